Context: an optimization exercise on an open-source flow, tuned for small area and a short achievable clock period. The choices shown serve that exercise and are no tape-out recipe.
Where RTL was checked, it was by simulation tests only, not by an equivalence proof against the original.
The runs stand in the order in which they began. Some may have run side by side, so a run need not build on the results above it, and the first need not be the original design.
Some runs may be left out. An edit can pass the tests and still lose a function that they never use.
The RTL of runs 1 to 5, 13, 14 and 25 was laid out without a check of its function.

## design/flow/design.v

```verilog
`timescale 1ns/10ps
module CS(Y, X, reset, clk);
input clk, reset; 
input 	[7:0] X;
output 	[9:0] Y;
wire[8:0] flag;
reg [7:0]inputx[0:8];
integer i;
reg [11:0] accum;
wire  [12:0] sum;
wire[29:0] avg;
wire o_valid_11,o_valid_12,o_valid_13,o_valid_14,o_valid_21,o_valid_22,o_valid_31,
    o_valid_41;
wire [7:0] o_value_11,o_value_12,o_value_13,o_value_14,o_value_21,o_value_22,
            o_value_31,o_value_41;
always @(posedge clk or posedge reset) begin
    if(reset)begin
        for(i=0;i<9;i=i+1)begin
            inputx[i]<=8'b0;
        end
    end
    else begin
        inputx[0] <= X;
        for(i=0;i<8;i=i+1)begin
            inputx[i+1] <= inputx[i];
        end
    end    
end
always @(posedge clk or posedge reset)begin
    if(reset)begin
        accum <= 8'b0;
    end
    else begin
        accum <= accum + {4'b0,X} - {4'b0,inputx[8]};
    end
end
parameter one_nine = 18'b000111000111001000;
wire [29:0]a;
assign a = {4'b0,accum,14'b0}+{5'b0,accum,13'b0}+{6'b0,accum,12'b0}+{10'b0,accum,8'b0}+{11'b0,accum,7'b0}+{12'b0,accum,6'b0}+{15'b0,accum,3'b0};
assign avg = a>>18;
assign flag[0] = inputx[0] > avg[7:0];
assign flag[1] = inputx[1] > avg[7:0];
assign flag[2] = inputx[2] > avg[7:0];
assign flag[3] = inputx[3] > avg[7:0];
assign flag[4] = inputx[4] > avg[7:0];
assign flag[5] = inputx[5] > avg[7:0];
assign flag[6] = inputx[6] > avg[7:0];
assign flag[7] = inputx[7] > avg[7:0];
assign flag[8] = inputx[8] > avg[7:0];
Compare c11(flag[0],flag[1],inputx[0],inputx[1],o_valid_11,o_value_11);
Compare c12(flag[2],flag[3],inputx[2],inputx[3],o_valid_12,o_value_12);
Compare c13(flag[4],flag[5],inputx[4],inputx[5],o_valid_13,o_value_13);
Compare c14(flag[6],flag[7],inputx[6],inputx[7],o_valid_14,o_value_14);
Compare c21(o_valid_11,o_valid_12,o_value_11,o_value_12,o_valid_21,o_value_21);
Compare c22(o_valid_13,o_valid_14,o_value_13,o_value_14,o_valid_22,o_value_22);
Compare c31(o_valid_21,o_valid_22,o_value_21,o_value_22,o_valid_31,o_value_31);
Compare c41(o_valid_31,flag[8],o_value_31,inputx[8],o_valid_41,o_value_41);
wire [11:0]xappr9;
assign xappr9 = {1'b0,o_value_41,3'b0} + {4'b0,o_value_41};
assign sum = accum + xappr9;
assign Y = sum[12:3];
endmodule
module Compare (in_valid1,in_valid2,in_value1,in_value2,out_valid,out_value);
input in_valid1;
input in_valid2;
input [7:0]in_value1;
input [7:0]in_value2;
output reg out_valid;
output reg [7:0]out_value;
wire flag;
assign flag = in_value1 > in_value2;
always @(*) begin
    case({in_valid1,in_valid2})
        2'b00:begin
            out_valid = 1'b0;
            if(flag) out_value = in_value1;
            else out_value = in_value2;
        end
        2'b01:begin
            out_valid = 1'b0;
            out_value = in_value1;
        end
        2'b10:begin
            out_valid = 1'b0;
            out_value = in_value2;
        end
        default:begin
            out_valid = 1'b1;
            out_value = 8'bx;
        end
    endcase
end
endmodule
```

## design/flow/run.sh

```bash
#!/bin/bash
# synth_recipe.tcl (not shown) runs the flow's synth.tcl, then flattens the netlist and writes it again
# the make line also repeats each setting of config.mk as NAME=value (left out here)
make -C /OpenROAD-flow-scripts/flow DESIGN_CONFIG=/design/flow/config.mk WORK_HOME=/design/flow/orfs CLKGATE_MAP_FILE= SYNTH_SCRIPT=/design/flow/synth_recipe.tcl finish
```

## design/flow/config.mk

```make
export PLATFORM = sky130hd
export DESIGN_NAME = CS
export DESIGN_NICKNAME = CS
export VERILOG_FILES = /design/flow/design.v
export SDC_FILE = /design/flow/constraint.sdc
export NUM_CORES = 4
export LEC_CHECK = 0
export CAP_MARGIN = 20
export CORE_MARGIN = 2
export CORE_UTILIZATION = 40
export SLEW_MARGIN = 20
```

## design/flow/constraint.sdc

```tcl
create_clock -name core_clock -period 20.0 [get_ports {clk}]
set_input_delay 4.0000 -clock core_clock [delete_from_list [all_inputs] [get_ports {clk}]]
set_output_delay 4.0000 -clock core_clock [all_outputs]
set_load 0.01 [all_outputs]
```

==> flow_summary.yaml, run 1 <==
status:
  outcome: "complete, no violations"
sta:
  rsz0062_at_grt: "yes"
  finalCriticalPeriod_ps: 19290
  tns_ps: 0
  finalCritPeriodShare: 0.9644
  max_slew.worst_pin.slew_ps: 845.7
  maxSlewHeadroom: 0.4362
  max_freq_ghz: 0.05185
  skew_ps: 5.323
  hold_viol_final: 0
  finalSetupViolations: 0
  drv_slew: 0
placement:
  io_buffers: 19
  gp_congestion: 0.8680
  post_dp_cell_area_um2: 10610
  hpwl_mm: 20.56
  dpl.cell_count: 1399
synthesis:
  synth_area_leaders: "ha_1 (25%), dfrtp_1 (21%), fa_1 (9.3%), inv_1 (6.8%), xnor2_1 (4.8%)"
  synth.top_cell.area_share: 0.2475
  synth_seq_cells: 84
  ys.flop_type: "dfrtp_1"
  syn_area_um2: 9908
  ys_warn_count: 4
  syn_area_per_cell_um2: 9.427
  yosysMostFrequentCell: "ha_1"
  synth_area_leader_cell: "ha_1"
  netlist_top_cells_count: "ha_1 (196), inv_1 (180), dfrtp_1 (84), a21oi_1 (69), xnor2_1 (54)"
  synthDistinctLibCells: 71
  synth_edf_count: 0
  async_reset_ff_frac: 1.000
  netlist_instances: 1051
  synthesis.nets: 1303
  seq_area_frac_synth: 0.2121
cts:
  h-tree-depth: 3
  cts_hold_buffers: 0
  clockRootBuffer: "clkbuf_16"
  clk_pin_slew_ps: 60
  cts_tree: "done"
  clockBufferDepth: 2
  numCtsBuffers: 9
  cts.sink_count: 84
  clk_latency_ps: 350
setup_path:
  path_buf_inv: 8
  critPathCapture: "Y[8]"
  path_common_cell: "ha_1"
  timing.rr.end: "accum[11]"
  crit_arrival_ps: 15290
  crit_path_start: "accum[0]"
  r2r_start: "accum[1]"
  critPathTopFamily: "compound AO/OA/AOI/OAI gates"
  start_kind: "flop"
  critical_path_required_ps: 16000
  path_depth: 63
  crit_fanout: 8
  r2r_cells: 14
  crit_path_end_kind: "output pin"
  reg2reg_slack_ps: 16690
  crit_type: "reg2out"
  slowest_delay_ps: 590
  cp_slowest_cell: "fa_1"
cells_and_area:
  finalNonFillerCells: 1429
  multiInputGateArea_um2: 7295
  seqCellArea_um2: 2106
  fillers: 2260
  design_area_um2: 11220
  areaGrowthSynthToFinish_pct: 13.26
  drive_gt1_frac: 0.08869
  nets: 1352
  diodes: 0
global_routing:
  overflow: 0
  grt_max_degree: 66
  grtUsageTotal: 0.2031
  grt_pass1_wl_mm: 41.39
  grt_pass1_vias: 7786
  antenna_found_initial: 1
drt:
  routed_wl_mm: 25.68
  dr.first_iter.drc_count: 444
  firstDrtPassIters: 5
  drtAntennaViolNets: 0
  route.detailed.drc: 0
  wl_per_cell_um: 17.97
  vias: 7856
  drt-vias-per-instance: 5.498
flow_run:
  drv_cap: 0
floorplan:
  core-area_um2: 24320
  die_x_um: 161.4
  ios: 20
  die_area_um2: 26050
  start_util: 0.4074
  fp.dieH_um: 161.4
  fp-row-count: 57
hold_path:
  hp-class: "reg2reg"
-- timing repair --
action                                  in CTS  in global routing
pin swaps                                    0                  8
gates cloned                                 0                  0
setup buffers                                0                 14
endpoints found under the setup margin       6                  9
resized for setup                           12                 38
-- worst register-to-register path: stages (launching register included) --
cell,delay [ps]
dfrtp_2,420
inv_1,130
fa_1,580
inv_1,60
ha_1,290
a21o_1,180
a21oi_1,230
o21bai_1,110
a21oi_1,240
o21bai_1,90
a21oi_1,240
o21bai_1,100
a21oi_1,220
o21ai_0,160
xnor2_1,140
-- cell usage in the layout, fill, tap and decap left out, types with 16 or more instances in the layout --
cell	instances
ha_1	195
dfrtp_1	81
buf_4	32
xnor2_1	50
clkdlybuf4s50_1	17
mux2i_1	16
nor2_1	40
nand4_1	18
inv_1	179
a21o_1	27
a22o_1	38
fa_1	45
nand2_1	34
o21ai_0	21
nor2b_1	18
maj3_1	19
a21oi_1	63
-- metrics by stage --
stage / hold WS, ps / util / worst slack, ps
global placement: 412.0 / 0.4364 / 258.2
detailed placement: 415.5 / 0.4364 / -0.5667
CTS: 429.6 / 0.4501 / 4.366
floorplan: 374.2 / - / 1103
global route: 442.5 / 0.4614 / -111.2
finish: 431.0 / 0.4614 / 712.9
-- registers in the layout, indices dropped and copies added, names as in the netlist --
signal  flops
accum      12
inputx     72
-- layer usage --
layer  global-route usage  part of all wire  up-vias
met5                    0                 0        -
met4              0.05073             0.016        0
met3              0.02440             0.038       27
met2               0.3285              0.46      146
met1               0.2895              0.49     3857
li1                     -                 -     3826
-- final cells by class --
cell class,instances,share of cell area
inverter,180,0.06032
multi-input combinational,773,0.6500
timing repair buffer,52,0.03980
clock buffer,10,0.02040
clock inverter,6,0.005686
tap,324,0.03612
sequential,84,0.1876
-- logic make-up after synthesis --
family,share of synthesized area
muxes,0.01730
xor gates and xnor gates,0.05670
buffers and inverters,0.07387
DFF,0.2121
and+or+nand+nor,0.08991
AOI/OAI and AO/OA,0.1904
adders and majority gates,0.3596
-- worst min-delay path by stage --
stage	end	start	slack (ps)	cells after the start
2_1_floorplan	inputx[3][0]	inputx[2][0]	370	0
3_3_place_gp	inputx[7][0]	inputx[6][0]	410	0
3_5_place_dp	inputx[7][0]	inputx[6][0]	420	0
4_1_cts	inputx[7][0]	inputx[6][0]	430	0
5_1_grt	inputx[7][0]	inputx[6][0]	440	0
6_report	inputx[7][0]	inputx[6][0]	430	0
Power of run 1 is left out: the tool's default activity adds up to more than one toggle a clock period on the data nets, which glitch-free logic cannot reach.
==> inputs of run 2 (changes only) <==
==> design/flow/design.v (replaced) <==
`timescale 1ns/10ps
module CS(Y, X, reset, clk);
input clk, reset;
input  [7:0] X;
output [9:0] Y;
reg [7:0] w [0:8];
reg [11:0] S;
integer i;
always @(posedge clk or posedge reset) begin
    if (reset) begin
        for (i = 0; i < 9; i = i + 1) w[i] <= 8'd0;
        S <= 12'd0;
    end else begin
        w[0] <= X;
        for (i = 0; i < 8; i = i + 1) w[i+1] <= w[i];
        S <= S + {4'd0, X} - {4'd0, w[8]};
    end
end
function [7:0] div9;
    input [11:0] s;
    reg [3:0] r;
    reg [4:0] t;
    integer b;
    begin
        r = s[11:8];
        for (b = 7; b >= 0; b = b - 1) begin
            t = {r, s[b]};
            div9[b] = (t >= 5'd9);
            r = div9[b] ? (t - 5'd9) : t[3:0];
        end
    end
endfunction
wire [7:0] avg = div9(S);
wire [8:0] f;
genvar g;
generate for (g = 0; g < 9; g = g + 1) begin : cmp
    assign f[g] = (w[g] <= avg);
end endgenerate
function [8:0] pick;  
    input [8:0] a, b;
    begin
        if (a[8] & (~b[8] | (a[7:0] >= b[7:0]))) pick = a;
        else pick = {b[8], b[7:0]};
    end
endfunction
wire [8:0] l1_0 = pick({f[0], w[0]}, {f[1], w[1]});
wire [8:0] l1_1 = pick({f[2], w[2]}, {f[3], w[3]});
wire [8:0] l1_2 = pick({f[4], w[4]}, {f[5], w[5]});
wire [8:0] l1_3 = pick({f[6], w[6]}, {f[7], w[7]});
wire [8:0] l2_0 = pick(l1_0, l1_1);
wire [8:0] l2_1 = pick(l1_2, l1_3);
wire [8:0] l3_0 = pick(l2_0, l2_1);
wire [8:0] l4_0 = pick(l3_0, {f[8], w[8]});
wire [7:0] A = l4_0[7:0];
wire [12:0] T = {1'b0, S} + {2'b0, A, 3'b0} + {5'b0, A};
assign Y = T[12:3];
endmodule
==> run 2 against run 1 <==
Effect of this change: register-to-register slack lost 150 ps; routed wire length is 18% lower; fmax increased by 1.6%; highest routed layer unchanged.
==> flow_summary.yaml, run 2 <==
status:
  outcome: "complete, no violations"
sta:
  max_slew.worst_pin.slew_ps: 926.8
  tns_ps: 0
  max_freq_ghz: 0.05267
  maxSlewHeadroom: 0.3821
  hold_viol_final: 0
  hold_ws_ps: 419.9
  finalSetupViolations: 0
  finalCritPeriodShare: 0.9493
  drv_slew: 0
  finalCriticalPeriod_ps: 18990
  skew_ps: 7.310
cells_and_area:
  mostFrequentLayoutCells: "ha_1 (173), inv_1 (119), dfrtp_1 (83)"
  mostFrequentLayoutCell: "ha_1"
  drive_gt1_frac: 0.1092
  nets: 1116
  regMostFlops: "w"
  areaGrowthSynthToFinish_pct: 13.68
  largest_reg_flops: 72
  top_regs: "w x72, S x12"
  diodes: 0
  finalNonFillerCells: 1195
floorplan:
  die_x_um: 148.2
  ios: 20
  core-area_um2: 20300
  fp-row-count: 52
  fp.dieH_um: 148.2
  die_area_um2: 21960
  start_util: 0.4096
synthesis:
  syn_area_um2: 8315
  synth_seq_cells: 84
  async_reset_ff_frac: 1.000
  syn_area_per_cell_um2: 9.525
  ys.flop_type: "dfrtp_1"
  synth_edf_count: 0
  netlist_top_cells_count: "ha_1 (173), inv_1 (122), dfrtp_1 (84), mux2i_1 (47), a21oi_1 (45)"
  ys_warn_count: 2
  yosysMostFrequentCell: "ha_1"
  synth_area_leaders: "ha_1 (26%), dfrtp_1 (25%), mux2i_1 (5.7%), inv_1 (5.5%), fa_1 (3.1%)"
  synth.top_cell.area_share: 0.2603
  synthDistinctLibCells: 73
  netlist_instances: 873
  seq_area_frac_synth: 0.2528
  synthesis.nets: 1069
  synth_area_leader_cell: "ha_1"
flow_run:
  drv_cap: 0
hold_path:
  hold_depth: 0
  hp-class: "reg2reg"
  min_from: "w[2][0]"
  min_to: "w[3][0]"
cts:
  numCtsBuffers: 9
  cts_hold_buffers: 0
  cts.sink_count: 84
  clockRootBuffer: "clkbuf_16"
  clk_latency_ps: 350
  h-tree-depth: 3
  cts_tree: "done"
  clk_pin_slew_ps: 70
  clockBufferDepth: 2
placement:
  dpl.cell_count: 1169
  io_buffers: 19
  gp_congestion: 0.8752
  hpwl_mm: 16.44
setup_path:
  start_kind: "flop"
  crit_path_end_kind: "output pin"
  cp_slowest_cell: "clkdlybuf4s50_1"
  critical_path_required_ps: 16000
  crit_type: "reg2out"
  r2r_start: "S[3]"
  crit_arrival_ps: 14990
  path_common_cell: "ha_1"
  timing.rr.end: "S[11]"
  r2r_cells: 14
  slowest_delay_ps: 550
  crit_fanout: 17
  reg2reg_slack_ps: 16540
drt:
  vias: 6499
  routed_wl_mm: 20.98
  dr.first_iter.drc_count: 353
  drt-vias-per-instance: 5.438
  route.detailed.drc: 0
  wl_per_cell_um: 17.55
  drtAntennaViolNets: 0
  firstDrtPassIters: 5
global_routing:
  overflow: 0
  grt_pass1_wl_mm: 33.95
  grt_max_degree: 71
  grt_pass1_vias: 6313
  antenna_found_initial: 1
  grtUsageTotal: 0.1966
-- run 2: cell types whose count changed after synthesis, moves of 10 or more --
cell | previous run | this run
inv_1 | 180 | 122
xnor2_1 | 54 | 17
a211o_1 | 13 | 3
o21ai_0 | 24 | 37
a22o_1 | 38 | 1
mux2i_1 | 16 | 47
o21a_1 | 8 | 26
maj3_1 | 19 | 0
ha_1 | 196 | 173
fa_1 | 46 | 13
nor2_1 | 42 | 30
a21oi_1 | 69 | 45
-- run 2: final cells by class --
type                            count  area (µm²)
Inverter                          124       466.7
Multi-Input combinational cell    658        5856
Timing Repair Buffer               43       370.4
Fill cell                        1962       10850
Sequential cell                    84        2103
Clock buffer                        9       225.2
Clock inverter                      7       93.84
Tap cell                          270       337.8
-- run 2: per-layer routing --
layer | global-route usage | part of all wire | up-vias
li1 | - | - | 3255
met2 | 0.3255 | 0.47 | 121
met4 | 0.05524 | 0.021 | 0
met3 | 0.02975 | 0.033 | 31
met5 | 0 | 0 | -
met1 | 0.2682 | 0.48 | 3092
-- run 2: worst max-delay path by stage --
stage,depth (start not counted),endpoint,from
floorplan,68,Y[8],S[9]
global placement,72,Y[8],S[8]
detailed placement,72,Y[8],S[9]
CTS,68,Y[8],S[9]
global route,70,Y[7],S[8]
finish,70,Y[7],S[8]
-- run 2: what timing repair did --
| action | 4_1_cts | 5_1_grt |
|---|---|---|
| resized for setup | 2 | 32 |
| endpoints found under the setup margin | 6 | 10 |
| pin swaps | 0 | 5 |
| buffers inserted | 0 | 10 |
-- run 2: kinds of logic (layout without fill, tap and decap cells) --
| kind of cell | count (synthesis) | in the layout | share of synthesized area |
|---|---|---|---|
| compound gates | 234 | 234 | 0.2021 |
| fa+ha+maj | 186 | 186 | 0.2916 |
| simple gates | 157 | 157 | 0.09690 |
| buf+inv | 131 | 183 | 0.05958 |
| flops | 84 | 84 | 0.2528 |
| mux | 57 | 57 | 0.07087 |
| xor+xnor | 24 | 24 | 0.02618 |
-- run 2: stage by stage --
stage / setup WS (ps) / cell area [µm²] / util
after floorplan: 1342 / 8315 / -
after global placement: 507.8 / 8920 / 0.4394
after detailed placement: 241.5 / 8920 / 0.4394
after CTS: 19.48 / 9246 / 0.4555
after global routing: -59.90 / 9453 / 0.4657
final: 1015 / 9453 / 0.4657
-- run 2: worst max-delay path, delay by kind of cell (launching register included) --
kind	cells	cell delay, ps
compound gates	34	6520
fa+ha+maj	9	2610
simple gates	14	2460
buf+inv	7	1400
mux	4	800
flops	1	450
xor+xnor	2	350
Power of run 2 is left out for the same reason.
==> inputs of run 3 (changes only) <==
--- a/design/flow/design.v
+++ b/design/flow/design.v
@@ -4,17 +4,4 @@
 input  [7:0] X;
 output [9:0] Y;
-reg [7:0] w [0:8];
-reg [11:0] S;
-integer i;
-always @(posedge clk or posedge reset) begin
-    if (reset) begin
-        for (i = 0; i < 9; i = i + 1) w[i] <= 8'd0;
-        S <= 12'd0;
-    end else begin
-        w[0] <= X;
-        for (i = 0; i < 8; i = i + 1) w[i+1] <= w[i];
-        S <= S + {4'd0, X} - {4'd0, w[8]};
-    end
-end
 function [7:0] div9;
     input [11:0] s;
@@ -31,10 +18,24 @@
     end
 endfunction
-wire [7:0] avg = div9(S);
-wire [8:0] f;
-genvar g;
-generate for (g = 0; g < 9; g = g + 1) begin : cmp
-    assign f[g] = (w[g] <= avg);
-end endgenerate
+reg [7:0] w [0:8];
+reg [11:0] S;
+reg [8:0] g;    
+integer i;
+wire [11:0] Sn = S + {4'd0, X} - {4'd0, w[8]};
+wire [7:0] avgn = div9(Sn);
+always @(posedge clk or posedge reset) begin
+    if (reset) begin
+        for (i = 0; i < 9; i = i + 1) w[i] <= 8'd0;
+        S <= 12'd0;
+        g <= 9'd0;
+    end else begin
+        w[0] <= X;
+        for (i = 0; i < 8; i = i + 1) w[i+1] <= w[i];
+        S <= Sn;
+        g[0] <= X > avgn;
+        for (i = 0; i < 8; i = i + 1) g[i+1] <= w[i] > avgn;
+    end
+end
+wire [8:0] f = ~g;
 function [8:0] pick;  
     input [8:0] a, b;
==> run 3 against run 2 <==
Effect of this change: clock skew grew 0.74 ps; synthesized cell count grew 9.3%; fmax grew 18%; die area grew 5.1%; final cell count grew 5.5%; routed wire length grew 6.2%; clock-buffer cell count grew 4; design area grew 1.6%; flip-flop and latch count grew 9; non-clock buffer count shrank 17; critical path type unchanged.
==> flow_summary.yaml, run 3 <==
drt:
  drtAntennaViolNets: 0
  firstDrtPassIters: 5
  vias: 7074
  route.detailed.drc: 0
  dr.first_iter.drc_count: 417
  drt-vias-per-instance: 5.610
  routed_wl_mm: 22.28
  wl_per_cell_um: 17.67
global_routing:
  grtUsageMet1: 0.2755
  overflow: 0
  antenna_found_initial: 0
  globalRouteMet3Util: 0.02966
  grt_pass1_wl_mm: 36.83
  grt_max_degree: 72
  grt_use_met2: 0.3263
  grt_pass1_vias: 6911
  grtUsageTotal: 0.1991
  top_usage_layer: "met2"
placement:
  post_dp_cell_area_um2: 9271
  gp_congestion: 0.8769
  hpwl_mm: 17.34
  post-place-ws_ps: 4383
  io_buffers: 19
sta:
  hold_ws_ps: 403.5
  rsz0062_at_grt: "no"
  skew_ps: 8.054
  finalCriticalPeriod_ps: 16150
  max_freq_ghz: 0.06191
  hold_viol_final: 0
  tns_ps: 0
  finalCritPeriodShare: 0.8077
  max_slew.worst_pin.slew_ps: 1056
  maxSlewHeadroom: 0.2866
  finalSetupViolations: 0
  fin_ws_ps: 3847
  drv_slew: 0
synthesis:
  synthDistinctLibCells: 77
  ys_warn_count: 2
  synth_xor_area_frac: 0.01301
  synth-simple-area-share: 0.1192
  synth_area_leader_cell: "dfrtp_1"
  synth.top_cell.area_share: 0.2659
  netlist_instances: 954
  synthesis.nets: 1142
  async_reset_ff_frac: 1.000
  ys.flop_type: "dfrtp_1"
  synth_fa_ha_area_frac: 0.2669
  yosysMostFrequentCell: "ha_1"
  syn_area_um2: 8752
  synth_area_leaders: "dfrtp_1 (27%), ha_1 (24%), inv_1 (4.4%), a21o_1 (4.3%), o21ai_0 (3.5%)"
  syn_area_per_cell_um2: 9.174
  synth_mux_area_frac: 0.03774
  synth_compound_area_frac: 0.2410
  synth_seq_cells: 93
  netlist_top_cells_count: "ha_1 (165), inv_1 (103), dfrtp_1 (93), o21ai_0 (61)"
  seq_area_frac_synth: 0.2659
  synth_top_family_by_area: "adder cells"
  synth_edf_count: 0
setup_path:
  start_kind: "flop"
  crit_path_end_kind: "output pin"
  crit_type: "reg2out"
  path_buf_inv: 3
  crit_arrival_ps: 12150
  crit_fanout: 17
  cp_slowest_cell: "clkdlybuf4s50_1"
  slowest_delay_ps: 520
  path_common_cell: "a21o_1"
  critical_path_required_ps: 16000
  critPathTopFamily: "compound AO/OA/AOI/OAI gates"
cells_and_area:
  mostFrequentLayoutCells: "ha_1 (165), inv_1 (102), dfrtp_1 (93)"
  nets: 1164
  mostFrequentLayoutCell: "ha_1"
  areaGrowthSynthToFinish_pct: 9.764
  fillers: 2101
  drive_gt1_frac: 0.06218
  largest_reg_flops: 72
  design_area_um2: 9607
  regMostFlops: "w"
  top_regs: "w x72, S x12, g x9"
  diodes: 0
cts:
  clk_latency_ps: 350
  h-tree-depth: 3
  cts_tree: "done"
  cts_hold_buffers: 0
  clockBufferDepth: 2
  cts.sink_count: 93
  clockRootBuffer: "clkbuf_16"
  cts_setup_buffers: 0
  numCtsBuffers: 9
  cts_resized: 0
  clk_pin_slew_ps: 70
floorplan:
  die_x_um: 151.9
  core-area_um2: 21620
  start_util: 0.4048
  fp-row-count: 54
  die_area_um2: 23080
  ios: 20
  fp.dieH_um: 151.9
flow_run:
  drv_cap: 0
status:
  outcome: "complete, no violations"
hold_path:
  hp-class: "reg2reg"
## run 3: cell count changes after synthesis, sizes merged, moves of 11 or more
cell and delta:
mux2i -24, a211oi +15, a21o +15, nor2 +27
a21oi +12, o21ai +25, nand2 +31, inv -19
o21bai -11
## run 3: final cells by class
cell class	instances	area, µm²	area share
Multi-Input combinational cell	738	5951	0.6194
Clock inverter	3	67.56	0.007033
Sequential cell	93	2327	0.2423
Inverter	108	407.9	0.04246
Tap cell	280	350.3	0.03647
Clock buffer	13	260.3	0.02709
Timing Repair Buffer	26	242.7	0.02527
## run 3: path summary, 6_finish.rpt
kind | end | cells after the start | from | slack (ps)
min | w[1][0] | 0 | w[0][0] | 400
min reg2reg | w[1][0] | 0 | w[0][0] | 400
max reg2reg | g[8] | 30 | S[4] | 11610
min in group asynchronous | w[1][3] | 2 | reset | 3960
max in group asynchronous | w[7][5] | 3 | reset | 14830
max | Y[8] | 53 | w[0][0] | 3850
## run 3: cell families (layout without fill, tap and decap cells)
logic type,Yosys count,after routing
compound gates,300,300
simple gates,214,214
fa+ha+maj,179,179
buf+inv,123,150
flops,93,93
mux,32,32
xor+xnor,13,13
## run 3: stage by stage
stage | utilization | instances
after floorplan | - | 954
after global placement | 0.4288 | 1245
after detailed placement | 0.4288 | 1245
after CTS | 0.4440 | 1261
after global routing | 0.4443 | 1261
final | 0.4443 | 1261
## run 3: per-layer routing
metal | vias to the layer above | share of wire
met2 | 144 | 0.46
met1 | 3369 | 0.49
li1 | 3537 | -
met3 | 24 | 0.034
met4 | 0 | 0.019
met5 | - | 0
Power of run 3 is left out for the same reason.
==> inputs of run 4 (changes only) <==
==> design/flow/design.v (replaced) <==
`timescale 1ns/10ps
module CS(Y, X, reset, clk);
input clk, reset;
input  [7:0] X;
output [9:0] Y;
function [7:0] dm9;
    input [7:0] v;
    begin
        dm9[7:4] = v / 9;
        dm9[3:0] = v % 9;
    end
endfunction
reg [7:0]  w [0:8];      
reg [11:0] S;            
reg [8:0]  F;            
reg [80:0] c;         
integer i, j;
wire [11:0] P = S - {4'd0, w[8]};
wire [7:0] d1 = dm9({P[11:8], P[7:4]});
wire [7:0] d2 = dm9({d1[3:0], P[3:0]});
wire [7:0] p  = {d1[7:4], d2[7:4]};
wire [3:0] r  = d2[3:0];
wire [8:0] rx = {5'd0, r} + {1'b0, X};
wire [4:0] q  = rx / 9;
wire [7:0] avgn = p + {3'd0, q};
wire [11:0] Sn = P + {4'd0, X};
always @(posedge clk or posedge reset) begin
    if (reset) begin
        for (i = 0; i < 9; i = i + 1) w[i] <= 8'd0;
        S <= 12'd0;
        F <= 9'h1ff;
        for (i = 0; i < 9; i = i + 1)
            for (j = 0; j < 9; j = j + 1) c[(i)*9+(j)] <= 1'b0;
    end else begin
        w[0] <= X;
        for (i = 0; i < 8; i = i + 1) w[i+1] <= w[i];
        S <= Sn;
        F[0] <= ({1'b0, X} <= P[11:3]);
        for (i = 0; i < 8; i = i + 1) F[i+1] <= (w[i] <= avgn);
        for (j = 1; j < 9; j = j + 1) c[(0)*9+(j)] <= (X > w[j-1]);
        for (i = 1; i < 9; i = i + 1)
            for (j = i + 1; j < 9; j = j + 1) c[(i)*9+(j)] <= c[(i-1)*9+(j-1)];
    end
end
reg [8:0] sel;
reg [7:0] A;
always @(*) begin
    for (i = 0; i < 9; i = i + 1) begin
        sel[i] = F[i];
        for (j = 0; j < 9; j = j + 1)
            if (j < i)      sel[i] = sel[i] & (~F[j] | ~c[(j)*9+(i)]);
            else if (j > i) sel[i] = sel[i] & (~F[j] | c[(i)*9+(j)]);
    end
    A = 8'd0;
    for (i = 0; i < 9; i = i + 1) A = A | ({8{sel[i]}} & w[i]);
end
wire [12:0] T = {1'b0, S} + {2'b0, A, 3'b0} + {5'b0, A};
assign Y = T[12:3];
endmodule
==> run 4 against run 3 <==
Effect of this change: still clean on timing, DRC and antenna; clock skew hardly changed; design area is 46% higher; sequential share of layout area is 1.1 points lower; flip-flop and latch count is 36 higher; synthesized area is 38% higher; clock-buffer cell count is 7 higher; fmax is 14% lower; final cell count is 42% higher; die area is 37% higher.
==> flow_summary.yaml, run 4 <==
cells_and_area:
  drive_gt1_frac: 0.1359
  top_regs: "w x72, c x36, S x12"
  diodes: 0
  areaGrowthSynthToFinish_pct: 15.69
  mostFrequentLayoutCells: "ha_1 (168), inv_1 (123), dfrtp_1 (119)"
  largest_reg_flops: 72
  mostFrequentLayoutCell: "ha_1"
  nets: 1587
  regMostFlops: "w"
  utilization: 0.4705
  design_area_um2: 13980
synthesis:
  async_reset_ff_frac: 1.000
  syn_area_per_cell_um2: 9.136
  ys_warn_count: 2
  netlist_top_cells_count: "ha_1 (183), inv_1 (125), dfrtp_1 (120), a21oi_1 (73), nand2_1 (72)"
  synth_area_leaders: "dfrtp_1 (25%), ha_1 (19%), inv_1 (3.9%), xnor2_1 (3.8%), a21oi_1 (3.0%)"
  yosysMostFrequentCell: "ha_1"
  seq_area_frac_synth: 0.2680
  synth_edf_count: 0
  synth.top_cell.area_share: 0.2484
  ys.flop_type: "dfrtp_1"
  synthDistinctLibCells: 110
  synth_seq_cells: 129
  synth_area_leader_cell: "dfrtp_1"
  syn_area_um2: 12090
  synthesis.nets: 1525
  netlist_instances: 1323
placement:
  io_buffers: 19
  gp_congestion: 0.9040
  post_dp_cell_area_um2: 12930
  hpwl_mm: 27.31
setup_path:
  cp_slowest_cell: "or4b_2"
  start_kind: "flop"
  critPathTopFamily: "compound AO/OA/AOI/OAI gates"
  crit_fanout: 9
  crit_type: "reg2reg"
  path_common_cell: "ha_1"
  slowest_delay_ps: 650
  path_buf_inv: 12
  crit_path_end_kind: "flop"
  crit_arrival_ps: 19100
  r2r_cells: 97
  timing.rr.end: "F[1]"
  reg2reg_slack_ps: 1230
  critical_path_required_ps: 20340
  r2r_start: "S[0]"
floorplan:
  die_x_um: 177.8
  core-area_um2: 29720
  fp.dieH_um: 177.8
  fp-row-count: 63
  ios: 20
  start_util: 0.4067
  die_area_um2: 31620
drt:
  routed_wl_mm: 36.63
  route.detailed.drc: 0
  drt-vias-per-instance: 6.023
  vias: 10770
  dr.first_iter.drc_count: 926
  firstDrtPassIters: 7
  wl_per_cell_um: 20.49
  drtAntennaViolNets: 0
sta:
  finalCriticalPeriod_ps: 18770
  max_freq_ghz: 0.05329
  skew_ps: 7.899
  finalSetupViolations: 0
  max_slew.worst_pin.slew_ps: 1106
  tns_ps: 0
  hold_viol_final: 0
  drv_slew: 0
  finalCritPeriodShare: 0.9383
  maxSlewHeadroom: 0.2600
global_routing:
  overflow: 0
  grt_pass1_wl_mm: 58.13
  grt_max_degree: 82
  antenna_found_initial: 0
  grtUsageTotal: 0.2379
  grt_pass1_vias: 10571
cts:
  cts_tree: "done"
  numCtsBuffers: 17
  cts.sink_count: 129
  clk_latency_ps: 430
  clockBufferDepth: 2
  clk_pin_slew_ps: 60
  cts_hold_buffers: 0
  h-tree-depth: 4
  clockRootBuffer: "clkbuf_16"
hold_path:
  min_from: "c[52]"
  hp-class: "reg2reg"
  hold_depth: 0
  min_to: "c[62]"
flow_run:
  drv_cap: 0
status:
  outcome: "complete, no violations"
[run 4: cell types whose count changed after synthesis, moves of 13 or more]
cell     change
maj3_1      +15
nand4_1     +16
o22ai_1     +15
inv_1       +22
dfrtp_1     +27
ha_1        +18
xnor2_1     +43
a21oi_1     +16
a21o_1      -20
nand3_1     +28
nand2_1     +13
mux2i_1     -13
nor3_1      +15
[run 4: area by class of cell]
type / count / area, µm²
clock buffers: 20 / 466.7
clock inverters: 12 / 180.2
fillers: 2823 / 15730
inverters: 128 / 485.5
multi-input cells: 1039 / 8529
flip-flops and latches: 129 / 3241
well taps: 390 / 488.0
repair buffers: 70 / 593.1
[run 4: worst max path at each step]
stage	cells past startpoint	endpoint	start
after global routing	98	F[6]	S[0]
after detailed placement	93	F[2]	S[6]
final	97	F[1]	S[0]
after global placement	91	F[2]	S[6]
after floorplan	96	F[1]	S[6]
after CTS	93	F[6]	S[6]
[run 4: stage by stage]
step | std cells | hold WS [ps] | setup WS [ps]
2_1_floorplan | 1323 | 353.7 | 305.7
3_3_place_gp | 1743 | 366.6 | 255.3
3_5_place_dp | 1743 | 378.3 | -168.3
4_1_cts | 1775 | 386.9 | 40.58
5_1_grt | 1788 | 397.0 | -79.57
6_report | 1788 | 382.1 | 1235
[run 4: kinds of logic (layout without fill, tap and decap cells)]
family                   Yosys count  in the layout  synth area share
buffers and inverters            155            230           0.05124
AND/OR/NAND/NOR                  345            345            0.1522
flip-flops                       129            129            0.2680
AO/OA/AOI/OAI                    404            404            0.2478
multiplexers                      15             15           0.01346
XOR/XNOR                          68             68           0.05052
adder cells (fa/ha/maj)          207            207            0.2168
[run 4: routing by layer]
| layer | vias up | part of all wire | GRT usage |
|---|---|---|---|
| met5 | - | 0 | 0 |
| met4 | 0 | 0.034 | 0.08607 |
| met3 | 82 | 0.055 | 0.03877 |
| met2 | 357 | 0.47 | 0.3937 |
| met1 | 5272 | 0.44 | 0.3125 |
| li1 | 5059 | - | - |
[run 4: timing repair]
| action | 4_1_cts | 5_1_grt |
|---|---|---|
| hold endpoints to repair | 0 | 0 |
| setup buffers | 0 | 13 |
| pin swaps | 0 | 17 |
| gates resized for setup | 2 | 48 |
| endpoints found under the setup margin | 8 | 8 |
Power of run 4 is left out for the same reason.
==> inputs of run 5 (changes only) <==
==> design/flow/design.v (replaced) <==
`timescale 1ns/10ps
module CS(Y, X, reset, clk);
input clk, reset;
input  [7:0] X;
output [9:0] Y;
reg [7:0] w [0:8];
reg [11:0] S;
integer i;
always @(posedge clk or posedge reset) begin
    if (reset) begin
        for (i = 0; i < 9; i = i + 1) w[i] <= 8'd0;
        S <= 12'd0;
    end else begin
        w[0] <= X;
        for (i = 0; i < 8; i = i + 1) w[i+1] <= w[i];
        S <= S + {4'd0, X} - {4'd0, w[8]};
    end
end
function [7:0] div9;
    input [11:0] s;
    reg [3:0] r;
    reg [4:0] t;
    integer b;
    begin
        r = s[11:8];
        for (b = 7; b >= 0; b = b - 1) begin
            t = {r, s[b]};
            div9[b] = (t >= 5'd9);
            r = div9[b] ? (t - 5'd9) : t[3:0];
        end
    end
endfunction
wire [7:0] avg = div9(S);
wire [8:0] f;
genvar g;
generate for (g = 0; g < 9; g = g + 1) begin : cmp
    assign f[g] = (w[g] <= avg);
end endgenerate
function [8:0] pick;  
    input [8:0] a, b;
    begin
        if (a[8] & (~b[8] | (a[7:0] >= b[7:0]))) pick = a;
        else pick = {b[8], b[7:0]};
    end
endfunction
wire [8:0] l1_0 = pick({f[0], w[0]}, {f[1], w[1]});
wire [8:0] l1_1 = pick({f[2], w[2]}, {f[3], w[3]});
wire [8:0] l1_2 = pick({f[4], w[4]}, {f[5], w[5]});
wire [8:0] l1_3 = pick({f[6], w[6]}, {f[7], w[7]});
wire [8:0] l2_0 = pick(l1_0, l1_1);
wire [8:0] l2_1 = pick(l1_2, l1_3);
wire [8:0] l3_0 = pick(l2_0, l2_1);
wire [8:0] l4_0 = pick(l3_0, {f[8], w[8]});
wire [7:0] A = l4_0[7:0];
wire [12:0] T = {1'b0, S} + {2'b0, A, 3'b0} + {5'b0, A};
assign Y = T[12:3];
endmodule
==> design/flow/flow/run.sh (new file) <==
#!/bin/bash
bash standard.sh > standard.log 2>&1
==> design/flow/standard.sh (new file) <==
#!/bin/bash
# synth_recipe.tcl (not shown) runs the flow's synth.tcl, then flattens the netlist and writes it again
# the make line also repeats each setting of config.mk as NAME=value (left out here)
make -C /OpenROAD-flow-scripts/flow DESIGN_CONFIG=/design/flow/config.mk WORK_HOME=/design/flow/orfs CLKGATE_MAP_FILE= SYNTH_SCRIPT=/design/flow/synth_recipe.tcl "${@:-finish}"
removed: design/flow/run.sh
==> run 5 against run 4 <==
Effect of this change: via count shrank 40%; synthesized area shrank 31%; synthesized cell count shrank 34%; worst hold slack gained 38 ps; sequential share of layout area shrank 0.92 points; clock skew shrank 0.59 ps; core utilization shrank 0.49 points; first-iteration DRC count shrank 62%; global-route usage shrank 4.1 points; largest cell class unchanged; highest routed layer unchanged.
==> flow_summary.yaml, run 5 <==
status:
  outcome: "complete, no violations"
floorplan:
  fp.dieH_um: 148.2
  core-area_um2: 20300
  ios: 20
  die_area_um2: 21960
  fp-row-count: 52
  die_x_um: 148.2
  start_util: 0.4096
setup_path:
  start_kind: "flop"
  critPathTopFamily: "compound AO/OA/AOI/OAI gates"
  slowest_delay_ps: 550
  path_common_cell: "ha_1"
  crit_arrival_ps: 14990
  path_buf_inv: 7
  cp_slowest_cell: "clkdlybuf4s50_1"
  crit_type: "reg2out"
  critical_path_required_ps: 16000
  crit_path_end_kind: "output pin"
  crit_fanout: 17
cells_and_area:
  regMostFlops: "w"
  top_regs: "w x72, S x12"
  mostFrequentLayoutCell: "ha_1"
  mostFrequentLayoutCells: "ha_1 (173), inv_1 (119), dfrtp_1 (83)"
  areaGrowthSynthToFinish_pct: 13.68
  nets: 1116
  largest_reg_flops: 72
  drive_gt1_frac: 0.1092
  diodes: 0
  finalNonFillerCells: 1195
flow_run:
  drv_cap: 0
drt:
  route.detailed.drc: 0
  firstDrtPassIters: 5
  vias: 6499
  wl_per_cell_um: 17.55
  routed_wl_mm: 20.98
  dr.first_iter.drc_count: 353
  drtAntennaViolNets: 0
  drt-vias-per-instance: 5.438
synthesis:
  ys.flop_type: "dfrtp_1"
  netlist_instances: 873
  yosysMostFrequentCell: "ha_1"
  seq_area_frac_synth: 0.2528
  syn_area_um2: 8315
  synth_edf_count: 0
  synth_area_leader_cell: "ha_1"
  synth.top_cell.area_share: 0.2603
  syn_area_per_cell_um2: 9.525
  synth_seq_cells: 84
  netlist_top_cells_count: "ha_1 (173), inv_1 (122), dfrtp_1 (84), mux2i_1 (47), a21oi_1 (45)"
  synth_area_leaders: "ha_1 (26%), dfrtp_1 (25%), mux2i_1 (5.7%), inv_1 (5.5%), fa_1 (3.1%)"
  async_reset_ff_frac: 1.000
  synthesis.nets: 1069
  synthDistinctLibCells: 73
  ys_warn_count: 2
cts:
  cts_hold_buffers: 0
  cts.sink_count: 84
  numCtsBuffers: 9
  cts_tree: "done"
  clockBufferDepth: 2
  clk_pin_slew_ps: 70
  clockRootBuffer: "clkbuf_16"
  clk_latency_ps: 350
  h-tree-depth: 3
global_routing:
  grt_pass1_wl_mm: 33.95
  grt_pass1_vias: 6313
  grt_use_met2: 0.3255
  top_usage_layer: "met2"
  grt_max_degree: 71
  overflow: 0
  antenna_found_initial: 1
  grtUsageTotal: 0.1966
  globalRouteMet3Util: 0.02975
  grtUsageMet1: 0.2682
sta:
  finalSetupViolations: 0
  drv_slew: 0
  hold_viol_final: 0
  tns_ps: 0
  maxSlewHeadroom: 0.3821
  skew_ps: 7.310
  max_slew.worst_pin.slew_ps: 926.8
  max_freq_ghz: 0.05267
  hold_ws_ps: 419.9
  finalCriticalPeriod_ps: 18990
  finalCritPeriodShare: 0.9493
  fin_ws_ps: 1015
hold_path:
  hp-class: "reg2reg"
placement:
  gp_congestion: 0.8752
  hpwl_mm: 16.44
  post-place-ws_ps: 241.5
  io_buffers: 19
  dpl.cell_count: 1169
run 5: layer usage:
| layer | share of wire | vias to the layer above |
|---|---|---|
| met5 | 0 | - |
| met4 | 0.021 | 0 |
| met3 | 0.033 | 31 |
| met2 | 0.47 | 121 |
| met1 | 0.48 | 3092 |
| li1 | - | 3255 |
run 5: timing repair:
| action | in CTS | in global routing |
|---|---|---|
| gates resized for setup | 2 | 32 |
| pin swaps | 0 | 5 |
| endpoints found under the setup margin | 6 | 10 |
| setup buffers | 0 | 10 |
| hold endpoints to repair | 0 | 0 |
run 5: logic make-up (layout without fill, tap and decap cells):
family | Yosys count | after routing | share of synthesized area
buf+inv | 131 | 183 | 0.05958
xor+xnor | 24 | 24 | 0.02618
fa+ha+maj | 186 | 186 | 0.2916
simple gates | 157 | 157 | 0.09690
mux | 57 | 57 | 0.07087
compound gates | 234 | 234 | 0.2021
flops | 84 | 84 | 0.2528
run 5: final cells by class:
cell class / instances / area [µm²]
fillers: 1962 / 10850
multi-input cells: 658 / 5856
flip-flops and latches: 84 / 2103
inverters: 124 / 466.7
repair buffers: 43 / 370.4
well taps: 270 / 337.8
clock buffers: 9 / 225.2
clock inverters: 7 / 93.84
run 5: per-stage QoR:
stage / cell area, µm² / utilization
floorplan: 8315 / -
detailed placement: 8920 / 0.4394
CTS: 9246 / 0.4555
global placement: 8920 / 0.4394
finish: 9453 / 0.4657
global route: 9453 / 0.4657
run 5: path summary, 6_finish.rpt:
path / start / depth (start not counted) / endpoint / slack (ps)
worst min register to register: w[2][0] / 0 / w[3][0] / 420
worst max-delay path: S[8] / 70 / Y[7] / 1010
min in group asynchronous: reset / 2 / w[0][2] / 3870
worst max register to register: S[3] / 14 / S[11] / 16540
worst min-delay path: w[2][0] / 0 / w[3][0] / 420
max in group asynchronous: reset / 3 / S[8] / 14910
run 5: worst register-to-register path: stages, from the launching register on:
cell	delay (ps)
dfrtp_1	630
inv_1	240
fa_1	590
inv_1	50
ha_1	310
inv_1	80
o21bai_1	80
a21oi_1	270
o21bai_1	110
a21oi_1	250
o21bai_1	110
a21oi_1	250
o21bai_1	110
a21oi_1	180
xnor2_1	130
Power of run 5 is left out for the same reason.
==> inputs of run 6 (changes only) <==
==> design/flow/design.v (replaced) <==
`timescale 1ns/10ps
module CS(Y, X, reset, clk);
input clk, reset;
input  [7:0] X;
output [9:0] Y;
reg [11:0] v [0:8];      
reg [11:0] S;            
reg [8:0]  sel;          
reg [80:0] c;            
integer i, j;
wire [7:0]  u8 = v[8][7:0] * 8'd57;
wire [11:0] P  = S - {4'd0, u8};           
wire [11:0] Sn = P + {4'd0, X};
wire [11:0] vx = {X, 3'b000} + {4'd0, X};  
reg [8:0] Fn;    
reg [8:0] cn0;   
reg [8:0] seln;
always @(*) begin
    Fn[0] = ({1'b0, X} <= P[11:3]);        
    for (i = 1; i < 9; i = i + 1) Fn[i] = (v[i-1] <= Sn);
    cn0[0] = 1'b0;
    for (j = 1; j < 9; j = j + 1) cn0[j] = (vx[11:3] > v[j-1][11:3]);
    for (i = 0; i < 9; i = i + 1) begin
        seln[i] = Fn[i];
        for (j = 0; j < 9; j = j + 1)
            if (j < i) begin
                if (j == 0) seln[i] = seln[i] & (~Fn[j] | ~cn0[i]);
                else        seln[i] = seln[i] & (~Fn[j] | ~c[(j-1)*9+i-1]);
            end else if (j > i) begin
                if (i == 0) seln[i] = seln[i] & (~Fn[j] | cn0[j]);
                else        seln[i] = seln[i] & (~Fn[j] | c[(i-1)*9+j-1]);
            end
    end
end
always @(posedge clk or posedge reset) begin
    if (reset) begin
        for (i = 0; i < 9; i = i + 1) v[i] <= 12'd0;
        S   <= 12'd0;
        sel <= 9'h100;
        c   <= 81'd0;
    end else begin
        v[0] <= vx;
        for (i = 0; i < 8; i = i + 1) v[i+1] <= v[i];
        S   <= Sn;
        sel <= seln;
        for (j = 1; j < 9; j = j + 1) c[j] <= cn0[j];
        for (i = 1; i < 9; i = i + 1)
            for (j = i + 1; j < 9; j = j + 1) c[i*9+j] <= c[(i-1)*9+j-1];
    end
end
reg [11:0] A9;
always @(*) begin
    A9 = 12'd0;
    for (i = 0; i < 9; i = i + 1) A9 = A9 | ({12{sel[i]}} & v[i]);
end
wire [12:0] T = {1'b0, S} + {1'b0, A9};
assign Y = T[12:3];
endmodule
==> design/flow/run.sh (new file) <==
#!/bin/bash
# synth_recipe.tcl (not shown) runs the flow's synth.tcl, then flattens the netlist and writes it again
# the make line also repeats each setting of config.mk as NAME=value (left out here)
make -C /OpenROAD-flow-scripts/flow DESIGN_CONFIG=/design/flow/config.mk WORK_HOME=/design/flow/orfs CLKGATE_MAP_FILE= SYNTH_SCRIPT=/design/flow/synth_recipe.tcl finish
removed: design/flow/flow/run.sh
removed: design/flow/standard.sh
==> run 6 against run 5 <==
Effect of this change: still clean; worst setup slack better by 9900 ps; via count up 55%; fmax up 110%; routed wire length up 95%; global-route usage up 7.5 points; core utilization down 1.6 points; clock skew up 6.4 ps; register-to-register slack worse by 4500 ps; final cell count up 36%; synthesized area up 41%; critical endpoint is now sel[6].
==> flow_summary.yaml, run 6 <==
status:
  outcome: "complete, no violations"
synthesis:
  netlist_top_cells_count: "ha_1 (198), dfrtp_1 (156), inv_1 (137), a21oi_1 (61), nand2_1 (57)"
  synth_area_leaders: "dfrtp_1 (33%), ha_1 (21%), inv_1 (4.4%), a21oi_1 (2.6%), xnor2_1 (2.0%)"
  ys.flop_type: "dfrtp_1"
  seq_area_frac_synth: 0.3354
  synthDistinctLibCells: 86
  yosysMostFrequentCell: "ha_1"
  ys_warn_count: 2
  synth_seq_cells: 157
  netlist_instances: 1207
  syn_area_per_cell_um2: 9.707
  synth_edf_count: 0
  async_reset_ff_frac: 1.000
  synth_area_leader_cell: "dfrtp_1"
  synthesis.nets: 1423
  synth.top_cell.area_share: 0.3332
  syn_area_um2: 11720
placement:
  dpl.cell_count: 1591
  io_buffers: 19
  hpwl_mm: 31.26
  gp_congestion: 0.9502
  post_dp_cell_area_um2: 12340
setup_path:
  critPathCapture: "sel[6]"
  path_cells: "clkdlybuf4s50_1, ha_1, inv_1, fa_1, nor2b_1, o2111ai_1, nand3_1, and2_1, xnor2_1, inv_1, ha_1, nand2_1, o31ai_1, o31ai_1, a31oi_1, nand3_1, o21ai_0, or3_1, a21oi_1, a221o_1, nor4_1"
  crit_type: "in2reg"
  start_kind: "primary input"
  path_depth: 21
  r2r_start: "v[8][0]"
  slowest_delay_ps: 560
  crit_path_end_kind: "flop"
  r2r_cells: 29
  cp_slowest_cell: "clkdlybuf4s50_1"
  critPathTopFamily: "compound AO/OA/AOI/OAI gates"
  critical_path_required_ps: 20360
  crit_arrival_ps: 9410
  timing.rr.end: "sel[6]"
  path_buf_inv: 3
  crit_path_start: "X[0]"
  crit_fanout: 11
  reg2reg_slack_ps: 11990
flow_run:
  drv_cap: 0
cells_and_area:
  fillers: 2742
  mostFrequentLayoutCells: "ha_1 (198), dfrtp_1 (156), inv_1 (136)"
  design_area_um2: 12950
  top_regs: "v x108, c x28, S x12"
  regMostFlops: "v"
  finalNonFillerCells: 1622
  areaGrowthSynthToFinish_pct: 10.52
  mostFrequentLayoutCell: "ha_1"
  nets: 1442
  largest_reg_flops: 108
  diodes: 0
  drive_gt1_frac: 0.05008
floorplan:
  fp-row-count: 62
  start_util: 0.4071
  core-area_um2: 28780
  fp.dieH_um: 175.1
  ios: 20
  die_x_um: 175.1
  die_area_um2: 30680
cts:
  cts_setup_buffers: 0
  cts.sink_count: 157
  numCtsBuffers: 17
  clk_pin_slew_ps: 70
  cts_resized: 0
  clockRootBuffer: "clkbuf_16"
  clk_latency_ps: 450
  cts_tree: "done"
  h-tree-depth: 4
  clockBufferDepth: 2
  cts_hold_buffers: 0
drt:
  routed_wl_mm: 40.81
  firstDrtPassIters: 7
  dr.first_iter.drc_count: 1013
  wl_per_cell_um: 25.16
  route.detailed.drc: 0
  vias: 10087
  drt-vias-per-instance: 6.219
  drtAntennaViolNets: 0
sta:
  tns_ps: 0
  finalCriticalPeriod_ps: 9055
  maxSlewHeadroom: 0.4073
  finalSetupViolations: 0
  max_freq_ghz: 0.1104
  drv_slew: 0
  rsz0062_at_grt: "no"
  max_slew.worst_pin.slew_ps: 884.7
  hold_viol_final: 0
  finalCritPeriodShare: 0.4528
  skew_ps: 13.76
global_routing:
  grt_pass1_vias: 9859
  antenna_found_initial: 0
  grt_max_degree: 90
  overflow: 0
  grt_pass1_wl_mm: 62.18
  grtUsageTotal: 0.2713
hold_path:
  hp-class: "reg2reg"
[run 6: cell count changes after synthesis, moves of 15 or more]
cell | previous run | this run
a21o_1 | 34 | 12
a21oi_1 | 45 | 61
a221oi_1 | 3 | 19
a22o_1 | 1 | 16
a22oi_1 | 2 | 17
dfrtp_1 | 84 | 156
ha_1 | 173 | 198
inv_1 | 122 | 137
mux2i_1 | 47 | 1
nand2_1 | 29 | 57
nand3_1 | 22 | 40
nand4_1 | 13 | 28
nor2_1 | 30 | 50
nor3_1 | 7 | 27
[run 6: cell families (layout without fill, tap and decap cells)]
kind of cell / after synthesis / in the layout / synth area share
and+or+nand+nor: 282 / 282 / 0.1259
adders and majority gates: 210 / 210 / 0.2287
DFF: 157 / 157 / 0.3354
muxes: 2 / 2 / 0.001815
xor gates and xnor gates: 43 / 43 / 0.03642
AOI/OAI and AO/OA: 345 / 345 / 0.2166
buffers and inverters: 168 / 199 / 0.05510
[run 6: worst min-delay path by stage]
stage / from / to / slack [ps] / depth (start not counted)
floorplan: v[4][11] / v[5][11] / 350 / 0
global placement: c[42] / c[52] / 360 / 0
detailed placement: c[42] / c[52] / 370 / 0
CTS: c[42] / c[52] / 380 / 0
global route: c[42] / c[52] / 390 / 0
finish: c[42] / c[52] / 380 / 0
[run 6: per-layer routing]
metal / track usage / vias up / routed length [µm]
met1: 0.3706 / 4893 / 17940
met2: 0.4218 / 480 / 18040
li1: - / 4591 / -
met5: 0 / - / 0
met3: 0.03329 / 123 / 2576
met4: 0.1410 / 0 / 2245
[run 6: metrics by stage]
stage | worst slack, ps | hold WS, ps | utilization
after floorplan | 11700 | 351.9 | -
after global placement | 10720 | 360.7 | 0.4289
after detailed placement | 10590 | 367.1 | 0.4289
after CTS | 11010 | 382.2 | 0.4499
after global routing | 10490 | 392.8 | 0.4499
final | 10940 | 379.7 | 0.4499
[run 6: layout make-up]
cell class	count	area, µm²	share of cell area
clock buffers	18	439.2	0.03392
clock inverters	13	166.4	0.01285
inverters	139	526.8	0.04068
multi-input cells	882	7141	0.5515
flip-flops and latches	157	3930	0.3035
well taps	384	480.5	0.03710
repair buffers	29	265.3	0.02048
[run 6: worst reg2reg max path, delay by kind of cell, from the launching register on]
family          cells  cell delay [ps]
xor+xnor            2              400
buf+inv             4              370
simple gates        7             1540
compound gates      8             2350
flops               1              470
fa+ha+maj           8             2830
Power of run 6 is left out for the same reason.
==> inputs of run 7 (changes only) <==
==> design/flow/flow/run.sh (new file) <==
#!/bin/bash
# The standard flow's own layout (standard.sh), with the synthesis of flow/my_synth.tcl:
# no adder-cell extraction before abc, and abc's script from flow/abc.script.
set -euo pipefail
here=$(pwd)
export ABC_SCRIPT_FILE=$here/flow/abc.script
bash standard.sh SYNTH_SCRIPT=$here/flow/my_synth.tcl finish > standard.log 2>&1
==> design/flow/flow/abc.script (new file) <==
strash
ifraig
scorr
dc2
dretime
strash
&get -n
&dch -f
&nf {D}
&put
==> design/flow/flow/my_synth.tcl (new file) <==
# The standard flow's synthesis (synth_recipe.tcl) with two changes: no full/half adder cells are
# extracted before abc, and abc maps with the script in ABC_SCRIPT_FILE (if set).
proc synth {args} { yosys synth -nofsm -noshare {*}$args }
proc extract_fa {args} { puts "extract_fa skipped" }
proc abc {args} {
  set out {}
  set skip 0
  foreach a $args {
    if {$skip} { set skip 0; continue }
    if {$a eq "-script" && [info exists ::env(ABC_SCRIPT_FILE)] && $::env(ABC_SCRIPT_FILE) ne ""} {
      lappend out -script $::env(ABC_SCRIPT_FILE); set skip 1; continue
    }
    if {$a eq "-D" && [info exists ::env(ABC_D_OVERRIDE)]} {
      set skip 1
      if {$::env(ABC_D_OVERRIDE) ne "none"} { lappend out -D $::env(ABC_D_OVERRIDE) }
      continue
    }
    lappend out $a
  }
  puts "abc override: $out"
  yosys abc {*}$out
}
source $::env(SCRIPTS_DIR)/synth.tcl
# left out here: clear keep_hierarchy, flatten, clean up, hide names made inside functions, write 1_2_yosys.v
==> design/flow/standard.sh (new file) <==
#!/bin/bash
# synth_recipe.tcl (not shown) runs the flow's synth.tcl, then flattens the netlist and writes it again
# the make line also repeats each setting of config.mk as NAME=value (left out here)
make -C /OpenROAD-flow-scripts/flow DESIGN_CONFIG=/design/flow/config.mk WORK_HOME=/design/flow/orfs CLKGATE_MAP_FILE= SYNTH_SCRIPT=/design/flow/synth_recipe.tcl "${@:-finish}"
removed: design/flow/run.sh
==> run 7 against run 6 <==
Effect of this change: still clean on timing, DRC and antenna; register-to-register slack gained 1600 ps; core utilization grew 2.0 points; non-clock buffer count grew 1; largest cell class is now sequential cells; highest routed layer is now met5.
==> flow_summary.yaml, run 7 <==
status:
  outcome: "complete, no violations"
cells_and_area:
  drive_gt1_frac: 0.05913
  fillers: 1755
  areaGrowthSynthToFinish_pct: 14.90
  design_area_um2: 9205
  diodes: 0
  regMostFlops: "v"
  mostFrequentLayoutCells: "dfrtp_1 (156), maj3_1 (115), clkinv_1 (44)"
  top_regs: "v x108, c x28, S x12"
  nets: 758
  largest_reg_flops: 108
  mostFrequentLayoutCell: "dfrtp_1"
synthesis:
  seq_area_frac_synth: 0.4906
  syn_area_um2: 8011
  netlist_instances: 699
  yosysMostFrequentCell: "dfrtp_1"
  synth_seq_cells: 157
  ys.flop_type: "dfrtp_1"
  netlist_top_cells_count: "dfrtp_1 (156), maj3_1 (115), clkinv_1 (45), xnor2_1 (39), nand2_1 (37)"
  synth_area_leader_cell: "dfrtp_1"
  synth.top_cell.area_share: 0.4873
  synthDistinctLibCells: 44
  synth_edf_count: 0
  synth_area_leaders: "dfrtp_1 (49%), maj3_1 (14%), a222oi_1 (4.5%), xnor2_1 (4.3%), xnor3_1 (3.1%)"
  async_reset_ff_frac: 1.000
  synthesis.nets: 709
  syn_area_per_cell_um2: 11.46
  ys_warn_count: 2
global_routing:
  overflow: 0
  antenna_found_initial: 0
  grt_pass1_wl_mm: 35.36
  grt_max_degree: 99
  grtUsageTotal: 0.2151
  grt_pass1_vias: 6246
placement:
  hpwl_mm: 15.84
  gp_congestion: 0.9094
  io_buffers: 19
  post_dp_cell_area_um2: 8621
sta:
  skew_ps: 11.49
  maxSlewHeadroom: 0.2553
  finalCritPeriodShare: 0.4842
  finalSetupViolations: 0
  max_slew.worst_pin.slew_ps: 1112
  tns_ps: 0
  finalCriticalPeriod_ps: 9684
  rsz0062_at_grt: "no"
  drv_slew: 0
  max_freq_ghz: 0.1033
  hold_viol_final: 0
cts:
  cts_hold_buffers: 0
  cts_tree: "done"
  cts_setup_buffers: 0
  clk_pin_slew_ps: 70
  clockBufferDepth: 2
  cts.sink_count: 157
  clk_latency_ps: 430
  clockRootBuffer: "clkbuf_16"
  h-tree-depth: 4
  cts_resized: 0
  numCtsBuffers: 17
setup_path:
  r2r_start: "v[8][0]"
  crit_fanout: 14
  start_kind: "primary input"
  cp_slowest_cell: "xor2_1"
  path_cells: "clkdlybuf4s50_1, and2_0, maj3_1, maj3_1, maj3_1, maj3_1, maj3_1, maj3_1, o21ai_0, xor2_1, maj3_1, o221ai_1, a21oi_1, nor2_1, a2111oi_0, and3_1"
  critical_path_required_ps: 20370
  crit_type: "in2reg"
  path_buf_inv: 1
  path_common_cell: "maj3_1"
  crit_arrival_ps: 10050
  crit_path_start: "X[0]"
  crit_path_end_kind: "flop"
  critPathTopFamily: "adder cells"
  slowest_delay_ps: 790
floorplan:
  die_x_um: 145.5
  core-area_um2: 19590
  fp.dieH_um: 145.5
  die_area_um2: 21180
  start_util: 0.4090
  fp-row-count: 51
  ios: 20
drt:
  drt-vias-per-instance: 5.970
  routed_wl_mm: 22.21
  route.detailed.drc: 0
  firstDrtPassIters: 10
  vias: 6125
  drtAntennaViolNets: 0
  wl_per_cell_um: 21.64
  dr.first_iter.drc_count: 801
hold_path:
  min_from: "c[31]"
  hp-class: "reg2reg"
flow_run:
  drv_cap: 0
-- run 7: final timing paths --
kind / end / slack, ps / depth (start not counted)
max in group asynchronous: v[4][9] / 14600 / 3
hold reg to reg: c[41] / 380 / 0
setup / recovery: sel[3] / 10320 / 16
min in group asynchronous: v[0][8] / 4140 / 2
setup reg to reg: sel[3] / 13610 / 16
hold / removal: c[41] / 380 / 0
-- run 7: logic make-up after synthesis --
| group | share of synthesized area |
|---|---|
| AO/OA/AOI/OAI | 0.1629 |
| XOR/XNOR | 0.09699 |
| adder cells (fa/ha/maj) | 0.1437 |
| buffers and inverters | 0.02108 |
| flip-flops | 0.4906 |
| AND/OR/NAND/NOR | 0.08480 |
-- run 7: final cells by class --
cell class                 count  area [µm²]  area share
clock buffer                  19       452.9     0.04920
tap                          265       331.6     0.03602
inverter                      45       173.9     0.01889
multi-input combinational    497        3913      0.4250
timing repair buffer          30       272.8     0.02963
sequential                   157        3930      0.4269
clock inverter                13       131.4     0.01427
-- run 7: through the flow --
stage                     hold WS, ps  utilization  setup WS (ps)  std cells
after global placement          373.6       0.4401          10060        994
after detailed placement        369.8       0.4401           9974        994
after floorplan                 360.9            -          11070        699
after global routing            399.3       0.4699           9943       1026
after CTS                       384.8       0.4699          10410       1026
final                           381.6       0.4699          10320       1026
-- run 7: routing by layer --
layer  part of all wire  track usage  routed length [µm]  vias up
met5             0.0029      0.02273                  65        -
met1               0.47       0.3190               10360     3055
met2               0.44       0.3145                9700      278
met4              0.011      0.05294                 237        2
li1                   -            -                   -     2766
met3              0.083      0.05329                1845       24
Power of run 7 is left out for the same reason.
==> inputs of run 8 (changes only) <==
--- a/design/flow/config.mk
+++ b/design/flow/config.mk
@@ -9,3 +9,6 @@
 export CORE_MARGIN = 2
 export CORE_UTILIZATION = 40
+export CTS_BUF_LIST = sky130_fd_sc_hd__clkbuf_8
+export CTS_CLUSTER_DIAMETER = 100
+export CTS_CLUSTER_SIZE = 20
 export SLEW_MARGIN = 20
==> run 8 against run 7 <==
Effect of this change: flip-flop and latch count unchanged; core utilization shrank 0.98 points; sequential share of layout area grew 0.91 points; clock-buffer cell count unchanged; worst hold slack better by 4.5 ps; die area did not move; synthesized cell count stayed put; final cell count unchanged; clock skew is 3.1 ps higher; synthesized area is the same.
==> flow_summary.yaml, run 8 <==
status:
  outcome: "complete, no violations"
drt:
  route.detailed.drc: 0
  drtAntennaViolNets: 0
  firstDrtPassIters: 8
  routed_wl_mm: 22.21
  wl_per_cell_um: 21.64
  drt-vias-per-instance: 6.012
  dr.first_iter.drc_count: 747
  vias: 6168
placement:
  post_dp_cell_area_um2: 8621
  io_buffers: 19
  hpwl_mm: 15.84
  gp_congestion: 0.9094
cells_and_area:
  mostFrequentLayoutCells: "dfrtp_1 (156), maj3_1 (115), clkinv_1 (44)"
  nets: 758
  design_area_um2: 9014
  largest_reg_flops: 108
  diodes: 0
  areaGrowthSynthToFinish_pct: 12.51
  top_regs: "v x108, c x28, S x12"
  regMostFlops: "v"
  drive_gt1_frac: 0.05913
  mostFrequentLayoutCell: "dfrtp_1"
global_routing:
  overflow: 0
  grt_pass1_vias: 6241
  grt_max_degree: 99
  grt_pass1_wl_mm: 35.33
  grtUsageTotal: 0.2153
  antenna_found_initial: 0
floorplan:
  start_util: 0.4090
  fp.dieH_um: 145.5
  die_x_um: 145.5
  fp-row-count: 51
  ios: 20
  die_area_um2: 21180
  core-area_um2: 19590
sta:
  max_slew.worst_pin.slew_ps: 1169
  drv_slew: 0
  maxSlewHeadroom: 0.2175
  hold_viol_final: 0
  rsz0062_at_grt: "no"
  max_freq_ghz: 0.1037
  finalSetupViolations: 0
  skew_ps: 14.56
  tns_ps: 0
  finalCriticalPeriod_ps: 9646
  finalCritPeriodShare: 0.4823
cts:
  clockRootBuffer: "clkbuf_8"
  clockBufferDepth: 2
  numCtsBuffers: 17
  h-tree-depth: 4
  clk_pin_slew_ps: 90
  clk_latency_ps: 460
  cts_setup_buffers: 0
  cts.sink_count: 157
  cts_tree: "done"
  cts_hold_buffers: 0
  cts_resized: 0
synthesis:
  synth_area_leader_cell: "dfrtp_1"
  ys_warn_count: 2
  seq_area_frac_synth: 0.4906
  ys.flop_type: "dfrtp_1"
  synth_edf_count: 0
  async_reset_ff_frac: 1.000
  syn_area_um2: 8011
  synthesis.nets: 709
  synth_area_leaders: "dfrtp_1 (49%), maj3_1 (14%), a222oi_1 (4.5%), xnor2_1 (4.3%), xnor3_1 (3.1%)"
  synthDistinctLibCells: 44
  netlist_instances: 699
  netlist_top_cells_count: "dfrtp_1 (156), maj3_1 (115), clkinv_1 (45), xnor2_1 (39), nand2_1 (37)"
  synth_seq_cells: 157
  syn_area_per_cell_um2: 11.46
  synth.top_cell.area_share: 0.4873
  yosysMostFrequentCell: "dfrtp_1"
setup_path:
  crit_path_end_kind: "flop"
  critPathCapture: "sel[3]"
  reg2reg_slack_ps: 13590
  crit_type: "in2reg"
  path_cells: "clkdlybuf4s50_1, and2_0, maj3_1, maj3_1, maj3_1, maj3_1, maj3_1, maj3_1, o21ai_0, xor2_1, maj3_1, o221ai_1, a21oi_1, nor2_1, a2111oi_0, and3_1"
  path_buf_inv: 1
  crit_fanout: 14
  timing.rr.end: "sel[3]"
  r2r_start: "v[8][0]"
  cp_slowest_cell: "a21oi_1"
  critPathTopFamily: "adder cells"
  r2r_cells: 16
  path_depth: 16
  crit_path_start: "X[0]"
  crit_arrival_ps: 10050
  critical_path_required_ps: 20410
  start_kind: "primary input"
  path_common_cell: "maj3_1"
  slowest_delay_ps: 780
hold_path:
  hp-class: "reg2reg"
flow_run:
  drv_cap: 0
-- run 8: cell counts after synthesis --
Identical to the previous run, type by type.
-- run 8: cells by family after synthesis --
family / after synthesis / share of synthesized area
compound gates: 175 / 0.1629
simple gates: 139 / 0.08480
buf+inv: 45 / 0.02108
xor+xnor: 68 / 0.09699
flops: 157 / 0.4906
fa+ha+maj: 115 / 0.1437
-- run 8: worst min path at each step --
stage,slack [ps],to,startpoint,cells after the start
2_1_floorplan,360,c[41],c[31],0
3_3_place_gp,370,c[41],c[31],0
3_5_place_dp,370,c[41],c[31],0
4_1_cts,390,c[41],c[31],0
5_1_grt,400,c[41],c[31],0
6_report,390,c[41],c[31],0
-- run 8: cell type report --
class | count | area (µm²)
inverter | 45 | 173.9
clock buffer | 19 | 261.5
tap | 265 | 331.6
timing repair buffer | 30 | 272.8
multi-input combinational | 497 | 3913
clock inverter | 13 | 131.4
fill | 1778 | 10580
sequential | 157 | 3930
-- run 8: worst reg2reg max path, stage by stage (launching register included) --
cell	delay, ps
dfrtp_1	630
nor2b_1	280
xnor2_1	160
maj3_1	410
maj3_1	390
maj3_1	400
maj3_1	420
maj3_1	400
maj3_1	410
o21ai_0	210
xor2_1	770
maj3_1	290
o221ai_1	100
a21oi_1	780
nor2_1	80
a2111oi_0	420
and3_1	200
-- run 8: metal layers --
| layer | track usage | routed length [µm] |
|---|---|---|
| met1 | 0.3176 | 10410 |
| met2 | 0.3135 | 9553 |
| met3 | 0.05611 | 1933 |
| met4 | 0.06078 | 310 |
| met5 | 0 | 0 |
-- run 8: stage by stage --
| step | cells | worst slack (ps) | util | hold WS, ps |
|---|---|---|---|---|
| floorplan | 699 | 11070 | - | 360.9 |
| global placement | 994 | 10060 | 0.4401 | 373.6 |
| detailed placement | 994 | 9974 | 0.4401 | 369.8 |
| CTS | 1026 | 10460 | 0.4601 | 389.9 |
| global route | 1026 | 9993 | 0.4601 | 405.0 |
| finish | 1026 | 10350 | 0.4601 | 386.1 |
Power of run 8 is left out for the same reason.
==> inputs of run 9 (changes only) <==
==> design/flow/design.v (replaced) <==
`timescale 1ns/10ps
module CS(Y, X, reset, clk);
input clk, reset;
input  [7:0] X;
output [9:0] Y;
reg [11:0] v [0:8];      
reg [11:0] S;            
reg [8:0]  sel;          
reg [80:0] c;            
integer i, j;
wire [7:0]  u8 = v[8][7:0] * 8'd57;
wire [11:0] P  = S - {4'd0, u8};           
wire [11:0] Sn, vx;
wire [8:0]  seln;
wire [8:1]  cn0;
CS_next u_next (
    .X(X), .P(P),
    .v0(v[0]), .v1(v[1]), .v2(v[2]), .v3(v[3]), .v4(v[4]), .v5(v[5]), .v6(v[6]), .v7(v[7]),
    .c(c), .Sn(Sn), .vx(vx), .cn0(cn0), .seln(seln));
always @(posedge clk or posedge reset) begin
    if (reset) begin
        for (i = 0; i < 9; i = i + 1) v[i] <= 12'd0;
        S <= 12'd0;
    end else begin
        v[0] <= vx;
        for (i = 0; i < 8; i = i + 1) v[i+1] <= v[i];
        S <= Sn;
    end
end
always @(posedge clk) begin
    sel <= seln;
    c[8:0] <= {cn0, 1'b0};
    for (i = 1; i < 9; i = i + 1)
        for (j = 0; j < 9; j = j + 1)
            if (j > i) c[i*9+j] <= c[(i-1)*9+j-1];
            else       c[i*9+j] <= 1'b0;
end
reg [11:0] A9;
always @(*) begin
    A9 = 12'd0;
    for (i = 0; i < 9; i = i + 1) A9 = A9 | ({12{sel[i]}} & v[i]);
end
wire [12:0] T = {1'b0, S} + {1'b0, A9};
assign Y = T[12:3];
endmodule
module CS_next(X, P, v0, v1, v2, v3, v4, v5, v6, v7, c, Sn, vx, cn0, seln);
input  [7:0]  X;
input  [11:0] P;
input  [11:0] v0, v1, v2, v3, v4, v5, v6, v7;
input  [80:0] c;
output [11:0] Sn, vx;
output [8:1]  cn0;
output reg [8:0] seln;
wire [11:0] v [0:7];
assign v[0] = v0; assign v[1] = v1; assign v[2] = v2; assign v[3] = v3;
assign v[4] = v4; assign v[5] = v5; assign v[6] = v6; assign v[7] = v7;
assign Sn = P + {4'd0, X};
assign vx = {1'b0, X, 3'b000} + {4'd0, X};    
reg [8:0] Fn;    
reg [8:0] cx;    
integer i, j;
assign cn0 = cx[8:1];
always @(*) begin
    Fn[0] = ({1'b0, X} <= P[11:3]);        
    for (i = 1; i < 9; i = i + 1) Fn[i] = (v[i-1] <= Sn);
    cx[0] = 1'b0;
    for (j = 1; j < 9; j = j + 1) cx[j] = (vx[11:3] > v[j-1][11:3]);
    for (i = 0; i < 9; i = i + 1) begin
        seln[i] = Fn[i];
        for (j = 0; j < 9; j = j + 1)
            if (j < i) begin
                if (j == 0) seln[i] = seln[i] & (~Fn[j] | ~cx[i]);
                else        seln[i] = seln[i] & (~Fn[j] | ~c[(j-1)*9+i-1]);
            end else if (j > i) begin
                if (i == 0) seln[i] = seln[i] & (~Fn[j] | cx[j]);
                else        seln[i] = seln[i] & (~Fn[j] | c[(i-1)*9+j-1]);
            end
    end
end
endmodule
==> design/flow/flow/run.sh (replaced) <==
#!/bin/bash
# The standard flow's own layout (standard.sh), with the synthesis of flow/my_synth.tcl: no
# adder-cell extraction before abc; abc maps the logic that completes the next
# window from X (module CS_next) with flow/abc_fast.script and the rest with
# flow/abc.script; then the design is flattened as in the standard flow's synthesis.
set -euo pipefail
here=$(pwd)
export ABC_SCRIPT_FILE=$here/flow/abc.script
export ABC_FAST_SCRIPT_FILE=$here/flow/abc_fast.script
export FAST_MODULES=CS_next
bash standard.sh SYNTH_SCRIPT=$here/flow/my_synth.tcl SYNTH_KEEP_MODULES=CS_next finish > standard.log 2>&1
==> design/flow/flow/abc_fast.script (new file) <==
strash
dc2
&get -n
&dch
&nf
&put
==> design/flow/flow/my_synth.tcl (replaced) <==
# The standard flow's synthesis (synth_recipe.tcl) with these changes: no full/half adder cells
# are extracted before abc; abc maps with flow/abc.script; and the modules named
# in FAST_MODULES (kept apart until then by SYNTH_KEEP_MODULES) are mapped by abc
# with flow/abc_fast.script. The design is flattened afterwards as the standard flow's is.
proc synth {args} { yosys synth -nofsm -noshare {*}$args }
proc extract_fa {args} { puts "extract_fa skipped" }
proc abc_with_script {args script} {
  set out {}
  set skip 0
  foreach a $args {
    if {$skip} { set skip 0; continue }
    if {$a eq "-script"} { lappend out -script $script; set skip 1; continue }
    lappend out $a
  }
  return $out
}
proc abc {args} {
  set fast {}
  if {[info exists ::env(FAST_MODULES)]} { set fast $::env(FAST_MODULES) }
  if {$fast ne ""} {
    set fa [abc_with_script $args $::env(ABC_FAST_SCRIPT_FILE)]
    puts "abc (fast): $fa $fast"
    yosys abc {*}$fa {*}$fast
    set na [abc_with_script $args $::env(ABC_SCRIPT_FILE)]
    puts "abc (rest): $na $::env(DESIGN_NAME)"
    yosys abc {*}$na $::env(DESIGN_NAME)
  } else {
    set na [abc_with_script $args $::env(ABC_SCRIPT_FILE)]
    yosys abc {*}$na
  }
}
source $::env(SCRIPTS_DIR)/synth.tcl
# left out here: clear keep_hierarchy, flatten, clean up, hide names made inside functions, write 1_2_yosys.v
--- a/design/flow/config.mk
+++ b/design/flow/config.mk
@@ -9,6 +9,3 @@
 export CORE_MARGIN = 2
 export CORE_UTILIZATION = 40
-export CTS_BUF_LIST = sky130_fd_sc_hd__clkbuf_8
-export CTS_CLUSTER_DIAMETER = 100
-export CTS_CLUSTER_SIZE = 20
 export SLEW_MARGIN = 20
==> run 9 against run 8 <==
Effect of this change: still clean on timing, DRC and antenna; register-to-register slack gained 400 ps; flip-flop and latch count is the same; critical path depth shrank 1; die area is essentially flat; routed wire length grew 7.0%; sequential share of layout area shrank 3.0 points; clock-buffer cell count shrank 2; global-route usage grew 1.3 points; core utilization grew 1.2 points; synthesized cell count grew 11%; final cell count grew 7.4%; non-clock buffer count grew 4.
==> flow_summary.yaml, run 9 <==
status:
  outcome: "complete, no violations"
cells_and_area:
  largest_reg_flops: 108
  top_regs: "v x108, c x28, S x12"
  multiInputGateArea_um2: 4076
  mostFrequentLayoutCells: "dfrtp_1 (120), nand2_1 (68), maj3_1 (62)"
  areaGrowthSynthToFinish_pct: 15.23
  drive_gt1_frac: 0.05854
  fillers: 1843
  finalNonFillerCells: 1102
  regMostFlops: "v"
  diodes: 0
  seqCellArea_um2: 3744
  nets: 834
  mostFrequentLayoutCell: "dfrtp_1"
sta:
  finalCriticalPeriod_ps: 8663
  hold_viol_final: 0
  hold_ws_ps: 365.5
  max_slew.worst_pin.slew_ps: 1015
  tns_ps: 0
  finalSetupViolations: 0
  fin_ws_ps: 11340
  maxSlewHeadroom: 0.3164
  skew_ps: 9.439
  rsz0062_at_grt: "no"
  finalCritPeriodShare: 0.4332
  drv_slew: 0
  max_freq_ghz: 0.1154
setup_path:
  crit_fanout: 17
  crit_arrival_ps: 9020
  critical_path_required_ps: 20360
  start_kind: "primary input"
  crit_path_end_kind: "flop"
  crit_type: "in2reg"
synthesis:
  syn_area_um2: 8004
  ys_warn_count: 4
  synthesis.nets: 784
  netlist_instances: 774
  syn_area_per_cell_um2: 10.34
cts:
  cts_tree: "done"
  cts.sink_count: 157
  cts_resized: 0
  clk_pin_slew_ps: 70
  cts_setup_buffers: 0
  clockBufferDepth: 2
  numCtsBuffers: 17
  cts_hold_buffers: 0
  clockRootBuffer: "clkbuf_16"
  h-tree-depth: 4
  clk_latency_ps: 440
placement:
  gp_congestion: 0.8709
  post-place-ws_ps: 11000
  hpwl_mm: 16.63
  dpl.cell_count: 1070
  io_buffers: 19
drt:
  route.met2.wl_mm: 10.40
  dr.first_iter.drc_count: 891
  wl_per_cell_um: 21.57
  drtAntennaViolNets: 0
  routed-wl-met3_mm: 2.045
  vias: 6785
  wl_met1_mm: 10.60
  top_layer_used: "met4"
  route.detailed.drc: 0
  drt-vias-per-instance: 6.157
  routed_wl_mm: 23.77
  firstDrtPassIters: 8
floorplan:
  start_util: 0.4099
  fp-row-count: 51
  fp.dieH_um: 145.5
  die_area_um2: 21160
  core-area_um2: 19530
  die_x_um: 145.5
  ios: 20
global_routing:
  overflow: 0
  grt_max_degree: 70
  grtUsageTotal: 0.2283
  grt_pass1_vias: 6392
  grt_pass1_wl_mm: 37.42
  antenna_found_initial: 0
hold_path:
  hp-class: "reg2reg"
flow_run:
  drv_cap: 0
-- run 9: changes by cell type in the layout (fill, tap and decap cells not counted), sizes merged, moves of 6 or more --
cell / before / now
a21oi: 23 / 37
a22o: 5 / 22
a22oi: 19 / 11
dfrtp: 156 / 120
dfxtp: 0 / 37
maj3: 115 / 62
nand2: 37 / 68
nand2b: 3 / 10
o21a: 1 / 8
o21ai: 24 / 30
o22ai: 25 / 38
or3: 1 / 8
xnor3: 11 / 3
-- run 9: final cells by class --
type | count | area share
Timing Repair Buffer | 34 | 0.03283
Tap cell | 265 | 0.03595
Inverter | 45 | 0.01859
Clock inverter | 15 | 0.01859
Clock buffer | 17 | 0.04613
Multi-Input combinational cell | 569 | 0.4420
Sequential cell | 157 | 0.4059
-- run 9: worst max-delay path: stages --
cell and delay [ps]:
clkdlybuf4s50_1 640, xnor2_1 550, o21ai_0 250, maj3_1 440, maj3_1 400, maj3_1 420
nand3_1 140, nand2_1 410, o22ai_1 310, nor2_1 60, a221oi_1 250, a2bb2oi_1 350
clkinv_1 150, a2111oi_0 430, nor3b_1 210
-- run 9: path summary, 6_finish.rpt --
check | to | slack, ps | from | cells after the start
setup reg to reg | sel[1] | 13990 | v[8][2] | 18
hold / removal | c[32] | 370 | c[22] | 0
setup / recovery | sel[0] | 11340 | X[4] | 15
min in group asynchronous | v[4][3] | 4000 | reset | 2
hold reg to reg | c[32] | 370 | c[22] | 0
max in group asynchronous | v[5][10] | 14680 | reset | 3
-- run 9: stage by stage --
step	utilization	cell area (µm²)
floorplan	-	8004
global placement	0.4414	8618
detailed placement	0.4414	8618
CTS	0.4719	9215
global route	0.4723	9223
finish	0.4723	9223
-- run 9: metal layers --
| layer | global-route usage | vias up |
|---|---|---|
| li1 | - | 3085 |
| met3 | 0.05141 | 60 |
| met1 | 0.3316 | 3297 |
| met4 | 0.08971 | 0 |
| met2 | 0.3308 | 343 |
| met5 | 0 | - |
Power of run 9 is left out for the same reason.
==> inputs of run 10 (changes only) <==
--- a/design/flow/config.mk
+++ b/design/flow/config.mk
@@ -9,3 +9,6 @@
 export CORE_MARGIN = 2
 export CORE_UTILIZATION = 40
+export CTS_BUF_LIST = sky130_fd_sc_hd__clkbuf_8
+export CTS_CLUSTER_DIAMETER = 100
+export CTS_CLUSTER_SIZE = 20
 export SLEW_MARGIN = 20
==> run 10 against run 9 <==
Effect of this change: routed wire length fell by 0.23%; final cell count did not move; die area did not move; synthesized cell count did not move; register-to-register slack got worse by 20 ps; non-clock buffer count did not move; still clean.
==> flow_summary.yaml, run 10 <==
status:
  outcome: "complete, no violations"
global_routing:
  grtUsageTotal: 0.2297
  antenna_found_initial: 0
  overflow: 0
  grt_max_degree: 70
  grt_pass1_wl_mm: 37.49
  grt_pass1_vias: 6355
setup_path:
  critPathTopFamily: "compound AO/OA/AOI/OAI gates"
  critical_path_required_ps: 20400
  path_cells: "clkdlybuf4s50_1, xnor2_1, o21ai_0, maj3_1, maj3_1, maj3_1, nand3_1, nand2_1, o22ai_1, nor2_1, a221oi_1, a2bb2oi_1, clkinv_1, a2111oi_0, nor3b_1"
  critPathCapture: "sel[0]"
  r2r_cells: 18
  path_common_cell: "maj3_1"
  crit_path_end_kind: "flop"
  start_kind: "primary input"
  slowest_delay_ps: 640
  crit_path_start: "X[4]"
  path_buf_inv: 2
  path_depth: 15
  crit_arrival_ps: 9010
  reg2reg_slack_ps: 13970
  crit_type: "in2reg"
  r2r_start: "v[8][2]"
  timing.rr.end: "sel[1]"
  cp_slowest_cell: "clkdlybuf4s50_1"
  crit_fanout: 17
placement:
  gp_congestion: 0.8709
  hpwl_mm: 16.63
  post_dp_cell_area_um2: 8618
  io_buffers: 19
cts:
  clockRootBuffer: "clkbuf_8"
  cts_hold_buffers: 0
  cts_setup_buffers: 0
  h-tree-depth: 4
  cts.sink_count: 157
  clockBufferDepth: 2
  clk_latency_ps: 480
  numCtsBuffers: 17
  cts_resized: 0
  cts_tree: "done"
  clk_pin_slew_ps: 100
synthesis:
  ys_warn_count: 4
  syn_area_per_cell_um2: 10.34
  syn_area_um2: 8004
  netlist_instances: 774
  synthesis.nets: 784
cells_and_area:
  multiInputGateArea_um2: 4076
  drive_gt1_frac: 0.05854
  mostFrequentLayoutCell: "dfrtp_1"
  diodes: 0
  areaGrowthSynthToFinish_pct: 12.83
  top_regs: "v x108, c x28, S x12"
  largest_reg_flops: 108
  fillers: 1862
  utilization: 0.4625
  regMostFlops: "v"
  design_area_um2: 9031
  mostFrequentLayoutCells: "dfrtp_1 (120), nand2_1 (68), maj3_1 (62)"
  nets: 834
  seqCellArea_um2: 3744
sta:
  max_freq_ghz: 0.1161
  rsz0062_at_grt: "no"
  maxSlewHeadroom: 0.3387
  skew_ps: 13.03
  finalSetupViolations: 0
  drv_slew: 0
  hold_viol_final: 0
  finalCriticalPeriod_ps: 8610
  tns_ps: 0
  max_slew.worst_pin.slew_ps: 981.6
  finalCritPeriodShare: 0.4305
drt:
  routed_wl_mm: 23.71
  wl_met1_mm: 10.77
  vias: 6682
  top_layer_used: "met4"
  dr.first_iter.drc_count: 945
  route.detailed.drc: 0
  routed-wl-met3_mm: 1.917
  route.met2.wl_mm: 10.20
  drt-vias-per-instance: 6.064
  firstDrtPassIters: 7
  drtAntennaViolNets: 0
  wl_per_cell_um: 21.52
floorplan:
  fp-row-count: 51
  ios: 20
  core-area_um2: 19530
  fp.dieH_um: 145.5
  die_area_um2: 21160
  start_util: 0.4099
  die_x_um: 145.5
flow_run:
  drv_cap: 0
hold_path:
  hp-class: "reg2reg"
run 10: layout make-up:
type	count	area share
Inverter	45	0.01898
Timing Repair Buffer	34	0.03353
Clock buffer	17	0.02591
Multi-Input combinational cell	569	0.4514
Clock inverter	15	0.01898
Tap cell	265	0.03671
Sequential cell	157	0.4145
run 10: metrics by stage:
step,hold WS [ps],setup WS (ps),instances
2_1_floorplan,338.0,12360,774
3_3_place_gp,352.5,11120,1070
3_5_place_dp,361.2,11000,1070
4_1_cts,370.0,11490,1102
5_1_grt,383.1,11100,1102
6_report,369.1,11390,1102
run 10: worst min-delay path by stage:
stage               startpoint    end  slack [ps]  cells past startpoint
global placement         c[22]  c[32]         350                      0
finish                   c[22]  c[32]         370                      0
detailed placement       c[22]  c[32]         360                      0
floorplan                c[22]  c[32]         340                      0
global route              c[1]  c[11]         380                      0
CTS                       c[1]  c[11]         370                      0
run 10: routing by layer:
metal	GRT usage	vias to the layer above
met3	0.04295	51
met4	0.09902	0
met1	0.3368	3213
met5	0	-
li1	-	3078
met2	0.3315	340
Power of run 10 is left out for the same reason.
==> inputs of run 11 (changes only) <==
--- a/design/flow/config.mk
+++ b/design/flow/config.mk
@@ -8,7 +8,8 @@
 export CAP_MARGIN = 20
 export CORE_MARGIN = 2
-export CORE_UTILIZATION = 40
+export CORE_UTILIZATION = 70
 export CTS_BUF_LIST = sky130_fd_sc_hd__clkbuf_8
 export CTS_CLUSTER_DIAMETER = 100
 export CTS_CLUSTER_SIZE = 20
+export PLACE_DENSITY = 0.8
 export SLEW_MARGIN = 20
==> run 11 against run 10 <==
Effect of this change: worst setup slack worse by 140 ps; clock-buffer cell count is 1 higher; critical path type unchanged; sequential share of layout area is 0.89 points higher; die area is 42% lower; via count is 6.1% higher; global-route usage is 18 points higher; register-to-register slack worse by 350 ps; worst hold slack worse by 0.91 ps; synthesized cell count stayed put.
==> flow_summary.yaml, run 11 <==
cells_and_area:
  nets: 829
  fillers: 747
  seqCellArea_um2: 3744
  drive_gt1_frac: 0.05288
  top_regs: "v x108, c x28, S x12"
  mostFrequentLayoutCells: "dfrtp_1 (120), nand2_1 (68), maj3_1 (62)"
  regMostFlops: "v"
  diodes: 0
  areaGrowthSynthToFinish_pct: 10.47
  multiInputGateArea_um2: 4088
  design_area_um2: 8842
  mostFrequentLayoutCell: "dfrtp_1"
  largest_reg_flops: 108
synthesis:
  syn_area_um2: 8004
  synthesis.nets: 784
  syn_area_per_cell_um2: 10.34
  ys_warn_count: 4
  netlist_instances: 774
sta:
  hold_ws_ps: 368.2
  tns_ps: 0
  finalSetupViolations: 0
  rsz0062_at_grt: "no"
  skew_ps: 18.23
  drv_slew: 0
  finalCritPeriodShare: 0.4375
  maxSlewHeadroom: 0.3394
  finalCriticalPeriod_ps: 8750
  max_slew.worst_pin.slew_ps: 983.9
  max_freq_ghz: 0.1143
  hold_viol_final: 0
drt:
  routed_wl_mm: 24.13
  dr.first_iter.drc_count: 1249
  wl_per_cell_um: 24.74
  firstDrtPassIters: 8
  drt-vias-per-instance: 7.274
  vias: 7092
  drtAntennaViolNets: 0
  route.detailed.drc: 0
floorplan:
  core-area_um2: 11270
  die_area_um2: 12310
  die_x_um: 110.9
  ios: 20
  start_util: 0.7101
  fp.dieH_um: 110.9
  fp-row-count: 39
cts:
  cts_setup_buffers: 0
  h-tree-depth: 4
  clk_latency_ps: 470
  numCtsBuffers: 17
  cts_hold_buffers: 0
  cts.sink_count: 157
  clockRootBuffer: "clkbuf_8"
  clockBufferDepth: 2
  cts_resized: 0
  cts_tree: "done"
  clk_pin_slew_ps: 90
setup_path:
  crit_type: "in2reg"
  crit_path_end_kind: "flop"
  crit_fanout: 16
  crit_arrival_ps: 9140
  critical_path_required_ps: 20390
  start_kind: "primary input"
  reg2reg_slack_ps: 13620
global_routing:
  grt_pass1_vias: 6985
  overflow: 0
  grt_max_degree: 89
  grtUsageTotal: 0.4083
  grt_pass1_wl_mm: 38.38
  antenna_found_initial: 0
placement:
  post_dp_cell_area_um2: 8428
  gp_congestion: 0.9308
  hpwl_mm: 16.35
  io_buffers: 19
flow_run:
  drv_cap: 0
status:
  outcome: "complete, no violations"
hold_path:
  hp-class: "reg2reg"
==> run 11: path summary, 6_finish.rpt <==
check | from | end | depth (start not counted)
min in group asynchronous | reset | v[5][1] | 2
max | X[1] | sel[5] | 15
min reg2reg | c[31] | c[41] | 0
max in group asynchronous | reset | v[4][9] | 3
min | c[31] | c[41] | 0
max reg2reg | v[8][1] | sel[8] | 18
==> run 11: critical path, stage by stage <==
cell             delay [ps]
clkdlybuf4s50_1         560
xnor2_1                 290
o21ai_0                 220
a221o_1                 390
a22o_1                  270
a311oi_1                460
o31ai_1                 190
and3_1                  260
or2_0                   550
a22o_1                  320
o221a_1                 210
a21oi_1                 600
a21boi_0                450
o2111ai_1               200
nor3_1                  160
==> run 11: metal layers <==
| layer | share of wire | global-route usage | wire length [µm] | vias to the layer above |
|---|---|---|---|---|
| met2 | 0.45 | 0.6041 | 10780 | 531 |
| met1 | 0.39 | 0.5686 | 9523 | 3408 |
| met3 | 0.12 | 0.1099 | 2957 | 91 |
| met4 | 0.036 | 0.1867 | 867 | 0 |
| li1 | - | - | - | 3062 |
| met5 | 0 | 0 | 0 | - |
==> run 11: per-stage QoR <==
step | setup WS [ps] | util | std cells
after floorplan | 12360 | - | 774
after global placement | 11070 | 0.7477 | 943
after detailed placement | 10950 | 0.7477 | 943
after CTS | 11370 | 0.7824 | 975
after global routing | 11090 | 0.7844 | 975
final | 11250 | 0.7844 | 975
==> run 11: cell type report <==
cell class | instances | share of cell area
sequential | 157 | 0.4234
inverter | 45 | 0.01939
timing repair buffer | 29 | 0.03042
clock inverter | 14 | 0.01627
multi-input combinational | 569 | 0.4623
clock buffer | 18 | 0.02802
tap | 143 | 0.02023
Power of run 11 is left out for the same reason.
==> inputs of run 12 (changes only) <==
--- a/design/flow/flow/run.sh
+++ b/design/flow/flow/run.sh
@@ -4,4 +4,5 @@
 # window from X (module CS_next) with flow/abc_fast.script and the rest with
 # flow/abc.script; then the design is flattened as in the standard flow's synthesis.
+# Ports are buffered with buf_2 cells instead of the delay buffers buffer_ports picks.
 set -euo pipefail
 here=$(pwd)
@@ -9,3 +10,3 @@
 export ABC_FAST_SCRIPT_FILE=$here/flow/abc_fast.script
 export FAST_MODULES=CS_next
-bash standard.sh SYNTH_SCRIPT=$here/flow/my_synth.tcl SYNTH_KEEP_MODULES=CS_next finish > standard.log 2>&1
+bash standard.sh SYNTH_SCRIPT=$here/flow/my_synth.tcl SYNTH_KEEP_MODULES=CS_next "BUFFER_PORTS_ARGS=-buffer_cell sky130_fd_sc_hd__buf_2" finish > standard.log 2>&1
--- a/design/flow/config.mk
+++ b/design/flow/config.mk
@@ -8,8 +8,7 @@
 export CAP_MARGIN = 20
 export CORE_MARGIN = 2
-export CORE_UTILIZATION = 70
+export CORE_UTILIZATION = 40
 export CTS_BUF_LIST = sky130_fd_sc_hd__clkbuf_8
 export CTS_CLUSTER_DIAMETER = 100
 export CTS_CLUSTER_SIZE = 20
-export PLACE_DENSITY = 0.8
 export SLEW_MARGIN = 20
==> run 12 against run 11 <==
Effect of this change: still clean on timing, DRC and antenna; global-route usage shrank 18 points; clock-buffer cell count shrank 1; routed wire length shrank 1.1%; die area grew 72%; flip-flop and latch count is the same; critical endpoint is now sel[0]; highest routed layer unchanged.
==> flow_summary.yaml, run 12 <==
setup_path:
  crit_fanout: 17
  critical_path_required_ps: 20390
  crit_arrival_ps: 8430
  crit_path_start: "X[4]"
  start_kind: "primary input"
  r2r_start: "v[8][2]"
  crit_type: "in2reg"
  crit_path_end_kind: "flop"
cells_and_area:
  mostFrequentLayoutCells: "dfrtp_1 (120), nand2_1 (68), maj3_1 (62)"
  diodes: 0
  drive_gt1_frac: 0.08343
  nets: 836
  top_regs: "v x108, c x28, S x12"
  mostFrequentLayoutCell: "dfrtp_1"
  largest_reg_flops: 108
  areaGrowthSynthToFinish_pct: 12.16
  regMostFlops: "v"
cts:
  h-tree-depth: 4
  clk_latency_ps: 480
  cts_setup_buffers: 0
  cts_hold_buffers: 0
  cts_tree: "done"
  clk_pin_slew_ps: 90
  clockBufferDepth: 2
  cts.sink_count: 157
  clockRootBuffer: "clkbuf_8"
  numCtsBuffers: 17
  cts_resized: 0
drt:
  drtAntennaViolNets: 0
  firstDrtPassIters: 8
  dr.first_iter.drc_count: 895
  drt-vias-per-instance: 6.114
  wl_per_cell_um: 21.61
  routed_wl_mm: 23.86
  vias: 6750
  route.detailed.drc: 0
global_routing:
  grt_pass1_vias: 6387
  grt_use_met2: 0.3355
  overflow: 0
  grtUsageMet1: 0.3253
  grt_pass1_wl_mm: 37.28
  grt_max_degree: 65
  antenna_found_initial: 0
  top_usage_layer: "met2"
  grtUsageTotal: 0.2274
  globalRouteMet3Util: 0.06019
sta:
  skew_ps: 12.24
  tns_ps: 0
  rsz0062_at_grt: "no"
  max_freq_ghz: 0.1244
  hold_viol_final: 0
  finalCriticalPeriod_ps: 8041
  finalSetupViolations: 0
  maxSlewHeadroom: 0.3537
  finalCritPeriodShare: 0.4021
  drv_slew: 0
  max_slew.worst_pin.slew_ps: 969.5
synthesis:
  synthesis.nets: 784
  ys_warn_count: 4
  syn_area_per_cell_um2: 10.34
  netlist_instances: 774
  syn_area_um2: 8004
hold_path:
  hp-class: "reg2reg"
  min_from: "c[22]"
floorplan:
  die_x_um: 145.5
  fp.dieH_um: 145.5
  start_util: 0.4099
  ios: 20
  fp-row-count: 51
  core-area_um2: 19530
  die_area_um2: 21160
placement:
  io_buffers: 19
  hpwl_mm: 16.79
  gp_congestion: 0.8919
flow_run:
  drv_cap: 0
status:
  outcome: "complete, no violations"
run 12: layout make-up:
| cell class | count | area, µm² |
|---|---|---|
| Fill cell | 1877 | 10550 |
| Multi-Input combinational cell | 569 | 4076 |
| Sequential cell | 157 | 3744 |
| Tap cell | 265 | 331.6 |
| Clock buffer | 17 | 234.0 |
| Timing Repair Buffer | 36 | 222.7 |
| Clock inverter | 15 | 197.7 |
| Inverter | 45 | 171.4 |
run 12: layer usage:
metal  part of all wire  routed length (µm)
met4              0.021                 512
met3              0.090                2151
met2               0.44               10550
met1               0.45               10650
met5                  0                   0
run 12: worst paths after layout:
path	cells after the start	endpoint	slack (ps)
worst max-delay path	15	sel[0]	11960
worst min-delay path	0	c[32]	360
worst max register to register	18	sel[8]	13800
worst min register to register	0	c[32]	360
max in group asynchronous	3	v[3][10]	15090
min in group asynchronous	2	v[3][3]	3630
run 12: metrics by stage:
stage	hold slack, ps	util	area [µm²]	cells	setup slack (ps)
5_1_grt	374.2	0.4598	8977	1104	11640
2_1_floorplan	338.0	-	8004	774	12360
4_1_cts	369.6	0.4594	8970	1104	12040
6_report	364.8	0.4598	8977	1104	11960
3_3_place_gp	345.1	0.4373	8538	1072	11590
3_5_place_dp	351.8	0.4373	8538	1072	11540
run 12: worst max-delay path, cell delays in order:
cell and delay, ps:
buf_2 180, xnor2_1 420, o21ai_0 250, maj3_1 430, maj3_1 410, maj3_1 430, nand3_1 150, nand2_1 370
o22ai_1 300, nor2_1 80, a221oi_1 260, a2bb2oi_1 380, clkinv_1 130, a2111oi_0 410, nor3b_1 240
Power of run 12 is left out for the same reason.
==> inputs of run 13 (changes only) <==
==> design/flow/design.v (replaced) <==
`timescale 1ns/10ps
module CS(Y, X, reset, clk);
input clk, reset;
input  [7:0] X;
output [9:0] Y;
reg [11:0] v [0:8];      
reg [11:0] S;            
reg [8:0]  F;            
reg [80:0] c;            
integer i, j;
wire [7:0]  u8 = v[8][7:0] * 8'd57;
wire [11:0] P  = S - {4'd0, u8};           
wire [11:0] Sn, vx;
wire [8:0]  Fn;
wire [8:1]  cn0;
CS_next u_next (
    .X(X), .P(P),
    .v0(v[0]), .v1(v[1]), .v2(v[2]), .v3(v[3]), .v4(v[4]), .v5(v[5]), .v6(v[6]), .v7(v[7]),
    .Sn(Sn), .vx(vx), .cn0(cn0), .Fn(Fn));
always @(posedge clk or posedge reset) begin
    if (reset) begin
        for (i = 0; i < 9; i = i + 1) v[i] <= 12'd0;
        S <= 12'd0;
    end else begin
        v[0] <= vx;
        for (i = 0; i < 8; i = i + 1) v[i+1] <= v[i];
        S <= Sn;
    end
end
always @(posedge clk) begin
    F <= Fn;
    c[8:0] <= {cn0, 1'b0};
    for (i = 1; i < 9; i = i + 1)
        for (j = 0; j < 9; j = j + 1)
            if (j > i) c[i*9+j] <= c[(i-1)*9+j-1];
            else       c[i*9+j] <= 1'b0;
end
CS_out u_out (
    .S(S), .F(F), .c(c),
    .v0(v[0]), .v1(v[1]), .v2(v[2]), .v3(v[3]), .v4(v[4]), .v5(v[5]), .v6(v[6]), .v7(v[7]), .v8(v[8]),
    .Y(Y));
endmodule
module CS_next(X, P, v0, v1, v2, v3, v4, v5, v6, v7, Sn, vx, cn0, Fn);
input  [7:0]  X;
input  [11:0] P;
input  [11:0] v0, v1, v2, v3, v4, v5, v6, v7;
output [11:0] Sn, vx;
output [8:1]  cn0;
output [8:0]  Fn;
assign Sn = P + {4'd0, X};
assign vx = {1'b0, X, 3'b000} + {4'd0, X};    
assign Fn[0] = ({1'b0, X} <= P[11:3]);        
assign Fn[1] = (v0 <= Sn);
assign Fn[2] = (v1 <= Sn);
assign Fn[3] = (v2 <= Sn);
assign Fn[4] = (v3 <= Sn);
assign Fn[5] = (v4 <= Sn);
assign Fn[6] = (v5 <= Sn);
assign Fn[7] = (v6 <= Sn);
assign Fn[8] = (v7 <= Sn);
assign cn0[1] = (vx[11:3] > v0[11:3]);
assign cn0[2] = (vx[11:3] > v1[11:3]);
assign cn0[3] = (vx[11:3] > v2[11:3]);
assign cn0[4] = (vx[11:3] > v3[11:3]);
assign cn0[5] = (vx[11:3] > v4[11:3]);
assign cn0[6] = (vx[11:3] > v5[11:3]);
assign cn0[7] = (vx[11:3] > v6[11:3]);
assign cn0[8] = (vx[11:3] > v7[11:3]);
endmodule
module CS_out(S, F, c, v0, v1, v2, v3, v4, v5, v6, v7, v8, Y);
input  [11:0] S;
input  [8:0]  F;
input  [80:0] c;
input  [11:0] v0, v1, v2, v3, v4, v5, v6, v7, v8;
output [9:0]  Y;
wire [11:0] v [0:8];
assign v[0] = v0; assign v[1] = v1; assign v[2] = v2; assign v[3] = v3; assign v[4] = v4;
assign v[5] = v5; assign v[6] = v6; assign v[7] = v7; assign v[8] = v8;
reg [8:0]  sel;
reg [11:0] A9;
integer i, j;
always @(*) begin
    for (i = 0; i < 9; i = i + 1) begin
        sel[i] = F[i];
        for (j = 0; j < 9; j = j + 1)
            if (j < i)      sel[i] = sel[i] & (~F[j] | ~c[j*9+i]);
            else if (j > i) sel[i] = sel[i] & (~F[j] | c[i*9+j]);
    end
    A9 = 12'd0;
    for (i = 0; i < 9; i = i + 1) A9 = A9 | ({12{sel[i]}} & v[i]);
end
wire [12:0] T = {1'b0, S} + {1'b0, A9};
assign Y = T[12:3];
endmodule
==> design/flow/flow/run.sh (replaced) <==
#!/bin/bash
# The standard flow's own layout (standard.sh), with the synthesis of flow/my_synth.tcl: no
# adder-cell extraction before abc; abc maps the logic between X and the next
# window (module CS_next) and between the registers and Y (module CS_out) with
# flow/abc_fast.script and the rest with flow/abc.script; then the design is
# flattened as in the standard flow's synthesis.
# Ports are buffered with buf_2 cells instead of the delay buffers buffer_ports picks.
set -euo pipefail
here=$(pwd)
export ABC_SCRIPT_FILE=$here/flow/abc.script
export ABC_FAST_SCRIPT_FILE=$here/flow/abc_fast.script
export FAST_MODULES="CS_next CS_out"
bash standard.sh SYNTH_SCRIPT=$here/flow/my_synth.tcl "SYNTH_KEEP_MODULES=CS_next CS_out" \
  "BUFFER_PORTS_ARGS=-buffer_cell sky130_fd_sc_hd__buf_2" finish > standard.log 2>&1
==> run 13 against run 12 <==
Effect of this change: via count fell by 4.9%; fmax fell by 6.1%; global-route usage fell by 2.2 points; sequential share of layout area rose by 1.5 points; synthesized area rose by 1.1%; clock-buffer cell count did not move; critical endpoint is now Y[7].
==> flow_summary.yaml, run 13 <==
synthesis:
  ys_warn_count: 4
  syn_area_per_cell_um2: 10.55
  synthesis.nets: 777
  netlist_instances: 767
  syn_area_um2: 8095
cells_and_area:
  drive_gt1_frac: 0.08293
  multiInputGateArea_um2: 3978
  largest_reg_flops: 108
  fillers: 1953
  seqCellArea_um2: 3904
  areaGrowthSynthToFinish_pct: 11.65
  diodes: 0
  mostFrequentLayoutCell: "dfrtp_1"
  nets: 829
  regMostFlops: "v"
  mostFrequentLayoutCells: "dfrtp_1 (120), maj3_1 (79), nand2_1 (70)"
  top_regs: "v x108, c x36, S x12"
  design_area_um2: 9039
  finalNonFillerCells: 1102
setup_path:
  slowest_delay_ps: 560
  critical_path_required_ps: 16000
  path_cells: "clkinv_1, a2111oi_0, and3_1, a222oi_1, a31oi_1, o221a_1, o21ai_0, a21boi_0, o311ai_0, a211oi_1, o21bai_1, a211o_1, and2_0, buf_2"
  timing.rr.end: "F[2]"
  r2r_cells: 14
  crit_path_end_kind: "output pin"
  crit_type: "reg2out"
  reg2reg_slack_ps: 14600
  crit_fanout: 12
  r2r_start: "v[8][0]"
  crit_arrival_ps: 4560
  cp_slowest_cell: "and3_1"
  start_kind: "flop"
sta:
  finalSetupViolations: 0
  rsz0062_at_grt: "no"
  finalCriticalPeriod_ps: 8561
  tns_ps: 0
  fin_ws_ps: 11440
  drv_slew: 0
  hold_viol_final: 0
  finalCritPeriodShare: 0.4280
  maxSlewHeadroom: 0.3266
  skew_ps: 10.65
  max_slew.worst_pin.slew_ps: 1007
  max_freq_ghz: 0.1168
cts:
  cts.sink_count: 165
  numCtsBuffers: 17
  clk_latency_ps: 460
  cts_tree: "done"
  cts_setup_buffers: 0
  h-tree-depth: 4
  cts_hold_buffers: 0
  clk_pin_slew_ps: 90
  clockBufferDepth: 2
  cts_resized: 0
  clockRootBuffer: "clkbuf_8"
drt:
  vias: 6419
  drtAntennaViolNets: 0
  firstDrtPassIters: 6
  wl_per_cell_um: 19.14
  dr.first_iter.drc_count: 723
  drt-vias-per-instance: 5.825
  routed_wl_mm: 21.09
  route.detailed.drc: 0
global_routing:
  grt_max_degree: 75
  overflow: 0
  grt_pass1_wl_mm: 34.41
  grt_pass1_vias: 6240
  grtUsageTotal: 0.2050
  antenna_found_initial: 1
placement:
  post-place-ws_ps: 12010
  io_buffers: 19
  post_dp_cell_area_um2: 8636
  dpl.cell_count: 1070
  hpwl_mm: 15.53
  gp_congestion: 0.8693
floorplan:
  ios: 20
  core-area_um2: 20040
  fp-row-count: 52
  fp.dieH_um: 146.3
  die_area_um2: 21390
  start_util: 0.4040
  die_x_um: 146.3
hold_path:
  hold_depth: 0
  hp-class: "reg2reg"
  min_from: "c[32]"
  min_to: "c[42]"
status:
  outcome: "complete, no violations"
flow_run:
  drv_cap: 0
==> run 13: area by class of cell <==
cell class,instances,share of cell area
multi-input combinational,548,0.4401
sequential,165,0.4319
tap,270,0.03738
clock buffer,17,0.02589
timing repair buffer,36,0.02464
inverter,51,0.02146
clock inverter,15,0.01869
==> run 13: through the flow <==
step | hold slack (ps) | utilization
after global routing | 373.1 | 0.4510
after floorplan | 325.6 | -
after global placement | 362.8 | 0.4309
after detailed placement | 346.6 | 0.4309
final | 370.3 | 0.4510
after CTS | 362.3 | 0.4510
==> run 13: worst max-delay path by stage <==
stage	start	endpoint	slack (ps)	depth (start not counted)
after floorplan	F[3]	Y[9]	12430	13
after global placement	F[2]	Y[7]	12080	14
after detailed placement	F[2]	Y[7]	12010	14
after CTS	F[2]	Y[7]	11480	14
after global routing	F[2]	Y[9]	11030	14
final	F[2]	Y[7]	11440	14
==> run 13: critical path: cells and delay by family (launching register included) <==
family                 cells  cell delay [ps]
AO/OA/AOI/OAI             10             2580
AND/OR/NAND/NOR            2              710
flip-flops                 1              500
buffers and inverters      2              310
==> run 13: per-layer routing <==
layer  global-route usage  vias to the layer above  routed length [µm]
met2               0.2896                      248                8889
met1               0.3187                     3151               10410
met5                    0                        -                   0
met3              0.04188                       20                1550
met4              0.05291                        0                 238
li1                     -                     3000                   -
Power of run 13 is not shown: the default activity estimate is doubtful for this run.
==> inputs of run 14 (changes only) <==
--- a/design/flow/design.v
+++ b/design/flow/design.v
@@ -5,9 +5,10 @@
 output [9:0] Y;
 reg [11:0] v [0:8];      
+reg [8:0]  vld;          
 reg [11:0] S;            
 reg [8:0]  F;            
 reg [80:0] c;            
 integer i, j;
-wire [7:0]  u8 = v[8][7:0] * 8'd57;
+wire [7:0]  u8 = (v[8][7:0] * 8'd57) & {8{vld[8]}};
 wire [11:0] P  = S - {4'd0, u8};           
 wire [11:0] Sn, vx;
@@ -20,14 +21,15 @@
 always @(posedge clk or posedge reset) begin
     if (reset) begin
-        for (i = 0; i < 9; i = i + 1) v[i] <= 12'd0;
-        S <= 12'd0;
+        vld <= 9'd0;
+        S   <= 12'd0;
     end else begin
-        v[0] <= vx;
-        for (i = 0; i < 8; i = i + 1) v[i+1] <= v[i];
-        S <= Sn;
+        vld <= {vld[7:0], 1'b1};
+        S   <= Sn;
     end
 end
 always @(posedge clk) begin
-    F <= Fn;
+    v[0] <= vx;
+    for (i = 0; i < 8; i = i + 1) v[i+1] <= v[i];
+    F <= Fn & {vld[7:0], 1'b1} & {9{~reset}};
     c[8:0] <= {cn0, 1'b0};
     for (i = 1; i < 9; i = i + 1)
==> design/flow/flow/abc_fast.script (replaced) <==
strash
dc2
&get -n
&dch
&nf
&put
topo
buffer -p
upsize -D 1800
dnsize -D 1800
==> run 14 against run 13 <==
Effect of this change: still clean on timing, DRC and antenna; global-route usage is 0.079 points higher; register-to-register slack better by 570 ps; synthesized area is 1.3% higher; critical path depth stayed put; clock skew is 1.6 ps higher; critical endpoint unchanged; highest routed layer unchanged.
==> flow_summary.yaml, run 14 <==
cells_and_area:
  regMostFlops: "v"
  diodes: 0
  fillers: 1930
  mostFrequentLayoutCell: "dfxtp_1"
  drive_gt1_frac: 0.1583
  mostFrequentLayoutCells: "dfxtp_1 (153), nand2_1 (72), inv_1 (48)"
  areaGrowthSynthToFinish_pct: 9.031
  top_regs: "v x108, c x36, S x12"
  largest_reg_flops: 108
  nets: 850
floorplan:
  start_util: 0.4066
  fp-row-count: 52
  die_area_um2: 21660
  fp.dieH_um: 147.2
  die_x_um: 147.2
  ios: 20
  core-area_um2: 20170
status:
  outcome: "complete, no violations"
setup_path:
  start_kind: "flop"
  r2r_cells: 15
  path_cells: "a21boi_0, o211a_1, and3_1, a222oi_1, a31oi_1, o221a_2, o21ai_2, a21boi_2, o311ai_2, a211oi_2, o21bai_2, a211o_1, and2_1, buf_2"
  crit_path_end_kind: "output pin"
  critPathTopFamily: "compound AO/OA/AOI/OAI gates"
  cp_slowest_cell: "and3_1"
  crit_fanout: 12
  critical_path_required_ps: 16000
  path_buf_inv: 1
  path_depth: 14
  crit_arrival_ps: 4110
  slowest_delay_ps: 560
  crit_type: "reg2out"
flow_run:
  drv_cap: 0
drt:
  drtAntennaViolNets: 0
  dr.first_iter.drc_count: 678
  vias: 6464
  drt-vias-per-instance: 5.756
  routed_wl_mm: 21.80
  firstDrtPassIters: 6
  route.detailed.drc: 0
  wl_per_cell_um: 19.41
cts:
  clockRootBuffer: "clkbuf_8"
  cts_setup_buffers: 0
  numCtsBuffers: 17
  h-tree-depth: 4
  cts_hold_buffers: 0
  clockBufferDepth: 2
  clk_latency_ps: 470
  cts_tree: "done"
  cts_resized: 0
  clk_pin_slew_ps: 90
  cts.sink_count: 174
synthesis:
  synthesis.nets: 833
  syn_area_per_cell_um2: 9.966
  ys_warn_count: 4
  netlist_instances: 823
  syn_area_um2: 8202
sta:
  tns_ps: 0
  rsz0062_at_grt: "no"
  max_slew.worst_pin.slew_ps: 997.9
  finalCritPeriodShare: 0.4053
  maxSlewHeadroom: 0.3299
  hold_viol_final: 0
  skew_ps: 12.21
  drv_slew: 0
  finalCriticalPeriod_ps: 8106
  finalSetupViolations: 0
  max_freq_ghz: 0.1234
hold_path:
  hold_depth: 0
  hp-class: "reg2reg"
placement:
  gp_congestion: 0.8754
  io_buffers: 19
  hpwl_mm: 16.52
global_routing:
  grt_pass1_vias: 6066
  antenna_found_initial: 0
  overflow: 0
  grt_max_degree: 30
  grtUsageTotal: 0.2058
  grt_pass1_wl_mm: 34.44
==> run 14: path summary, 6_finish.rpt <==
path	from	endpoint	slack, ps
worst min-delay path	vld[6]	vld[7]	370
worst max register to register	v[8][0]	F[1]	15170
min in group asynchronous	reset	S[9]	3440
worst max-delay path	F[5]	Y[7]	11890
max in group asynchronous	reset	S[2]	16160
worst min register to register	vld[6]	vld[7]	370
==> run 14: cell type report <==
cell class | instances | area, µm² | area share
Clock inverter | 12 | 110.1 | 0.01231
Inverter | 52 | 195.2 | 0.02183
Sequential cell | 174 | 3588 | 0.4013
Timing Repair Buffer | 31 | 192.7 | 0.02155
Multi-Input combinational cell | 564 | 4243 | 0.4745
Clock buffer | 20 | 275.3 | 0.03078
Tap cell | 270 | 337.8 | 0.03778
==> run 14: layer usage <==
metal / track usage / up-vias / share of wire
met1: 0.3096 / 3096 / 0.50
li1: - / 3090 / -
met3: 0.04441 / 34 / 0.072
met5: 0 / - / 0
met4: 0.06683 / 0 / 0.015
met2: 0.2914 / 244 / 0.42
==> run 14: stage by stage <==
step / hold WS, ps / instance area [µm²] / utilization / setup slack (ps) / cells
after CTS: 375.6 / 8927 / 0.4426 / 11910 / 1122
after detailed placement: 355.3 / 8542 / 0.4235 / 12460 / 1090
after floorplan: 325.6 / 8202 / - / 13060 / 823
after global routing: 377.0 / 8942 / 0.4434 / 11630 / 1123
final: 374.4 / 8942 / 0.4434 / 11890 / 1123
after global placement: 350.3 / 8542 / 0.4235 / 12500 / 1090
Power of run 14 is not shown: the default activity estimate is doubtful for this run.
==> inputs of run 15 (changes only) <==
==> design/flow/design.v (replaced) <==
`timescale 1ns/10ps
module CS(Y, X, reset, clk);
input clk, reset;
input  [7:0] X;
output [9:0] Y;
reg [11:0] v [0:8];      
reg [8:0]  vld;          
reg [11:0] S;            
reg [8:0]  sel;          
reg [80:0] c;            
integer i, j;
wire [7:0]  u8 = (v[8][7:0] * 8'd57) & {8{vld[8]}};
wire [11:0] P  = S - {4'd0, u8};           
wire [11:0] Sn, vx;
wire [8:0]  seln;
wire [8:1]  cn0;
CS_next u_next (
    .X(X), .P(P),
    .v0(v[0]), .v1(v[1]), .v2(v[2]), .v3(v[3]), .v4(v[4]), .v5(v[5]), .v6(v[6]), .v7(v[7]),
    .vld({vld[7:0], ~reset}), .c(c), .Sn(Sn), .vx(vx), .cn0(cn0), .seln(seln));
always @(posedge clk or posedge reset) begin
    if (reset) begin
        vld <= 9'd0;
        S   <= 12'd0;
    end else begin
        vld <= {vld[7:0], 1'b1};
        S   <= Sn;
    end
end
always @(posedge clk) begin
    v[0] <= vx;
    for (i = 0; i < 8; i = i + 1) v[i+1] <= v[i];
    sel <= seln;
    c[8:0] <= {cn0, 1'b0};
    for (i = 1; i < 9; i = i + 1)
        for (j = 0; j < 9; j = j + 1)
            if (j > i) c[i*9+j] <= c[(i-1)*9+j-1];
            else       c[i*9+j] <= 1'b0;
end
CS_out u_out (
    .S(S), .sel(sel),
    .v0(v[0]), .v1(v[1]), .v2(v[2]), .v3(v[3]), .v4(v[4]), .v5(v[5]), .v6(v[6]), .v7(v[7]), .v8(v[8]),
    .Y(Y));
endmodule
module CS_next(X, P, v0, v1, v2, v3, v4, v5, v6, v7, vld, c, Sn, vx, cn0, seln);
input  [7:0]  X;
input  [11:0] P;
input  [11:0] v0, v1, v2, v3, v4, v5, v6, v7;
input  [8:0]  vld;       
input  [80:0] c;
output [11:0] Sn, vx;
output [8:1]  cn0;
output reg [8:0] seln;
wire [11:0] v [0:7];
assign v[0] = v0; assign v[1] = v1; assign v[2] = v2; assign v[3] = v3;
assign v[4] = v4; assign v[5] = v5; assign v[6] = v6; assign v[7] = v7;
assign Sn = P + {4'd0, X};
assign vx = {1'b0, X, 3'b000} + {4'd0, X};    
reg [8:0] Fn;    
reg [8:0] cx;    
integer i, j;
assign cn0 = cx[8:1];
always @(*) begin
    Fn[0] = ({1'b0, X} <= P[11:3]) & vld[0];    
    for (i = 1; i < 9; i = i + 1) Fn[i] = (v[i-1] <= Sn) & vld[i];
    cx[0] = 1'b0;
    for (j = 1; j < 9; j = j + 1) cx[j] = (vx[11:3] > v[j-1][11:3]);
    for (i = 0; i < 9; i = i + 1) begin
        seln[i] = Fn[i];
        for (j = 0; j < 9; j = j + 1)
            if (j < i) begin
                if (j == 0) seln[i] = seln[i] & (~Fn[j] | ~cx[i]);
                else        seln[i] = seln[i] & (~Fn[j] | ~c[(j-1)*9+i-1]);
            end else if (j > i) begin
                if (i == 0) seln[i] = seln[i] & (~Fn[j] | cx[j]);
                else        seln[i] = seln[i] & (~Fn[j] | c[(i-1)*9+j-1]);
            end
    end
end
endmodule
module CS_out(S, sel, v0, v1, v2, v3, v4, v5, v6, v7, v8, Y);
input  [11:0] S;
input  [8:0]  sel;
input  [11:0] v0, v1, v2, v3, v4, v5, v6, v7, v8;
output [9:0]  Y;
wire [11:0] A9 = ({12{sel[0]}} & v0) | ({12{sel[1]}} & v1) | ({12{sel[2]}} & v2)
               | ({12{sel[3]}} & v3) | ({12{sel[4]}} & v4) | ({12{sel[5]}} & v5)
               | ({12{sel[6]}} & v6) | ({12{sel[7]}} & v7) | ({12{sel[8]}} & v8);
wire [12:0] T = {1'b0, S} + {1'b0, A9};
assign Y = T[12:3];
endmodule
==> run 15 against run 14 <==
Effect of this change: sequential share of layout area decreased by 1.0 points; final cell count shrank 0.53%; still clean on timing, DRC and antenna; worst setup slack better by 110 ps; via count is 5.6% higher; global-route usage grew 2.1 points; flip-flop and latch count decreased by 8; first-iteration DRC count is 44% higher; critical path type unchanged; design area is 2.0% lower; routed wire length increased by 9.0%; worst hold slack got worse by 18 ps; synthesized cell count increased by 0.49%; clock skew is 5.6 ps higher.
==> flow_summary.yaml, run 15 <==
global_routing:
  antenna_found_initial: 0
  overflow: 0
  grt_pass1_wl_mm: 37.47
  grt_max_degree: 23
  grtUsageTotal: 0.2265
  grt_pass1_vias: 6617
drt:
  vias: 6823
  routed_wl_mm: 23.77
  firstDrtPassIters: 8
  wl_per_cell_um: 21.28
  drtAntennaViolNets: 0
  dr.first_iter.drc_count: 977
  drt-vias-per-instance: 6.108
  route.detailed.drc: 0
setup_path:
  start_kind: "flop"
  path_depth: 11
  path_buf_inv: 1
  critical_path_required_ps: 16000
  path_cells: "a222oi_1, a31oi_1, o221ai_1, a21oi_1, o21a_1, o21bai_1, a211oi_2, o21ai_1, a2111o_1, a31oi_1, buf_2"
  slowest_delay_ps: 820
  crit_fanout: 12
  r2r_cells: 17
  critPathTopFamily: "compound AO/OA/AOI/OAI gates"
  crit_path_end_kind: "output pin"
  critPathCapture: "Y[9]"
  cp_slowest_cell: "dfxtp_1"
  path_common_cell: "a31oi_1"
  reg2reg_slack_ps: 14090
  crit_type: "reg2out"
  crit_path_start: "sel[3]"
  crit_arrival_ps: 4000
  timing.rr.end: "sel[3]"
  r2r_start: "vld[8]"
cells_and_area:
  largest_reg_flops: 108
  top_regs: "v x108, c x28, S x12"
  mostFrequentLayoutCells: "dfxtp_1 (145), maj3_1 (62), nand2_1 (50)"
  nets: 849
  regMostFlops: "v"
  mostFrequentLayoutCell: "dfxtp_1"
  diodes: 0
  areaGrowthSynthToFinish_pct: 8.703
  utilization: 0.4461
  fillers: 1935
  drive_gt1_frac: 0.1033
status:
  outcome: "complete, no violations"
hold_path:
  hp-class: "reg2reg"
  min_from: "c[14]"
cts:
  cts_tree: "done"
  clk_pin_slew_ps: 90
  cts_setup_buffers: 0
  clockRootBuffer: "clkbuf_8"
  clk_latency_ps: 480
  h-tree-depth: 4
  clockBufferDepth: 2
  cts_hold_buffers: 0
  cts_resized: 0
  cts.sink_count: 166
  numCtsBuffers: 17
flow_run:
  drv_cap: 0
sta:
  maxSlewHeadroom: 0.1909
  finalCriticalPeriod_ps: 8000
  finalSetupViolations: 0
  finalCritPeriodShare: 0.4000
  tns_ps: 0
  hold_viol_final: 0
  rsz0062_at_grt: "no"
  skew_ps: 17.80
  max_slew.worst_pin.slew_ps: 1211
  max_freq_ghz: 0.1250
  drv_slew: 0
placement:
  io_buffers: 19
  hpwl_mm: 17.11
  gp_congestion: 0.9141
floorplan:
  fp.dieH_um: 146.0
  ios: 20
  start_util: 0.4104
  die_x_um: 146.0
  fp-row-count: 51
  core-area_um2: 19650
  die_area_um2: 21310
synthesis:
  syn_area_um2: 8065
  ys_warn_count: 4
  netlist_instances: 827
  synthesis.nets: 837
  syn_area_per_cell_um2: 9.752
==> run 15: worst register-to-register path: stages, from the launching register on <==
cell and delay (ps):
dfrtp_1 550, nand3b_1 240, maj3_1 240, maj3_1 240, a21oi_1 130, maj3_1 420, maj3_1 410, maj3_1 400
a21oi_1 420, nor3_1 120, nand2b_1 250, and3_1 280, xnor2_2 700, a22o_1 260, a21oi_1 40, o211ai_1 660
o221ai_1 220, nor4_1 240
==> run 15: layout make-up <==
cell class	instances	area [µm²]	area share
multi-input cells	577	4263	0.4862
repair buffers	25	140.1	0.01598
clock inverters	15	175.2	0.01998
inverters	52	195.2	0.02226
clock buffers	17	234.0	0.02669
well taps	265	331.6	0.03782
flip-flops and latches	166	3428	0.3910
==> run 15: per-stage QoR <==
stage / instance area, µm² / cells / hold WS [ps] / setup slack, ps
3_3_place_gp: 8351 / 1085 / 337.0 / 11840
6_report: 8767 / 1117 / 356.7 / 12000
2_1_floorplan: 8065 / 827 / 330.8 / 12850
3_5_place_dp: 8351 / 1085 / 340.8 / 11760
4_1_cts: 8760 / 1117 / 358.9 / 12030
5_1_grt: 8767 / 1117 / 363.1 / 11720
==> run 15: worst min-delay path by stage <==
| stage | endpoint | slack (ps) | cells past startpoint |
|---|---|---|---|
| 2_1_floorplan | c[24] | 330 | 0 |
| 3_3_place_gp | c[24] | 340 | 0 |
| 3_5_place_dp | c[24] | 340 | 0 |
| 4_1_cts | c[24] | 360 | 0 |
| 5_1_grt | c[24] | 360 | 0 |
| 6_report | c[24] | 360 | 0 |
==> run 15: per-layer routing <==
metal	track usage	wire (µm)	share of wire	vias to the layer above
met5	0	0	0	-
met4	0.1024	804	0.034	0
met3	0.04796	2212	0.093	63
met2	0.3377	10310	0.43	342
met1	0.3149	10440	0.44	3253
li1	-	-	-	3165
Power of run 15 is not shown: the default activity estimate is doubtful for this run.
==> inputs of run 16 (changes only) <==
--- a/design/flow/flow/run.sh
+++ b/design/flow/flow/run.sh
@@ -6,4 +6,5 @@
 # flattened as in the standard flow's synthesis.
 # Ports are buffered with buf_2 cells instead of the delay buffers buffer_ports picks.
+# The resizer's timing repair aims for 12.3 ns of setup slack (a 7.699999999999999 ns period).
 set -euo pipefail
 here=$(pwd)
@@ -12,3 +13,4 @@
 export FAST_MODULES="CS_next CS_out"
 bash standard.sh SYNTH_SCRIPT=$here/flow/my_synth.tcl "SYNTH_KEEP_MODULES=CS_next CS_out" \
-  "BUFFER_PORTS_ARGS=-buffer_cell sky130_fd_sc_hd__buf_2" finish > standard.log 2>&1
+  "BUFFER_PORTS_ARGS=-buffer_cell sky130_fd_sc_hd__buf_2" \
+  SETUP_SLACK_MARGIN=12.3 finish > standard.log 2>&1
==> run 16 against run 15 <==
Effect of this change: clock skew is 0.60 ps lower; design area is 1.8% higher; core utilization up 0.78 points; highest routed layer unchanged; worst setup slack gained 450 ps; first-iteration DRC count grew 8.7%.
==> flow_summary.yaml, run 16 <==
status:
  outcome: "complete, no violations"
floorplan:
  die_area_um2: 21310
  ios: 20
  start_util: 0.4104
  core-area_um2: 19650
  die_x_um: 146.0
  fp-row-count: 51
  fp.dieH_um: 146.0
sta:
  hold_viol_final: 0
  skew_ps: 17.20
  rsz0062_at_grt: "no"
  finalSetupViolations: 0
  drv_slew: 0
  max_slew.worst_pin.slew_ps: 1177
  finalCritPeriodShare: 0.3773
  maxSlewHeadroom: 0.2139
  max_freq_ghz: 0.1325
  tns_ps: 0
  finalCriticalPeriod_ps: 7547
drt:
  routed_wl_mm: 23.94
  vias: 6901
  wl_per_cell_um: 21.26
  firstDrtPassIters: 8
  drtAntennaViolNets: 0
  dr.first_iter.drc_count: 1062
  drt-vias-per-instance: 6.129
  route.detailed.drc: 0
cts:
  clockBufferDepth: 2
  numCtsBuffers: 17
  clockRootBuffer: "clkbuf_8"
  cts.sink_count: 166
  clk_latency_ps: 480
  h-tree-depth: 4
  clk_pin_slew_ps: 100
  cts_tree: "done"
  cts_hold_buffers: 0
cells_and_area:
  drive_gt1_frac: 0.1359
  regMostFlops: "v"
  top_regs: "v x108, c x28, S x12"
  seqCellArea_um2: 3438
  diodes: 0
  fillers: 1927
  largest_reg_flops: 108
  mostFrequentLayoutCell: "dfxtp_1"
  areaGrowthSynthToFinish_pct: 10.61
  nets: 858
  mostFrequentLayoutCells: "dfxtp_1 (137), maj3_1 (62), nand2_1 (50)"
  multiInputGateArea_um2: 4335
synthesis:
  syn_area_per_cell_um2: 9.752
  netlist_instances: 827
  ys_warn_count: 4
  synthesis.nets: 837
  syn_area_um2: 8065
placement:
  io_buffers: 19
  gp_congestion: 0.9141
  hpwl_mm: 17.11
setup_path:
  crit_path_end_kind: "output pin"
  start_kind: "flop"
  reg2reg_slack_ps: 14400
  crit_fanout: 12
  crit_arrival_ps: 3550
  critical_path_required_ps: 16000
  crit_type: "reg2out"
global_routing:
  grtUsageTotal: 0.2265
  grt_pass1_wl_mm: 37.47
  antenna_found_initial: 0
  grt_max_degree: 23
  overflow: 0
  grt_pass1_vias: 6609
hold_path:
  hp-class: "reg2reg"
flow_run:
  drv_cap: 0
run 16: path summary, 6_finish.rpt:
path                              from  cells after the start      to
worst max register to register  vld[8]                     18  sel[0]
max in group asynchronous        reset                      3    S[4]
worst min-delay path             c[14]                      0   c[24]
min in group asynchronous        reset                      3    S[2]
worst min register to register   c[14]                      0   c[24]
worst max-delay path            sel[0]                     11    Y[9]
run 16: per-stage QoR:
step           setup WS, ps  cells  utilization  hold WS [ps]  area (µm²)
6_report              12450   1126       0.4539         356.6        8921
4_1_cts               12270   1117       0.4468         358.9        8781
5_1_grt               12290   1126       0.4539         363.1        8921
3_5_place_dp          11760   1085       0.4249         340.8        8351
3_3_place_gp          11840   1085       0.4249         337.0        8351
2_1_floorplan         12850    827            -         330.8        8065
run 16: what timing repair did:
item | in CTS | in global routing
pin swaps | 0 | 3
endpoints found under the setup margin | 4 | 11
buffers inserted | 0 | 9
gates resized for setup | 9 | 16
run 16: per-layer routing:
metal  global-route usage  part of all wire
met5                    0                 0
met3              0.04765             0.089
met4               0.1000             0.033
met2               0.3389              0.44
met1               0.3151              0.44
run 16: layout make-up:
class / instances / share of cell area
well taps: 265 / 0.03717
inverters: 52 / 0.02230
clock buffers: 17 / 0.02623
repair buffers: 34 / 0.02328
flip-flops and latches: 166 / 0.3854
multi-input cells: 577 / 0.4860
clock inverters: 15 / 0.01964
run 16: worst max-delay path, stage by stage (launching register included):
cell      delay [ps]
dfxtp_2          450
a222oi_1         480
nand3_1          200
xnor2_1          200
a21oi_2          200
o21a_2           200
o21bai_1         110
a211oi_2         340
o21ai_1          150
a2111o_1         390
a31oi_1          190
buf_2            160
Power of run 16 is not shown: the default activity estimate is doubtful for this run.
==> inputs of run 17 (changes only) <==
--- a/design/flow/flow/run.sh
+++ b/design/flow/flow/run.sh
@@ -6,5 +6,5 @@
 # flattened as in the standard flow's synthesis.
 # Ports are buffered with buf_2 cells instead of the delay buffers buffer_ports picks.
-# The resizer's timing repair aims for 12.3 ns of setup slack (a 7.699999999999999 ns period).
+# The resizer's timing repair aims for 13.3 ns of setup slack (a 6.7 ns period).
 set -euo pipefail
 here=$(pwd)
@@ -14,3 +14,3 @@
 bash standard.sh SYNTH_SCRIPT=$here/flow/my_synth.tcl "SYNTH_KEEP_MODULES=CS_next CS_out" \
   "BUFFER_PORTS_ARGS=-buffer_cell sky130_fd_sc_hd__buf_2" \
-  SETUP_SLACK_MARGIN=12.3 finish > standard.log 2>&1
+  SETUP_SLACK_MARGIN=13.3 finish > standard.log 2>&1
==> run 17 against run 16 <==
Effect of this change: clock-buffer cell count rose by 1; final cell count is 8.0% higher; clock skew decreased by 2.1 ps; still clean on timing, DRC and antenna; worst hold slack about the same; synthesized cell count is the same.
==> flow_summary.yaml, run 17 <==
status:
  outcome: "complete, no violations"
setup_path:
  cp_slowest_cell: "dfxtp_4"
  critical_path_required_ps: 16000
  crit_fanout: 7
  slowest_delay_ps: 400
  r2r_start: "vld[8]"
  crit_path_start: "sel[3]"
  path_cells: "a222oi_1, nand3_1, xnor2_2, a21oi_2, o21a_4, o21bai_4, a211oi_4, o21ai_2, a2111o_1, a31oi_1, buf_2"
  start_kind: "flop"
  crit_arrival_ps: 3180
  crit_path_end_kind: "output pin"
  critPathTopFamily: "compound AO/OA/AOI/OAI gates"
  path_buf_inv: 1
  crit_type: "reg2out"
floorplan:
  ios: 20
  die_area_um2: 21310
  fp-row-count: 51
  core-area_um2: 19650
  die_x_um: 146.0
  start_util: 0.4104
  fp.dieH_um: 146.0
placement:
  io_buffers: 19
  hpwl_mm: 17.69
  gp_congestion: 0.8921
  dpl.cell_count: 1082
  post-place-ws_ps: 12000
sta:
  max_slew.worst_pin.slew_ps: 863.1
  finalCritPeriodShare: 0.3591
  hold_ws_ps: 356.6
  rsz0062_at_grt: "yes"
  finalSetupViolations: 0
  maxSlewHeadroom: 0.4226
  hold_viol_final: 0
  max_freq_ghz: 0.1392
  skew_ps: 15.14
  finalCriticalPeriod_ps: 7182
  fin_ws_ps: 12820
  drv_slew: 0
  tns_ps: 0
global_routing:
  grt_pass1_wl_mm: 42.19
  grt_max_degree: 23
  overflow: 0
  grtUsageTotal: 0.2585
  antenna_found_initial: 0
  grt_pass1_vias: 7162
drt:
  firstDrtPassIters: 7
  drt-vias-per-instance: 6.189
  wl_per_cell_um: 23.35
  dr.first_iter.drc_count: 1152
  route.detailed.drc: 0
  vias: 7526
  drtAntennaViolNets: 0
  routed_wl_mm: 28.40
cells_and_area:
  drive_gt1_frac: 0.3449
  largest_reg_flops: 108
  top_regs: "v x108, c x28, S x12"
  areaGrowthSynthToFinish_pct: 32.83
  regMostFlops: "v"
  mostFrequentLayoutCells: "dfxtp_1 (134), buf_4 (83), nand2_1 (46)"
  mostFrequentLayoutCell: "dfxtp_1"
  diodes: 0
  finalNonFillerCells: 1216
  nets: 948
cts:
  clockBufferDepth: 2
  clk_pin_slew_ps: 100
  h-tree-depth: 4
  clockRootBuffer: "clkbuf_8"
  numCtsBuffers: 17
  cts_hold_buffers: 0
  cts.sink_count: 166
  cts_tree: "done"
  clk_latency_ps: 490
synthesis:
  synthesis.nets: 837
  syn_area_per_cell_um2: 9.752
  netlist_instances: 827
  ys_warn_count: 4
  syn_area_um2: 8065
hold_path:
  hp-class: "reg2reg"
  min_from: "c[14]"
flow_run:
  drv_cap: 0
-- run 17: repair_timing --
action / in CTS / in global routing
cloned: 4 / 1
gates resized for setup: 110 / 69
setup buffers: 65 / 32
pin swaps: 67 / 69
hold endpoints to repair: 0 / 0
endpoints found under the setup margin: 25 / 18
-- run 17: per-layer routing --
| layer | global-route usage | vias to the layer above | share of wire |
|---|---|---|---|
| li1 | - | 3386 | - |
| met1 | 0.3494 | 3572 | 0.41 |
| met2 | 0.3972 | 456 | 0.45 |
| met3 | 0.04702 | 112 | 0.088 |
| met4 | 0.1306 | 0 | 0.049 |
| met5 | 0 | - | 0 |
-- run 17: final timing paths --
kind / endpoint / slack [ps] / cells after the start
min in group asynchronous: S[3] / 3560 / 3
max in group asynchronous: S[10] / 16160 / 3
min: c[24] / 360 / 0
max reg2reg: sel[6] / 14360 / 19
min reg2reg: c[24] / 360 / 0
max: Y[9] / 12820 / 11
-- run 17: layout make-up --
| cell class | instances | area (µm²) |
|---|---|---|
| clock buffer | 18 | 247.7 |
| clock inverter | 14 | 152.6 |
| fill | 1726 | 8941 |
| inverter | 52 | 200.2 |
| multi-input combinational | 582 | 5329 |
| sequential | 166 | 3465 |
| tap | 265 | 331.6 |
| timing repair buffer | 119 | 987.2 |
-- run 17: per-stage QoR --
| step | area (µm²) | utilization |
|---|---|---|
| 6_report | 10710 | 0.5451 |
| 5_1_grt | 10710 | 0.5451 |
| 4_1_cts | 10090 | 0.5132 |
| 3_5_place_dp | 8557 | 0.4354 |
| 3_3_place_gp | 8557 | 0.4354 |
| 2_1_floorplan | 8338 | - |
Power of run 17 is not shown: the default activity estimate is doubtful for this run.
==> inputs of run 18 (changes only) <==
--- a/design/flow/flow/run.sh
+++ b/design/flow/flow/run.sh
@@ -6,5 +6,5 @@
 # flattened as in the standard flow's synthesis.
 # Ports are buffered with buf_2 cells instead of the delay buffers buffer_ports picks.
-# The resizer's timing repair aims for 13.3 ns of setup slack (a 6.7 ns period).
+# The resizer's timing repair aims for 12.8 ns of setup slack (a 7.2 ns period).
 set -euo pipefail
 here=$(pwd)
@@ -14,3 +14,3 @@
 bash standard.sh SYNTH_SCRIPT=$here/flow/my_synth.tcl "SYNTH_KEEP_MODULES=CS_next CS_out" \
   "BUFFER_PORTS_ARGS=-buffer_cell sky130_fd_sc_hd__buf_2" \
-  SETUP_SLACK_MARGIN=13.3 finish > standard.log 2>&1
+  SETUP_SLACK_MARGIN=12.8 finish > standard.log 2>&1
==> run 18 against run 17 <==
Effect of this change: global-route usage down 2.5 points; critical path depth unchanged; core utilization down 6.6 points; synthesized area unchanged; die area unchanged; worst hold slack worse by 1.0 ps; fmax down 1.8%; critical endpoint unchanged; register-to-register slack better by 30 ps; non-clock buffer count down 69; first-iteration DRC count up 15%; via count down 6.4%; routed wire length down 13%.
==> flow_summary.yaml, run 18 <==
sta:
  drv_slew: 0
  max_freq_ghz: 0.1367
  rsz0062_at_grt: "yes"
  finalCriticalPeriod_ps: 7313
  tns_ps: 0
  finalSetupViolations: 0
  maxSlewHeadroom: 0.2190
  max_slew.worst_pin.slew_ps: 1169
  skew_ps: 16.41
  finalCritPeriodShare: 0.3656
  hold_viol_final: 0
placement:
  hpwl_mm: 17.11
  gp_congestion: 0.9141
  io_buffers: 19
cells_and_area:
  mostFrequentLayoutCell: "dfxtp_1"
  regMostFlops: "v"
  areaGrowthSynthToFinish_pct: 16.68
  largest_reg_flops: 108
  top_regs: "v x108, c x28, S x12"
  drive_gt1_frac: 0.1845
  nets: 875
  diodes: 0
  mostFrequentLayoutCells: "dfxtp_1 (136), maj3_1 (62), nand2_1 (48)"
floorplan:
  fp.dieH_um: 146.0
  start_util: 0.4104
  die_area_um2: 21310
  core-area_um2: 19650
  fp-row-count: 51
  die_x_um: 146.0
  ios: 20
synthesis:
  ys_warn_count: 4
  netlist_instances: 827
  syn_area_per_cell_um2: 9.752
  syn_area_um2: 8065
  synthesis.nets: 837
global_routing:
  grtUsageTotal: 0.2330
  antenna_found_initial: 1
  overflow: 0
  grt_pass1_wl_mm: 38.54
  grt_max_degree: 23
  grt_pass1_vias: 6742
setup_path:
  crit_fanout: 12
  timing.rr.end: "sel[0]"
  cp_slowest_cell: "dfxtp_4"
  path_buf_inv: 1
  slowest_delay_ps: 440
  start_kind: "flop"
  critPathTopFamily: "compound AO/OA/AOI/OAI gates"
  path_cells: "a222oi_1, nand3_1, xnor2_2, a21oi_2, o21a_2, o21bai_4, a211oi_4, o21ai_2, a2111o_1, a31oi_1, buf_2"
  critical_path_required_ps: 16000
  crit_arrival_ps: 3310
  r2r_cells: 18
  crit_type: "reg2out"
  reg2reg_slack_ps: 14390
  r2r_start: "vld[8]"
  crit_path_end_kind: "output pin"
cts:
  clockBufferDepth: 2
  cts.sink_count: 166
  h-tree-depth: 4
  clk_pin_slew_ps: 100
  clockRootBuffer: "clkbuf_8"
  cts_hold_buffers: 0
  numCtsBuffers: 17
  cts_tree: "done"
  clk_latency_ps: 480
drt:
  vias: 7044
  routed_wl_mm: 24.82
  firstDrtPassIters: 9
  dr.first_iter.drc_count: 1324
  drt-vias-per-instance: 6.163
  drtAntennaViolNets: 0
  wl_per_cell_um: 21.72
  route.detailed.drc: 0
status:
  outcome: "complete, no violations"
hold_path:
  hold_depth: 0
  hp-class: "reg2reg"
  min_to: "c[24]"
  min_from: "c[14]"
flow_run:
  drv_cap: 0
-- run 18: worst max-delay path by stage --
stage	to	slack [ps]	cells past startpoint	startpoint
3_5_place_dp	sel[3]	11760	14	X[1]
5_1_grt	Y[8]	12560	13	sel[0]
6_report	Y[9]	12690	11	sel[5]
4_1_cts	Y[9]	12680	11	sel[0]
2_1_floorplan	sel[0]	12850	15	X[4]
3_3_place_gp	sel[3]	11840	14	X[1]
-- run 18: repair_timing --
item                                   in CTS  in global routing
buffers inserted                           13                 11
endpoints found under the hold margin       0                  0
setup endpoints to repair                  14                 13
cloned                                      0                  2
pin swaps                                  19                 19
resized for setup                          53                 29
-- run 18: layout make-up --
cell class | count | area [µm²]
repair buffers | 50 | 377.9
flip-flops and latches | 166 | 3455
clock inverters | 15 | 175.2
inverters | 52 | 197.7
clock buffers | 17 | 234.0
multi-input cells | 578 | 4639
fillers | 1882 | 10240
well taps | 265 | 331.6
-- run 18: per-layer routing --
layer,share of wire,vias up,GRT usage
li1,-,3224,-
met1,0.44,3367,0.3233
met2,0.44,387,0.3514
met3,0.089,64,0.05235
met4,0.031,2,0.09417
met5,0.00052,-,0
-- run 18: per-stage QoR --
| stage | utilization | hold slack, ps | std cells | setup slack (ps) | instance area (µm²) |
|---|---|---|---|---|---|
| 6_report | 0.4788 | 355.6 | 1143 | 12690 | 9410 |
| 5_1_grt | 0.4788 | 363.1 | 1143 | 12560 | 9410 |
| 4_1_cts | 0.4641 | 358.9 | 1130 | 12680 | 9121 |
| 3_5_place_dp | 0.4249 | 340.8 | 1085 | 11760 | 8351 |
| 3_3_place_gp | 0.4249 | 337.0 | 1085 | 11840 | 8351 |
| 2_1_floorplan | - | 330.8 | 827 | 12850 | 8065 |
Power of run 18 is not shown: the default activity estimate is doubtful for this run.
==> inputs of run 19 (changes only) <==
==> design/flow/flow/abc_fast.script (replaced) <==
strash
dc2
&get -n
&dch
&nf
&put
==> run 19 against run 18 <==
Effect of this change: die area shrank 3.2%; highest routed layer is now met4; still clean on timing, DRC and antenna; critical path depth shrank 1; design area grew 2.0%.
==> flow_summary.yaml, run 19 <==
placement:
  io_buffers: 19
  gp_congestion: 0.8757
  hpwl_mm: 16.83
cells_and_area:
  mostFrequentLayoutCells: "dfxtp_1 (133), maj3_1 (59), buf_4 (52)"
  drive_gt1_frac: 0.2064
  seqCellArea_um2: 3463
  mostFrequentLayoutCell: "dfxtp_1"
  diodes: 0
  regMostFlops: "v"
  nets: 898
  largest_reg_flops: 108
  areaGrowthSynthToFinish_pct: 23.10
  fillers: 1789
  multiInputGateArea_um2: 4662
  top_regs: "v x108, c x28, S x12"
sta:
  maxSlewHeadroom: 0.3642
  drv_slew: 0
  skew_ps: 17.07
  finalCritPeriodShare: 0.3633
  max_slew.worst_pin.slew_ps: 951.7
  hold_viol_final: 0
  finalSetupViolations: 0
  finalCriticalPeriod_ps: 7266
  rsz0062_at_grt: "yes"
  tns_ps: 0
  max_freq_ghz: 0.1376
setup_path:
  critical_path_required_ps: 16000
  reg2reg_slack_ps: 14550
  start_kind: "flop"
  crit_fanout: 7
  crit_path_end_kind: "output pin"
  crit_type: "reg2out"
  crit_arrival_ps: 3270
synthesis:
  syn_area_um2: 7801
  syn_area_per_cell_um2: 9.776
  synthesis.nets: 808
  ys_warn_count: 4
  netlist_instances: 798
global_routing:
  grtUsageTotal: 0.2416
  grtUsageMet1: 0.3428
  overflow: 0
  globalRouteMet3Util: 0.03965
  grt_pass1_wl_mm: 37.95
  antenna_found_initial: 0
  grt_use_met2: 0.3697
  grt_pass1_vias: 6697
  top_usage_layer: "met2"
  grt_max_degree: 23
floorplan:
  die_x_um: 143.7
  core-area_um2: 19270
  die_area_um2: 20640
  fp.dieH_um: 143.7
  start_util: 0.4048
  fp-row-count: 51
  ios: 20
cts:
  cts_hold_buffers: 0
  clk_latency_ps: 480
  clockBufferDepth: 2
  clockRootBuffer: "clkbuf_8"
  h-tree-depth: 4
  numCtsBuffers: 17
  cts.sink_count: 166
  clk_pin_slew_ps: 100
  cts_tree: "done"
hold_path:
  hp-class: "reg2reg"
drt:
  drtAntennaViolNets: 0
  firstDrtPassIters: 8
  routed_wl_mm: 24.66
  vias: 7103
  route.detailed.drc: 0
  drt-vias-per-instance: 6.092
  wl_per_cell_um: 21.15
  dr.first_iter.drc_count: 1138
status:
  outcome: "complete, no violations"
flow_run:
  drv_cap: 0
[run 19: cell types whose count changed in the layout (fill, tap and decap cells not counted), sizes merged]
cell    change
clkinv     +43
inv        -43
buf        +23
clkbuf      +1
xnor2       -1
[run 19: final cells by class]
type,instances,share of cell area
Multi-Input combinational cell,577,0.4855
Sequential cell,166,0.3607
Timing Repair Buffer,74,0.05681
Tap cell,265,0.03453
Clock buffer,17,0.02436
Inverter,52,0.02059
Clock inverter,15,0.01759
[run 19: timing repair]
item | CTS | global route
endpoints found under the setup margin | 14 | 12
buffers inserted | 32 | 19
cloned | 0 | 0
resized for setup | 74 | 43
pin swaps | 23 | 37
[run 19: through the flow]
step                hold slack, ps  instance area (µm²)  setup WS, ps  utilization  std cells
floorplan                    335.3                 7910         12810            -        798
CTS                          365.6                 9271         12770       0.4811       1147
global route                 377.6                 9603         12620       0.4983       1166
global placement             345.4                 8344         11320       0.4330       1083
finish                       364.7                 9603         12730       0.4983       1166
detailed placement           353.3                 8344         11430       0.4330       1083
[run 19: critical path, cell delays in order, from the launching register on]
cell,delay [ps]
dfxtp_4,400
a222oi_1,370
nand2_1,240
o31ai_4,270
nand2_1,110
o21bai_2,220
a211oi_2,340
o21ai_1,140
a2111o_1,380
a31oi_1,160
buf_2,150
[run 19: worst paths after layout]
| kind | cells past startpoint | start | end |
|---|---|---|---|
| setup / recovery | 10 | sel[0] | Y[9] |
| hold / removal | 0 | vld[1] | vld[2] |
| setup reg to reg | 16 | vld[8] | sel[5] |
| hold reg to reg | 0 | vld[1] | vld[2] |
| max in group asynchronous | 2 | reset | S[3] |
| min in group asynchronous | 2 | reset | vld[3] |
[run 19: per-layer routing]
metal / vias to the layer above / routed length, µm
met3: 53 / 1853
met5: - / 0
met2: 354 / 10840
met4: 0 / 701
met1: 3422 / 11260
li1: 3274 / -
Power of run 19 is not shown: the default activity estimate is doubtful for this run.
==> inputs of run 20 (changes only) <==
--- a/design/flow/flow/run.sh
+++ b/design/flow/flow/run.sh
@@ -6,5 +6,5 @@
 # flattened as in the standard flow's synthesis.
 # Ports are buffered with buf_2 cells instead of the delay buffers buffer_ports picks.
-# The resizer's timing repair aims for 12.8 ns of setup slack (a 7.2 ns period).
+# The resizer's timing repair aims for 12.5 ns of setup slack (a 7.5 ns period).
 set -euo pipefail
 here=$(pwd)
@@ -14,3 +14,3 @@
 bash standard.sh SYNTH_SCRIPT=$here/flow/my_synth.tcl "SYNTH_KEEP_MODULES=CS_next CS_out" \
   "BUFFER_PORTS_ARGS=-buffer_cell sky130_fd_sc_hd__buf_2" \
-  SETUP_SLACK_MARGIN=12.8 finish > standard.log 2>&1
+  SETUP_SLACK_MARGIN=12.5 finish > standard.log 2>&1
==> design/flow/flow/abc_fast.script (replaced) <==
strash
dc2
&get -n
&dch
&nf
&put
topo
buffer -p
upsize -D 1800
dnsize -D 1800
==> run 20 against run 19 <==
Effect of this change: first-iteration DRC count shrank 4.7%; largest cell class unchanged; register-to-register slack lost 150 ps; critical path type unchanged; synthesized cell count grew 3.6%; routed wire length shrank 2.0%; die area grew 3.3%; critical path depth grew 1; core utilization shrank 3.4 points; clock skew is essentially flat; via count shrank 2.4%; critical endpoint unchanged.
==> flow_summary.yaml, run 20 <==
floorplan:
  core-area_um2: 19650
  fp.dieH_um: 146.0
  ios: 20
  start_util: 0.4104
  fp-row-count: 51
  die_area_um2: 21310
  die_x_um: 146.0
cts:
  clk_latency_ps: 480
  clockBufferDepth: 2
  numCtsBuffers: 17
  cts_hold_buffers: 0
  clockRootBuffer: "clkbuf_8"
  h-tree-depth: 4
  cts_tree: "done"
  cts.sink_count: 166
  clk_pin_slew_ps: 100
drt:
  vias: 6933
  wl_per_cell_um: 21.26
  route.detailed.drc: 0
  dr.first_iter.drc_count: 1084
  drt-vias-per-instance: 6.098
  routed_wl_mm: 24.17
  firstDrtPassIters: 8
  drtAntennaViolNets: 0
placement:
  gp_congestion: 0.9141
  io_buffers: 19
  hpwl_mm: 17.11
global_routing:
  antenna_found_initial: 0
  grtUsageTotal: 0.2267
  grt_pass1_wl_mm: 37.48
  grt_pass1_vias: 6595
  grt_max_degree: 23
  overflow: 0
cells_and_area:
  mostFrequentLayoutCell: "dfxtp_1"
  areaGrowthSynthToFinish_pct: 13.22
  top_regs: "v x108, c x28, S x12"
  mostFrequentLayoutCells: "dfxtp_1 (136), maj3_1 (62), nand2_1 (49)"
  drive_gt1_frac: 0.1606
  regMostFlops: "v"
  fillers: 1917
  largest_reg_flops: 108
  nets: 869
  diodes: 0
status:
  outcome: "complete, no violations"
sta:
  max_freq_ghz: 0.1350
  maxSlewHeadroom: 0.2564
  rsz0062_at_grt: "yes"
  finalCriticalPeriod_ps: 7407
  hold_viol_final: 0
  skew_ps: 17.38
  tns_ps: 0
  drv_slew: 0
  finalSetupViolations: 0
  finalCritPeriodShare: 0.3704
  max_slew.worst_pin.slew_ps: 1113
setup_path:
  crit_fanout: 7
  path_cells: "a222oi_1, nand3_1, xnor2_2, a21oi_2, o21a_2, o21bai_4, a211oi_4, o21ai_2, a2111o_1, a31oi_1, buf_2"
  start_kind: "flop"
  crit_path_end_kind: "output pin"
  critical_path_required_ps: 16000
  slowest_delay_ps: 450
  crit_type: "reg2out"
  crit_arrival_ps: 3410
  r2r_cells: 18
  cp_slowest_cell: "a222oi_1"
synthesis:
  syn_area_per_cell_um2: 9.752
  netlist_instances: 827
  syn_area_um2: 8065
  synthesis.nets: 837
  ys_warn_count: 4
hold_path:
  hold_depth: 0
  hp-class: "reg2reg"
flow_run:
  drv_cap: 0
==> run 20: final cells by class <==
class                   instances  area (µm²)  share of cell area
clock buffers                  17       234.0             0.02562
clock inverters                15       175.2             0.01918
inverters                      52       198.9             0.02179
multi-input cells             577        4434              0.4856
flip-flops and latches        166        3457              0.3786
well taps                     265       331.6             0.03631
repair buffers                 45       300.3             0.03289
==> run 20: critical path, delay by kind of cell, from the launching register on <==
family	cells	cell delay [ps]
AO/OA/AOI/OAI	8	1930
XOR/XNOR	1	210
buffers and inverters	1	160
flip-flops	1	400
AND/OR/NAND/NOR	1	240
==> run 20: per-stage QoR <==
step                utilization  instances  worst slack, ps  hold slack (ps)  area [µm²]
finish                   0.4646       1137            12590            356.3        9131
global route             0.4646       1137            12460            363.1        9131
CTS                      0.4491       1121            12440            358.9        8826
detailed placement       0.4249       1085            11760            340.8        8351
global placement         0.4249       1085            11840            337.0        8351
floorplan                     -        827            12850            330.8        8065
==> run 20: worst paths after layout <==
path                            slack (ps)     end  startpoint
worst min-delay path                   360   c[24]       c[14]
min in group asynchronous             3560    S[2]       reset
max in group asynchronous            16180    S[4]       reset
worst min register to register         360   c[24]       c[14]
worst max register to register       14400  sel[0]      vld[8]
worst max-delay path                 12590    Y[9]      sel[0]
==> run 20: what timing repair did <==
item                                    in CTS  in global routing
gates resized for setup                     16                 36
endpoints found under the setup margin      13                 12
setup buffers                                4                 16
pin swaps                                    4                 11
==> run 20: per-layer routing <==
layer  wire length (µm)  part of all wire  GRT usage  vias up
met1              10300              0.43     0.3155     3298
met3               2415              0.10    0.04639       52
li1                   -                 -          -     3201
met4                706             0.029    0.09466        0
met5                  0                 0          0        -
met2              10750              0.44     0.3425      382
Power of run 20 is not shown: the default activity estimate is doubtful for this run.
==> inputs of run 21 (changes only) <==
--- a/design/flow/flow/run.sh
+++ b/design/flow/flow/run.sh
@@ -6,5 +6,5 @@
 # flattened as in the standard flow's synthesis.
 # Ports are buffered with buf_2 cells instead of the delay buffers buffer_ports picks.
-# The resizer's timing repair aims for 12.5 ns of setup slack (a 7.5 ns period).
+# The resizer's timing repair aims for 12.3 ns of setup slack (a 7.7 ns period).
 set -euo pipefail
 here=$(pwd)
@@ -14,3 +14,3 @@
 bash standard.sh SYNTH_SCRIPT=$here/flow/my_synth.tcl "SYNTH_KEEP_MODULES=CS_next CS_out" \
   "BUFFER_PORTS_ARGS=-buffer_cell sky130_fd_sc_hd__buf_2" \
-  SETUP_SLACK_MARGIN=12.5 finish > standard.log 2>&1
+  SETUP_SLACK_MARGIN=12.3 finish > standard.log 2>&1
--- a/design/flow/config.mk
+++ b/design/flow/config.mk
@@ -6,5 +6,5 @@
 export NUM_CORES = 4
 export LEC_CHECK = 0
-export CAP_MARGIN = 20
+export CAP_MARGIN = 0
 export CORE_MARGIN = 2
 export CORE_UTILIZATION = 40
@@ -12,3 +12,3 @@
 export CTS_CLUSTER_DIAMETER = 100
 export CTS_CLUSTER_SIZE = 20
-export SLEW_MARGIN = 20
+export SLEW_MARGIN = 0
==> run 21 against run 20 <==
Effect of this change: still clean on timing, DRC and antenna; critical path depth is the same; synthesized cell count is the same; die area is the same; global-route usage is essentially flat; clock skew grew 1.1 ps.
==> flow_summary.yaml, run 21 <==
status:
  outcome: "complete, no violations"
cells_and_area:
  fillers: 1927
  top_regs: "v x108, c x28, S x12"
  diodes: 0
  seqCellArea_um2: 3438
  largest_reg_flops: 108
  areaGrowthSynthToFinish_pct: 10.61
  design_area_um2: 8921
  regMostFlops: "v"
  nets: 858
  multiInputGateArea_um2: 4335
  drive_gt1_frac: 0.1359
  mostFrequentLayoutCell: "dfxtp_1"
  mostFrequentLayoutCells: "dfxtp_1 (137), maj3_1 (62), nand2_1 (50)"
cts:
  numCtsBuffers: 17
  clockRootBuffer: "clkbuf_8"
  cts_hold_buffers: 0
  h-tree-depth: 4
  clk_pin_slew_ps: 100
  cts_tree: "done"
  clk_latency_ps: 480
  cts.sink_count: 166
  clockBufferDepth: 2
global_routing:
  grt_pass1_wl_mm: 37.47
  grt_max_degree: 23
  grt_pass1_vias: 6609
  grtUsageTotal: 0.2265
  overflow: 0
  antenna_found_initial: 0
setup_path:
  crit_arrival_ps: 3550
  crit_path_end_kind: "output pin"
  start_kind: "flop"
  crit_type: "reg2out"
  crit_fanout: 12
  critical_path_required_ps: 16000
drt:
  drt-vias-per-instance: 6.116
  drtAntennaViolNets: 0
  route.detailed.drc: 0
  firstDrtPassIters: 9
  vias: 6887
  dr.first_iter.drc_count: 1034
  routed_wl_mm: 23.96
  wl_per_cell_um: 21.28
sta:
  drv_slew: 0
  finalCritPeriodShare: 0.3775
  max_slew.worst_pin.slew_ps: 1147
  finalSetupViolations: 0
  tns_ps: 0
  skew_ps: 18.46
  max_freq_ghz: 0.1325
  hold_viol_final: 0
  maxSlewHeadroom: 0.2339
  finalCriticalPeriod_ps: 7550
  rsz0062_at_grt: "no"
placement:
  hpwl_mm: 17.11
  post_dp_cell_area_um2: 8351
  gp_congestion: 0.9141
  io_buffers: 19
floorplan:
  core-area_um2: 19650
  fp-row-count: 51
  ios: 20
  start_util: 0.4104
  fp.dieH_um: 146.0
  die_area_um2: 21310
  die_x_um: 146.0
synthesis:
  netlist_instances: 827
  syn_area_um2: 8065
  ys_warn_count: 4
  syn_area_per_cell_um2: 9.752
  synthesis.nets: 837
hold_path:
  hp-class: "reg2reg"
flow_run:
  drv_cap: 0
## run 21: final timing paths
path,end,start,cells past startpoint,slack [ps]
hold / removal,c[24],c[14],0,360
max in group asynchronous,S[4],reset,3,16190
hold reg to reg,c[24],c[14],0,360
setup reg to reg,sel[0],vld[8],18,14380
setup / recovery,Y[9],sel[0],11,12450
min in group asynchronous,S[2],reset,3,3560
## run 21: what timing repair did
action | 4_1_cts | 5_1_grt
setup endpoints to repair | 4 | 11
gates resized for setup | 9 | 17
endpoints found under the hold margin | 0 | 0
buffers inserted | 0 | 9
pin swaps | 0 | 3
## run 21: cell type report
class	count	area share
repair buffers	34	0.02328
well taps	265	0.03717
flip-flops and latches	166	0.3854
clock inverters	15	0.01964
clock buffers	17	0.02623
multi-input cells	577	0.4860
inverters	52	0.02230
## run 21: through the flow
| step | setup slack [ps] | std cells | utilization | hold WS [ps] |
|---|---|---|---|---|
| 2_1_floorplan | 12850 | 827 | - | 330.8 |
| 3_3_place_gp | 11840 | 1085 | 0.4249 | 337.0 |
| 3_5_place_dp | 11760 | 1085 | 0.4249 | 340.8 |
| 4_1_cts | 12270 | 1117 | 0.4468 | 358.9 |
| 5_1_grt | 12290 | 1126 | 0.4539 | 363.1 |
| 6_report | 12450 | 1126 | 0.4539 | 356.3 |
## run 21: worst max-delay path, cell delays in order (launching register included)
cell      delay, ps
dfxtp_2         450
a222oi_1        470
nand3_1         200
xnor2_1         200
a21oi_2         200
o21a_2          210
o21bai_1        110
a211oi_2        340
o21ai_1         150
a2111o_1        390
a31oi_1         190
buf_2           160
## run 21: layer usage
layer / wire, µm / global-route usage / up-vias / part of all wire
met1: 10610 / 0.3151 / 3291 / 0.44
met3: 2049 / 0.04765 / 62 / 0.086
met5: 0 / 0 / - / 0
met4: 779 / 0.1000 / 0 / 0.033
met2: 10520 / 0.3389 / 350 / 0.44
li1: - / - / 3184 / -
Power of run 21 is not shown: the default activity estimate is doubtful for this run.
==> inputs of run 22 (changes only) <==
--- a/design/flow/config.mk
+++ b/design/flow/config.mk
@@ -6,5 +6,5 @@
 export NUM_CORES = 4
 export LEC_CHECK = 0
-export CAP_MARGIN = 0
+export CAP_MARGIN = 20
 export CORE_MARGIN = 2
 export CORE_UTILIZATION = 40
@@ -12,3 +12,3 @@
 export CTS_CLUSTER_DIAMETER = 100
 export CTS_CLUSTER_SIZE = 20
-export SLEW_MARGIN = 0
+export SLEW_MARGIN = 20
==> run 22 against run 21 <==
Effect of this change: still clean on timing, DRC and antenna; worst hold slack barely moved; die area did not move; via count rose by 0.20%; synthesized cell count did not move; core utilization did not move; non-clock buffer count did not move; worst setup slack improved by 3.1 ps; clock skew fell by 1.3 ps; critical path depth did not move; design area did not move; highest routed layer unchanged.
==> flow_summary.yaml, run 22 <==
drt:
  vias: 6901
  firstDrtPassIters: 8
  route.detailed.drc: 0
  routed_wl_mm: 23.94
  dr.first_iter.drc_count: 1062
  drt-vias-per-instance: 6.129
  wl_per_cell_um: 21.26
  drtAntennaViolNets: 0
cells_and_area:
  top_regs: "v x108, c x28, S x12"
  mostFrequentLayoutCell: "dfxtp_1"
  regMostFlops: "v"
  largest_reg_flops: 108
  areaGrowthSynthToFinish_pct: 10.61
  design_area_um2: 8921
  drive_gt1_frac: 0.1359
  nets: 858
  mostFrequentLayoutCells: "dfxtp_1 (137), maj3_1 (62), nand2_1 (50)"
  diodes: 0
  fillers: 1927
sta:
  fin_ws_ps: 12450
  finalCriticalPeriod_ps: 7547
  rsz0062_at_grt: "no"
  tns_ps: 0
  drv_slew: 0
  maxSlewHeadroom: 0.2139
  skew_ps: 17.20
  finalSetupViolations: 0
  max_slew.worst_pin.slew_ps: 1177
  hold_viol_final: 0
  max_freq_ghz: 0.1325
  finalCritPeriodShare: 0.3773
cts:
  cts_hold_buffers: 0
  clk_pin_slew_ps: 100
  numCtsBuffers: 17
  clockRootBuffer: "clkbuf_8"
  clk_latency_ps: 480
  cts_tree: "done"
  cts.sink_count: 166
  clockBufferDepth: 2
  h-tree-depth: 4
synthesis:
  syn_area_per_cell_um2: 9.752
  ys_warn_count: 4
  netlist_instances: 827
  synthesis.nets: 837
  syn_area_um2: 8065
status:
  outcome: "complete, no violations"
setup_path:
  crit_path_end_kind: "output pin"
  start_kind: "flop"
  crit_arrival_ps: 3550
  crit_type: "reg2out"
  critical_path_required_ps: 16000
  crit_fanout: 12
floorplan:
  core-area_um2: 19650
  start_util: 0.4104
  fp-row-count: 51
  die_area_um2: 21310
  ios: 20
  die_x_um: 146.0
  fp.dieH_um: 146.0
placement:
  post-place-ws_ps: 11760
  post_dp_cell_area_um2: 8351
  hpwl_mm: 17.11
  gp_congestion: 0.9141
  io_buffers: 19
global_routing:
  grt_pass1_vias: 6609
  antenna_found_initial: 0
  grt_max_degree: 23
  grt_pass1_wl_mm: 37.47
  overflow: 0
  grtUsageTotal: 0.2265
hold_path:
  hp-class: "reg2reg"
flow_run:
  drv_cap: 0
==> run 22: metrics by stage <==
step	utilization	std cells	hold WS, ps
2_1_floorplan	-	827	330.8
3_3_place_gp	0.4249	1085	337.0
3_5_place_dp	0.4249	1085	340.8
4_1_cts	0.4468	1117	358.9
5_1_grt	0.4539	1126	363.1
6_report	0.4539	1126	356.6
==> run 22: cell type report <==
class,count,area [µm²],share of cell area
Clock buffer,17,234.0,0.02623
Clock inverter,15,175.2,0.01964
Inverter,52,198.9,0.02230
Multi-Input combinational cell,577,4335,0.4860
Sequential cell,166,3438,0.3854
Tap cell,265,331.6,0.03717
Timing Repair Buffer,34,207.7,0.02328
==> run 22: routing by layer <==
layer,global-route usage,up-vias,share of wire
met2,0.3389,342,0.44
met1,0.3151,3318,0.44
met3,0.04765,57,0.089
met5,0,-,0
li1,-,3184,-
met4,0.1000,0,0.033
==> run 22: timing repair <==
| item | 4_1_cts | 5_1_grt |
|---|---|---|
| pin swaps | 0 | 3 |
| gates resized for setup | 9 | 16 |
| endpoints found under the setup margin | 4 | 11 |
| setup buffers | 0 | 9 |
==> run 22: critical path, cell delays in order, from the launching register on <==
cell and delay, ps:
dfxtp_2 450, a222oi_1 480, nand3_1 200, xnor2_1 200, a21oi_2 200, o21a_2 200, o21bai_1 110, a211oi_2 340
o21ai_1 150, a2111o_1 390, a31oi_1 190, buf_2 160
==> run 22: worst paths after layout <==
check / start / to / slack (ps) / depth (start not counted)
worst min-delay path: c[14] / c[24] / 360 / 0
worst max-delay path: sel[0] / Y[9] / 12450 / 11
max in group asynchronous: reset / S[4] / 16190 / 3
worst min register to register: c[14] / c[24] / 360 / 0
worst max register to register: vld[8] / sel[0] / 14400 / 18
min in group asynchronous: reset / S[2] / 3560 / 3
Power of run 22 is not shown: the default activity estimate is doubtful for this run.
==> inputs of run 23 (changes only) <==
==> design/flow/flow/abc_fast.script (replaced) <==
strash
dc2
&get -n
&dch
&nf
&put
topo
buffer -p
upsize -D 3000
dnsize -D 3000
==> run 23 against run 22 <==
Effect of this change: via count is 0.20% lower; core utilization is 0.42 points higher; register-to-register slack worse by 40 ps; critical path type unchanged; critical endpoint unchanged; largest cell class unchanged; clock-buffer cell count stayed put; clock skew is 1.5 ps higher; worst hold slack better by 7.7 ps; first-iteration DRC count is 21% lower.
==> flow_summary.yaml, run 23 <==
status:
  outcome: "complete, no violations"
cells_and_area:
  drive_gt1_frac: 0.1321
  nets: 860
  top_regs: "v x108, c x28, S x12"
  mostFrequentLayoutCell: "dfxtp_1"
  regMostFlops: "v"
  areaGrowthSynthToFinish_pct: 11.81
  largest_reg_flops: 108
  diodes: 0
  mostFrequentLayoutCells: "dfxtp_1 (139), maj3_1 (62), nand2_1 (51)"
drt:
  drt-vias-per-instance: 6.105
  route.detailed.drc: 0
  drtAntennaViolNets: 0
  wl_per_cell_um: 21.75
  firstDrtPassIters: 6
  vias: 6887
  routed_wl_mm: 24.54
  dr.first_iter.drc_count: 844
setup_path:
  crit_fanout: 12
  crit_path_start: "sel[6]"
  cp_slowest_cell: "a211oi_2"
  crit_type: "reg2out"
  critical_path_required_ps: 16000
  start_kind: "flop"
  r2r_cells: 18
  slowest_delay_ps: 400
  reg2reg_slack_ps: 14360
  crit_arrival_ps: 3540
  crit_path_end_kind: "output pin"
  path_cells: "buf_4, a222oi_1, buf_4, a31oi_1, o221ai_1, a21oi_2, o21a_2, o21bai_2, a211oi_2, o21ai_2, a2111o_1, a31oi_1, buf_2"
  r2r_start: "vld[8]"
  timing.rr.end: "sel[0]"
hold_path:
  hp-class: "reg2reg"
  hold_depth: 0
  min_from: "c[14]"
  min_to: "c[24]"
cts:
  clockBufferDepth: 2
  numCtsBuffers: 17
  cts.sink_count: 166
  cts_hold_buffers: 0
  h-tree-depth: 4
  cts_tree: "done"
  clk_pin_slew_ps: 110
  clockRootBuffer: "clkbuf_8"
  clk_latency_ps: 470
sta:
  tns_ps: 0
  hold_viol_final: 0
  finalCriticalPeriod_ps: 7539
  rsz0062_at_grt: "no"
  max_slew.worst_pin.slew_ps: 985.4
  finalCritPeriodShare: 0.3769
  finalSetupViolations: 0
  maxSlewHeadroom: 0.3383
  max_freq_ghz: 0.1326
  skew_ps: 18.70
  drv_slew: 0
floorplan:
  core-area_um2: 19530
  ios: 20
  die_x_um: 145.4
  start_util: 0.4098
  fp-row-count: 51
  die_area_um2: 21150
  fp.dieH_um: 145.4
synthesis:
  syn_area_um2: 8001
  ys_warn_count: 4
  syn_area_per_cell_um2: 9.675
  netlist_instances: 827
  synthesis.nets: 837
global_routing:
  grt_max_degree: 23
  grtUsageTotal: 0.2325
  grt_pass1_vias: 6498
  overflow: 0
  grt_pass1_wl_mm: 38.32
  antenna_found_initial: 0
placement:
  gp_congestion: 0.9021
  io_buffers: 19
  hpwl_mm: 17.64
flow_run:
  drv_cap: 0
==> run 23: metrics by stage <==
step | hold slack [ps] | cell area (µm²) | instances | worst slack [ps] | utilization
2_1_floorplan | 330.8 | 8001 | 827 | 12850 | -
3_3_place_gp | 334.7 | 8351 | 1088 | 11820 | 0.4277
3_5_place_dp | 344.1 | 8351 | 1088 | 11720 | 0.4277
4_1_cts | 363.4 | 8808 | 1121 | 12300 | 0.4511
5_1_grt | 373.7 | 8946 | 1128 | 12310 | 0.4582
6_report | 364.3 | 8946 | 1128 | 12460 | 0.4582
==> run 23: worst max-delay path by stage <==
stage             end  cells past startpoint
2_1_floorplan  sel[0]                     15
3_3_place_gp   sel[3]                     14
3_5_place_dp   sel[3]                     14
4_1_cts        sel[6]                     14
5_1_grt          Y[9]                     12
6_report         Y[9]                     13
==> run 23: what timing repair did <==
| action | CTS | global route |
|---|---|---|
| resized for setup | 8 | 20 |
| buffers inserted | 1 | 7 |
| cloned | 0 | 0 |
| pin swaps | 2 | 10 |
| setup endpoints to repair | 7 | 12 |
==> run 23: layer usage <==
metal | routed length, µm | track usage | up-vias
li1 | - | - | 3190
met1 | 11330 | 0.3290 | 3350
met4 | 494 | 0.07353 | 0
met2 | 10880 | 0.3614 | 305
met3 | 1827 | 0.04138 | 42
met5 | 0 | 0 | -
==> run 23: cell type report <==
type                       count  area, µm²
tap                          265      331.6
multi-input combinational    577       4312
fill                        1892      10580
sequential                   166       3443
clock inverter                15      200.2
timing repair buffer          36      226.5
clock buffer                  17      234.0
inverter                      52      198.9
==> run 23: critical path: cells and delay by family (launching register included) <==
| family | cells | cell delay (ps) |
|---|---|---|
| flops | 1 | 320 |
| compound gates | 10 | 2130 |
| buf+inv | 3 | 590 |
Power of run 23 is not shown: the default activity estimate is doubtful for this run.
==> inputs of run 24 (changes only) <==
==> design/flow/flow/abc_fast.script (replaced) <==
strash
dc2
&get -n
&dch
&nf
&put
topo
buffer -p
upsize -D 1800
dnsize -D 1800
--- a/design/flow/config.mk
+++ b/design/flow/config.mk
@@ -12,3 +12,4 @@
 export CTS_CLUSTER_DIAMETER = 100
 export CTS_CLUSTER_SIZE = 20
+export PLACE_DENSITY = 0.7
 export SLEW_MARGIN = 20
==> run 24 against run 23 <==
Effect of this change: still clean on timing, DRC and antenna; first-iteration DRC count grew 13%; final cell count shrank 0.44%; design area shrank 0.64%; flip-flop and latch count is the same; non-clock buffer count shrank 5; register-to-register slack gained 40 ps; die area grew 0.77%; critical path type is now in2reg; critical endpoint is now sel[4].
==> flow_summary.yaml, run 24 <==
cts:
  numCtsBuffers: 17
  h-tree-depth: 4
  cts.sink_count: 166
  clockBufferDepth: 2
  clk_latency_ps: 480
  clockRootBuffer: "clkbuf_8"
  cts_tree: "done"
  clk_pin_slew_ps: 100
global_routing:
  grt_max_degree: 23
  grtUsageTotal: 0.2173
  grt_pass1_wl_mm: 36.35
  grt_pass1_vias: 6457
  overflow: 0
  antenna_found_initial: 0
placement:
  gp_congestion: 0.9641
  hpwl_mm: 16.52
  io_buffers: 19
  post-place-ws_ps: 11630
flow_run:
  drv_cap: 0
cells_and_area:
  nets: 855
  areaGrowthSynthToFinish_pct: 10.21
  top_regs: "v x108, c x28, S x12"
  largest_reg_flops: 108
  drive_gt1_frac: 0.1352
  diodes: 0
  mostFrequentLayoutCells: "dfxtp_1 (136), maj3_1 (62), nand2_1 (50)"
  mostFrequentLayoutCell: "dfxtp_1"
  regMostFlops: "v"
drt:
  vias: 6870
  wl_per_cell_um: 20.55
  firstDrtPassIters: 9
  route.detailed.drc: 0
  routed_wl_mm: 23.08
  dr.first_iter.drc_count: 950
  drtAntennaViolNets: 0
  drt-vias-per-instance: 6.118
setup_path:
  crit_fanout: 9
  critPathCapture: "sel[4]"
  r2r_cells: 20
  crit_type: "in2reg"
  r2r_start: "v[8][0]"
  critical_path_required_ps: 20350
  reg2reg_slack_ps: 14400
  timing.rr.end: "sel[4]"
  crit_path_start: "X[0]"
  start_kind: "primary input"
  crit_arrival_ps: 7880
  crit_path_end_kind: "flop"
sta:
  fin_ws_ps: 12470
  drv_slew: 0
  tns_ps: 0
  hold_ws_ps: 356.6
  max_slew.worst_pin.slew_ps: 977.0
  max_freq_ghz: 0.1327
  skew_ps: 12.83
  finalCriticalPeriod_ps: 7534
  rsz0062_at_grt: "no"
  hold_viol_final: 0
  finalSetupViolations: 0
  maxSlewHeadroom: 0.3473
  finalCritPeriodShare: 0.3767
floorplan:
  die_area_um2: 21310
  ios: 20
  die_x_um: 146.0
  core-area_um2: 19650
  start_util: 0.4104
  fp-row-count: 51
  fp.dieH_um: 146.0
synthesis:
  syn_area_um2: 8065
  netlist_instances: 827
  ys_warn_count: 4
  synthesis.nets: 837
  syn_area_per_cell_um2: 9.752
status:
  outcome: "complete, no violations"
hold_path:
  hp-class: "reg2reg"
[run 24: cell type report]
type	instances	area [µm²]
fillers	1890	10770
multi-input cells	577	4350
repair buffers	31	185.2
flip-flops and latches	166	3440
clock buffers	18	247.7
clock inverters	14	135.1
inverters	52	198.9
well taps	265	331.6
[run 24: worst max-delay path, stage by stage]
cell and delay, ps:
buf_2 210, xnor2_1 260, and2_2 280, maj3_1 380, maj3_1 390, maj3_1 370, maj3_1 410, o221ai_1 200
a31oi_1 130, o21a_1 220, o21ai_2 430, nand3_1 170, nor4_1 430
[run 24: routing by layer]
metal	share of wire	vias up	track usage
li1	-	3179	-
met1	0.43	3241	0.3004
met2	0.44	375	0.3333
met3	0.095	75	0.04890
met4	0.030	0	0.07913
met5	0	-	0
[run 24: worst min path at each step]
stage | startpoint | end | slack (ps) | cells after the start
floorplan | c[14] | c[24] | 330 | 0
global placement | c[14] | c[24] | 340 | 0
global route | c[14] | c[24] | 370 | 0
detailed placement | c[14] | c[24] | 340 | 0
CTS | c[14] | c[24] | 360 | 0
finish | c[14] | c[24] | 360 | 0
[run 24: per-stage QoR]
step,cell area (µm²),cells,utilization
6_report,8889,1123,0.4523
5_1_grt,8889,1123,0.4523
4_1_cts,8761,1118,0.4458
3_5_place_dp,8343,1084,0.4245
3_3_place_gp,8343,1084,0.4245
2_1_floorplan,8065,827,-
[run 24: timing repair]
item | CTS | global route
hold buffers | 0 | 0
setup buffers | 2 | 5
pin swaps | 2 | 4
resized for setup | 9 | 17
setup endpoints to repair | 10 | 13
Power of run 24 is not shown: the default activity estimate is doubtful for this run.
==> inputs of run 25 (changes only) <==
==> design/flow/design.v: back to that of run 14 <==
--- a/design/flow/config.mk
+++ b/design/flow/config.mk
@@ -12,4 +12,3 @@
 export CTS_CLUSTER_DIAMETER = 100
 export CTS_CLUSTER_SIZE = 20
-export PLACE_DENSITY = 0.7
 export SLEW_MARGIN = 20
==> run 25 against run 24 <==
Effect of this change: register-to-register slack gained 790 ps; non-clock buffer count grew 13; die area up 1.6%; critical endpoint is now Y[7].
==> flow_summary.yaml, run 25 <==
flow_run:
  drv_cap: 0
setup_path:
  crit_fanout: 12
  start_kind: "flop"
  critical_path_required_ps: 16000
  crit_type: "reg2out"
  crit_path_end_kind: "output pin"
  crit_arrival_ps: 3740
sta:
  maxSlewHeadroom: 0.3260
  finalCritPeriodShare: 0.3872
  rsz0062_at_grt: "yes"
  max_freq_ghz: 0.1291
  drv_slew: 0
  finalCriticalPeriod_ps: 7744
  tns_ps: 0
  skew_ps: 12.34
  hold_viol_final: 0
  max_slew.worst_pin.slew_ps: 1004
  finalSetupViolations: 0
cts:
  cts_tree: "done"
  clockBufferDepth: 2
  clockRootBuffer: "clkbuf_8"
  clk_pin_slew_ps: 90
  cts.sink_count: 174
  h-tree-depth: 4
  numCtsBuffers: 17
  clk_latency_ps: 470
floorplan:
  fp.dieH_um: 147.2
  start_util: 0.4066
  die_area_um2: 21660
  fp-row-count: 52
  ios: 20
  die_x_um: 147.2
  core-area_um2: 20170
cells_and_area:
  mostFrequentLayoutCell: "dfxtp_1"
  areaGrowthSynthToFinish_pct: 11.64
  regMostFlops: "v"
  diodes: 0
  top_regs: "v x108, c x36, S x12"
  mostFrequentLayoutCells: "dfxtp_1 (144), nand2_1 (72), inv_1 (47)"
  utilization: 0.4540
  nets: 863
  largest_reg_flops: 108
  fillers: 1919
  finalNonFillerCells: 1136
  drive_gt1_frac: 0.1963
global_routing:
  overflow: 0
  grt_pass1_wl_mm: 35.04
  grt_max_degree: 30
  grt_pass1_vias: 6145
  antenna_found_initial: 0
  grtUsageTotal: 0.2104
synthesis:
  netlist_instances: 823
  synthesis.nets: 833
  ys_warn_count: 4
  syn_area_per_cell_um2: 9.966
  syn_area_um2: 8202
placement:
  io_buffers: 19
  gp_congestion: 0.8754
  hpwl_mm: 16.52
  dpl.cell_count: 1090
drt:
  route.detailed.drc: 0
  drtAntennaViolNets: 0
  wl_per_cell_um: 19.65
  firstDrtPassIters: 9
  drt-vias-per-instance: 5.768
  routed_wl_mm: 22.32
  dr.first_iter.drc_count: 708
  vias: 6553
hold_path:
  hp-class: "reg2reg"
status:
  outcome: "complete, no violations"
==> run 25: layout make-up <==
cell class / count / area, µm² / share of cell area
Timing Repair Buffer: 44 / 304.0 / 0.03321
Multi-Input combinational cell: 564 / 4322 / 0.4720
Clock buffer: 20 / 275.3 / 0.03006
Sequential cell: 174 / 3612 / 0.3945
Tap cell: 270 / 337.8 / 0.03690
Clock inverter: 12 / 110.1 / 0.01203
Inverter: 52 / 195.2 / 0.02132
==> run 25: timing repair <==
item / in CTS / in global routing
hold buffers: 0 / 0
gates resized for setup: 26 / 13
cloned: 0 / 0
setup buffers: 9 / 4
pin swaps: 11 / 13
setup endpoints to repair: 7 / 7
==> run 25: critical path, cell delays in order, from the launching register on <==
cell and delay (ps):
dfxtp_4 390, a21boi_0 340, o211a_1 220, and3_4 300, a222oi_1 150, a31oi_1 200, o221a_2 230, o21ai_2 70
a21boi_2 240, o311ai_4 120, a211oi_2 290, o21bai_2 150, a211o_1 300, and2_1 150, buf_2 130
==> run 25: per-stage QoR <==
stage	hold WS, ps	setup slack, ps	cell area, µm²
4_1_cts	375.6	12280	9049
6_report	373.2	12260	9156
5_1_grt	377.0	12030	9156
2_1_floorplan	325.6	13060	8202
3_3_place_gp	350.3	12500	8542
3_5_place_dp	355.3	12460	8542
==> run 25: worst paths after layout <==
kind                       cells after the start      end    start  slack, ps
max reg2reg                                   15     F[1]  v[8][0]      15190
max                                           14     Y[7]     F[5]      12260
max in group asynchronous                      3     S[0]    reset      16160
min reg2reg                                    0  v[8][0]  v[7][0]        370
min in group asynchronous                      2    S[10]    reset       3440
min                                            0  v[8][0]  v[7][0]        370
==> run 25: layer usage <==
layer  part of all wire  vias to the layer above  track usage
met5                  0                        -            0
met4              0.015                        0      0.06731
met3              0.079                       29      0.04472
met2               0.43                      267       0.3030
met1               0.48                     3142       0.3131
li1                   -                     3115            -
Power of run 25 is not shown: the default activity estimate is doubtful for this run.
==> inputs of run 26 (changes only) <==
==> design/flow/design.v: back to that of run 15 <==
--- a/design/flow/config.mk
+++ b/design/flow/config.mk
@@ -9,6 +9,6 @@
 export CORE_MARGIN = 2
 export CORE_UTILIZATION = 40
-export CTS_BUF_LIST = sky130_fd_sc_hd__clkbuf_8
-export CTS_CLUSTER_DIAMETER = 100
+export CTS_BUF_LIST = sky130_fd_sc_hd__clkbuf_4 sky130_fd_sc_hd__clkbuf_8
+export CTS_CLUSTER_DIAMETER = 60
 export CTS_CLUSTER_SIZE = 20
 export SLEW_MARGIN = 20
==> run 26 against run 25 <==
Effect of this change: final cell count down 1.3%; synthesized cell count up 0.49%; design area down 2.9%; routed wire length up 6.7%; flip-flop and latch count down 8; global-route usage up 1.6 points; critical endpoint is now Y[9]; highest routed layer unchanged.
==> flow_summary.yaml, run 26 <==
cts:
  clk_latency_ps: 480
  clockBufferDepth: 2
  clk_pin_slew_ps: 100
  cts.sink_count: 166
  clockRootBuffer: "clkbuf_8"
  numCtsBuffers: 17
  cts_tree: "done"
  h-tree-depth: 4
hold_path:
  hp-class: "reg2reg"
sta:
  tns_ps: 0
  drv_slew: 0
  finalSetupViolations: 0
  finalCriticalPeriod_ps: 7584
  max_freq_ghz: 0.1319
  max_slew.worst_pin.slew_ps: 1188
  finalCritPeriodShare: 0.3792
  rsz0062_at_grt: "yes"
  maxSlewHeadroom: 0.2066
  hold_viol_final: 0
  skew_ps: 18.88
placement:
  hpwl_mm: 17.11
  post_dp_cell_area_um2: 8351
  io_buffers: 19
  gp_congestion: 0.9141
  dpl.cell_count: 1085
drt:
  route.detailed.drc: 0
  firstDrtPassIters: 10
  routed_wl_mm: 23.83
  dr.first_iter.drc_count: 1067
  wl_per_cell_um: 21.26
  drt-vias-per-instance: 6.121
  vias: 6862
  drtAntennaViolNets: 0
floorplan:
  fp-row-count: 51
  die_x_um: 146.0
  die_area_um2: 21310
  core-area_um2: 19650
  fp.dieH_um: 146.0
  start_util: 0.4104
  ios: 20
global_routing:
  grt_pass1_wl_mm: 37.41
  grtUsageTotal: 0.2263
  grt_max_degree: 23
  grt_pass1_vias: 6591
  antenna_found_initial: 0
  overflow: 0
setup_path:
  crit_type: "reg2out"
  start_kind: "flop"
  crit_fanout: 12
  critical_path_required_ps: 16000
  crit_path_end_kind: "output pin"
  crit_arrival_ps: 3580
flow_run:
  drv_cap: 0
cells_and_area:
  regMostFlops: "v"
  seqCellArea_um2: 3438
  areaGrowthSynthToFinish_pct: 10.19
  nets: 853
  finalNonFillerCells: 1121
  largest_reg_flops: 108
  design_area_um2: 8887
  diodes: 0
  mostFrequentLayoutCells: "dfxtp_1 (137), maj3_1 (62), nand2_1 (50)"
  drive_gt1_frac: 0.1320
  mostFrequentLayoutCell: "dfxtp_1"
  fillers: 1930
  multiInputGateArea_um2: 4335
  top_regs: "v x108, c x28, S x12"
synthesis:
  ys_warn_count: 4
  netlist_instances: 827
  syn_area_um2: 8065
  synthesis.nets: 837
  syn_area_per_cell_um2: 9.752
status:
  outcome: "complete, no violations"
==> run 26: what timing repair did <==
item / CTS / global route
pin swaps: 0 / 2
hold buffers: 0 / 0
setup buffers: 0 / 4
endpoints found under the setup margin: 4 / 11
gates cloned: 0 / 0
gates resized for setup: 9 / 16
==> run 26: path summary, 6_finish.rpt <==
path | from | to | slack, ps | cells after the start
worst max-delay path | sel[0] | Y[9] | 12420 | 11
max in group asynchronous | reset | S[4] | 16180 | 3
min in group asynchronous | reset | S[2] | 3560 | 3
worst min-delay path | c[14] | c[24] | 360 | 0
worst max register to register | vld[8] | sel[0] | 14380 | 18
worst min register to register | c[14] | c[24] | 360 | 0
==> run 26: routing by layer <==
| layer | track usage | vias to the layer above | routed length (µm) |
|---|---|---|---|
| met4 | 0.1005 | 0 | 731 |
| li1 | - | 3178 | - |
| met5 | 0 | - | 0 |
| met3 | 0.04859 | 60 | 2042 |
| met2 | 0.3384 | 333 | 10460 |
| met1 | 0.3142 | 3291 | 10590 |
==> run 26: final cells by class <==
type	instances	area share
clock buffer	18	0.02717
timing repair buffer	29	0.01915
multi-input combinational	577	0.4878
tap	265	0.03731
sequential	166	0.3869
clock inverter	14	0.01929
inverter	52	0.02238
==> run 26: through the flow <==
stage          hold WS (ps)  utilization  worst slack (ps)
2_1_floorplan         330.8            -             12850
3_3_place_gp          337.0       0.4249             11840
3_5_place_dp          340.8       0.4249             11760
4_1_cts               358.9       0.4470             12270
5_1_grt               363.1       0.4522             12240
6_report              356.0       0.4522             12420
==> run 26: worst max-delay path, cell delays in order (launching register included) <==
cell and delay [ps]:
dfxtp_2 450, a222oi_1 510, nand3_1 210, xnor2_1 200, a21oi_2 190, o21a_2 210, o21bai_1 110, a211oi_2 340
o21ai_1 150, a2111o_1 390, a31oi_1 190, buf_2 160
Power of run 26 is not shown: the default activity estimate is doubtful for this run.
==> inputs of run 27 (changes only) <==
--- a/design/flow/config.mk
+++ b/design/flow/config.mk
@@ -9,6 +9,7 @@
 export CORE_MARGIN = 2
 export CORE_UTILIZATION = 40
-export CTS_BUF_LIST = sky130_fd_sc_hd__clkbuf_4 sky130_fd_sc_hd__clkbuf_8
-export CTS_CLUSTER_DIAMETER = 60
+export CTS_BUF_LIST = sky130_fd_sc_hd__clkbuf_8
+export CTS_CLUSTER_DIAMETER = 100
 export CTS_CLUSTER_SIZE = 20
 export SLEW_MARGIN = 20
+export TNS_END_PERCENT = 5
==> run 27 against run 26 <==
Effect of this change: critical endpoint unchanged; core utilization decreased by 0.19 points; routed wire length increased by 0.15%; flip-flop and latch count unchanged; synthesized cell count unchanged; die area unchanged; register-to-register slack about the same; via count increased by 0.44%; sequential share of layout area increased by 0.16 points; worst setup slack got worse by 36 ps; fmax decreased by 0.47%; critical path type unchanged; first-iteration DRC count increased by 12%.
==> flow_summary.yaml, run 27 <==
status:
  outcome: "complete, no violations"
cts:
  h-tree-depth: 4
  numCtsBuffers: 17
  clockRootBuffer: "clkbuf_8"
  clk_pin_slew_ps: 100
  cts.sink_count: 166
  cts_tree: "done"
  clk_latency_ps: 480
  cts_hold_buffers: 0
  clockBufferDepth: 2
setup_path:
  cp_slowest_cell: "a222oi_1"
  path_buf_inv: 1
  critical_path_required_ps: 16000
  start_kind: "flop"
  crit_arrival_ps: 3620
  crit_path_end_kind: "output pin"
  reg2reg_slack_ps: 14390
  slowest_delay_ps: 460
  r2r_cells: 18
  path_cells: "a222oi_1, nand3_1, xnor2_1, a21oi_2, o21a_1, o21bai_1, a211oi_2, o21ai_1, a2111o_1, a31oi_1, buf_2"
  timing.rr.end: "sel[0]"
  critPathTopFamily: "compound AO/OA/AOI/OAI gates"
  crit_fanout: 12
  crit_type: "reg2out"
  r2r_start: "vld[8]"
floorplan:
  die_area_um2: 21310
  fp.dieH_um: 146.0
  core-area_um2: 19650
  fp-row-count: 51
  ios: 20
  start_util: 0.4104
  die_x_um: 146.0
cells_and_area:
  diodes: 0
  fillers: 1926
  drive_gt1_frac: 0.1251
  finalNonFillerCells: 1120
  mostFrequentLayoutCell: "dfxtp_1"
  areaGrowthSynthToFinish_pct: 9.727
  mostFrequentLayoutCells: "dfxtp_1 (137), maj3_1 (62), nand2_1 (50)"
  top_regs: "v x108, c x28, S x12"
  largest_reg_flops: 108
  regMostFlops: "v"
  nets: 852
global_routing:
  grtUsageTotal: 0.2265
  grt_max_degree: 23
  grt_pass1_wl_mm: 37.47
  antenna_found_initial: 0
  overflow: 0
  grt_pass1_vias: 6609
sta:
  finalSetupViolations: 0
  fin_ws_ps: 12380
  tns_ps: 0
  hold_viol_final: 0
  rsz0062_at_grt: "yes"
  drv_slew: 0
  max_freq_ghz: 0.1312
  finalCriticalPeriod_ps: 7619
  max_slew.worst_pin.slew_ps: 1153
  finalCritPeriodShare: 0.3810
  maxSlewHeadroom: 0.2295
  skew_ps: 17.94
placement:
  post-place-ws_ps: 11760
  dpl.cell_count: 1085
  io_buffers: 19
  hpwl_mm: 17.11
  gp_congestion: 0.9141
hold_path:
  min_to: "c[24]"
  hold_depth: 0
  hp-class: "reg2reg"
  min_from: "c[14]"
drt:
  drtAntennaViolNets: 0
  drt-vias-per-instance: 6.154
  wl_per_cell_um: 21.31
  firstDrtPassIters: 7
  routed_wl_mm: 23.86
  dr.first_iter.drc_count: 1197
  route.detailed.drc: 0
  vias: 6892
synthesis:
  syn_area_um2: 8065
  synthesis.nets: 837
  ys_warn_count: 4
  syn_area_per_cell_um2: 9.752
  netlist_instances: 827
flow_run:
  drv_cap: 0
run 27: area by class of cell:
type                    count  area, µm²  share of cell area
repair buffers             28      162.7             0.01838
multi-input cells         577       4309              0.4869
flip-flops and latches    166       3438              0.3885
well taps                 265      331.6             0.03747
inverters                  52      198.9             0.02248
clock inverters            15      175.2             0.01979
clock buffers              17      234.0             0.02644
run 27: layer usage:
| layer | vias to the layer above | wire, µm | global-route usage | share of wire |
|---|---|---|---|---|
| met1 | 3305 | 10520 | 0.3151 | 0.44 |
| met5 | - | 0 | 0 | 0 |
| li1 | 3162 | - | - | - |
| met4 | 0 | 664 | 0.1000 | 0.028 |
| met3 | 48 | 2165 | 0.04765 | 0.091 |
| met2 | 377 | 10520 | 0.3389 | 0.44 |
run 27: worst max-delay path by stage:
stage / start / to / slack [ps] / cells after the start
3_5_place_dp: X[1] / sel[3] / 11760 / 14
2_1_floorplan: X[4] / sel[0] / 12850 / 15
5_1_grt: X[1] / sel[3] / 12220 / 14
3_3_place_gp: X[1] / sel[3] / 11840 / 14
4_1_cts: sel[0] / Y[9] / 12270 / 11
6_report: sel[0] / Y[9] / 12380 / 11
run 27: through the flow:
step                      hold slack [ps]    util  cell area [µm²]
after floorplan                     330.8       -             8065
after global placement              337.0  0.4249             8351
after detailed placement            340.8  0.4249             8351
after CTS                           358.9  0.4468             8781
after global routing                363.1  0.4503             8850
final                               356.1  0.4503             8850
run 27: timing repair:
item | in CTS | in global routing
setup endpoints to repair | 4 | 11
buffers inserted | 0 | 3
pin swaps | 0 | 1
resized for setup | 9 | 11
Power of run 27 is not shown: the default activity estimate is doubtful for this run.
==> inputs of run 28 (changes only) <==
--- a/design/flow/config.mk
+++ b/design/flow/config.mk
@@ -13,3 +13,3 @@
 export CTS_CLUSTER_SIZE = 20
 export SLEW_MARGIN = 20
-export TNS_END_PERCENT = 5
+export TNS_END_PERCENT = 0
==> run 28 against run 27 <==
Effect of this change: still clean; clock-buffer cell count unchanged; die area unchanged; fmax unchanged; flip-flop and latch count unchanged; global-route usage unchanged; non-clock buffer count unchanged; sequential share of layout area unchanged; register-to-register slack about the same; worst setup slack unchanged; highest routed layer unchanged.
==> flow_summary.yaml, run 28 <==
synthesis:
  synthesis.nets: 837
  ys_warn_count: 4
  netlist_instances: 827
  syn_area_um2: 8065
  syn_area_per_cell_um2: 9.752
setup_path:
  critPathCapture: "Y[9]"
  start_kind: "flop"
  crit_path_start: "sel[0]"
  reg2reg_slack_ps: 14390
  critical_path_required_ps: 16000
  timing.rr.end: "sel[0]"
  crit_fanout: 12
  r2r_cells: 18
  crit_path_end_kind: "output pin"
  r2r_start: "vld[8]"
  crit_type: "reg2out"
  crit_arrival_ps: 3620
sta:
  tns_ps: 0
  max_slew.worst_pin.slew_ps: 1153
  finalCriticalPeriod_ps: 7619
  rsz0062_at_grt: "yes"
  hold_viol_final: 0
  drv_slew: 0
  finalSetupViolations: 0
  skew_ps: 17.94
  maxSlewHeadroom: 0.2295
  finalCritPeriodShare: 0.3810
  max_freq_ghz: 0.1312
drt:
  dr.first_iter.drc_count: 1197
  firstDrtPassIters: 7
  drtAntennaViolNets: 0
  wl_per_cell_um: 21.31
  route.detailed.drc: 0
  vias: 6892
  drt-vias-per-instance: 6.154
  routed_wl_mm: 23.86
global_routing:
  antenna_found_initial: 0
  grtUsageTotal: 0.2265
  grt_max_degree: 23
  overflow: 0
  grt_pass1_wl_mm: 37.47
  grt_pass1_vias: 6609
placement:
  hpwl_mm: 17.11
  io_buffers: 19
  gp_congestion: 0.9141
cts:
  clockBufferDepth: 2
  numCtsBuffers: 17
  h-tree-depth: 4
  clk_latency_ps: 480
  cts_hold_buffers: 0
  cts_tree: "done"
  cts.sink_count: 166
  clk_pin_slew_ps: 100
  clockRootBuffer: "clkbuf_8"
cells_and_area:
  diodes: 0
  areaGrowthSynthToFinish_pct: 9.727
  nets: 852
  mostFrequentLayoutCell: "dfxtp_1"
  fillers: 1926
  drive_gt1_frac: 0.1251
  largest_reg_flops: 108
  top_regs: "v x108, c x28, S x12"
  regMostFlops: "v"
  mostFrequentLayoutCells: "dfxtp_1 (137), maj3_1 (62), nand2_1 (50)"
floorplan:
  fp-row-count: 51
  fp.dieH_um: 146.0
  die_x_um: 146.0
  core-area_um2: 19650
  start_util: 0.4104
  ios: 20
  die_area_um2: 21310
hold_path:
  hp-class: "reg2reg"
status:
  outcome: "complete, no violations"
flow_run:
  drv_cap: 0
[run 28: cell counts in the layout (fill, tap and decap cells not counted)]
No cell type changed its count.
[run 28: routing by layer]
layer	vias to the layer above	track usage	share of wire
li1	3162	-	-
met5	-	0	0
met1	3305	0.3151	0.44
met2	377	0.3389	0.44
met3	48	0.04765	0.091
met4	0	0.1000	0.028
[run 28: worst max-delay path: stages (launching register included)]
cell      delay (ps)
dfxtp_2          450
a222oi_1         460
nand3_1          200
xnor2_1          200
a21oi_2          190
o21a_1           240
o21bai_1         130
a211oi_2         370
o21ai_1          150
a2111o_1         390
a31oi_1          190
buf_2            160
[run 28: area by class of cell]
| class | count | area, µm² | area share |
|---|---|---|---|
| clock buffer | 17 | 234.0 | 0.02644 |
| clock inverter | 15 | 175.2 | 0.01979 |
| inverter | 52 | 198.9 | 0.02248 |
| multi-input combinational | 577 | 4309 | 0.4869 |
| sequential | 166 | 3438 | 0.3885 |
| tap | 265 | 331.6 | 0.03747 |
| timing repair buffer | 28 | 162.7 | 0.01838 |
[run 28: how the worst min path moves through the flow]
stage / from / slack [ps] / endpoint / depth (start not counted)
finish: c[14] / 360 / c[24] / 0
global route: c[14] / 360 / c[24] / 0
CTS: c[14] / 360 / c[24] / 0
detailed placement: c[14] / 340 / c[24] / 0
global placement: c[14] / 340 / c[24] / 0
floorplan: c[14] / 330 / c[24] / 0
[run 28: repair_timing]
action / in CTS / in global routing
buffers inserted: 0 / 3
pin swaps: 0 / 1
resized for setup: 9 / 11
cloned: 0 / 0
endpoints found under the setup margin: 4 / 11
[run 28: stage by stage]
step	setup slack [ps]	std cells	hold slack, ps	instance area [µm²]	util
after floorplan	12850	827	330.8	8065	-
after global placement	11840	1085	337.0	8351	0.4249
after detailed placement	11760	1085	340.8	8351	0.4249
after CTS	12270	1117	358.9	8781	0.4468
after global routing	12220	1120	363.1	8850	0.4503
final	12380	1120	356.1	8850	0.4503
Power of run 28 is not shown: the default activity estimate is doubtful for this run.
==> inputs of run 29 (changes only) <==
--- a/design/flow/flow/run.sh
+++ b/design/flow/flow/run.sh
@@ -6,5 +6,5 @@
 # flattened as in the standard flow's synthesis.
 # Ports are buffered with buf_2 cells instead of the delay buffers buffer_ports picks.
-# The resizer's timing repair aims for 12.3 ns of setup slack (a 7.7 ns period).
+# The resizer's timing repair aims for 13.1 ns of setup slack (a 6.9 ns period).
 set -euo pipefail
 here=$(pwd)
@@ -14,3 +14,3 @@
 bash standard.sh SYNTH_SCRIPT=$here/flow/my_synth.tcl "SYNTH_KEEP_MODULES=CS_next CS_out" \
   "BUFFER_PORTS_ARGS=-buffer_cell sky130_fd_sc_hd__buf_2" \
-  SETUP_SLACK_MARGIN=12.3 finish > standard.log 2>&1
+  SETUP_SLACK_MARGIN=13.1 finish > standard.log 2>&1
--- a/design/flow/config.mk
+++ b/design/flow/config.mk
@@ -13,3 +13,3 @@
 export CTS_CLUSTER_SIZE = 20
 export SLEW_MARGIN = 20
-export TNS_END_PERCENT = 0
+export TNS_END_PERCENT = 5
==> run 29 against run 28 <==
Effect of this change: still clean on timing, DRC and antenna; critical path depth rose by 2; worst hold slack improved by 9.5 ps; flip-flop and latch count did not move; clock skew fell by 1.0 ps; fmax rose by 4.2%; final cell count rose by 1.4%; global-route usage rose by 1.3 points; synthesized area did not move; synthesized cell count did not move; largest cell class unchanged; highest routed layer unchanged.
==> flow_summary.yaml, run 29 <==
status:
  outcome: "complete, no violations"
sta:
  skew_ps: 16.90
  hold_viol_final: 0
  rsz0062_at_grt: "yes"
  drv_slew: 0
  finalCritPeriodShare: 0.3656
  finalCriticalPeriod_ps: 7312
  max_freq_ghz: 0.1368
  maxSlewHeadroom: 0.3816
  finalSetupViolations: 0
  tns_ps: 0
  max_slew.worst_pin.slew_ps: 920.9
cts:
  h-tree-depth: 4
  clk_pin_slew_ps: 90
  cts_hold_buffers: 0
  clockBufferDepth: 2
  cts.sink_count: 166
  clk_latency_ps: 490
  clockRootBuffer: "clkbuf_8"
  numCtsBuffers: 17
  cts_tree: "done"
synthesis:
  synthesis.nets: 837
  ys_warn_count: 4
  syn_area_per_cell_um2: 9.752
  syn_area_um2: 8065
  netlist_instances: 827
setup_path:
  crit_path_end_kind: "flop"
  start_kind: "primary input"
  r2r_cells: 18
  path_common_cell: "maj3_1"
  crit_type: "in2reg"
  path_buf_inv: 1
  slowest_delay_ps: 390
  crit_fanout: 11
  timing.rr.end: "sel[0]"
  r2r_start: "vld[8]"
  path_cells: "buf_2, xnor2_2, xnor2_4, maj3_1, maj3_1, maj3_1, maj3_1, o221ai_1, a31oi_1, o21a_1, o21ai_4, nand3_1, nor4_1"
  reg2reg_slack_ps: 14320
  cp_slowest_cell: "maj3_1"
  crit_arrival_ps: 7680
  critical_path_required_ps: 20370
  critPathTopFamily: "adder cells"
floorplan:
  fp.dieH_um: 146.0
  fp-row-count: 51
  die_area_um2: 21310
  start_util: 0.4104
  ios: 20
  core-area_um2: 19650
  die_x_um: 146.0
drt:
  drt-vias-per-instance: 6.107
  firstDrtPassIters: 6
  route.detailed.drc: 0
  drtAntennaViolNets: 0
  vias: 6938
  wl_per_cell_um: 22.35
  dr.first_iter.drc_count: 1063
  routed_wl_mm: 25.39
cells_and_area:
  regMostFlops: "v"
  mostFrequentLayoutCell: "dfxtp_1"
  drive_gt1_frac: 0.1699
  mostFrequentLayoutCells: "dfxtp_1 (135), maj3_1 (60), inv_1 (49)"
  nets: 868
  largest_reg_flops: 108
  top_regs: "v x108, c x28, S x12"
  diodes: 0
  areaGrowthSynthToFinish_pct: 14.51
global_routing:
  overflow: 0
  grt_pass1_wl_mm: 39.48
  grt_max_degree: 23
  grtUsageTotal: 0.2398
  grt_pass1_vias: 6756
  antenna_found_initial: 0
hold_path:
  hp-class: "reg2reg"
  min_to: "v[8][0]"
  min_from: "v[7][0]"
  hold_depth: 0
placement:
  gp_congestion: 0.9333
  hpwl_mm: 17.80
  io_buffers: 19
flow_run:
  drv_cap: 0
==> run 29: worst max path at each step <==
stage | start | end | slack, ps | cells past startpoint
2_1_floorplan | X[0] | sel[8] | 13070 | 13
3_3_place_gp | X[1] | sel[6] | 11970 | 14
3_5_place_dp | X[1] | sel[3] | 11930 | 14
4_1_cts | sel[6] | Y[9] | 12640 | 12
5_1_grt | sel[6] | Y[9] | 12520 | 12
6_report | X[1] | sel[4] | 12690 | 13
==> run 29: cell type report <==
type	count	area [µm²]
timing repair buffer	44	290.3
sequential	166	3461
clock buffer	19	261.5
inverter	52	196.4
fill	1879	10420
multi-input combinational	577	4537
clock inverter	13	157.7
tap	265	331.6
==> run 29: worst register-to-register path, stage by stage, from the launching register on <==
cell and delay (ps):
dfrtp_1 550, nand3b_1 220, maj3_1 230, maj3_1 250
a21oi_1 130, maj3_1 440, maj3_1 410, maj3_1 410
a21oi_1 420, nor3_1 130, xor2_1 510, nand4_1 190
xor2_1 180, buf_4 210, a21boi_1 670, inv_1 80
or3b_1 390, o2111ai_1 100, nor3_1 60
==> run 29: per-stage QoR <==
step                setup WS [ps]  cell area (µm²)  hold WS, ps  instances  utilization
finish                      12690             9235        365.6       1136       0.4699
global route                12520             9235        377.9       1136       0.4699
CTS                         12640             9099        365.6       1130       0.4629
detailed placement          11930             8497        362.7       1087       0.4323
global placement            11970             8497        363.1       1087       0.4323
floorplan                   13070             8208        330.8        827            -
==> run 29: what timing repair did <==
item / in CTS / in global routing
pin swaps: 11 / 12
hold endpoints to repair: 0 / 0
setup endpoints to repair: 17 / 24
buffers inserted: 11 / 6
gates resized for setup: 32 / 14
==> run 29: layer usage <==
metal  up-vias  wire length (µm)  global-route usage
met5         -                 0                   0
met3        58              1988             0.04639
met1      3341             11320              0.3304
met2       340             11250              0.3715
met4         0               822             0.09466
li1       3199                 -                   -
Power of run 29 is not shown: the default activity estimate is doubtful for this run.
==> inputs of run 30 (changes only) <==
--- a/design/flow/flow/run.sh
+++ b/design/flow/flow/run.sh
@@ -6,5 +6,5 @@
 # flattened as in the standard flow's synthesis.
 # Ports are buffered with buf_2 cells instead of the delay buffers buffer_ports picks.
-# The resizer's timing repair aims for 13.1 ns of setup slack (a 6.9 ns period).
+# The resizer's timing repair aims for 12.8 ns of setup slack (a 7.2 ns period).
 set -euo pipefail
 here=$(pwd)
@@ -14,3 +14,3 @@
 bash standard.sh SYNTH_SCRIPT=$here/flow/my_synth.tcl "SYNTH_KEEP_MODULES=CS_next CS_out" \
   "BUFFER_PORTS_ARGS=-buffer_cell sky130_fd_sc_hd__buf_2" \
-  SETUP_SLACK_MARGIN=13.1 finish > standard.log 2>&1
+  SETUP_SLACK_MARGIN=12.8 finish > standard.log 2>&1
==> run 30 against run 29 <==
Effect of this change: flip-flop and latch count did not move; sequential share of layout area rose by 0.52 points; non-clock buffer count fell by 5; fmax fell by 0.72%; routed wire length fell by 4.0%; worst setup slack got worse by 53 ps; first-iteration DRC count fell by 0.19%; die area did not move; clock skew rose by 2.3 ps; design area fell by 1.7%; core utilization fell by 0.78 points; clock-buffer cell count fell by 2; critical path type is now reg2out; critical endpoint is now Y[9].
==> flow_summary.yaml, run 30 <==
status:
  outcome: "complete, no violations"
sta:
  tns_ps: 0
  drv_slew: 0
  fin_ws_ps: 12630
  max_freq_ghz: 0.1358
  finalCriticalPeriod_ps: 7365
  finalSetupViolations: 0
  rsz0062_at_grt: "yes"
  maxSlewHeadroom: 0.2162
  finalCritPeriodShare: 0.3683
  skew_ps: 19.17
  hold_viol_final: 0
  max_slew.worst_pin.slew_ps: 1173
placement:
  post_dp_cell_area_um2: 8351
  gp_congestion: 0.9141
  io_buffers: 19
  post-place-ws_ps: 11760
  hpwl_mm: 17.11
setup_path:
  path_cells: "a222oi_1, buf_4, a31oi_1, o221ai_2, a21oi_2, o21a_2, o21bai_2, a211oi_2, o21ai_2, a2111o_1, a31oi_1, buf_2"
  crit_fanout: 12
  cp_slowest_cell: "dfxtp_2"
  start_kind: "flop"
  slowest_delay_ps: 560
  path_common_cell: "a31oi_1"
  crit_arrival_ps: 3370
  crit_type: "reg2out"
  critical_path_required_ps: 16000
  crit_path_end_kind: "output pin"
cells_and_area:
  diodes: 0
  design_area_um2: 9082
  regMostFlops: "v"
  drive_gt1_frac: 0.1559
  nets: 863
  fillers: 1920
  mostFrequentLayoutCells: "dfxtp_1 (137), maj3_1 (62), nand2_1 (49)"
  mostFrequentLayoutCell: "dfxtp_1"
  largest_reg_flops: 108
  areaGrowthSynthToFinish_pct: 12.61
  top_regs: "v x108, c x28, S x12"
cts:
  clockRootBuffer: "clkbuf_8"
  h-tree-depth: 4
  clk_pin_slew_ps: 90
  clockBufferDepth: 2
  clk_latency_ps: 490
  numCtsBuffers: 17
  cts_tree: "done"
  cts.sink_count: 166
floorplan:
  fp.dieH_um: 146.0
  start_util: 0.4104
  core-area_um2: 19650
  fp-row-count: 51
  die_area_um2: 21310
  die_x_um: 146.0
  ios: 20
flow_run:
  drv_cap: 0
drt:
  routed_wl_mm: 24.37
  vias: 6950
  route.detailed.drc: 0
  dr.first_iter.drc_count: 1061
  drtAntennaViolNets: 0
  wl_per_cell_um: 21.55
  drt-vias-per-instance: 6.145
  firstDrtPassIters: 8
synthesis:
  syn_area_per_cell_um2: 9.752
  netlist_instances: 827
  syn_area_um2: 8065
  synthesis.nets: 837
  ys_warn_count: 4
global_routing:
  grtUsageTotal: 0.2311
  grt_pass1_vias: 6690
  grt_pass1_wl_mm: 38.17
  overflow: 0
  grt_max_degree: 23
  antenna_found_initial: 1
hold_path:
  hp-class: "reg2reg"
==> run 30: layer usage <==
metal  global-route usage  wire, µm  up-vias  part of all wire
li1                     -         -     3192                 -
met1               0.3234     10520     3308              0.43
met2               0.3467     10730      388              0.44
met3              0.04859      2324       60             0.095
met4              0.09563       784        2             0.032
met5                    0        13        -           0.00053
==> run 30: critical path: cells and delay by family (launching register included) <==
family	cells	cell delay [ps]
compound gates	10	1990
flops	1	560
buf+inv	2	330
==> run 30: final timing paths <==
check	to	start	slack, ps	cells after the start
setup / recovery	Y[9]	sel[6]	12630	12
hold / removal	c[24]	c[14]	360	0
setup reg to reg	sel[0]	vld[8]	14360	18
hold reg to reg	c[24]	c[14]	360	0
max in group asynchronous	S[4]	reset	16180	3
min in group asynchronous	S[2]	reset	3560	3
==> run 30: stage by stage <==
stage                     utilization  hold WS (ps)  std cells
after detailed placement       0.4249         340.8       1085
final                          0.4621         356.1       1131
after global placement         0.4249         337.0       1085
after CTS                      0.4577         358.9       1129
after global routing           0.4621         363.1       1131
after floorplan                     -         330.8        827
==> run 30: what timing repair did <==
item	in CTS	in global routing
endpoints found under the setup margin	14	13
hold buffers	0	0
pin swaps	16	4
buffers inserted	12	2
gates resized for setup	37	12
==> run 30: cell type report <==
cell class / count / area [µm²] / share of cell area
Multi-Input combinational cell: 577 / 4448 / 0.4897
Tap cell: 265 / 331.6 / 0.03651
Inverter: 52 / 196.4 / 0.02163
Timing Repair Buffer: 39 / 246.5 / 0.02714
Sequential cell: 166 / 3451 / 0.3799
Clock buffer: 17 / 234.0 / 0.02576
Clock inverter: 15 / 175.2 / 0.01929
Power of run 30 is not shown: the default activity estimate is doubtful for this run.

[separate check: timing with driven ports]
In the flow no input, the clock included, has a driving cell. The finished layouts below were timed again as built, in two steps. Step 1 assumes that a clkbuf_16 drives the clock port and a buf_2 every other input. Step 2 times the ports against the registers' clock, not the clock port: input delays grow and output delays shrink by t, the midpoint of the rising clock arrivals with the driver on. Slacks: ideal / step 1 / step 2; pairs: ideal / step 1.
run | t (ns) | setup slack, ns | worst hold slack (ns) | worst slew at a driven data input, ns
run 1 | 0.389 | 0.713 / 0.672 / 1.061 | 0.431 / 0.431 / 0.431 | 0.03
run 2 | 0.395 | 1.015 / 0.972 / 1.366 | 0.420 / 0.420 / 0.420 | 0.04
run 3 | 0.389 | 3.847 / 3.806 / 4.195 | 0.403 / 0.403 / 0.403 | 0.03
run 4 | 0.474 | 1.235 / 1.235 / 1.235 | 0.382 / 0.382 / 0.382 | 0.03
run 5 | 0.395 | 1.015 / 0.972 / 1.366 | 0.420 / 0.420 / 0.420 | 0.04
run 6 | 0.493 | 10.945 / 10.971 / 10.478 | 0.380 / 0.380 / 0.380 | 0.03
run 7 | 0.471 | 10.316 / 10.343 / 9.872 | 0.382 / 0.382 / 0.382 | 0.03
run 8 | 0.496 | 10.354 / 10.376 / 9.879 | 0.386 / 0.386 / 0.386 | 0.03
run 9 | 0.474 | 11.337 / 11.350 / 10.877 | 0.365 / 0.365 / 0.365 | 0.04
run 10 | 0.512 | 11.390 / 11.401 / 10.889 | 0.369 / 0.369 / 0.369 | 0.04
run 11 | 0.503 | 11.250 / 11.262 / 10.759 | 0.368 / 0.368 / 0.368 | 0.03
run 12 | 0.517 | 11.959 / 11.982 / 11.465 | 0.365 / 0.365 / 0.365 | 0.04
run 13 | 0.493 | 11.439 / 11.404 / 11.898 | 0.370 / 0.370 / 0.370 | 0.03
run 14 | 0.510 | 11.894 / 11.852 / 12.363 | 0.374 / 0.374 / 0.374 | 0.05
run 15 | 0.512 | 12.000 / 11.961 / 11.664 | 0.357 / 0.357 / 0.357 | 0.03
run 16 | 0.508 | 12.453 / 12.414 / 12.041 | 0.357 / 0.357 / 0.357 | 0.03
run 17 | 0.524 | 12.818 / 12.775 / 12.591 | 0.357 / 0.357 / 0.357 | 0.06
run 18 | 0.510 | 12.687 / 12.648 / 12.345 | 0.356 / 0.356 / 0.356 | 0.03
run 19 | 0.511 | 12.734 / 12.699 / 12.319 | 0.365 / 0.365 / 0.365 | 0.05
run 20 | 0.508 | 12.593 / 12.555 / 12.182 | 0.356 / 0.356 / 0.356 | 0.03
run 21 | 0.512 | 12.450 / 12.411 / 12.066 | 0.356 / 0.356 / 0.356 | 0.03
run 22 | 0.508 | 12.453 / 12.414 / 12.041 | 0.357 / 0.357 / 0.357 | 0.03
run 23 | 0.507 | 12.461 / 12.419 / 12.015 | 0.364 / 0.364 / 0.364 | 0.03
run 24 | 0.513 | 12.466 / 12.432 / 11.973 | 0.357 / 0.357 / 0.357 | 0.03
run 25 | 0.509 | 12.256 / 12.213 / 12.465 | 0.373 / 0.373 / 0.373 | 0.05
run 26 | 0.512 | 12.416 / 12.378 / 12.063 | 0.356 / 0.356 / 0.356 | 0.03
run 27 | 0.510 | 12.381 / 12.341 / 12.027 | 0.356 / 0.356 / 0.356 | 0.03
run 28 | 0.510 | 12.381 / 12.341 / 12.027 | 0.356 / 0.356 / 0.356 | 0.03
run 29 | 0.518 | 12.688 / 12.669 / 12.186 | 0.366 / 0.366 / 0.366 | 0.03
run 30 | 0.516 | 12.635 / 12.595 / 12.189 | 0.356 / 0.356 / 0.356 | 0.03
After both steps setup and hold are still met in every run listed. For run 29, which loses most, drivers alone change the setup slack by -0.019 ns; drivers and shift together by -0.502 ns.
